Context: an optimization exercise on an open-source flow, tuned for small area. The choices shown serve that exercise and are no tape-out recipe. The RTL was checked by simulation tests, not by an equivalence proof against the original design. The runs stand in the order in which they began. Some may have run side by side, so a run need not build on the results above it, and the first need not be the original design. Some runs may be left out. An edit can pass the tests and still lose a function that they never use.

==> design.v <==
`timescale 1ns / 1ps
module blk_mem_gen_0 (
    input  wire        clka,
    input  wire        ena,
    input  wire [15:0] addra,
    output reg  [15:0] douta,
    input  wire        clkb,
    input  wire        enb,
    input  wire [15:0] addrb,
    output reg  [15:0] doutb
);
    reg [15:0] mem [0:1023];
    initial $readmemh("sin1024_16bit.hex", mem);
    reg [15:0] qa, qb;
    always @(posedge clka)
        if (ena) begin
            qa      <= mem[addra[9:0]];
            douta   <= qa;
        end
    always @(posedge clkb)
        if (enb) begin
            qb      <= mem[addrb[9:0]];
            doutb   <= qb;
        end
endmodule
`timescale 1ns / 1ps
module Nco_Single_Gen(
    input wire clk, 
	input wire rst_n,
	input wire ref_pps_pedge,
	input wire [15:0] init_phase,
	input wire DDS_enable,
	input wire DDS_CH_enable,
	input wire signed [7:0] DDS_scale,
	input wire [63:0] D_i,
	output wire [31:0] DDS_IQ_o
    );
    reg DDS_CH_enable_d1;
    always @(posedge clk or negedge rst_n)
	if(!rst_n)
        DDS_CH_enable_d1 <= 1'b0;
    else
        DDS_CH_enable_d1 <= DDS_CH_enable;
    wire DDS_CH_enable_pedge;
    assign DDS_CH_enable_pedge = DDS_CH_enable & ~DDS_CH_enable_d1;
	reg ref_pps_pedge_d1;
	always @(posedge clk or negedge rst_n)
	if(!rst_n)
	   ref_pps_pedge_d1 <= 1'b0;
	else
	   ref_pps_pedge_d1 <= ref_pps_pedge;
	reg shock_time;
	always @(posedge clk or negedge rst_n)
	if(!rst_n)
	   shock_time <= 'd0;
	else if(DDS_CH_enable_pedge)
	   shock_time <= 1'b1;
	else if(ref_pps_pedge_d1)
	   shock_time <= 1'b0;
	else
	   shock_time <= shock_time;
    reg [63:0] D;
	always @(posedge clk or negedge rst_n)
	if(!rst_n)
		D <= 'd0;
	else if(DDS_enable)
		D <= D_i;
	else
		D <= 'd0;
	reg [47:0] cnt0;
	always @(posedge clk or negedge rst_n)
	if(!rst_n)
		cnt0 <= 'd0;
	else if(shock_time == 1'b1)
	    cnt0 <= 'd0;
	else
		cnt0 <= cnt0 + D;
wire rd_en1;
wire rd_en2;
wire [15:0] rd_addr1;
wire [15:0] rd_addr2;
wire signed [15:0]  rd_data1;
wire signed [15:0]  rd_data2;
blk_mem_gen_0  r1(
  .clka(clk),     
  .ena(rd_en1),       
  .addra(rd_addr1),   
  .douta(rd_data1),   
  .clkb(clk),     
  .enb(rd_en2),       
  .addrb(rd_addr2),   
  .doutb(rd_data2)   
);
wire signed [15:0] data_I_p1;
assign data_I_p1 = rd_data1 >>> DDS_scale;
wire signed [15:0] data_Q_p1;
assign data_Q_p1 = rd_data2 >>> DDS_scale;
assign rd_addr1 = cnt0[47:38] + 256 + init_phase;
assign rd_en1 = 1'b1;
assign rd_addr2 = cnt0[47:38] + init_phase;
assign rd_en2 = 1'b1;
assign DDS_IQ_o = (DDS_CH_enable == 1'b1) ? {data_Q_p1,data_I_p1} : 32'd0;
endmodule
==> sin1024_16bit.hex <==
0000
00c9
0192
025b
0324
03ed
04b6
057f
0648
0711
07d9
08a2
096a
0a33
0afb
0bc4
0c8c
0d54
0e1c
0ee3
0fab
1072
113a
1201
12c8
138f
1455
151c
15e2
16a8
176e
1833
18f9
19be
1a82
1b47
1c0b
1ccf
1d93
1e57
1f1a
1fdd
209f
2161
2223
22e5
23a6
2467
2528
25e8
26a8
2767
2826
28e5
29a3
2a61
2b1f
2bdc
2c99
2d55
2e11
2ecc
2f87
3041
30fb
31b5
326e
3326
33df
3496
354d
3604
36ba
376f
3824
38d9
398c
3a40
3af2
3ba5
3c56
3d07
3db8
3e68
3f17
3fc5
4073
4121
41ce
427a
4325
43d0
447a
4524
45cd
4675
471c
47c3
4869
490f
49b4
4a58
4afb
4b9d
4c3f
4ce0
4d81
4e20
4ebf
4f5d
4ffb
5097
5133
51ce
5268
5302
539b
5432
54c9
5560
55f5
568a
571d
57b0
5842
58d3
5964
59f3
5a82
5b0f
5b9c
5c28
5cb3
5d3e
5dc7
5e4f
5ed7
5f5d
5fe3
6068
60eb
616e
61f0
6271
62f1
6370
63ee
646c
64e8
6563
65dd
6656
66cf
6746
67bc
6832
68a6
6919
698b
69fd
6a6d
6adc
6b4a
6bb7
6c23
6c8e
6cf8
6d61
6dc9
6e30
6e96
6efb
6f5e
6fc1
7022
7083
70e2
7140
719d
71f9
7254
72ae
7307
735e
73b5
740a
745f
74b2
7504
7555
75a5
75f3
7641
768d
76d8
7722
776b
77b3
77fa
783f
7884
78c7
7909
794a
7989
79c8
7a05
7a41
7a7c
7ab6
7aee
7b26
7b5c
7b91
7bc5
7bf8
7c29
7c59
7c88
7cb6
7ce3
7d0e
7d39
7d62
7d89
7db0
7dd5
7dfa
7e1d
7e3e
7e5f
7e7e
7e9c
7eb9
7ed5
7eef
7f09
7f21
7f37
7f4d
7f61
7f74
7f86
7f97
7fa6
7fb4
7fc1
7fcd
7fd8
7fe1
7fe9
7ff0
7ff5
7ff9
7ffd
7ffe
7fff
7ffe
7ffd
7ff9
7ff5
7ff0
7fe9
7fe1
7fd8
7fcd
7fc1
7fb4
7fa6
7f97
7f86
7f74
7f61
7f4d
7f37
7f21
7f09
7eef
7ed5
7eb9
7e9c
7e7e
7e5f
7e3e
7e1d
7dfa
7dd5
7db0
7d89
7d62
7d39
7d0e
7ce3
7cb6
7c88
7c59
7c29
7bf8
7bc5
7b91
7b5c
7b26
7aee
7ab6
7a7c
7a41
7a05
79c8
7989
794a
7909
78c7
7884
783f
77fa
77b3
776b
7722
76d8
768d
7641
75f3
75a5
7555
7504
74b2
745f
740a
73b5
735e
7307
72ae
7254
71f9
719d
7140
70e2
7083
7022
6fc1
6f5e
6efb
6e96
6e30
6dc9
6d61
6cf8
6c8e
6c23
6bb7
6b4a
6adc
6a6d
69fd
698b
6919
68a6
6832
67bc
6746
66cf
6656
65dd
6563
64e8
646c
63ee
6370
62f1
6271
61f0
616e
60eb
6068
5fe3
5f5d
5ed7
5e4f
5dc7
5d3e
5cb3
5c28
5b9c
5b0f
5a82
59f3
5964
58d3
5842
57b0
571d
568a
55f5
5560
54c9
5432
539b
5302
5268
51ce
5133
5097
4ffb
4f5d
4ebf
4e20
4d81
4ce0
4c3f
4b9d
4afb
4a58
49b4
490f
4869
47c3
471c
4675
45cd
4524
447a
43d0
4325
427a
41ce
4121
4073
3fc5
3f17
3e68
3db8
3d07
3c56
3ba5
3af2
3a40
398c
38d9
3824
376f
36ba
3604
354d
3496
33df
3326
326e
31b5
30fb
3041
2f87
2ecc
2e11
2d55
2c99
2bdc
2b1f
2a61
29a3
28e5
2826
2767
26a8
25e8
2528
2467
23a6
22e5
2223
2161
209f
1fdd
1f1a
1e57
1d93
1ccf
1c0b
1b47
1a82
19be
18f9
1833
176e
16a8
15e2
151c
1455
138f
12c8
1201
113a
1072
0fab
0ee3
0e1c
0d54
0c8c
0bc4
0afb
0a33
096a
08a2
07d9
0711
0648
057f
04b6
03ed
0324
025b
0192
00c9
0000
ff37
fe6e
fda5
fcdc
fc13
fb4a
fa81
f9b8
f8ef
f827
f75e
f696
f5cd
f505
f43c
f374
f2ac
f1e4
f11d
f055
ef8e
eec6
edff
ed38
ec71
ebab
eae4
ea1e
e958
e892
e7cd
e707
e642
e57e
e4b9
e3f5
e331
e26d
e1a9
e0e6
e023
df61
de9f
dddd
dd1b
dc5a
db99
dad8
da18
d958
d899
d7da
d71b
d65d
d59f
d4e1
d424
d367
d2ab
d1ef
d134
d079
cfbf
cf05
ce4b
cd92
ccda
cc21
cb6a
cab3
c9fc
c946
c891
c7dc
c727
c674
c5c0
c50e
c45b
c3aa
c2f9
c248
c198
c0e9
c03b
bf8d
bedf
be32
bd86
bcdb
bc30
bb86
badc
ba33
b98b
b8e4
b83d
b797
b6f1
b64c
b5a8
b505
b463
b3c1
b320
b27f
b1e0
b141
b0a3
b005
af69
aecd
ae32
ad98
acfe
ac65
abce
ab37
aaa0
aa0b
a976
a8e3
a850
a7be
a72d
a69c
a60d
a57e
a4f1
a464
a3d8
a34d
a2c2
a239
a1b1
a129
a0a3
a01d
9f98
9f15
9e92
9e10
9d8f
9d0f
9c90
9c12
9b94
9b18
9a9d
9a23
99aa
9931
98ba
9844
97ce
975a
96e7
9675
9603
9593
9524
94b6
9449
93dd
9372
9308
929f
9237
91d0
916a
9105
90a2
903f
8fde
8f7d
8f1e
8ec0
8e63
8e07
8dac
8d52
8cf9
8ca2
8c4b
8bf6
8ba1
8b4e
8afc
8aab
8a5b
8a0d
89bf
8973
8928
88de
8895
884d
8806
87c1
877c
8739
86f7
86b6
8677
8638
85fb
85bf
8584
854a
8512
84da
84a4
846f
843b
8408
83d7
83a7
8378
834a
831d
82f2
82c7
829e
8277
8250
822b
8206
81e3
81c2
81a1
8182
8164
8147
812b
8111
80f7
80df
80c9
80b3
809f
808c
807a
8069
805a
804c
803f
8033
8028
801f
8017
8010
800b
8007
8003
8002
8001
8002
8003
8007
800b
8010
8017
801f
8028
8033
803f
804c
805a
8069
807a
808c
809f
80b3
80c9
80df
80f7
8111
812b
8147
8164
8182
81a1
81c2
81e3
8206
822b
8250
8277
829e
82c7
82f2
831d
834a
8378
83a7
83d7
8408
843b
846f
84a4
84da
8512
854a
8584
85bf
85fb
8638
8677
86b6
86f7
8739
877c
87c1
8806
884d
8895
88de
8928
8973
89bf
8a0d
8a5b
8aab
8afc
8b4e
8ba1
8bf6
8c4b
8ca2
8cf9
8d52
8dac
8e07
8e63
8ec0
8f1e
8f7d
8fde
903f
90a2
9105
916a
91d0
9237
929f
9308
9372
93dd
9449
94b6
9524
9593
9603
9675
96e7
975a
97ce
9844
98ba
9931
99aa
9a23
9a9d
9b18
9b94
9c12
9c90
9d0f
9d8f
9e10
9e92
9f15
9f98
a01d
a0a3
a129
a1b1
a239
a2c2
a34d
a3d8
a464
a4f1
a57e
a60d
a69c
a72d
a7be
a850
a8e3
a976
aa0b
aaa0
ab37
abce
ac65
acfe
ad98
ae32
aecd
af69
b005
b0a3
b141
b1e0
b27f
b320
b3c1
b463
b505
b5a8
b64c
b6f1
b797
b83d
b8e4
b98b
ba33
badc
bb86
bc30
bcdb
bd86
be32
bedf
bf8d
c03b
c0e9
c198
c248
c2f9
c3aa
c45b
c50e
c5c0
c674
c727
c7dc
c891
c946
c9fc
cab3
cb6a
cc21
ccda
cd92
ce4b
cf05
cfbf
d079
d134
d1ef
d2ab
d367
d424
d4e1
d59f
d65d
d71b
d7da
d899
d958
da18
dad8
db99
dc5a
dd1b
dddd
de9f
df61
e023
e0e6
e1a9
e26d
e331
e3f5
e4b9
e57e
e642
e707
e7cd
e892
e958
ea1e
eae4
ebab
ec71
ed38
edff
eec6
ef8e
f055
f11d
f1e4
f2ac
f374
f43c
f505
f5cd
f696
f75e
f827
f8ef
f9b8
fa81
fb4a
fc13
fcdc
fda5
fe6e
ff37
==> run.sh <==
#!/bin/bash
# synth_recipe.tcl (not shown) runs the flow's synth.tcl, then flattens the netlist and writes it again
# the make line also repeats each setting of config.mk as NAME=value (left out here)
make -C /OpenROAD-flow-scripts/flow DESIGN_CONFIG=/design/flow/config.mk WORK_HOME=/design/flow/orfs CLKGATE_MAP_FILE= SYNTH_SCRIPT=/design/flow/synth_recipe.tcl finish
==> config.mk <==
export PLATFORM = sky130hd
export DESIGN_NAME = Nco_Single_Gen
export DESIGN_NICKNAME = Nco_Single_Gen
export VERILOG_FILES = /design/flow/design.v
export SDC_FILE = /design/flow/constraint.sdc
export NUM_CORES = 4
export LEC_CHECK = 0
export CAP_MARGIN = 20
export CORE_MARGIN = 2
export CORE_UTILIZATION = 25
export PLACE_DENSITY = 0.4
export SLEW_MARGIN = 20
export SYNTH_MEMORY_MAX_BITS = 32768
==> constraint.sdc <==
create_clock -name core_clock -period 8.0 [get_ports {clk}]
set_input_delay 1.6000 -clock core_clock [delete_from_list [all_inputs] [get_ports {clk}]]
set_output_delay 1.6000 -clock core_clock [all_outputs]
set_load 0.01 [all_outputs]
==> results of run 1 <==
## layer usage
layer  GRT usage (%)  part of all wire (%)
met1            66.1                    41
met2            63.1                    36
met3            26.7                    17
met4            25.1                   6.5
met5               0                  0.12
## sequential cells by signal, indices dropped and copies added (netlist names)
signal	cells
shock_time	1
cnt0	48
r1.qa	16
r1.qb	16
D	48
DDS_CH_enable_d1	1
ref_pps_pedge_d1	1
r1.doutb	16
r1.douta	16
## worst max-delay path, delay by kind of cell
family,cells,cell delay (ns)
adders and majority gates,3,1.42
AOI/OAI and AO/OA,5,1.74
and+or+nand+nor,2,0.64
buffers and inverters,7,2.17
## worst min-delay path by stage
stage               cells past startpoint                    to  slack [ns]                 start
finish                                  0   r1.doutb[9]$_DFF_P_        0.32      r1.qb[9]$_DFF_P_
global placement                        0  r1.douta[12]$_DFF_P_        0.31     r1.qa[12]$_DFF_P_
floorplan                               0   r1.douta[0]$_DFF_P_        0.31      r1.qa[0]$_DFF_P_
detailed placement                      0   r1.doutb[9]$_DFF_P_        0.31      r1.qb[9]$_DFF_P_
global route                            0  r1.douta[15]$_DFF_P_        0.33  r1.qa[15]$_SDFF_PP0_
CTS                                     0   r1.doutb[9]$_DFF_P_        0.33      r1.qb[9]$_DFF_P_
## cell families after synthesis
| kind of cell | after synthesis | synth area share [%] |
|---|---|---|
| adder cells (fa/ha/maj) | 114 | 4.30 |
| AND/OR/NAND/NOR | 1870 | 24.3 |
| multiplexers | 96 | 3.56 |
| XOR/XNOR | 70 | 2.07 |
| buffers and inverters | 693 | 9.44 |
| AO/OA/AOI/OAI | 2341 | 45.6 |
| flip-flops | 163 | 10.8 |
## final cells by class
class / instances / area share [%]
flip-flops and latches: 163 / 8.95
inverters: 49 / 0.473
repair buffers: 804 / 16.1
clock buffers: 20 / 1.06
diodes: 27 / 0.161
clock inverters: 12 / 0.458
multi-input cells: 4491 / 67.2
well taps: 1876 / 5.59
## through the flow
step / cell area [um2] / hold slack [ns] / utilization [%] / std cells
after floorplan: 34900 / 0.310 / - / 5347
after global placement: 41200 / 0.313 / 29.6 / 7379
after CTS: 41900 / 0.327 / 30.1 / 7414
after global routing: 42000 / 0.332 / 30.2 / 7418
final: 42000 / 0.325 / 30.2 / 7442
after detailed placement: 41300 / 0.312 / 29.7 / 7382
## cell usage in the layout, fill, tap and decap left out, types with 145 or more instances in the layout
cell	netlist	layout
a31oi_1	149	149
nand3_1	197	197
a21oi_1	533	533
o21ai_0	440	436
nor2_1	576	564
nor3_1	194	190
o211ai_1	145	145
nand2_1	562	560
buf_4	44	663
a211oi_1	160	160
==> impl.org, run 1 <==
** Synthesis
- Yosys instantiated no cell more often than nor2_1.
- After synthesis, flip-flops and latches occupy 10.8% of the total area.
- After synthesis, the cell types taking the most area are a21oi_1, dfrtp_1, o21ai_0, nor2_1, nand2_1.
- Top post-synthesis cells by count :: nor2_1, nand2_1, a21oi_1
- In the synthesized netlist the dominant register cell turns out to be dfrtp_1.
- Biggest area consumer among synthesized cells :: a21oi_1
- Averaged over all synthesized cells, the footprint is around 6.5 um2.
- Post-synth top area share :: 7.63%
- Number of enable-type register cells in the synthesized netlist :: 0
- YS warnings :: 2
- Count of mapped cells out of synthesis :: 5347
- Number of different library cells in the post-synthesis netlist :: 111
- For this run, asynchronously set or reset flops after synthesis account for 60.7%.
- The synthesized design contains 163 register bits.
- Synthesized Nets :: between 5000 and 6000
- Post-Synthesis Cell Area :: 0.0349 mm2

** Setup path
- The worst register-to-register path has a setup slack of 2.15 ns.
- Launch point of the worst path :: init_phase[0]
- Critical Path AT :: 7.60 ns
- For the worst setup path, the data required time is 8.40 ns.
- Along the worst path, the maximum fanout reaches 10.
- Depth of the worst register-to-register path :: 16
- Endpoint of the worst setup timing path :: r1.qa[1]$_DFF_P_
- STA classifies the critical path startpoint as an input pin.
- Start-to-end type of the worst setup path :: in2reg
- Worst flop-to-flop path startpoint :: cnt0[38]$_DFF_PN0_
- Counting stages on the worst path, the most repeated cell is buf_4.
- CP cell instances :: clkdlybuf4s50_1 -> ha_4 -> inv_1 -> fa_4 -> clkinv_1 -> buf_4 -> ha_1 -> nor2_1 -> o311ai_0 -> buf_4 -> a211oi_1 -> nor4_1 -> buf_4 -> a211oi_2 -> buf_4 -> o221ai_1 -> a211oi_1
- Kind of end point of the critical path :: register
- Crit path largest cell delay :: 0.80 ns
- Highest-delay cell along the critical path :: fa_4
- R2r endpoint :: r1.qa[1]$_DFF_P_

** Floorplanning
- The floorplan step set the die height to 378 um.
- In this run the count of I/O pins placed on the die edge is 125.
- Width of the chip :: 378 um
- Die outline area :: 0.143 mm2
- Initial Utilization :: between 20% and 30%
- Core Rows :: 137
- Placeable core region :: around 0.14 mm2

** Placement
- The count of buffers added on input and output ports is 102.
- HPWL after DPL :: approximately 280000 um
- At the end of routability-driven placement, the weighted congestion stood at 1.10.
- Setup WS pre-CTS :: 0.741 ns

** Timing
- Relative max-transition margin :: ~9.0%
- Transition time at the pin with the least slew margin :: 1.36 ns
- Setup repair after global routing left no endpoint under its margin.
- Clock period minus worst slack :: about 7.2 ns
- Count of final setup violators :: 0
- Clk_skew :: 0.0183 ns
- Final hold violations :: 0
- After routing, the total negative slack on setup checks comes to 0 ns.
- Fin. max-slew vios :: 0
- Worst setup margin :: 0.802 ns
- Maximum clock frequency :: 139 MHz
- Final clock period utilization by the worst path :: 90.0%

** Final layout
- Total area of multi-input combinational cells :: around 0.028 mm2
- Compared with the post-synthesis result, the final layout area differs by 20.2%.
- Ratio of cells with drive above 1 in the final layout :: 16.0%
- Count of fill cells added during filler insertion :: 15600
- Sequential cell area :: ~0.0038 mm2
- For this run, the post-layout net count is 5733.

** GRT
- Total GRT Usage :: 49.7%
- Maximum number of pins on one net before global-route repair :: 84
- Wire length of the first global-routing pass :: 481000 um
- The total overflow left after global routing is 0.
- The via count of the first global-routing pass is 49300.
- The number of antenna violations at the first check in global routing is 69.

** Clock network
- Total number of H-tree levels :: 4
- Clock Path Buffers :: 2
- CTS tree :: done
- Later-pin clock latency in the skew report :: 0.49 ns
- Number of clock buffers inserted by TritonCTS :: 17
- Buffer cell driving the clock tree root :: clkbuf_16
- After clock tree synthesis, the setup repair step added 0 buffers.
- Buffers inserted to repair hold after CTS numbered 0.
- Post-cts repair resize count :: 0
- The clock drives 163 sinks.
- Clock-pin slew was measured on the worst setup and hold paths at 0.08 ns.

** Route
- First-pass DRT Iterations :: 8
- In this run the remaining antenna-violating nets after routing total 0.
- For this run, design rule violations remaining after detail routing come to 0.
- Wire per inst :: 49.6 um
- Dividing the detail-routed via count by the number of cells gives 7.32.
- Initial detailed-routing violation count :: 10600
- The final layout contains routed wiring with a total length of around 370000 um.
- Vias post-DR :: approximately 54000

** Status
- The run finished with no timing, DRC or antenna violations.

** Run
- The tool flagged a number of max-cap violations equal to 0.

** Min path
- Path type of the worst min-delay path :: reg2reg
Power of run 1 is left out: the tool's default activity adds up to more than one toggle a clock period on the data nets, which glitch-free logic cannot reach.
==> run 2, diff against run 1 <==
==> design.v (replaced) <==
module blk_mem_gen_0 (
    input  wire [7:0]  x,
    output reg  [14:0] sin_o,
    output reg  [14:0] cos_o
);
    always @(*)
        case (x)
            8'd0: sin_o = 15'd0;
            8'd1: sin_o = 15'd201;
            8'd2: sin_o = 15'd402;
            8'd3: sin_o = 15'd603;
            8'd4: sin_o = 15'd804;
            8'd5: sin_o = 15'd1005;
            8'd6: sin_o = 15'd1206;
            8'd7: sin_o = 15'd1407;
            8'd8: sin_o = 15'd1608;
            8'd9: sin_o = 15'd1809;
            8'd10: sin_o = 15'd2009;
            8'd11: sin_o = 15'd2210;
            8'd12: sin_o = 15'd2410;
            8'd13: sin_o = 15'd2611;
            8'd14: sin_o = 15'd2811;
            8'd15: sin_o = 15'd3012;
            8'd16: sin_o = 15'd3212;
            8'd17: sin_o = 15'd3412;
            8'd18: sin_o = 15'd3612;
            8'd19: sin_o = 15'd3811;
            8'd20: sin_o = 15'd4011;
            8'd21: sin_o = 15'd4210;
            8'd22: sin_o = 15'd4410;
            8'd23: sin_o = 15'd4609;
            8'd24: sin_o = 15'd4808;
            8'd25: sin_o = 15'd5007;
            8'd26: sin_o = 15'd5205;
            8'd27: sin_o = 15'd5404;
            8'd28: sin_o = 15'd5602;
            8'd29: sin_o = 15'd5800;
            8'd30: sin_o = 15'd5998;
            8'd31: sin_o = 15'd6195;
            8'd32: sin_o = 15'd6393;
            8'd33: sin_o = 15'd6590;
            8'd34: sin_o = 15'd6786;
            8'd35: sin_o = 15'd6983;
            8'd36: sin_o = 15'd7179;
            8'd37: sin_o = 15'd7375;
            8'd38: sin_o = 15'd7571;
            8'd39: sin_o = 15'd7767;
            8'd40: sin_o = 15'd7962;
            8'd41: sin_o = 15'd8157;
            8'd42: sin_o = 15'd8351;
            8'd43: sin_o = 15'd8545;
            8'd44: sin_o = 15'd8739;
            8'd45: sin_o = 15'd8933;
            8'd46: sin_o = 15'd9126;
            8'd47: sin_o = 15'd9319;
            8'd48: sin_o = 15'd9512;
            8'd49: sin_o = 15'd9704;
            8'd50: sin_o = 15'd9896;
            8'd51: sin_o = 15'd10087;
            8'd52: sin_o = 15'd10278;
            8'd53: sin_o = 15'd10469;
            8'd54: sin_o = 15'd10659;
            8'd55: sin_o = 15'd10849;
            8'd56: sin_o = 15'd11039;
            8'd57: sin_o = 15'd11228;
            8'd58: sin_o = 15'd11417;
            8'd59: sin_o = 15'd11605;
            8'd60: sin_o = 15'd11793;
            8'd61: sin_o = 15'd11980;
            8'd62: sin_o = 15'd12167;
            8'd63: sin_o = 15'd12353;
            8'd64: sin_o = 15'd12539;
            8'd65: sin_o = 15'd12725;
            8'd66: sin_o = 15'd12910;
            8'd67: sin_o = 15'd13094;
            8'd68: sin_o = 15'd13279;
            8'd69: sin_o = 15'd13462;
            8'd70: sin_o = 15'd13645;
            8'd71: sin_o = 15'd13828;
            8'd72: sin_o = 15'd14010;
            8'd73: sin_o = 15'd14191;
            8'd74: sin_o = 15'd14372;
            8'd75: sin_o = 15'd14553;
            8'd76: sin_o = 15'd14732;
            8'd77: sin_o = 15'd14912;
            8'd78: sin_o = 15'd15090;
            8'd79: sin_o = 15'd15269;
            8'd80: sin_o = 15'd15446;
            8'd81: sin_o = 15'd15623;
            8'd82: sin_o = 15'd15800;
            8'd83: sin_o = 15'd15976;
            8'd84: sin_o = 15'd16151;
            8'd85: sin_o = 15'd16325;
            8'd86: sin_o = 15'd16499;
            8'd87: sin_o = 15'd16673;
            8'd88: sin_o = 15'd16846;
            8'd89: sin_o = 15'd17018;
            8'd90: sin_o = 15'd17189;
            8'd91: sin_o = 15'd17360;
            8'd92: sin_o = 15'd17530;
            8'd93: sin_o = 15'd17700;
            8'd94: sin_o = 15'd17869;
            8'd95: sin_o = 15'd18037;
            8'd96: sin_o = 15'd18204;
            8'd97: sin_o = 15'd18371;
            8'd98: sin_o = 15'd18537;
            8'd99: sin_o = 15'd18703;
            8'd100: sin_o = 15'd18868;
            8'd101: sin_o = 15'd19032;
            8'd102: sin_o = 15'd19195;
            8'd103: sin_o = 15'd19357;
            8'd104: sin_o = 15'd19519;
            8'd105: sin_o = 15'd19680;
            8'd106: sin_o = 15'd19841;
            8'd107: sin_o = 15'd20000;
            8'd108: sin_o = 15'd20159;
            8'd109: sin_o = 15'd20317;
            8'd110: sin_o = 15'd20475;
            8'd111: sin_o = 15'd20631;
            8'd112: sin_o = 15'd20787;
            8'd113: sin_o = 15'd20942;
            8'd114: sin_o = 15'd21096;
            8'd115: sin_o = 15'd21250;
            8'd116: sin_o = 15'd21403;
            8'd117: sin_o = 15'd21554;
            8'd118: sin_o = 15'd21705;
            8'd119: sin_o = 15'd21856;
            8'd120: sin_o = 15'd22005;
            8'd121: sin_o = 15'd22154;
            8'd122: sin_o = 15'd22301;
            8'd123: sin_o = 15'd22448;
            8'd124: sin_o = 15'd22594;
            8'd125: sin_o = 15'd22739;
            8'd126: sin_o = 15'd22884;
            8'd127: sin_o = 15'd23027;
            8'd128: sin_o = 15'd23170;
            default: sin_o = 15'bx;
        endcase
    always @(*)
        case (x)
            8'd0: cos_o = 15'd32767;
            8'd1: cos_o = 15'd32766;
            8'd2: cos_o = 15'd32765;
            8'd3: cos_o = 15'd32761;
            8'd4: cos_o = 15'd32757;
            8'd5: cos_o = 15'd32752;
            8'd6: cos_o = 15'd32745;
            8'd7: cos_o = 15'd32737;
            8'd8: cos_o = 15'd32728;
            8'd9: cos_o = 15'd32717;
            8'd10: cos_o = 15'd32705;
            8'd11: cos_o = 15'd32692;
            8'd12: cos_o = 15'd32678;
            8'd13: cos_o = 15'd32663;
            8'd14: cos_o = 15'd32646;
            8'd15: cos_o = 15'd32628;
            8'd16: cos_o = 15'd32609;
            8'd17: cos_o = 15'd32589;
            8'd18: cos_o = 15'd32567;
            8'd19: cos_o = 15'd32545;
            8'd20: cos_o = 15'd32521;
            8'd21: cos_o = 15'd32495;
            8'd22: cos_o = 15'd32469;
            8'd23: cos_o = 15'd32441;
            8'd24: cos_o = 15'd32412;
            8'd25: cos_o = 15'd32382;
            8'd26: cos_o = 15'd32351;
            8'd27: cos_o = 15'd32318;
            8'd28: cos_o = 15'd32285;
            8'd29: cos_o = 15'd32250;
            8'd30: cos_o = 15'd32213;
            8'd31: cos_o = 15'd32176;
            8'd32: cos_o = 15'd32137;
            8'd33: cos_o = 15'd32098;
            8'd34: cos_o = 15'd32057;
            8'd35: cos_o = 15'd32014;
            8'd36: cos_o = 15'd31971;
            8'd37: cos_o = 15'd31926;
            8'd38: cos_o = 15'd31880;
            8'd39: cos_o = 15'd31833;
            8'd40: cos_o = 15'd31785;
            8'd41: cos_o = 15'd31736;
            8'd42: cos_o = 15'd31685;
            8'd43: cos_o = 15'd31633;
            8'd44: cos_o = 15'd31580;
            8'd45: cos_o = 15'd31526;
            8'd46: cos_o = 15'd31470;
            8'd47: cos_o = 15'd31414;
            8'd48: cos_o = 15'd31356;
            8'd49: cos_o = 15'd31297;
            8'd50: cos_o = 15'd31237;
            8'd51: cos_o = 15'd31176;
            8'd52: cos_o = 15'd31113;
            8'd53: cos_o = 15'd31050;
            8'd54: cos_o = 15'd30985;
            8'd55: cos_o = 15'd30919;
            8'd56: cos_o = 15'd30852;
            8'd57: cos_o = 15'd30783;
            8'd58: cos_o = 15'd30714;
            8'd59: cos_o = 15'd30643;
            8'd60: cos_o = 15'd30571;
            8'd61: cos_o = 15'd30498;
            8'd62: cos_o = 15'd30424;
            8'd63: cos_o = 15'd30349;
            8'd64: cos_o = 15'd30273;
            8'd65: cos_o = 15'd30195;
            8'd66: cos_o = 15'd30117;
            8'd67: cos_o = 15'd30037;
            8'd68: cos_o = 15'd29956;
            8'd69: cos_o = 15'd29874;
            8'd70: cos_o = 15'd29791;
            8'd71: cos_o = 15'd29706;
            8'd72: cos_o = 15'd29621;
            8'd73: cos_o = 15'd29534;
            8'd74: cos_o = 15'd29447;
            8'd75: cos_o = 15'd29358;
            8'd76: cos_o = 15'd29268;
            8'd77: cos_o = 15'd29177;
            8'd78: cos_o = 15'd29085;
            8'd79: cos_o = 15'd28992;
            8'd80: cos_o = 15'd28898;
            8'd81: cos_o = 15'd28803;
            8'd82: cos_o = 15'd28706;
            8'd83: cos_o = 15'd28609;
            8'd84: cos_o = 15'd28510;
            8'd85: cos_o = 15'd28411;
            8'd86: cos_o = 15'd28310;
            8'd87: cos_o = 15'd28208;
            8'd88: cos_o = 15'd28105;
            8'd89: cos_o = 15'd28001;
            8'd90: cos_o = 15'd27896;
            8'd91: cos_o = 15'd27790;
            8'd92: cos_o = 15'd27683;
            8'd93: cos_o = 15'd27575;
            8'd94: cos_o = 15'd27466;
            8'd95: cos_o = 15'd27356;
            8'd96: cos_o = 15'd27245;
            8'd97: cos_o = 15'd27133;
            8'd98: cos_o = 15'd27019;
            8'd99: cos_o = 15'd26905;
            8'd100: cos_o = 15'd26790;
            8'd101: cos_o = 15'd26674;
            8'd102: cos_o = 15'd26556;
            8'd103: cos_o = 15'd26438;
            8'd104: cos_o = 15'd26319;
            8'd105: cos_o = 15'd26198;
            8'd106: cos_o = 15'd26077;
            8'd107: cos_o = 15'd25955;
            8'd108: cos_o = 15'd25832;
            8'd109: cos_o = 15'd25708;
            8'd110: cos_o = 15'd25582;
            8'd111: cos_o = 15'd25456;
            8'd112: cos_o = 15'd25329;
            8'd113: cos_o = 15'd25201;
            8'd114: cos_o = 15'd25072;
            8'd115: cos_o = 15'd24942;
            8'd116: cos_o = 15'd24811;
            8'd117: cos_o = 15'd24680;
            8'd118: cos_o = 15'd24547;
            8'd119: cos_o = 15'd24413;
            8'd120: cos_o = 15'd24279;
            8'd121: cos_o = 15'd24143;
            8'd122: cos_o = 15'd24007;
            8'd123: cos_o = 15'd23870;
            8'd124: cos_o = 15'd23731;
            8'd125: cos_o = 15'd23592;
            8'd126: cos_o = 15'd23452;
            8'd127: cos_o = 15'd23311;
            8'd128: cos_o = 15'd23170;
            default: cos_o = 15'bx;
        endcase
endmodule
`timescale 1ns / 1ps
module Nco_Single_Gen(
    input wire clk,
    input wire rst_n,
    input wire ref_pps_pedge,
    input wire [15:0] init_phase,
    input wire DDS_enable,
    input wire DDS_CH_enable,
    input wire signed [7:0] DDS_scale,
    input wire [63:0] D_i,
    output wire [31:0] DDS_IQ_o
    );
    reg        en_d1;
    reg        pps_d1;
    reg        shock;
    reg [47:0] B;         
    reg [9:0]  acc_hi;    
    always @(posedge clk or negedge rst_n)
        if (!rst_n) begin
            en_d1  <= 1'b0;
            pps_d1 <= 1'b0;
            shock  <= 1'b0;
            B      <= 48'd0;
            acc_hi <= 10'd0;
        end else begin
            en_d1  <= DDS_CH_enable;
            pps_d1 <= ref_pps_pedge;
            if (DDS_CH_enable & ~en_d1)
                shock <= 1'b1;
            else if (pps_d1)
                shock <= 1'b0;
            B      <= (shock ? 48'd0 : B) + (DDS_enable ? D_i[47:0] : 48'd0);
            acc_hi <= shock ? 10'd0 : B[47:38];
        end
    reg [9:0] ph1, ph2;
    always @(posedge clk) begin
        ph1 <= acc_hi + init_phase[9:0];
        ph2 <= ph1;
    end
    wire [7:0] j = ph2[7:0];
    wire [7:0] x = j[7] ? (8'd0 - j) : j;
    wire [14:0] s_o, c_o;
    blk_mem_gen_0 rom (.x(x), .sin_o(s_o), .cos_o(c_o));
    wire swap = ph2[8] ^ j[7];
    wire [14:0] mq = swap ? c_o : s_o;
    wire [14:0] mi = swap ? s_o : c_o;
    wire sq = ph2[9];
    wire si = ph2[9] ^ ph2[8];
    wire signed [15:0] vq = sq ? -{1'b0, mq} : {1'b0, mq};
    wire signed [15:0] vi = si ? -{1'b0, mi} : {1'b0, mi};
    wire signed [15:0] oq = vq >>> DDS_scale;
    wire signed [15:0] oi = vi >>> DDS_scale;
    assign DDS_IQ_o = DDS_CH_enable ? {oq, oi} : 32'd0;
endmodule
--- a/config.mk
+++ b/config.mk
@@ -5,6 +5,7 @@
 export SDC_FILE = /design/flow/constraint.sdc
 export NUM_CORES = 4
 export LEC_CHECK = 0
+export ABC_AREA = 1
 export CAP_MARGIN = 20
 export CORE_MARGIN = 2
 export CORE_UTILIZATION = 25
removed: sin1024_16bit.hex
==> run 2 against run 1 <==
  * Core utilization fell by 0.40 points
  * First-iteration DRC count shrank 87%
  * Cell area fell by 63%
  * Via count shrank 71%
  * Wire length down 85%
  * Count of clock-buffer cells in the layout shrank 11
  * Fmax down 1.8%
  * Clock skew is 0.011 ns lower
  * Die area fell by 62%
  * Worst setup slack got worse by 0.13 ns
  * Sequential share of layout area rose by 3.6 points
  * Largest cell class unchanged
  * Highest routed layer is now met4
==> impl.org, run 2 <==
** GRT
- Grt met2 use :: 33.7%
- Most Crowded Layer GR :: met2
- Entering global routing, the biggest net connects 67 pins.
- Total gr overflow :: 0
- For this run, the total global-route usage over all layers was measured as 20.7%.
- For this run, global-route usage on met1 was measured as 28.5%.
- Initial antenna violation count :: 0
- Met3 layer usage reported by global route :: 1.43%
- Wire length of the first global-routing pass :: between 80000 and 90000 um
- Via count of the first global-routing pass :: 15500

** Timing
- Setup violations remaining at the end of the flow were counted as 0.
- Final total negative setup slack :: 0 ns
- Clock period minus worst slack :: 7.33 ns
- Clk_skew :: 0.00761 ns
- Fin. max-slew vios :: 0
- The number of hold-slack violations in the final timing report was 0.
- Worst setup margin :: 0.672 ns
- The worst path uses approximately nine tenths of the clock period.
- Setup repair after global routing left no endpoint under its margin.
- For the pin with the worst max-slew slack, the measured transition is 0.995 ns.
- Measured against its own limit, the worst slew margin works out to roughly a third.
- Derived from the worst setup path, the maximum achievable clock frequency is 136 MHz.

** Route
- After detailed routing, the number of vias per cell comes to between 5 and 6.
- Number of DRC violations after detailed routing :: 0
- The first detailed-routing pass ran for 6 iterations.
- Vias post-DR :: between 15000 and 20000
- Wire per inst :: 17.8 um
- Final WL :: around 56000 um
- The detailed router finished its first iteration with 1411 violations.
- The detail route stage leaves a number of antenna-violating nets equal to 0.

** Floorplanning
- The floorplan step defined a die boundary enclosing 0.0541 mm2.
- Ports :: 125
- From bottom edge to top edge, the die measures between 200 and 250 um.
- The floorplan has 83 rows.
- The core region is 0.0515 mm2.
- In this run the horizontal extent of the chip is 233 um.
- Initial Utilization :: 25.4%

** Placement
- HPWL after DPL :: 43700 um
- Cell area after placement :: 0.0151 mm2
- Setup WS pre-CTS :: around 1.1 ns
- Buffers placed on the I/O ports in this run total 102.
- Final weighted congestion in routability-driven placement :: 0.958

** Synthesis
- The netlist uses 52 different library cells.
- After synthesis, the mean cell area works out to 5.57 um2.
- Post-Synthesis Cell Area :: around 0.013 mm2
- Most frequently used cell type in the post-synthesis netlist :: nand2_1
- Synth Register Bits :: slightly above 80
- Biggest area consumer among synthesized cells :: nand2_1
- By area the synthesized netlist is led by nand2_1, nand3_1, dfrtp_1, ha_1, inv_1.
- The number of nets in the synthesized netlist is roughly 2500.
- Count of mapped cells out of synthesis :: 2345
- The share of synthesized area in the top cell type comes to 25.2%.
- For this run, the leading register cell type out of synthesis is dfrtp_1.
- Counting instances in the post-synthesis netlist gives the leading cell types as nand2_1, nand3_1, inv_1.
- Share of synthesized flip-flops with an asynchronous set or reset :: around three quarters
- Sequential fraction of the synthesis area :: 14.7%
- Counting flops with a built-in enable in the synthesized netlist gives 0.
- During synthesis, Yosys emitted a total of 2 warnings.

** Clock network
- Clock Path Buffers :: 2
- The cell sitting at the root of the clock tree is a clkbuf_16.
- CTS Sinks :: 81
- Clock-pin slew was measured on the worst setup and hold paths at 0.07 ns.
- Clock tree synthesis inserted a total of 9 buffers.
- Buffer count from post-CTS setup fixing :: 0
- Post-cts repair resize count :: 0
- Later-pin clock latency in the skew report :: 0.35 ns
- CTS tree :: done
- The number of hold buffers added after CTS was 0.
- The clock tree synthesis step divided the H-tree into 3 levels.

** Final layout
- The library cell used most frequently in the layout, excluding fill and tap cells, is nand2_1.
- Counting the fill cells in the layout gives 5997.
- Compared with the post-synthesis result, the final layout area differs by 17.5%.
- Post-route cell area :: 0.0153 mm2
- In the final layout, the multi-input gates occupy between 0.009 and 0.01 mm2.
- The register with the most flip-flops in the layout has 48 of them.
- In the layout the commonest cells are nand2_1, nand3_1, inv_1, nor2_1, a21oi_1.
- Ratio of cells with drive above 1 in the final layout :: 7.71%
- At the end of the flow, the number of nets in the layout was between 2000 and 3000.
- Sequential cell area :: 0.00193 mm2
- Total inserted antenna cells :: 0
- Largest reg by FF count :: B

** Setup path
- Crit-path max FO :: 9
- Kind of start point of the critical path :: register
- The critical path in this run is classified as reg2out.
- Highest-delay cell along the critical path :: dfxtp_1
- Among the stages of the critical path, the cell type that occurs most often is nand2_1.
- The largest single stage delay on the critical path is 0.76 ns.
- Required time at the endpoint of the critical path :: 6.40 ns
- Critical Path AT :: 5.73 ns
- Kind of end point of the critical path :: primary output

** Run
- Max-cap violations in this run came to 0.

** Min path
- The min-delay analysis places its worst path in the category reg2reg.

** Status
- The run finished with no timing, DRC or antenna violations.
==> run 2: cell count changes in the layout (fill, tap and decap cells not counted), moves of 103 or more <==
cell,change
o211ai_1,-135
o311ai_0,-103
a21oi_1,-417
inv_1,+177
buf_4,-566
a211oi_1,-159
a311oi_1,-122
o21ai_0,-387
nand2_1,+316
a31oi_1,-134
nand3_1,+171
nor3_1,-184
nor2_1,-396
==> run 2: logic make-up after synthesis <==
kind of cell | Yosys count | share of synthesized area [%]
AOI/OAI and AO/OA | 262 | 11.5
xor gates and xnor gates | 57 | 3.82
adders and majority gates | 83 | 8.06
buffers and inverters | 346 | 11.8
DFF | 81 | 14.7
and+or+nand+nor | 1516 | 50.1
==> run 2: metal layers <==
metal	part of all wire, %	vias to the layer above
li1	-	7799
met1	46	7343
met2	45	569
met3	5.8	95
met4	3.3	0
met5	0	-
==> run 2: through the flow <==
stage / utilization (%) / hold slack (ns) / cells
floorplan: - / 0.310 / 2345
global placement: 29.2 / 0.310 / 3116
detailed placement: 29.2 / 0.312 / 3116
CTS: 29.8 / 0.329 / 3132
global route: 29.8 / 0.334 / 3132
finish: 29.8 / 0.327 / 3132
==> run 2: final timing paths <==
kind                              startpoint              end  slack, ns  cells after the start
hold reg to reg               ph1[8]$_DFF_P_   ph2[8]$_DFF_P_       0.33                      0
min in group asynchronous              rst_n   B[8]$_DFF_PN0_       1.42                      2
max in group asynchronous              rst_n  B[34]$_DFF_PN0_       6.00                      2
hold / removal                ph1[8]$_DFF_P_   ph2[8]$_DFF_P_       0.33                      0
setup reg to reg           shock$_DFFE_PN0P_  B[41]$_DFF_PN0_       3.03                     20
setup / recovery              ph2[7]$_DFF_P_     DDS_IQ_o[14]       0.67                     32
==> run 2: cell type report <==
class | count | area share (%)
inverters | 235 | 5.75
well taps | 680 | 5.54
repair buffers | 202 | 11.7
flip-flops and latches | 81 | 12.6
clock buffers | 9 | 1.47
multi-input cells | 1918 | 62.6
clock inverters | 7 | 0.375
==> run 2: worst max-delay path, delay by kind of cell (launching register included) <==
family / cells / cell delay (ns)
flip-flops: 1 / 0.76
adder cells (fa/ha/maj): 2 / 0.52
AO/OA/AOI/OAI: 1 / 0.17
buffers and inverters: 2 / 0.73
AND/OR/NAND/NOR: 27 / 3.18
Power of run 2 is left out for the same reason.
==> run 3, diff against run 2 <==
==> design.v (replaced) <==
module blk_mem_gen_0 (
    input  wire [6:0]  x,
    output reg  [14:0] sin_o,
    output reg  [14:0] cos_o
);
    always @(*)
        case (x)
            7'd0: begin sin_o = 15'd0; cos_o = 15'd32767; end
            7'd1: begin sin_o = 15'd201; cos_o = 15'd32766; end
            7'd2: begin sin_o = 15'd402; cos_o = 15'd32765; end
            7'd3: begin sin_o = 15'd603; cos_o = 15'd32761; end
            7'd4: begin sin_o = 15'd804; cos_o = 15'd32757; end
            7'd5: begin sin_o = 15'd1005; cos_o = 15'd32752; end
            7'd6: begin sin_o = 15'd1206; cos_o = 15'd32745; end
            7'd7: begin sin_o = 15'd1407; cos_o = 15'd32737; end
            7'd8: begin sin_o = 15'd1608; cos_o = 15'd32728; end
            7'd9: begin sin_o = 15'd1809; cos_o = 15'd32717; end
            7'd10: begin sin_o = 15'd2009; cos_o = 15'd32705; end
            7'd11: begin sin_o = 15'd2210; cos_o = 15'd32692; end
            7'd12: begin sin_o = 15'd2410; cos_o = 15'd32678; end
            7'd13: begin sin_o = 15'd2611; cos_o = 15'd32663; end
            7'd14: begin sin_o = 15'd2811; cos_o = 15'd32646; end
            7'd15: begin sin_o = 15'd3012; cos_o = 15'd32628; end
            7'd16: begin sin_o = 15'd3212; cos_o = 15'd32609; end
            7'd17: begin sin_o = 15'd3412; cos_o = 15'd32589; end
            7'd18: begin sin_o = 15'd3612; cos_o = 15'd32567; end
            7'd19: begin sin_o = 15'd3811; cos_o = 15'd32545; end
            7'd20: begin sin_o = 15'd4011; cos_o = 15'd32521; end
            7'd21: begin sin_o = 15'd4210; cos_o = 15'd32495; end
            7'd22: begin sin_o = 15'd4410; cos_o = 15'd32469; end
            7'd23: begin sin_o = 15'd4609; cos_o = 15'd32441; end
            7'd24: begin sin_o = 15'd4808; cos_o = 15'd32412; end
            7'd25: begin sin_o = 15'd5007; cos_o = 15'd32382; end
            7'd26: begin sin_o = 15'd5205; cos_o = 15'd32351; end
            7'd27: begin sin_o = 15'd5404; cos_o = 15'd32318; end
            7'd28: begin sin_o = 15'd5602; cos_o = 15'd32285; end
            7'd29: begin sin_o = 15'd5800; cos_o = 15'd32250; end
            7'd30: begin sin_o = 15'd5998; cos_o = 15'd32213; end
            7'd31: begin sin_o = 15'd6195; cos_o = 15'd32176; end
            7'd32: begin sin_o = 15'd6393; cos_o = 15'd32137; end
            7'd33: begin sin_o = 15'd6590; cos_o = 15'd32098; end
            7'd34: begin sin_o = 15'd6786; cos_o = 15'd32057; end
            7'd35: begin sin_o = 15'd6983; cos_o = 15'd32014; end
            7'd36: begin sin_o = 15'd7179; cos_o = 15'd31971; end
            7'd37: begin sin_o = 15'd7375; cos_o = 15'd31926; end
            7'd38: begin sin_o = 15'd7571; cos_o = 15'd31880; end
            7'd39: begin sin_o = 15'd7767; cos_o = 15'd31833; end
            7'd40: begin sin_o = 15'd7962; cos_o = 15'd31785; end
            7'd41: begin sin_o = 15'd8157; cos_o = 15'd31736; end
            7'd42: begin sin_o = 15'd8351; cos_o = 15'd31685; end
            7'd43: begin sin_o = 15'd8545; cos_o = 15'd31633; end
            7'd44: begin sin_o = 15'd8739; cos_o = 15'd31580; end
            7'd45: begin sin_o = 15'd8933; cos_o = 15'd31526; end
            7'd46: begin sin_o = 15'd9126; cos_o = 15'd31470; end
            7'd47: begin sin_o = 15'd9319; cos_o = 15'd31414; end
            7'd48: begin sin_o = 15'd9512; cos_o = 15'd31356; end
            7'd49: begin sin_o = 15'd9704; cos_o = 15'd31297; end
            7'd50: begin sin_o = 15'd9896; cos_o = 15'd31237; end
            7'd51: begin sin_o = 15'd10087; cos_o = 15'd31176; end
            7'd52: begin sin_o = 15'd10278; cos_o = 15'd31113; end
            7'd53: begin sin_o = 15'd10469; cos_o = 15'd31050; end
            7'd54: begin sin_o = 15'd10659; cos_o = 15'd30985; end
            7'd55: begin sin_o = 15'd10849; cos_o = 15'd30919; end
            7'd56: begin sin_o = 15'd11039; cos_o = 15'd30852; end
            7'd57: begin sin_o = 15'd11228; cos_o = 15'd30783; end
            7'd58: begin sin_o = 15'd11417; cos_o = 15'd30714; end
            7'd59: begin sin_o = 15'd11605; cos_o = 15'd30643; end
            7'd60: begin sin_o = 15'd11793; cos_o = 15'd30571; end
            7'd61: begin sin_o = 15'd11980; cos_o = 15'd30498; end
            7'd62: begin sin_o = 15'd12167; cos_o = 15'd30424; end
            7'd63: begin sin_o = 15'd12353; cos_o = 15'd30349; end
            7'd64: begin sin_o = 15'd12539; cos_o = 15'd30273; end
            7'd65: begin sin_o = 15'd12725; cos_o = 15'd30195; end
            7'd66: begin sin_o = 15'd12910; cos_o = 15'd30117; end
            7'd67: begin sin_o = 15'd13094; cos_o = 15'd30037; end
            7'd68: begin sin_o = 15'd13279; cos_o = 15'd29956; end
            7'd69: begin sin_o = 15'd13462; cos_o = 15'd29874; end
            7'd70: begin sin_o = 15'd13645; cos_o = 15'd29791; end
            7'd71: begin sin_o = 15'd13828; cos_o = 15'd29706; end
            7'd72: begin sin_o = 15'd14010; cos_o = 15'd29621; end
            7'd73: begin sin_o = 15'd14191; cos_o = 15'd29534; end
            7'd74: begin sin_o = 15'd14372; cos_o = 15'd29447; end
            7'd75: begin sin_o = 15'd14553; cos_o = 15'd29358; end
            7'd76: begin sin_o = 15'd14732; cos_o = 15'd29268; end
            7'd77: begin sin_o = 15'd14912; cos_o = 15'd29177; end
            7'd78: begin sin_o = 15'd15090; cos_o = 15'd29085; end
            7'd79: begin sin_o = 15'd15269; cos_o = 15'd28992; end
            7'd80: begin sin_o = 15'd15446; cos_o = 15'd28898; end
            7'd81: begin sin_o = 15'd15623; cos_o = 15'd28803; end
            7'd82: begin sin_o = 15'd15800; cos_o = 15'd28706; end
            7'd83: begin sin_o = 15'd15976; cos_o = 15'd28609; end
            7'd84: begin sin_o = 15'd16151; cos_o = 15'd28510; end
            7'd85: begin sin_o = 15'd16325; cos_o = 15'd28411; end
            7'd86: begin sin_o = 15'd16499; cos_o = 15'd28310; end
            7'd87: begin sin_o = 15'd16673; cos_o = 15'd28208; end
            7'd88: begin sin_o = 15'd16846; cos_o = 15'd28105; end
            7'd89: begin sin_o = 15'd17018; cos_o = 15'd28001; end
            7'd90: begin sin_o = 15'd17189; cos_o = 15'd27896; end
            7'd91: begin sin_o = 15'd17360; cos_o = 15'd27790; end
            7'd92: begin sin_o = 15'd17530; cos_o = 15'd27683; end
            7'd93: begin sin_o = 15'd17700; cos_o = 15'd27575; end
            7'd94: begin sin_o = 15'd17869; cos_o = 15'd27466; end
            7'd95: begin sin_o = 15'd18037; cos_o = 15'd27356; end
            7'd96: begin sin_o = 15'd18204; cos_o = 15'd27245; end
            7'd97: begin sin_o = 15'd18371; cos_o = 15'd27133; end
            7'd98: begin sin_o = 15'd18537; cos_o = 15'd27019; end
            7'd99: begin sin_o = 15'd18703; cos_o = 15'd26905; end
            7'd100: begin sin_o = 15'd18868; cos_o = 15'd26790; end
            7'd101: begin sin_o = 15'd19032; cos_o = 15'd26674; end
            7'd102: begin sin_o = 15'd19195; cos_o = 15'd26556; end
            7'd103: begin sin_o = 15'd19357; cos_o = 15'd26438; end
            7'd104: begin sin_o = 15'd19519; cos_o = 15'd26319; end
            7'd105: begin sin_o = 15'd19680; cos_o = 15'd26198; end
            7'd106: begin sin_o = 15'd19841; cos_o = 15'd26077; end
            7'd107: begin sin_o = 15'd20000; cos_o = 15'd25955; end
            7'd108: begin sin_o = 15'd20159; cos_o = 15'd25832; end
            7'd109: begin sin_o = 15'd20317; cos_o = 15'd25708; end
            7'd110: begin sin_o = 15'd20475; cos_o = 15'd25582; end
            7'd111: begin sin_o = 15'd20631; cos_o = 15'd25456; end
            7'd112: begin sin_o = 15'd20787; cos_o = 15'd25329; end
            7'd113: begin sin_o = 15'd20942; cos_o = 15'd25201; end
            7'd114: begin sin_o = 15'd21096; cos_o = 15'd25072; end
            7'd115: begin sin_o = 15'd21250; cos_o = 15'd24942; end
            7'd116: begin sin_o = 15'd21403; cos_o = 15'd24811; end
            7'd117: begin sin_o = 15'd21554; cos_o = 15'd24680; end
            7'd118: begin sin_o = 15'd21705; cos_o = 15'd24547; end
            7'd119: begin sin_o = 15'd21856; cos_o = 15'd24413; end
            7'd120: begin sin_o = 15'd22005; cos_o = 15'd24279; end
            7'd121: begin sin_o = 15'd22154; cos_o = 15'd24143; end
            7'd122: begin sin_o = 15'd22301; cos_o = 15'd24007; end
            7'd123: begin sin_o = 15'd22448; cos_o = 15'd23870; end
            7'd124: begin sin_o = 15'd22594; cos_o = 15'd23731; end
            7'd125: begin sin_o = 15'd22739; cos_o = 15'd23592; end
            7'd126: begin sin_o = 15'd22884; cos_o = 15'd23452; end
            7'd127: begin sin_o = 15'd23027; cos_o = 15'd23311; end
        endcase
endmodule
`timescale 1ns / 1ps
module Nco_Single_Gen(
    input wire clk,
    input wire rst_n,
    input wire ref_pps_pedge,
    input wire [15:0] init_phase,
    input wire DDS_enable,
    input wire DDS_CH_enable,
    input wire signed [7:0] DDS_scale,
    input wire [63:0] D_i,
    output wire [31:0] DDS_IQ_o
    );
    reg        en_d1;
    reg        pps_d1;
    reg        shock;
    reg [47:0] B;         
    reg [9:0]  acc_hi;    
    localparam K  = 6;
    localparam NB = 48 / K;
    wire [47:0] a = shock ? 48'd0 : B;
    wire [47:0] d = DDS_enable ? D_i[47:0] : 48'd0;
    wire [47:0] p = a ^ d;
    wire [47:0] g = a & d;
    wire [NB:0] C;
    wire [47:0] c;
    assign C[0] = 1'b0;
    genvar bk, j;
    generate for (bk = 0; bk < NB; bk = bk + 1) begin: blk
        wire [K:0] gg, pp;
        assign gg[0] = 1'b0;
        assign pp[0] = 1'b1;
        for (j = 0; j < K; j = j + 1) begin: bt
            assign gg[j+1] = g[bk*K+j] | (p[bk*K+j] & gg[j]);
            assign pp[j+1] = p[bk*K+j] & pp[j];
            assign c[bk*K+j] = gg[j] | (pp[j] & C[bk]);
        end
        assign C[bk+1] = gg[K] | (pp[K] & C[bk]);
    end endgenerate
    wire [47:0] sum = p ^ c;
    always @(posedge clk or negedge rst_n)
        if (!rst_n) begin
            en_d1  <= 1'b0;
            pps_d1 <= 1'b0;
            shock  <= 1'b0;
            B      <= 48'd0;
            acc_hi <= 10'd0;
        end else begin
            en_d1  <= DDS_CH_enable;
            pps_d1 <= ref_pps_pedge;
            if (DDS_CH_enable & ~en_d1)
                shock <= 1'b1;
            else if (pps_d1)
                shock <= 1'b0;
            B      <= sum;
            acc_hi <= a[47:38];
        end
    reg [9:0] ph1, ph2;
    always @(posedge clk) begin
        ph1 <= acc_hi + init_phase[9:0];
        ph2 <= ph1;
    end
    wire [7:0] jj = ph2[7:0];
    wire [7:0] x8 = jj[7] ? (8'd0 - jj) : jj;
    wire [14:0] s_t, c_t;
    blk_mem_gen_0 rom (.x(x8[6:0]), .sin_o(s_t), .cos_o(c_t));
    localparam [14:0] K45 = 15'd23170;
    wire [14:0] s_o = s_t | (K45 & {15{x8[7]}});
    wire [14:0] c_o = c_t & ~(~K45 & {15{x8[7]}});
    wire swap = ph2[8] ^ jj[7];
    wire [14:0] mq = swap ? c_o : s_o;
    wire [14:0] mi = swap ? s_o : c_o;
    wire sq = ph2[9];
    wire si = ph2[9] ^ ph2[8];
    wire signed [15:0] vq = sq ? -{1'b0, mq} : {1'b0, mq};
    wire signed [15:0] vi = si ? -{1'b0, mi} : {1'b0, mi};
    wire [3:0] sh = (DDS_scale[7:4] != 4'd0) ? 4'd15 : DDS_scale[3:0];
    wire signed [15:0] oq = vq >>> sh;
    wire signed [15:0] oi = vi >>> sh;
    assign DDS_IQ_o = DDS_CH_enable ? {oq, oi} : 32'd0;
endmodule
==> run 3 against run 2 <==
  * Still clean on timing, DRC and antenna
  * Register-to-register slack worse by 1.0 ns
  * Wire length decreased by 14%
  * Critical path depth shrank 4
  * Clock skew increased by 0.00070 ns
  * Sequential share of layout area increased by 1.6 points
  * Core utilization up 0.20 points
  * Synthesized area decreased by 12%
  * Critical path type unchanged
==> impl.org, run 3 <==
** Clock network
- TritonCTS built the clock tree.
- Clock-pin slew was measured on the worst setup and hold paths at 0.06 ns.
- Buffer count from post-CTS setup fixing :: 0
- Later-pin clock latency in the skew report :: 0.34 ns
- CTS Sinks :: 81
- Total number of H-tree levels :: 3
- In this run the deepest clock path goes through 2 buffers.
- Once the clock tree was built, the resizer swapped 0 gates to a different size.
- Hold-fix buffers, CTS :: 0
- Number of clock buffers inserted by TritonCTS :: 9
- Buffer cell driving the clock tree root :: clkbuf_16

** Final layout
- The layout has 5307 filler cells.
- Leaving out fill and tap cells, the most frequent cell in the layout is nand2_1.
- Total area of multi-input combinational cells :: a little over 0.008 mm2
- Flip-flop count of the largest register, all copies and words added :: 48
- Ratio of cells with drive above 1 in the final layout :: 6.45%
- After the last flow step, the layout net total stands at 2289.
- Most used cells in the layout excluding fill and tap cells :: nand2_1, nand3_1, inv_1, nor2_1, clkdlybuf4s50_1
- Leaving out filler cells and counting taps, the final layout contains 2709.
- Synth-to-Final Area Change :: 18.2%
- The finished cells cover 0.0136 mm2.
- Final design utilization :: 30.0%
- More flip-flops sit in one register than any other, and that register is B.
- Sequential cell area :: 0.00193 mm2

** Setup path
- Most used cell, CP :: nand2_1
- Crit path largest cell delay :: between 0.6 and 0.7 ns
- The worst setup path is launched from a register.
- STA puts the critical path data arrival time at approximately 5.7 ns.
- Depth of the worst register-to-register path :: 32
- For flop-to-flop paths, the worst setup slack is 2.01 ns.
- Along the worst path, the maximum fanout reaches 13.
- Kind of end point of the critical path :: primary output
- STA puts the critical path data required time at 6.40 ns.
- Worst flop-to-flop path startpoint :: shock$_DFFE_PN0P_
- The worst register-to-register path ends at B[43]$_DFF_PN0_.
- Start-to-end type of the worst setup path :: reg2out
- Highest-delay cell along the critical path :: dfxtp_1

** Route
- After detailed routing, the number of remaining DRC violations is 0.
- The pre-antenna-repair detailed-routing pass consisted of 6 iterations.
- Final WL :: 47800 um
- Vias post-DR :: 13500
- The detailed router finished its first iteration with 1046 violations.
- Via-per-instance ratio :: around 5
- Wire per inst :: 17.6 um
- Count of nets left with antenna violations after detail routing :: 0

** Floorplanning
- The initial utilization of the core area, before any placement, comes to 25.4%.
- roughly 130 I/O pins were placed.
- The die covers 0.0479 mm2.
- Core Rows :: 78
- From left edge to right edge, the die measures 219 um.
- Vertical die dimension :: 219 um
- Placeable core region :: 0.0455 mm2

** Synthesis
- Number of different library cells in the post-synthesis netlist :: 48
- In this run the cell area of the synthesized design comes to 0.0115 mm2.
- Top cells by area in the synthesized netlist :: nand2_1, nand3_1, dfrtp_1, ha_1, inv_1
- The share of synthesized area in the top cell type comes to between 20% and 30%.
- Mean instance size in the synthesized netlist :: 5.73 um2
- Synthesized Nets :: 2200
- The cell count after synthesis came out at 2014.
- During synthesis, Yosys emitted a total of 2 warnings.
- In the synthesized netlist the async set-or-reset flop fraction comes to 75.3%.
- Counting flops and latches in the post-synthesis netlist gives 81.
- In this run, synthesis inferred 0 flip-flops with an integrated enable.
- Summed over all instances, the cell type with the most area after synthesis is nand2_1.
- Sequential fraction of the synthesis area :: 16.7%
- Ranked by instance count, the synthesized netlist is headed by nand2_1, nand3_1, inv_1.
- Most frequently used cell type in the post-synthesis netlist :: nand2_1
- The most used flip-flop cell after synthesis is dfrtp_1.

** Status
- The run finished with no timing, DRC or antenna violations.

** Timing
- Count of final setup violators :: 0
- At the pin with the least slew margin, the transition time is 0.948 ns.
- Unrepaired setup endpoints after global routing :: false
- For the finished layout, the period the worst path requires is 7.27 ns.
- Static timing analysis puts the maximum clock frequency at 138 MHz.
- For the final database, setup skew stands at between 0.008 and 0.009 ns.
- The worst pin sits at a relative slew slack of between 30% and 40%.
- The count of final max-slew check failures is 0.
- The number of hold-slack violations in the final timing report came to 0.
- Final total negative setup slack :: 0 ns
- Dividing the final minimum period by the clock period gives 90.8%.

** GRT
- Initial antenna violation count :: 6
- For this run the aggregate overflow at the end of global routing stands at 0.
- The via count of the first global-routing pass is 13200.
- Global routing used ~20% of the available tracks.
- Maximum number of pins on one net before global-route repair :: 62
- Wire length of the first global-routing pass :: 75100 um

** Min path
- The min-delay analysis places its worst path in the category reg2reg.
- The worst hold path passes through 0 cells.
- Launch point of the worst hold path :: ph1[4]$_DFF_P_
- The worst hold path terminates at ph2[4]$_DFF_P_.

** Placement
- HPWL after DPL :: 37400 um
- The count of buffers added on input and output ports is 102.
- Final weighted congestion in routability-driven placement :: 0.998
- After detailed placement, the design holds a cell count of 2692.
- Once placement finished, the instance area stood at between 0.01 and 0.015 mm2.

** Run
- Across the run, the number of max-cap violations was 0.
-- run 3: cell types whose count changed in the layout (fill, tap and decap cells not counted), moves of 5 or more --
cell     previous run  this run
nand2_1           876       680
a21oi_1           116        82
buf_4              97        63
nor2_1            168       146
inv_1             216       231
nand4_1            38        25
nand3_1           368       356
fa_1                2        13
o21a_1             11         3
a31oi_1            15         8
inv_2              16        10
xnor2_1            20        14
nor3_1              6         1
-- run 3: how the worst max path moves through the flow --
stage / start / slack (ns) / endpoint / cells after the start
floorplan: DDS_enable / 1.53 / B[43]$_DFF_PN0_ / 33
CTS: ph2[7]$_DFF_P_ / 0.70 / DDS_IQ_o[21] / 28
detailed placement: D_i[0] / 0.57 / B[43]$_DFF_PN0_ / 33
global placement: D_i[0] / 0.62 / B[43]$_DFF_PN0_ / 33
global route: ph2[7]$_DFF_P_ / 0.21 / DDS_IQ_o[21] / 28
finish: ph2[7]$_DFF_P_ / 0.73 / DDS_IQ_o[21] / 28
-- run 3: critical path: cells and delay by family (launching register included) --
family,cells,cell delay [ns]
simple gates,17,1.93
fa+ha+maj,3,0.87
buf+inv,5,1.11
compound gates,3,0.77
flops,1,0.64
-- run 3: cells by family (layout without fill, tap and decap cells) --
kind of cell / after synthesis / after routing / share of synthesized area (%)
XOR/XNOR: 48 / 48 / 3.71
flip-flops: 81 / 81 / 16.7
other: 0 / 1 / 0
AO/OA/AOI/OAI: 202 / 202 / 9.48
adder cells (fa/ha/maj): 93 / 93 / 10.9
AND/OR/NAND/NOR: 1255 / 1255 / 46.9
buffers and inverters: 335 / 429 / 12.3
-- run 3: stage by stage --
stage,hold WS [ns],setup slack [ns]
detailed placement,0.313,0.574
global placement,0.311,0.616
global route,0.332,0.209
finish,0.325,0.732
CTS,0.325,0.699
floorplan,0.310,1.53
-- run 3: final cells by class --
| type | instances | area share (%) |
|---|---|---|
| well taps | 600 | 5.50 |
| clock inverters | 5 | 0.440 |
| multi-input cells | 1598 | 60.1 |
| inverters | 247 | 6.85 |
| repair buffers | 166 | 11.0 |
| flip-flops and latches | 81 | 14.1 |
| clock buffers | 11 | 1.94 |
| diodes | 1 | 0.0183 |
-- run 3: metal layers --
layer	GRT usage [%]	share of wire (%)	up-vias
li1	-	-	6659
met1	27.1	45	6247
met2	32.5	44	483
met3	2.98	6.9	102
met4	7.86	4.1	10
met5	0	0.14	-
Power of run 3 is left out for the same reason.
==> run 4, diff against run 3 <==
--- a/config.mk
+++ b/config.mk
@@ -8,7 +8,7 @@
 export ABC_AREA = 1
 export CAP_MARGIN = 20
 export CORE_MARGIN = 2
-export CORE_UTILIZATION = 25
-export PLACE_DENSITY = 0.4
+export CORE_UTILIZATION = 55
+export PLACE_DENSITY = 0.7
 export SLEW_MARGIN = 20
 export SYNTH_MEMORY_MAX_BITS = 32768
==> run 4 against run 3 <==
  * Sequential share of layout area up 0.58 points
  * Critical endpoint unchanged
  * Clock skew up 0.0014 ns
  * Count of clock-buffer cells in the layout rose by 4
  * Critical path type unchanged
==> impl.org, run 4 <==
** Clock network
- Once the clock tree was built, the resizer swapped 0 gates to a different size.
- The clock tree synthesis step divided the H-tree into 3 levels.
- Clock tree synthesis found a total of 81 sinks.
- In this run the post-CTS setup repair buffer count came out at 0.
- The tree is rooted in a clkbuf_16.
- Counting along the longest clock path gives a buffer depth of 2.
- After clock tree synthesis, the flow added hold-fix buffers numbering 0.
- At the later pin of the worst-skew pair, clock insertion delay measures 0.34 ns.
- TritonCTS created 9 clock buffers.
- After clock tree synthesis, the clock-pin slew on the worst setup and hold paths is 0.06 ns.
- CTS tree :: done

** Timing
- Final total negative setup slack :: 0 ns
- Relative max-transition margin :: 37.0%
- Final clock period utilization by the worst path :: 93.3%
- The number of hold-slack violations in the final timing report came to 0.
- Final hold slack :: 0.329 ns
- Unrepaired setup endpoints after global routing :: false
- Count of final setup violators :: 0
- Transition time at the pin with the least slew margin :: between 0.9 and 1 ns
- Fin. max-slew vios :: 0
- Based on the critical path, the design can be clocked at up to 134 MHz.
- The clock arrives with slightly below 0.01 ns of skew.
- The routed design could run at a clock period as short as around 7.5 ns.

** Synthesis
- The top cell type by area accounts for 22.1% of the synthesized area.
- A synthesized cell averages ~5.7 um2.
- Number of different library cells in the post-synthesis netlist :: 48
- After synthesis, the share of flip-flops with an asynchronous set or reset is between 70% and 80%.
- The number of nets in the synthesized netlist is 2200.
- The mapped netlist covers about 0.012 mm2.
- Counting every instance in the synthesized netlist gives between 2000 and 2500.
- Top cells by area in the synthesized netlist :: nand2_1, nand3_1, dfrtp_1, ha_1, inv_1
- In this run, synthesis inferred 0 flip-flops with an integrated enable.
- The synthesized design spends more area on one cell type than any other, namely nand2_1.
- YS warnings :: 2
- Most frequently used cell type in the post-synthesis netlist :: nand2_1
- Top post-synthesis cells by count :: nand2_1, nand3_1, inv_1
- Leading register cell type out of synthesis :: dfrtp_1
- In this run, synthesis produced a sequential element count of 81.
- Summing the sequential cell areas from Yosys gives 16.7% of the chip area.

** GRT
- Wire length of the first global-routing pass :: 70800 um
- Met3 layer usage reported by global route :: 6.42%
- Grt met2 use :: 65.6%
- The global routing stage identified its most utilized layer as met2.
- Maximum number of pins on one net before global-route repair :: 62
- Total GRT Usage :: 40.7%
- The number of antenna violations at the first check in global routing came to 0.
- Total gr overflow :: 0
- Global routing used 52.6% of the available met1 tracks.
- The via count of the first global-routing pass was roughly 13000.

** Min path
- The worst hold path was traced through 0 stages.
- The worst hold path belongs to the class reg2reg.
- Launch point of the worst hold path :: ph1[0]$_DFF_P_
- WHS Endpoint :: ph2[0]$_DFF_P_

** Final layout
- Once layout is complete, the cells apart from fillers number 2361.
- Most frequent standard cell in the layout excluding fill and tap cells :: nand2_1
- Relative to the synthesized area, the layout overhead comes to 13.5%.
- For this run, the post-layout net count is 2267.
- After filler insertion, the fill cell instance count of the layout stands at 1966.
- Cells with a size suffix above 1 make up 5.27% of the layout.
- Largest reg by FF count :: B
- Cells fill 62.9% of the core in the end.
- Most used cells in the layout excluding fill and tap cells :: nand2_1, nand3_1, inv_1, nor2_1, clkdlybuf4s50_1
- The register with the most flip-flops in the layout has 48 of them.
- The number of antenna diodes in the final layout is 0.

** Placement
- Final weighted congestion in routability-driven placement :: around 1
- HPWL after DPL :: about 32000 um
- The count of buffers added on input and output ports is between 100 and 150.
- Including well taps, the total number of placed cells is roughly 2300.

** Floorplanning
- Ports :: 125
- Width of the chip :: between 100 and 150 um
- Initial Utilization :: a little under three fifths
- Placeable core region :: 0.0208 mm2
- Vertical die dimension :: 149 um
- After floorplanning, the core was divided into 53 placement rows.
- The die covers 0.0222 mm2.

** Setup path
- Required time at the endpoint of the critical path :: 6.40 ns
- Counting cells, the worst reg-to-reg path comes to 31.
- R2r endpoint :: B[43]$_DFF_PN0_
- Setup slack on the worst flop-to-flop path :: 1.50 ns
- Start-to-end type of the worst setup path :: reg2out
- Launch point of the worst path :: ph2[0]$_DFF_P_
- Most used cell, CP :: nand2_1
- Worst flop-to-flop path startpoint :: shock$_DFFE_PN0P_
- At the worst endpoint, the arrival time is 5.86 ns.
- Kind of end point of the critical path :: primary output
- Kind of start point of the critical path :: register
- For this run, the slowest stage of the critical path takes 0.55 ns.
- Highest-delay cell along the critical path :: clkdlybuf4s50_1
- Crit-path max FO :: 11

** Route
- Once detail routing completed, the nets flagged for antenna violations numbered 0.
- Via-per-instance ratio :: between 6 and 7
- Number of DRC violations after detailed routing :: 0
- For this block, the initial DRC count from the detailed router was 1444.
- Wire per inst :: 19.1 um
- Before antenna repair, the detailed router went through 6 iterations.
- Final WL :: 45100 um
- Detailed routing inserted a total of 14200 vias.

** Run
- Number of max-cap violations :: 0

** Status
- The run finished with no timing, DRC or antenna violations.
==> run 4: cell counts after synthesis <==
No cell type changed its count.
==> run 4: worst max-delay path by stage <==
stage | slack, ns | depth (start not counted) | end
3_5_place_dp | 0.56 | 33 | B[43]$_DFF_PN0_
2_1_floorplan | 1.53 | 33 | B[43]$_DFF_PN0_
3_3_place_gp | 0.75 | 33 | B[43]$_DFF_PN0_
6_report | 0.54 | 30 | DDS_IQ_o[21]
4_1_cts | 0.66 | 30 | DDS_IQ_o[21]
5_1_grt | 0.06 | 32 | DDS_IQ_o[21]
==> run 4: critical path, delay by kind of cell (launching register included) <==
kind,cells,cell delay [ns]
and+or+nand+nor,17,2.07
buffers and inverters,6,1.36
adders and majority gates,4,1.21
AOI/OAI and AO/OA,3,0.56
DFF,1,0.31
==> run 4: logic make-up after synthesis <==
logic type | share of synthesized area, %
buffers and inverters | 12.3
DFF | 16.7
xor gates and xnor gates | 3.71
AOI/OAI and AO/OA | 9.48
and+or+nand+nor | 46.9
adders and majority gates | 10.9
==> run 4: cell type report <==
cell class | count | area [um2] | area share, %
Clock buffer | 15 | 299 | 2.28
Clock inverter | 1 | 30.0 | 0.229
Inverter | 247 | 935 | 7.13
Multi-Input combinational cell | 1598 | 8200 | 62.6
Sequential cell | 81 | 1930 | 14.7
Tap cell | 275 | 344 | 2.63
Timing Repair Buffer | 144 | 1370 | 10.4
==> run 4: routing by layer <==
metal | vias up | part of all wire (%)
li1 | 6615 | -
met1 | 6450 | 39
met5 | - | 0
met4 | 0 | 5.6
met2 | 911 | 45
met3 | 191 | 10
==> run 4: stage by stage <==
stage          cell area (um2)  setup slack (ns)
2_1_floorplan            11500              1.53
3_3_place_gp             12800             0.753
3_5_place_dp             12800             0.562
4_1_cts                  13100             0.663
5_1_grt                  13100            0.0551
6_report                 13100             0.537
Power of run 4 is left out for the same reason.
==> run 5, diff against run 4 <==
==> flow/run.sh (new file) <==
#!/bin/bash
# Standard layout, with one change to synthesis: the technology-mapping ABC
# script is flow/area.abc instead of ORFS's abc_area.script. Everything else
# (registers, flattening, renaming, floorplan to finish) is the standard flow.
set -euo pipefail
W=$(pwd)
# ORFS synthesis script with the ABC script replaced
sed 's#^source $::env(SCRIPTS_DIR)/synth_preamble.tcl#&\nset abc_args [lreplace $abc_args 1 1 $::env(MY_ABC)]#' \
    "$FLOW_HOME/scripts/synth.tcl" > "$W/orfs_synth.tcl"
grep -q 'MY_ABC' "$W/orfs_synth.tcl"
sed "s#source \$::env(SCRIPTS_DIR)/synth.tcl#source $W/orfs_synth.tcl#" synth_recipe.tcl > "$W/my_synth.tcl"
grep -q "orfs_synth.tcl" "$W/my_synth.tcl"
sed "s#$W/synth_recipe.tcl#$W/my_synth.tcl#" standard.sh > "$W/my_standard.sh"
grep -q "my_synth.tcl" "$W/my_standard.sh"
export MY_ABC="$W/flow/area.abc"
bash "$W/my_standard.sh" > "$W/flow_make.log" 2>&1
==> flow/area.abc (new file) <==
strash
dch -f
amap
topo
stime -c
==> standard.sh (new file) <==
#!/bin/bash
# synth_recipe.tcl (not shown) runs the flow's synth.tcl, then flattens the netlist and writes it again
# the make line also repeats each setting of config.mk as NAME=value (left out here)
make -C /OpenROAD-flow-scripts/flow DESIGN_CONFIG=/design/flow/config.mk WORK_HOME=/design/flow/orfs CLKGATE_MAP_FILE= SYNTH_SCRIPT=/design/flow/synth_recipe.tcl "${@:-finish}"
removed: run.sh
==> run 5 against run 4 <==
  * Synthesized area fell by 18%
  * Cell count fell by 22%
  * Sequential cell count did not move
  * Die area fell by 18%
  * Critical path type is now in2reg
  * Largest cell class unchanged
==> impl.org, run 5 <==
** Setup path
- Setup slack on the worst flop-to-flop path :: 0.82 ns
- On the critical path, the stage with the largest delay is an instance of fa_2.
- Crit-path max FO :: 2
- The worst setup path is of the in2reg kind.
- Kind of end point of the critical path :: register
- In this run the worst setup path begins at DDS_enable.
- For this run, the slowest stage of the critical path takes around 0.4 ns.
- The worst register-to-register path has a depth of 32.
- R2r endpoint :: B[45]$_DFF_PN0_
- The worst register-to-register path begins at shock$_DFFE_PN0P_.
- Critical Path AT :: 8.11 ns
- For the worst setup path, the data required time is 8.23 ns.
- The worst setup path is launched from an input pin.
- Counting stages on the worst path, the most repeated cell is a21oi_2.

** Synthesis
- Biggest area consumer among synthesized cells :: dfrtp_1
- Sequential elements use between 20% and 30% of the synthesized area.
- In this run the biggest area consumer among cell types represents 16.2% of the synthesized area.
- Post-Synthesis Cell Area :: approximately 0.0094 mm2
- Synth Register Bits :: 81
- Mean instance size in the synthesized netlist :: just under 7 um2
- By area the synthesized netlist is led by dfrtp_1, nor2_1, ha_1, a21oi_1, nor2b_1.
- Top post-synthesis cells by count :: nor2_1, a21oi_1, o21ai_0
- Yosys mapped a number of flops with a built-in enable equal to 0.
- Most frequently used cell type in the post-synthesis netlist :: nor2_1
- After technology mapping, the gate count stands at 1372.
- The most used flip-flop cell after synthesis is dfrtp_1.
- When the netlist entered floorplanning its net count stood at 1558.
- Share of synthesized flip-flops with an asynchronous set or reset :: between 70 and 80%
- The netlist uses 50 different library cells.
- For this run, the number of Yosys warnings is 2.

** GRT
- The first global-routing pass estimated between 50000 and 60000 um of wire.
- Global routing consumed, over all layers together, 41.1% of the routing resources.
- Via count of the first global-routing pass :: approximately 11000
- Entering global routing, the biggest net connects 62 pins.
- Total gr overflow :: 0
- Initial antenna violation count :: 1

** Placement
- HPWL after DPL :: 25800 um
- Cell total after placement :: 1800
- Final weighted congestion in routability-driven placement :: roughly 1.2
- Input and output buffers added on the ports amount to 102.

** Timing
- Clock period minus worst slack :: ~8 ns
- The count of final max-slew check failures came to 0.
- In this run the tightest slew margin relative to its limit is 34.8%.
- After routing, the total negative slack on setup checks comes to 0 ns.
- Setup violations remaining at the end of the flow were counted as 0.
- For the pin with the worst max-slew slack, the measured transition is 0.979 ns.
- Between clock sinks in the finished design, the worst skew comes to 0.00831 ns.
- Final hold violations :: 0
- Final clock period utilization by the worst path :: between 90% and 100%
- Based on the critical path, the design can be clocked at up to 127 MHz.

** Route
- Via-per-instance ratio :: 6.75
- Final WL :: around 39000 um
- For this run, design rule violations remaining after detail routing come to 0.
- The final route contains between 10000 and 15000 vias.
- Count of nets left with antenna violations after detail routing :: 0
- In this run, the number of DRC markers left after iteration 0 of detailed routing was about 1700.
- Wire per inst :: 21.2 um
- Before antenna repair, the detailed router went through 12 iterations.

** Clock network
- Later-pin clock latency in the skew report :: 0.35 ns
- TritonCTS built the clock tree.
- Clock-pin slew was measured on the worst setup and hold paths at 0.06 ns.
- CTS placed an instance of clkbuf_16 at the clock tree root.
- Number of clock buffers inserted by TritonCTS :: 9
- In this run the deepest clock path goes through 2 buffers.
- The number of hold buffers added after CTS was 0.
- CTS Sinks :: 81
- Total number of H-tree levels :: 3

** Floorplanning
- Ports :: 125
- In this run the core area contains 47 standard-cell rows.
- The die is between 100 and 150 um wide.
- After floorplanning, the core was sized to cover 0.0166 mm2.
- In this run the vertical extent of the chip is 135 um.
- Initial Utilization :: approximately 57%
- The die covers ~0.018 mm2.

** Status
- The run finished with no timing, DRC or antenna violations.

** Final layout
- Ratio of cells with drive above 1 in the final layout :: 14.3%
- From synthesis to final layout, the design area changed by 32.6%.
- The count of cells in the finished layout, fillers not included, comes to around 1800.
- Post-layout nets :: 1800
- The register with the most flip-flops in the layout has 48 of them.
- Largest reg by FF count :: B
- Total inserted antenna cells :: 0
- Most used cells in the layout excluding fill and tap cells :: nor2_1, buf_4, a21oi_1, o21ai_0, clkdlybuf4s50_1
- Most frequent standard cell in the layout excluding fill and tap cells :: nor2_1

** Min path
- The startpoint identified for the worst hold timing path is ph1[9]$_DFF_P_.
- In this run the worst hold path is classified as reg2reg.
- The worst hold path terminates at ph2[9]$_DFF_P_.
- The worst hold path passes through 0 cells.

** Run
- Number of max-cap violations :: 0
## run 5: changes by cell type after synthesis, moves of 41 or more
cell and change:
o21ai_0 +59, nand3_1 -346, nor3_1 +41, o22ai_1 +86, nor2b_1 +94, a21oi_1 +42, inv_1 -231, nand2_1 -597
clkinv_1 +102, nor2_1 +180
## run 5: cells by family after synthesis
logic type / share of synthesized area (%)
buf+inv: 4.19
flops: 20.5
fa+ha+maj: 13.4
simple gates: 27.1
compound gates: 34.8
## run 5: through the flow
step	setup slack [ns]	area, um2	util [%]	hold slack, ns
2_1_floorplan	-0.00488	9500	-	0.310
3_3_place_gp	-0.575	11700	70.0	0.311
3_5_place_dp	-0.725	11700	70.0	0.312
4_1_cts	0.00407	12000	72.3	0.326
5_1_grt	-0.117	12500	75.0	0.332
6_report	0.115	12500	75.0	0.326
## run 5: worst max path at each step
stage / endpoint / slack, ns / cells past startpoint
5_1_grt: DDS_IQ_o[16] / -0.12 / 32
3_3_place_gp: B[43]$_DFF_PN0_ / -0.58 / 32
3_5_place_dp: B[43]$_DFF_PN0_ / -0.73 / 32
2_1_floorplan: DDS_IQ_o[19] / -0.005 / 26
6_report: B[45]$_DFF_PN0_ / 0.12 / 33
4_1_cts: B[45]$_DFF_PN0_ / 0.004 / 32
## run 5: critical path, delay by kind of cell
family	cells	cell delay [ns]
and+or+nand+nor	3	0.25
adders and majority gates	6	2.07
AOI/OAI and AO/OA	16	3.33
buffers and inverters	8	0.84
## run 5: final cells by class
class / count / area, um2
sequential: 81 / 1930
fill: 1237 / 4160
timing repair buffer: 231 / 2080
tap: 220 / 275
multi-input combinational: 1186 / 7480
clock buffer: 11 / 243
clock inverter: 5 / 55.1
inverter: 105 / 432
## run 5: repair_timing
action,4_1_cts,5_1_grt
buffers inserted,6,16
cloned,0,1
setup endpoints to repair,14,40
gates resized for setup,22,87
pin swaps,10,36
## run 5: metal layers
metal | global-route usage [%] | vias to the layer above | part of all wire, %
met1 | 50.5 | 5640 | 36
li1 | - | 5539 | -
met5 | 0 | - | 0
met4 | 21.4 | 0 | 6.8
met3 | 14.5 | 281 | 13
met2 | 63.5 | 961 | 44
Power of run 5 is left out for the same reason.
==> run 6, diff against run 5 <==
==> flow/area.abc (replaced) <==
strash
&get -n
&dch -f
&nf -R 1000
&put
topo
stime -c
==> run 6 against run 5 <==
  * The layout now fails its checks (setup timing)
  * Cell area shrank 1.7%
  * Hold slack improved by 0.0012 ns
  * Cell count down 3.8%
  * Global-route usage grew 2.9 points
  * Critical path type unchanged
  * First-iteration DRC count grew 7.4%
  * Count of clock-buffer cells in the layout decreased by 2
  * Non-clock buffer count down 33
  * Synthesized cell count shrank 3.2%
  * Wire length grew 8.6%
  * Via count is 1.7% lower
==> impl.org, run 6 <==
** Route
- Count of nets left with antenna violations after detail routing :: 0
- Via-per-instance ratio :: 6.90
- Wire per inst :: 24.0 um
- Final WL :: 42400 um
- Summing over every cut layer, the via total after detailed routing is about 12000.
- The first routing iteration left 1821 violations.
- The first detailed-routing pass took 8 iterations.
- In the routed design, unresolved DRC markers number 0.

** Timing
- After layout, the worst setup slack is -0.111 ns.
- Count of final setup violators :: 2
- Measured against its own limit, the worst slew margin works out to 31.4%.
- In the finished design, the share of the clock period the worst path needs comes to 101%.
- For the finished layout, the period the worst path requires is 8.11 ns.
- Final hold violations :: 0
- Static timing analysis puts the maximum clock frequency at around 120 MHz.
- The count of final max-slew check failures came to 0.
- For the pin with the worst max-slew slack, the measured transition is 1.03 ns.
- The clock arrives with 0.0164 ns of skew.

** Clock network
- The clock tree synthesis step divided the H-tree into 3 levels.
- The clock net in this run drives a total of 81 sinks.
- TritonCTS created 9 clock buffers.
- The clock reaches the later pin of the worst-skew pair after 0.36 ns.
- Clock tree synthesis selected as its root buffer the cell clkbuf_16.
- Counting along the longest clock path gives a buffer depth of 2.
- The number of hold buffers added after CTS was 0.
- Clk slew on worst S/H paths :: 0.06 ns
- TritonCTS built the clock tree.

** GRT
- Entering global routing, the biggest net connects 62 pins.
- Wire length of the first global-routing pass :: ~63000 um
- The number of antenna violations at the first check in global routing is 0.
- Most Crowded Layer GR :: met2
- Global routing used 55.1% of the available met1 tracks.
- Global routing finished with a remaining overflow of 0.
- Grt met2 use :: just under 70%
- Met3 layer usage reported by global route :: about a tenth
- Across every metal layer, demand over resource in global routing totals a little over two fifths.
- Via count of the first global-routing pass :: 11300

** Floorplanning
- Initial Utilization :: 55.7%
- Vertical die dimension :: 136 um
- Core Rows :: 48
- 125 I/O pins were placed.
- The die covers 0.0184 mm2.
- Width of the chip :: 136 um
- Placeable core region :: 0.0171 mm2

** Setup path
- Setup slack on the worst flop-to-flop path :: 0.97 ns
- On the critical path the largest part of the delay comes from compound AO/OA/AOI/OAI gates.
- Most used cell, CP :: a21oi_2
- Critical Path AT :: 8.35 ns
- The critical path contains buffers and inverters numbering 5 combined.
- Highest-delay cell along the critical path :: fa_2
- In this run the critical register-to-register path is launched from shock$_DFFE_PN0P_.
- Kind of end point of the critical path :: register
- Kind of start point of the critical path :: input pin
- On the worst path, the slowest cell contributes a delay of about 0.41 ns.
- Required time at the endpoint of the critical path :: around 8.2 ns
- The most critical setup path has its startpoint at D_i[0].
- The critical path in this run is classified as in2reg.
- In this run the worst path has a maximum fanout of 4.

** Placement
- HPWL after DPL :: 27500 um
- Counting tap cells, the placed design contains a total of 1739 instances.
- Final weighted congestion in routability-driven placement :: 1.10
- Buffers on Ports :: 102

** Final layout
- Excluding fillers, the count of instances in the completed layout stands at roughly 1800.
- The final layout contains 1725 nets.
- In the final layout, the share of cells above drive strength 1 is 10.8%.
- Count of fill cells added during filler insertion :: 1291
- The library cell used most frequently in the layout, excluding fill and tap cells, is nor2_1.
- Largest reg by FF count :: B
- Most used cells in the layout excluding fill and tap cells :: nor2_1, a21oi_1, nand2_1, o21ai_0, clkdlybuf4s50_1
- Total inserted antenna cells :: 0
- Synth-to-Final Area Change :: 28.7%
- Flip-flop count of the largest register, all copies and words added :: 48

** Status
- The run did not pass the layout checks because of setup timing.
- Run status :: failed layout checks

** Synthesis
- The cell area that synthesis handed to floorplanning was approximately 0.0095 mm2.
- Top post-synthesis cells by count :: nor2_1, a21oi_1, o21ai_0
- nor2_1 is the most common cell in the netlist.
- Leading register cell type out of synthesis :: dfrtp_1
- The synthesized design contains 81 register bits.
- After synthesis, the cell types taking the most area are dfrtp_1, ha_1, a21oi_1, o21ai_0, nor2_1.
- After technology mapping, the gate count stands at around 1300.
- During synthesis, Yosys emitted a total of 2 warnings.
- Number of different library cells in the post-synthesis netlist :: 49
- Mean instance size in the synthesized netlist :: ~7.2 um2
- Summing the sequential cell areas from Yosys gives 20.2% of the chip area.
- Synthesized Nets :: 1514
- Biggest area consumer among synthesized cells :: dfrtp_1
- The synthesized design devotes to its leading area cell type 16.0% of total area.
- Counting flops with an async set or reset pin after synthesis yields a share of 75.3%.
- Number of enable-type register cells in the synthesized netlist :: 0

** Min path
- In this run the most critical hold path is launched from ph1[1]$_DFF_P_.
- The min-delay analysis places its worst path in the category reg2reg.

** Run
- Number of max-cap violations :: 0
## run 6: changes by cell type after synthesis, moves of 43 or more
cell | previous run | this run
o22ai_1 | 87 | 13
nand2_1 | 83 | 150
xor2_1 | 0 | 43
and2_0 | 1 | 51
clkinv_1 | 105 | 33
o21ai_0 | 110 | 165
nor2_1 | 327 | 176
## run 6: what timing repair did
action,CTS,global route
pin swaps,3,13
resized for setup,10,62
buffers inserted,2,10
cloned,0,2
setup endpoints to repair,16,44
## run 6: final cells by class
cell class | instances | area (um2) | area share, %
multi-input cells | 1216 | 7830 | 63.8
flip-flops and latches | 81 | 1930 | 15.7
repair buffers | 198 | 1760 | 14.3
well taps | 225 | 282 | 2.29
clock buffers | 9 | 225 | 1.84
inverters | 33 | 124 | 1.01
clock inverters | 7 | 119 | 0.969
## run 6: worst register-to-register path: cells and delay by family (launching register included)
| family | cells | cell delay, ns |
|---|---|---|
| AO/OA/AOI/OAI | 14 | 2.77 |
| XOR/XNOR | 1 | 0.20 |
| adder cells (fa/ha/maj) | 6 | 2.23 |
| buffers and inverters | 5 | 0.84 |
| flip-flops | 1 | 0.33 |
| AND/OR/NAND/NOR | 4 | 0.54 |
## run 6: cells by family after synthesis
family                   share of synthesized area, %
AND/OR/NAND/NOR                                  25.7
flip-flops                                       20.2
buffers and inverters                            1.30
multiplexers                                     2.34
adder cells (fa/ha/maj)                          13.2
AO/OA/AOI/OAI                                    29.5
XOR/XNOR                                         7.72
## run 6: metal layers
layer,wire length (um),vias to the layer above
met1,15100,5541
met3,5160,325
li1,-,5269
met5,0,-
met4,3680,0
met2,18400,1071
## run 6: path summary, 6_finish.rpt
path,to,cells past startpoint
max reg2reg,B[47]$_DFF_PN0_,30
max,B[47]$_DFF_PN0_,30
min,ph2[1]$_DFF_P_,0
min reg2reg,ph2[1]$_DFF_P_,0
max in group asynchronous,acc_hi[5]$_DFF_PN0_,2
min in group asynchronous,B[28]$_DFF_PN0_,2
## run 6: metrics by stage
step | util [%] | hold slack (ns) | area, um2 | setup slack [ns] | setup TNS, ns
finish | 71.7 | 0.327 | 12300 | -0.111 | -0.168
global route | 71.7 | 0.331 | 12300 | -0.118 | -0.245
CTS | 70.0 | 0.328 | 12000 | 0.00190 | 0
detailed placement | 67.7 | 0.315 | 11600 | -0.612 | -4.85
global placement | 67.7 | 0.311 | 11600 | -0.212 | -0.715
floorplan | - | 0.310 | 9580 | 0.0862 | 0
Power of run 6 is left out for the same reason.
==> run 7, diff against run 6 <==
==> design.v (replaced) <==
module blk_mem_gen_0 (
    input  wire [6:0]  x,
    output wire [14:0] sin_o,
    output wire [14:0] cos_o
);
    wire n_new_n100;
    wire n_new_n101;
    wire n_new_n102;
    wire n_new_n103;
    wire n_new_n104;
    wire n_new_n105;
    wire n_new_n106;
    wire n_new_n107;
    wire n_new_n108;
    wire n_new_n109;
    wire n_new_n110;
    wire n_new_n111;
    wire n_new_n112;
    wire n_new_n113;
    wire n_new_n114;
    wire n_new_n115;
    wire n_new_n116;
    wire n_new_n117;
    wire n_new_n118;
    wire n_new_n119;
    wire n_new_n120;
    wire n_new_n121;
    wire n_new_n122;
    wire n_new_n123;
    wire n_new_n124;
    wire n_new_n125;
    wire n_new_n127;
    wire n_new_n128;
    wire n_new_n129;
    wire n_new_n130;
    wire n_new_n131;
    wire n_new_n132;
    wire n_new_n133;
    wire n_new_n134;
    wire n_new_n135;
    wire n_new_n136;
    wire n_new_n137;
    wire n_new_n138;
    wire n_new_n139;
    wire n_new_n140;
    wire n_new_n141;
    wire n_new_n142;
    wire n_new_n143;
    wire n_new_n144;
    wire n_new_n145;
    wire n_new_n146;
    wire n_new_n147;
    wire n_new_n148;
    wire n_new_n149;
    wire n_new_n150;
    wire n_new_n151;
    wire n_new_n152;
    wire n_new_n153;
    wire n_new_n154;
    wire n_new_n155;
    wire n_new_n156;
    wire n_new_n157;
    wire n_new_n158;
    wire n_new_n159;
    wire n_new_n160;
    wire n_new_n161;
    wire n_new_n162;
    wire n_new_n163;
    wire n_new_n164;
    wire n_new_n165;
    wire n_new_n166;
    wire n_new_n167;
    wire n_new_n169;
    wire n_new_n170;
    wire n_new_n171;
    wire n_new_n172;
    wire n_new_n173;
    wire n_new_n174;
    wire n_new_n175;
    wire n_new_n176;
    wire n_new_n177;
    wire n_new_n178;
    wire n_new_n179;
    wire n_new_n180;
    wire n_new_n181;
    wire n_new_n182;
    wire n_new_n183;
    wire n_new_n184;
    wire n_new_n185;
    wire n_new_n186;
    wire n_new_n187;
    wire n_new_n188;
    wire n_new_n189;
    wire n_new_n190;
    wire n_new_n191;
    wire n_new_n192;
    wire n_new_n193;
    wire n_new_n194;
    wire n_new_n195;
    wire n_new_n196;
    wire n_new_n197;
    wire n_new_n198;
    wire n_new_n199;
    wire n_new_n200;
    wire n_new_n201;
    wire n_new_n202;
    wire n_new_n203;
    wire n_new_n204;
    wire n_new_n205;
    wire n_new_n206;
    wire n_new_n207;
    wire n_new_n208;
    wire n_new_n209;
    wire n_new_n210;
    wire n_new_n211;
    wire n_new_n213;
    wire n_new_n214;
    wire n_new_n215;
    wire n_new_n216;
    wire n_new_n217;
    wire n_new_n218;
    wire n_new_n219;
    wire n_new_n220;
    wire n_new_n221;
    wire n_new_n222;
    wire n_new_n223;
    wire n_new_n224;
    wire n_new_n225;
    wire n_new_n226;
    wire n_new_n228;
    wire n_new_n229;
    wire n_new_n230;
    wire n_new_n231;
    wire n_new_n232;
    wire n_new_n233;
    wire n_new_n234;
    wire n_new_n235;
    wire n_new_n236;
    wire n_new_n237;
    wire n_new_n238;
    wire n_new_n239;
    wire n_new_n240;
    wire n_new_n241;
    wire n_new_n242;
    wire n_new_n243;
    wire n_new_n244;
    wire n_new_n245;
    wire n_new_n246;
    wire n_new_n247;
    wire n_new_n248;
    wire n_new_n250;
    wire n_new_n251;
    wire n_new_n252;
    wire n_new_n253;
    wire n_new_n254;
    wire n_new_n255;
    wire n_new_n256;
    wire n_new_n257;
    wire n_new_n258;
    wire n_new_n259;
    wire n_new_n260;
    wire n_new_n261;
    wire n_new_n262;
    wire n_new_n263;
    wire n_new_n264;
    wire n_new_n265;
    wire n_new_n266;
    wire n_new_n267;
    wire n_new_n268;
    wire n_new_n269;
    wire n_new_n270;
    wire n_new_n272;
    wire n_new_n273;
    wire n_new_n274;
    wire n_new_n275;
    wire n_new_n276;
    wire n_new_n277;
    wire n_new_n278;
    wire n_new_n279;
    wire n_new_n280;
    wire n_new_n281;
    wire n_new_n282;
    wire n_new_n283;
    wire n_new_n284;
    wire n_new_n285;
    wire n_new_n286;
    wire n_new_n287;
    wire n_new_n288;
    wire n_new_n289;
    wire n_new_n290;
    wire n_new_n291;
    wire n_new_n293;
    wire n_new_n294;
    wire n_new_n295;
    wire n_new_n296;
    wire n_new_n297;
    wire n_new_n298;
    wire n_new_n299;
    wire n_new_n300;
    wire n_new_n301;
    wire n_new_n302;
    wire n_new_n303;
    wire n_new_n304;
    wire n_new_n305;
    wire n_new_n306;
    wire n_new_n307;
    wire n_new_n309;
    wire n_new_n310;
    wire n_new_n311;
    wire n_new_n312;
    wire n_new_n313;
    wire n_new_n314;
    wire n_new_n315;
    wire n_new_n316;
    wire n_new_n317;
    wire n_new_n318;
    wire n_new_n319;
    wire n_new_n320;
    wire n_new_n321;
    wire n_new_n322;
    wire n_new_n323;
    wire n_new_n324;
    wire n_new_n326;
    wire n_new_n327;
    wire n_new_n328;
    wire n_new_n329;
    wire n_new_n330;
    wire n_new_n331;
    wire n_new_n332;
    wire n_new_n333;
    wire n_new_n334;
    wire n_new_n335;
    wire n_new_n336;
    wire n_new_n337;
    wire n_new_n338;
    wire n_new_n339;
    wire n_new_n340;
    wire n_new_n341;
    wire n_new_n342;
    wire n_new_n343;
    wire n_new_n345;
    wire n_new_n346;
    wire n_new_n347;
    wire n_new_n348;
    wire n_new_n349;
    wire n_new_n350;
    wire n_new_n351;
    wire n_new_n352;
    wire n_new_n353;
    wire n_new_n354;
    wire n_new_n355;
    wire n_new_n356;
    wire n_new_n357;
    wire n_new_n358;
    wire n_new_n359;
    wire n_new_n361;
    wire n_new_n362;
    wire n_new_n363;
    wire n_new_n364;
    wire n_new_n365;
    wire n_new_n366;
    wire n_new_n367;
    wire n_new_n368;
    wire n_new_n370;
    wire n_new_n372;
    wire n_new_n373;
    wire n_new_n374;
    wire n_new_n376;
    wire n_new_n378;
    wire n_new_n379;
    wire n_new_n38;
    wire n_new_n380;
    wire n_new_n381;
    wire n_new_n382;
    wire n_new_n383;
    wire n_new_n384;
    wire n_new_n385;
    wire n_new_n386;
    wire n_new_n387;
    wire n_new_n388;
    wire n_new_n389;
    wire n_new_n39;
    wire n_new_n390;
    wire n_new_n391;
    wire n_new_n392;
    wire n_new_n393;
    wire n_new_n394;
    wire n_new_n395;
    wire n_new_n396;
    wire n_new_n398;
    wire n_new_n399;
    wire n_new_n40;
    wire n_new_n400;
    wire n_new_n401;
    wire n_new_n402;
    wire n_new_n403;
    wire n_new_n404;
    wire n_new_n405;
    wire n_new_n406;
    wire n_new_n407;
    wire n_new_n408;
    wire n_new_n409;
    wire n_new_n41;
    wire n_new_n410;
    wire n_new_n411;
    wire n_new_n412;
    wire n_new_n413;
    wire n_new_n415;
    wire n_new_n416;
    wire n_new_n417;
    wire n_new_n418;
    wire n_new_n419;
    wire n_new_n42;
    wire n_new_n420;
    wire n_new_n421;
    wire n_new_n422;
    wire n_new_n423;
    wire n_new_n424;
    wire n_new_n425;
    wire n_new_n426;
    wire n_new_n427;
    wire n_new_n428;
    wire n_new_n429;
    wire n_new_n43;
    wire n_new_n430;
    wire n_new_n431;
    wire n_new_n432;
    wire n_new_n434;
    wire n_new_n435;
    wire n_new_n436;
    wire n_new_n437;
    wire n_new_n438;
    wire n_new_n439;
    wire n_new_n44;
    wire n_new_n440;
    wire n_new_n441;
    wire n_new_n442;
    wire n_new_n443;
    wire n_new_n444;
    wire n_new_n445;
    wire n_new_n447;
    wire n_new_n448;
    wire n_new_n449;
    wire n_new_n45;
    wire n_new_n450;
    wire n_new_n451;
    wire n_new_n452;
    wire n_new_n453;
    wire n_new_n454;
    wire n_new_n455;
    wire n_new_n456;
    wire n_new_n457;
    wire n_new_n458;
    wire n_new_n459;
    wire n_new_n46;
    wire n_new_n460;
    wire n_new_n462;
    wire n_new_n463;
    wire n_new_n464;
    wire n_new_n465;
    wire n_new_n466;
    wire n_new_n467;
    wire n_new_n468;
    wire n_new_n469;
    wire n_new_n47;
    wire n_new_n471;
    wire n_new_n472;
    wire n_new_n473;
    wire n_new_n474;
    wire n_new_n475;
    wire n_new_n476;
    wire n_new_n477;
    wire n_new_n478;
    wire n_new_n479;
    wire n_new_n48;
    wire n_new_n481;
    wire n_new_n482;
    wire n_new_n483;
    wire n_new_n484;
    wire n_new_n485;
    wire n_new_n486;
    wire n_new_n487;
    wire n_new_n488;
    wire n_new_n489;
    wire n_new_n49;
    wire n_new_n491;
    wire n_new_n492;
    wire n_new_n493;
    wire n_new_n494;
    wire n_new_n495;
    wire n_new_n496;
    wire n_new_n497;
    wire n_new_n498;
    wire n_new_n50;
    wire n_new_n500;
    wire n_new_n501;
    wire n_new_n502;
    wire n_new_n503;
    wire n_new_n504;
    wire n_new_n505;
    wire n_new_n506;
    wire n_new_n507;
    wire n_new_n509;
    wire n_new_n51;
    wire n_new_n510;
    wire n_new_n511;
    wire n_new_n512;
    wire n_new_n513;
    wire n_new_n515;
    wire n_new_n516;
    wire n_new_n517;
    wire n_new_n52;
    wire n_new_n53;
    wire n_new_n54;
    wire n_new_n55;
    wire n_new_n56;
    wire n_new_n57;
    wire n_new_n58;
    wire n_new_n59;
    wire n_new_n60;
    wire n_new_n61;
    wire n_new_n62;
    wire n_new_n63;
    wire n_new_n64;
    wire n_new_n65;
    wire n_new_n66;
    wire n_new_n67;
    wire n_new_n68;
    wire n_new_n69;
    wire n_new_n70;
    wire n_new_n71;
    wire n_new_n72;
    wire n_new_n73;
    wire n_new_n74;
    wire n_new_n75;
    wire n_new_n76;
    wire n_new_n77;
    wire n_new_n78;
    wire n_new_n79;
    wire n_new_n80;
    wire n_new_n81;
    wire n_new_n82;
    wire n_new_n83;
    wire n_new_n84;
    wire n_new_n85;
    wire n_new_n86;
    wire n_new_n87;
    wire n_new_n88;
    wire n_new_n89;
    wire n_new_n90;
    wire n_new_n91;
    wire n_new_n92;
    wire n_new_n93;
    wire n_new_n94;
    wire n_new_n95;
    wire n_new_n96;
    wire n_new_n97;
    wire n_new_n98;
    wire n_new_n99;
    assign n_new_n38 = (~x[0]);
    assign n_new_n39 = (~x[1]);
    assign n_new_n40 = (~x[2]);
    assign n_new_n41 = (~x[3]);
    assign n_new_n42 = (~x[4]);
    assign n_new_n43 = (~x[5]);
    assign n_new_n44 = (~x[6]);
    assign n_new_n45 = (~n_new_n39 & ~x[2]);
    assign n_new_n46 = (~n_new_n45);
    assign n_new_n47 = (~n_new_n39 & ~x[3]);
    assign n_new_n48 = (~x[3] & ~n_new_n46);
    assign n_new_n49 = (~x[4]) | (~x[3] & ~n_new_n46);
    assign n_new_n50 = (~x[3] & ~n_new_n42);
    assign n_new_n51 = (~x[0] & ~x[2]);
    assign n_new_n52 = (~n_new_n51);
    assign n_new_n53 = ~((n_new_n50 & n_new_n52));
    assign n_new_n54 = (~n_new_n38 & ~x[2]);
    assign n_new_n55 = (~n_new_n39 & ~n_new_n40);
    assign n_new_n56 = (~n_new_n55);
    assign n_new_n57 = (~x[0] & ~n_new_n39);
    assign n_new_n58 = (~n_new_n57);
    assign n_new_n59 = ~((n_new_n49) | (n_new_n56 & n_new_n58 & n_new_n53));
    assign n_new_n60 = (~x[1] & ~n_new_n40);
    assign n_new_n61 = (~n_new_n41 & ~x[4]);
    assign n_new_n62 = (~n_new_n61);
    assign n_new_n63 = (~n_new_n60 & ~n_new_n62 & ~n_new_n38);
    assign n_new_n64 = (~x[3] & ~x[4]);
    assign n_new_n65 = (~n_new_n64);
    assign n_new_n66 = (~n_new_n38 & ~n_new_n40);
    assign n_new_n67 = (~n_new_n66);
    assign n_new_n68 = (~x[0] & ~n_new_n40);
    assign n_new_n69 = (~n_new_n68);
    assign n_new_n70 = (~x[1] & ~x[2]);
    assign n_new_n71 = (~n_new_n70);
    assign n_new_n72 = (~n_new_n45 & ~n_new_n66 & ~n_new_n65);
    assign n_new_n73 = (~n_new_n44 & ~n_new_n72 & ~n_new_n63 & ~n_new_n59);
    assign n_new_n74 = (~n_new_n41 & ~n_new_n42);
    assign n_new_n75 = (~n_new_n74);
    assign n_new_n76 = (~x[0] & ~x[1]);
    assign n_new_n77 = (~n_new_n38 & ~n_new_n39);
    assign n_new_n78 = (~n_new_n76 & ~n_new_n77);
    assign n_new_n79 = (~n_new_n78);
    assign n_new_n80 = (~x[2] & ~n_new_n79);
    assign n_new_n81 = ~((x[2] & n_new_n77));
    assign n_new_n82 = (~n_new_n81);
    assign n_new_n83 = (~n_new_n40 & ~n_new_n77);
    assign n_new_n84 = (~n_new_n80 & ~n_new_n82);
    assign n_new_n85 = (~n_new_n84);
    assign n_new_n86 = (~x[0] & ~x[3]);
    assign n_new_n87 = (~x[4] & ~n_new_n86);
    assign n_new_n88 = (~n_new_n41 & ~n_new_n78);
    assign n_new_n89 = (~x[4] & ~n_new_n86 & ~n_new_n88);
    assign n_new_n90 = (~n_new_n53 & ~n_new_n78);
    assign n_new_n91 = (~n_new_n85 & ~x[6] & ~n_new_n90 & ~n_new_n89) | (~n_new_n74 & ~x[6] & ~n_new_n90 & ~n_new_n89);
    assign n_new_n92 = (~n_new_n42 & ~n_new_n86);
    assign n_new_n93 = (~x[2] & ~n_new_n42);
    assign n_new_n94 = (~n_new_n92 & ~n_new_n93);
    assign n_new_n95 = (~n_new_n54 & ~n_new_n68);
    assign n_new_n96 = (~n_new_n95);
    assign n_new_n97 = (~n_new_n40 & ~x[3]);
    assign n_new_n98 = (~n_new_n97);
    assign n_new_n99 = ~((n_new_n41 & n_new_n71));
    assign n_new_n100 = (~n_new_n99 & ~n_new_n94) | (~n_new_n95 & ~n_new_n94);
    assign n_new_n101 = (~x[4] & ~n_new_n47);
    assign n_new_n102 = (~n_new_n101);
    assign n_new_n103 = (~n_new_n38 & ~x[3]);
    assign n_new_n104 = ~((n_new_n41 & n_new_n54));
    assign n_new_n105 = (~x[0] & ~n_new_n41);
    assign n_new_n106 = (~n_new_n40 & ~n_new_n41);
    assign n_new_n107 = (~n_new_n106);
    assign n_new_n108 = (~n_new_n41 & ~n_new_n54);
    assign n_new_n109 = (~n_new_n108);
    assign n_new_n110 = (n_new_n101 & n_new_n109 & n_new_n104);
    assign n_new_n111 = (~n_new_n55 & ~n_new_n70);
    assign n_new_n112 = (~n_new_n111);
    assign n_new_n113 = (~n_new_n41 & ~n_new_n111);
    assign n_new_n114 = (~n_new_n113);
    assign n_new_n115 = (~x[0] & ~n_new_n114);
    assign n_new_n116 = ~((n_new_n41 & n_new_n80));
    assign n_new_n117 = (~n_new_n116);
    assign n_new_n118 = (~n_new_n42) | (~n_new_n115 & ~n_new_n117);
    assign n_new_n119 = (~n_new_n76 & ~n_new_n98);
    assign n_new_n120 = (~n_new_n42 & ~n_new_n119);
    assign n_new_n121 = (~n_new_n77 & ~n_new_n105);
    assign n_new_n122 = ~((n_new_n120 & n_new_n121));
    assign n_new_n123 = ~((n_new_n44 & n_new_n122 & n_new_n118));
    assign n_new_n124 = (~n_new_n123) | (~n_new_n44 & ~n_new_n110 & ~n_new_n100);
    assign n_new_n125 = ~((x[5] & n_new_n124));
    assign sin_o[0] = (~n_new_n125) | (~x[5] & ~n_new_n91 & ~n_new_n73);
    assign n_new_n127 = (~n_new_n50) | (~n_new_n39 & ~n_new_n54);
    assign n_new_n128 = (~n_new_n38 & ~x[1]);
    assign n_new_n129 = (~n_new_n128);
    assign n_new_n130 = (~n_new_n55 & ~n_new_n76);
    assign n_new_n131 = ~((n_new_n130 & x[6] & n_new_n127) | (n_new_n62 & x[6] & n_new_n127));
    assign n_new_n132 = (~n_new_n40 & ~n_new_n57);
    assign n_new_n133 = (~x[1] & ~n_new_n51);
    assign n_new_n134 = (~n_new_n66 & ~n_new_n133);
    assign n_new_n135 = (~n_new_n134);
    assign n_new_n136 = (~n_new_n42) | (~x[0] & ~x[1]);
    assign n_new_n137 = (~x[3] & ~n_new_n95);
    assign n_new_n138 = (~x[3] & ~n_new_n95 & ~n_new_n136);
    assign n_new_n139 = (~n_new_n135 & ~n_new_n138 & ~n_new_n131) | (~n_new_n74 & ~n_new_n138 & ~n_new_n131);
    assign n_new_n140 = (~n_new_n41 & ~n_new_n55);
    assign n_new_n141 = (~n_new_n140);
    assign n_new_n142 = (~n_new_n38 & ~n_new_n141);
    assign n_new_n143 = (~n_new_n42) | (~x[2] & ~x[3]);
    assign n_new_n144 = (~x[1] & ~x[3]);
    assign n_new_n145 = (~n_new_n144);
    assign n_new_n146 = (~n_new_n143 & ~n_new_n142) | (~n_new_n136 & ~n_new_n142);
    assign n_new_n147 = (~x[2] & ~n_new_n77);
    assign n_new_n148 = (~x[3] & ~n_new_n147);
    assign n_new_n149 = (~n_new_n148);
    assign n_new_n150 = (~n_new_n66 & ~n_new_n149);
    assign n_new_n151 = (~x[6] & ~n_new_n115 & ~n_new_n146 & ~n_new_n150);
    assign n_new_n152 = (~n_new_n139 & ~n_new_n151);
    assign n_new_n153 = (~n_new_n43 & ~n_new_n152);
    assign n_new_n154 = (~n_new_n69) | (~n_new_n38 & ~n_new_n111);
    assign n_new_n155 = (~x[4]) | (~n_new_n82 & ~n_new_n149);
    assign n_new_n156 = (n_new_n155) | (x[3] & n_new_n154);
    assign n_new_n157 = (~n_new_n41 & ~n_new_n70);
    assign n_new_n158 = (~n_new_n41 & ~n_new_n147);
    assign n_new_n159 = (~n_new_n158);
    assign n_new_n160 = (~n_new_n82 & ~n_new_n159);
    assign n_new_n161 = ~((n_new_n160 & n_new_n44 & n_new_n156) | (n_new_n102 & n_new_n44 & n_new_n156));
    assign n_new_n162 = (~n_new_n114 & ~n_new_n66) | (~n_new_n42 & ~n_new_n66);
    assign n_new_n163 = (~n_new_n54 & ~n_new_n145);
    assign n_new_n164 = (~n_new_n42 & ~n_new_n67);
    assign n_new_n165 = (~n_new_n39 & ~n_new_n42);
    assign n_new_n166 = (~n_new_n165 & ~n_new_n44 & ~n_new_n164) | (~n_new_n98 & ~n_new_n44 & ~n_new_n164);
    assign n_new_n167 = (~n_new_n166) | (~n_new_n48 & ~n_new_n163 & ~n_new_n162);
    assign sin_o[1] = ~((n_new_n153) | (n_new_n43 & n_new_n167 & n_new_n161));
    assign n_new_n169 = (~n_new_n41 & ~n_new_n71);
    assign n_new_n170 = (~n_new_n169);
    assign n_new_n171 = (~n_new_n38 & ~n_new_n111) | (~x[1] & ~n_new_n69);
    assign n_new_n172 = (~n_new_n147 & ~n_new_n171);
    assign n_new_n173 = (~n_new_n128 & ~n_new_n172);
    assign n_new_n174 = (~x[3]) | (~n_new_n128 & ~n_new_n172);
    assign n_new_n175 = ~((n_new_n170 & n_new_n174));
    assign n_new_n176 = (~n_new_n55 & ~n_new_n149);
    assign n_new_n177 = (~n_new_n41 & ~n_new_n81);
    assign n_new_n178 = (~x[4] & ~n_new_n177);
    assign n_new_n179 = ~((x[3] & n_new_n67));
    assign n_new_n180 = (~n_new_n76 & ~n_new_n179);
    assign n_new_n181 = (~x[4]) | (~x[2] & ~x[3]);
    assign n_new_n182 = ~((n_new_n77 & n_new_n93));
    assign n_new_n183 = ~((n_new_n181 & n_new_n182));
    assign n_new_n184 = (~n_new_n183);
    assign n_new_n185 = (~n_new_n180 & ~n_new_n184);
    assign n_new_n186 = (~n_new_n178 & ~n_new_n185) | (~n_new_n98 & ~n_new_n185);
    assign n_new_n187 = (~n_new_n87) | (~n_new_n57 & ~n_new_n179);
    assign n_new_n188 = (~n_new_n42 & ~n_new_n176 & ~n_new_n175);
    assign n_new_n189 = ~((n_new_n188) | (n_new_n129 & n_new_n187 & n_new_n42));
    assign n_new_n190 = (~n_new_n44) | (~x[5] & ~n_new_n186) | (~n_new_n43 & ~n_new_n189);
    assign n_new_n191 = (~x[4] & ~x[5]);
    assign n_new_n192 = (~n_new_n191);
    assign n_new_n193 = (~x[3] & ~n_new_n78);
    assign n_new_n194 = (~n_new_n193);
    assign n_new_n195 = (~n_new_n194) | (~n_new_n38 & ~n_new_n107);
    assign n_new_n196 = (~n_new_n136 & ~n_new_n195);
    assign n_new_n197 = (~n_new_n191 & ~n_new_n196);
    assign n_new_n198 = (~n_new_n88 & ~n_new_n140);
    assign n_new_n199 = ~((~n_new_n154 & n_new_n58));
    assign n_new_n200 = (~n_new_n199) | (~n_new_n88 & ~n_new_n140);
    assign n_new_n201 = ~((n_new_n40 & n_new_n76));
    assign n_new_n202 = ~((n_new_n41 & n_new_n201));
    assign n_new_n203 = ~((n_new_n200 & n_new_n202));
    assign n_new_n204 = (~n_new_n203 & ~n_new_n197) | (~n_new_n43 & ~n_new_n197);
    assign n_new_n205 = (~n_new_n42 & ~n_new_n43);
    assign n_new_n206 = (~n_new_n103 & ~n_new_n105);
    assign n_new_n207 = (~n_new_n205) | (~n_new_n60 & ~n_new_n77 & ~n_new_n206);
    assign n_new_n208 = (~n_new_n108) | (~x[1] & ~n_new_n69);
    assign n_new_n209 = ~((x[4] & n_new_n43));
    assign n_new_n210 = ~((x[4] & n_new_n43 & n_new_n145 & n_new_n208));
    assign n_new_n211 = ~((x[6] & n_new_n207 & n_new_n210));
    assign sin_o[2] = (~n_new_n190) | (~n_new_n204 & ~n_new_n211);
    assign n_new_n213 = ~((n_new_n42 & n_new_n206) | (n_new_n170 & n_new_n174 & n_new_n92));
    assign n_new_n214 = (~n_new_n102 & ~n_new_n158);
    assign n_new_n215 = (~n_new_n41 & ~n_new_n129);
    assign n_new_n216 = (~n_new_n147 & ~n_new_n215);
    assign n_new_n217 = (~n_new_n42 & ~n_new_n216);
    assign n_new_n218 = ~((~x[5] & ~n_new_n213) | (~n_new_n43 & ~n_new_n217 & ~n_new_n214));
    assign n_new_n219 = (~n_new_n45 & ~n_new_n179);
    assign n_new_n220 = (~n_new_n187) | (~n_new_n49 & ~n_new_n219);
    assign n_new_n221 = (~n_new_n76 & ~n_new_n83);
    assign n_new_n222 = (~n_new_n76 & ~n_new_n83 & ~n_new_n41);
    assign n_new_n223 = (~n_new_n95 & ~n_new_n145);
    assign n_new_n224 = (~n_new_n222 & ~n_new_n223);
    assign n_new_n225 = (~x[4] & ~n_new_n224) | (~n_new_n80 & ~n_new_n94);
    assign n_new_n226 = ~((x[5] & n_new_n225) | (n_new_n43 & n_new_n220));
    assign sin_o[3] = ~((~n_new_n44 & ~n_new_n226) | (~x[6] & ~n_new_n218));
    assign n_new_n228 = (~n_new_n42) | (~n_new_n41 & ~n_new_n52);
    assign n_new_n229 = (~n_new_n169 & ~n_new_n228);
    assign n_new_n230 = (n_new_n111 & n_new_n229) | (x[3] & n_new_n229);
    assign n_new_n231 = (~n_new_n140 & ~n_new_n42) | (~n_new_n67 & ~n_new_n42);
    assign n_new_n232 = (~n_new_n43 & ~n_new_n230 & ~n_new_n231);
    assign n_new_n233 = ~((x[3] & n_new_n83));
    assign n_new_n234 = ~((n_new_n170 & n_new_n233));
    assign n_new_n235 = (~n_new_n193 & ~n_new_n209 & ~n_new_n234);
    assign n_new_n236 = (~n_new_n144 & ~n_new_n192 & ~n_new_n88);
    assign n_new_n237 = (~n_new_n80 & ~n_new_n132);
    assign n_new_n238 = (~n_new_n41 & ~n_new_n237);
    assign n_new_n239 = (~n_new_n47 & ~n_new_n238);
    assign n_new_n240 = ~((n_new_n191 & n_new_n239));
    assign n_new_n241 = (~n_new_n77 & ~n_new_n109);
    assign n_new_n242 = (~n_new_n77 & ~n_new_n208);
    assign n_new_n243 = (~n_new_n96 & ~n_new_n41) | (~n_new_n46 & ~n_new_n41);
    assign n_new_n244 = (~n_new_n42 & ~n_new_n163 & ~n_new_n243);
    assign n_new_n245 = ~((n_new_n40 & n_new_n42));
    assign n_new_n246 = (~x[5]) | (~n_new_n76 & ~n_new_n245);
    assign n_new_n247 = ~((~n_new_n244 & ~n_new_n246) | (~n_new_n103 & ~n_new_n209 & ~n_new_n242));
    assign n_new_n248 = (~n_new_n235 & ~n_new_n236 & ~x[6] & ~n_new_n232);
    assign sin_o[4] = ~((n_new_n248) | (x[6] & n_new_n247 & n_new_n240));
    assign n_new_n250 = (~x[4] & ~n_new_n158);
    assign n_new_n251 = (~n_new_n74 & ~n_new_n250);
    assign n_new_n252 = (~x[3] & ~n_new_n71);
    assign n_new_n253 = (~n_new_n252);
    assign n_new_n254 = (~n_new_n42 & ~n_new_n106);
    assign n_new_n255 = (~n_new_n106 & ~n_new_n155);
    assign n_new_n256 = (~x[4] & ~n_new_n160);
    assign n_new_n257 = (~n_new_n256 & ~n_new_n255) | (~n_new_n98 & ~n_new_n255);
    assign n_new_n258 = ~((~x[5] & ~n_new_n257) | (~n_new_n43 & ~n_new_n252 & ~n_new_n251));
    assign n_new_n259 = (~x[0] & ~n_new_n46);
    assign n_new_n260 = (~n_new_n41 & ~n_new_n133);
    assign n_new_n261 = (~x[4]) | (~n_new_n41 & ~n_new_n133 & ~n_new_n259);
    assign n_new_n262 = (~x[3] & ~n_new_n96);
    assign n_new_n263 = (~n_new_n261 & ~n_new_n262);
    assign n_new_n264 = (~n_new_n179 & ~n_new_n259);
    assign n_new_n265 = (~x[0] & ~n_new_n99);
    assign n_new_n266 = (~x[4] & ~n_new_n265 & ~n_new_n264);
    assign n_new_n267 = (~n_new_n43 & ~n_new_n266 & ~n_new_n263);
    assign n_new_n268 = (~n_new_n209 & ~n_new_n239);
    assign n_new_n269 = (~n_new_n55 & ~n_new_n159);
    assign n_new_n270 = (~x[6]) | (~n_new_n97 & ~n_new_n192 & ~n_new_n269);
    assign sin_o[5] = ~((~x[6] & ~n_new_n258) | (~n_new_n268 & ~n_new_n270 & ~n_new_n267));
    assign n_new_n272 = (~x[3] & ~n_new_n199);
    assign n_new_n273 = (~n_new_n42 & ~n_new_n55);
    assign n_new_n274 = (~x[0] & ~n_new_n46) | (~x[1] & ~n_new_n67);
    assign n_new_n275 = (~n_new_n92 & ~n_new_n273) | (~n_new_n41 & ~n_new_n274);
    assign n_new_n276 = (~n_new_n272 & ~n_new_n275);
    assign n_new_n277 = (~n_new_n174 & ~n_new_n276) | (~n_new_n87 & ~n_new_n276);
    assign n_new_n278 = (~n_new_n45 & ~n_new_n109);
    assign n_new_n279 = (~n_new_n66 & ~n_new_n112);
    assign n_new_n280 = (~n_new_n95 & ~n_new_n112);
    assign n_new_n281 = (~n_new_n41) | (~n_new_n95 & ~n_new_n112);
    assign n_new_n282 = (~n_new_n163 & ~n_new_n281);
    assign n_new_n283 = (~n_new_n278 & ~n_new_n282);
    assign n_new_n284 = (~n_new_n42 & ~n_new_n283);
    assign n_new_n285 = (~n_new_n79 & ~n_new_n228);
    assign n_new_n286 = ~((~x[5] & ~n_new_n277) | (~n_new_n43 & ~n_new_n285 & ~n_new_n284));
    assign n_new_n287 = (~n_new_n68 & ~n_new_n80);
    assign n_new_n288 = (~n_new_n65 & ~n_new_n287);
    assign n_new_n289 = (~n_new_n65 & ~n_new_n43 & ~n_new_n288) | (~n_new_n38 & ~n_new_n43 & ~n_new_n288);
    assign n_new_n290 = (~n_new_n42 & ~n_new_n105 & ~n_new_n56);
    assign n_new_n291 = (~x[5] & ~n_new_n86 & ~n_new_n142 & ~n_new_n290);
    assign sin_o[6] = ~((~n_new_n44 & ~n_new_n286) | (~x[6] & ~n_new_n291 & ~n_new_n289));
    assign n_new_n293 = (~n_new_n70 & ~n_new_n78) | (~n_new_n64 & ~n_new_n78);
    assign n_new_n294 = (~x[6]) | (~n_new_n62 & ~n_new_n199);
    assign n_new_n295 = (~n_new_n65 & ~n_new_n154);
    assign n_new_n296 = (~n_new_n57 & ~n_new_n75 & ~n_new_n68);
    assign n_new_n297 = ~((~n_new_n296 & x[4]));
    assign n_new_n298 = (~x[3] & ~n_new_n77);
    assign n_new_n299 = (~x[3] & ~n_new_n77 & ~n_new_n95);
    assign n_new_n300 = (~n_new_n297 & ~n_new_n299);
    assign n_new_n301 = ~((~x[6] & ~n_new_n293) | (~n_new_n295 & ~n_new_n300 & ~n_new_n294));
    assign n_new_n302 = (~x[3] & ~n_new_n274);
    assign n_new_n303 = (~n_new_n101) | (~n_new_n79 & ~n_new_n141);
    assign n_new_n304 = (n_new_n238 & n_new_n303 & x[6]) | (n_new_n302 & n_new_n303 & x[6]) | (n_new_n42 & n_new_n303 & x[6]);
    assign n_new_n305 = (~n_new_n194) | (~x[1] & ~n_new_n103);
    assign n_new_n306 = (~n_new_n44) | (~x[4] & ~n_new_n305);
    assign n_new_n307 = (~n_new_n305 & ~n_new_n306) | (~n_new_n273 & ~n_new_n306);
    assign sin_o[7] = (~n_new_n43 & ~n_new_n301) | (~x[5] & ~n_new_n307 & ~n_new_n304);
    assign n_new_n309 = (~n_new_n49 & ~n_new_n95);
    assign n_new_n310 = (~n_new_n132 & ~n_new_n259);
    assign n_new_n311 = (~n_new_n310);
    assign n_new_n312 = (~n_new_n200) | (~x[3] & ~n_new_n310);
    assign n_new_n313 = (~n_new_n312 & ~n_new_n309) | (~n_new_n42 & ~n_new_n309);
    assign n_new_n314 = (~x[6] & ~n_new_n313);
    assign n_new_n315 = (~n_new_n75 & ~n_new_n171) | (~x[3] & ~n_new_n237);
    assign n_new_n316 = (~n_new_n171 & ~n_new_n315) | (~n_new_n42 & ~n_new_n315);
    assign n_new_n317 = (~n_new_n64 & ~n_new_n316) | (~n_new_n65 & ~n_new_n95);
    assign n_new_n318 = (~n_new_n317 & ~n_new_n314) | (~x[6] & ~n_new_n314);
    assign n_new_n319 = (~n_new_n64 & ~n_new_n311);
    assign n_new_n320 = (~n_new_n54 & ~n_new_n79 & ~n_new_n62);
    assign n_new_n321 = (~n_new_n75 & ~n_new_n133);
    assign n_new_n322 = (~n_new_n44 & ~n_new_n321 & ~n_new_n193 & ~n_new_n320);
    assign n_new_n323 = ~((n_new_n253 & n_new_n322));
    assign n_new_n324 = (~n_new_n323) | (~x[5]) | (~x[6] & ~n_new_n319 & ~n_new_n138);
    assign sin_o[8] = (~n_new_n324) | (~x[5] & ~n_new_n318);
    assign n_new_n326 = (~n_new_n43) | (~n_new_n62 & ~n_new_n280);
    assign n_new_n327 = (~n_new_n326);
    assign n_new_n328 = (~n_new_n77 & ~n_new_n279);
    assign n_new_n329 = (~n_new_n77 & ~n_new_n279 & ~n_new_n41);
    assign n_new_n330 = (~x[4]) | (~x[3] & ~n_new_n328);
    assign n_new_n331 = ~((~n_new_n329 & ~n_new_n330) | (~x[4] & ~n_new_n176));
    assign n_new_n332 = ~((n_new_n47 & n_new_n69));
    assign n_new_n333 = ~((x[5] & n_new_n332));
    assign n_new_n334 = (~n_new_n44) | (~n_new_n234 & ~n_new_n333) | (~n_new_n326 & ~n_new_n331);
    assign n_new_n335 = (~x[4] & ~n_new_n113 & ~n_new_n215);
    assign n_new_n336 = (~n_new_n335) | (~x[3] & ~n_new_n328);
    assign n_new_n337 = ~((~n_new_n42 & ~n_new_n176 & ~n_new_n222));
    assign n_new_n338 = (~x[3] & ~n_new_n279);
    assign n_new_n339 = (~n_new_n338);
    assign n_new_n340 = (~n_new_n278 & ~n_new_n338);
    assign n_new_n341 = (~x[5]) | (~n_new_n42 & ~n_new_n340);
    assign n_new_n342 = (~n_new_n339 & ~n_new_n341) | (~n_new_n256 & ~n_new_n341);
    assign n_new_n343 = ~((n_new_n342) | (n_new_n43 & n_new_n337 & n_new_n336));
    assign sin_o[9] = (~n_new_n334) | (~n_new_n44 & ~n_new_n343);
    assign n_new_n345 = (~x[3] & ~n_new_n55);
    assign n_new_n346 = (~n_new_n345);
    assign n_new_n347 = (~n_new_n42 & ~n_new_n345);
    assign n_new_n348 = (~n_new_n164 & ~n_new_n347);
    assign n_new_n349 = (~n_new_n348);
    assign n_new_n350 = (~n_new_n43 & ~n_new_n178);
    assign n_new_n351 = (n_new_n43) | (n_new_n107 & n_new_n349) | (n_new_n99 & n_new_n178);
    assign n_new_n352 = ~((n_new_n254 & n_new_n346 & n_new_n43));
    assign n_new_n353 = (n_new_n169 & n_new_n352 & n_new_n351) | (n_new_n192 & n_new_n352 & n_new_n351) | (n_new_n119 & n_new_n352 & n_new_n351);
    assign n_new_n354 = (~n_new_n68 & ~n_new_n114);
    assign n_new_n355 = (~n_new_n97 & ~n_new_n354) | (~x[5] & ~n_new_n354);
    assign n_new_n356 = ~((n_new_n250 & n_new_n346) | (n_new_n42 & x[5]));
    assign n_new_n357 = (~n_new_n355 & ~n_new_n356) | (~x[5] & ~n_new_n356);
    assign n_new_n358 = ~((n_new_n120 & n_new_n355));
    assign n_new_n359 = ~((n_new_n44 & n_new_n358));
    assign sin_o[10] = ~((~n_new_n357 & ~n_new_n359) | (~n_new_n44 & ~n_new_n353));
    assign n_new_n361 = (~x[4] & ~n_new_n157);
    assign n_new_n362 = (~n_new_n43 & ~n_new_n361);
    assign n_new_n363 = (~n_new_n362) | (~n_new_n177 & ~n_new_n181);
    assign n_new_n364 = (~n_new_n177 & ~n_new_n348);
    assign n_new_n365 = (~n_new_n250 & ~n_new_n364);
    assign n_new_n366 = (n_new_n365 & n_new_n363) | (x[5] & n_new_n363);
    assign n_new_n367 = (~n_new_n177 & ~n_new_n43 & ~n_new_n252 & ~n_new_n254) | (~n_new_n42 & ~n_new_n43 & ~n_new_n252 & ~n_new_n254);
    assign n_new_n368 = (~x[5] & ~n_new_n347 & ~n_new_n361);
    assign sin_o[11] = ~((~x[6] & ~n_new_n366) | (~n_new_n44 & ~n_new_n368 & ~n_new_n367));
    assign n_new_n370 = (~x[6]) | (~x[5] & ~n_new_n347);
    assign sin_o[14] = (~n_new_n370);
    assign n_new_n372 = (~n_new_n56 & ~n_new_n75);
    assign n_new_n373 = ~((x[0] & n_new_n372));
    assign n_new_n374 = ~((n_new_n43 & n_new_n348) | (n_new_n362 & n_new_n373));
    assign sin_o[12] = ~((~x[6] & ~n_new_n374) | (~n_new_n350 & ~n_new_n370));
    assign n_new_n376 = (~x[6] & ~n_new_n362);
    assign sin_o[13] = (~sin_o[14] & ~n_new_n376);
    assign n_new_n378 = (~n_new_n86 & ~n_new_n303);
    assign n_new_n379 = (~x[6] & ~n_new_n296 & ~n_new_n378);
    assign n_new_n380 = (~n_new_n42) | (~x[3] & ~n_new_n132);
    assign n_new_n381 = (~n_new_n380);
    assign n_new_n382 = (~n_new_n381) | (~n_new_n77 & ~n_new_n208);
    assign n_new_n383 = (~n_new_n50 & ~n_new_n165) | (~n_new_n38 & ~n_new_n346);
    assign n_new_n384 = ~((n_new_n379) | (x[6] & n_new_n383 & n_new_n382));
    assign n_new_n385 = (~n_new_n215 & ~n_new_n245);
    assign n_new_n386 = (~n_new_n112 & ~n_new_n223) | (~n_new_n41 & ~n_new_n223);
    assign n_new_n387 = (~n_new_n386) | (~n_new_n41 & ~n_new_n172);
    assign n_new_n388 = (~n_new_n387 & ~n_new_n385) | (~x[4] & ~n_new_n385);
    assign n_new_n389 = (~x[3] & ~n_new_n173);
    assign n_new_n390 = (~n_new_n389);
    assign n_new_n391 = (~n_new_n64 & ~n_new_n385);
    assign n_new_n392 = (~n_new_n389 & ~n_new_n391);
    assign n_new_n393 = (~n_new_n42 & ~n_new_n242 & ~n_new_n272);
    assign n_new_n394 = (~n_new_n44) | (~n_new_n392 & ~n_new_n393);
    assign n_new_n395 = (~n_new_n394) | (~n_new_n44 & ~n_new_n388);
    assign n_new_n396 = ~((x[5] & n_new_n395));
    assign cos_o[0] = (~n_new_n396) | (~x[5] & ~n_new_n384);
    assign n_new_n398 = (~n_new_n130 & ~n_new_n42) | (~n_new_n104 & ~n_new_n42);
    assign n_new_n399 = ~((n_new_n398) | (n_new_n42 & n_new_n233 & n_new_n253));
    assign n_new_n400 = (~n_new_n160 & ~n_new_n298);
    assign n_new_n401 = (~n_new_n42 & ~n_new_n400);
    assign n_new_n402 = (~n_new_n106 & ~n_new_n136 & ~n_new_n48);
    assign n_new_n403 = ~((~x[6] & ~n_new_n399) | (~n_new_n44 & ~n_new_n402 & ~n_new_n401));
    assign n_new_n404 = (~n_new_n76 & ~n_new_n141) | (~n_new_n40 & ~n_new_n141);
    assign n_new_n405 = (~n_new_n76 & ~n_new_n107);
    assign n_new_n406 = (~n_new_n345 & ~x[4] & ~n_new_n405) | (~n_new_n52 & ~x[4] & ~n_new_n405);
    assign n_new_n407 = (~n_new_n66 & ~n_new_n42 & ~n_new_n404) | (~n_new_n41 & ~n_new_n42 & ~n_new_n404);
    assign n_new_n408 = (~x[6] & ~n_new_n407 & ~n_new_n406);
    assign n_new_n409 = (~n_new_n66 & ~n_new_n198) | (~n_new_n39 & ~n_new_n198);
    assign n_new_n410 = (~n_new_n42 & ~n_new_n150 & ~n_new_n409);
    assign n_new_n411 = (~x[6]) | (~n_new_n65 & ~n_new_n311);
    assign n_new_n412 = (~n_new_n411);
    assign n_new_n413 = (~n_new_n311 & ~n_new_n411 & ~n_new_n410) | (~n_new_n61 & ~n_new_n411 & ~n_new_n410);
    assign cos_o[1] = ~((~x[5] & ~n_new_n403) | (~n_new_n43 & ~n_new_n413 & ~n_new_n408));
    assign n_new_n415 = (~n_new_n262 & ~n_new_n354);
    assign n_new_n416 = ~((n_new_n41 & n_new_n60));
    assign n_new_n417 = ~((x[4] & n_new_n416));
    assign n_new_n418 = (~n_new_n415 & ~n_new_n417);
    assign n_new_n419 = (~x[4] & ~n_new_n70);
    assign n_new_n420 = (~n_new_n109) | (~n_new_n38 & ~n_new_n346);
    assign n_new_n421 = ~((~n_new_n195 & x[4]));
    assign n_new_n422 = (n_new_n228) | (~n_new_n76 & ~n_new_n149);
    assign n_new_n423 = (~n_new_n420 & ~n_new_n43 & ~n_new_n418) | (~n_new_n419 & ~n_new_n43 & ~n_new_n418);
    assign n_new_n424 = ~((n_new_n423) | (n_new_n43 & n_new_n422 & n_new_n421));
    assign n_new_n425 = (~n_new_n419 & ~n_new_n64) | (~n_new_n79 & ~n_new_n64);
    assign n_new_n426 = (~n_new_n425);
    assign n_new_n427 = (~x[4]) | (~n_new_n60 & ~n_new_n298);
    assign n_new_n428 = ~((x[5] & n_new_n427));
    assign n_new_n429 = (~n_new_n426 & ~n_new_n428) | (~n_new_n386 & ~n_new_n428);
    assign n_new_n430 = (~n_new_n103 & ~n_new_n105 & ~n_new_n209 & ~n_new_n147);
    assign n_new_n431 = (~n_new_n66 & ~n_new_n252 & ~n_new_n192);
    assign n_new_n432 = ~((~n_new_n44 & ~n_new_n430 & ~n_new_n429 & ~n_new_n431));
    assign cos_o[2] = (n_new_n424 & n_new_n432) | (x[6] & n_new_n432);
    assign n_new_n434 = ~((n_new_n42 & n_new_n219));
    assign n_new_n435 = ~((n_new_n133 & n_new_n44 & n_new_n434) | (n_new_n65 & n_new_n44 & n_new_n434));
    assign n_new_n436 = ~((n_new_n435) | (n_new_n74 & n_new_n199) | (n_new_n50 & n_new_n84));
    assign n_new_n437 = (~n_new_n56 & ~n_new_n298) | (~n_new_n38 & ~n_new_n298);
    assign n_new_n438 = (~n_new_n241 & ~n_new_n380) | (~n_new_n417 & ~n_new_n437);
    assign n_new_n439 = (~n_new_n438 & ~n_new_n436) | (~x[6] & ~n_new_n436);
    assign n_new_n440 = (~n_new_n43 & ~n_new_n439);
    assign n_new_n441 = ~((n_new_n372) | (n_new_n50 & n_new_n134) | (n_new_n170 & n_new_n381));
    assign n_new_n442 = (~n_new_n260 & ~n_new_n417);
    assign n_new_n443 = ~((n_new_n42 & n_new_n345));
    assign n_new_n444 = ~((n_new_n442) | (n_new_n61 & n_new_n173) | (n_new_n42 & n_new_n345));
    assign n_new_n445 = (~x[6] & ~n_new_n441) | (~n_new_n44 & ~n_new_n444);
    assign cos_o[3] = (~n_new_n445 & ~n_new_n440) | (~n_new_n43 & ~n_new_n440);
    assign n_new_n447 = (~n_new_n150 & ~n_new_n242 & ~n_new_n252);
    assign n_new_n448 = (~x[4] & ~n_new_n447);
    assign n_new_n449 = (~x[4]) | (~n_new_n52 & ~n_new_n145);
    assign n_new_n450 = (~x[5]) | (~n_new_n180 & ~n_new_n449);
    assign n_new_n451 = (~n_new_n62 & ~n_new_n287);
    assign n_new_n452 = ~((n_new_n65 & n_new_n43 & n_new_n127) | (n_new_n56 & n_new_n43 & n_new_n127));
    assign n_new_n453 = (~n_new_n448 & ~n_new_n450) | (~n_new_n451 & ~n_new_n452);
    assign n_new_n454 = ~((x[3] & x[5] & n_new_n85));
    assign n_new_n455 = ~((n_new_n43 & n_new_n234));
    assign n_new_n456 = ~((x[4]) | (n_new_n454 & n_new_n455 & n_new_n390));
    assign n_new_n457 = (~n_new_n181 & ~n_new_n264);
    assign n_new_n458 = (~n_new_n83 & ~n_new_n281);
    assign n_new_n459 = (~n_new_n80 & ~n_new_n179);
    assign n_new_n460 = ~((~n_new_n205 & ~n_new_n457) | (~n_new_n43 & ~n_new_n459 & ~n_new_n458));
    assign cos_o[4] = ~((~x[6] & ~n_new_n453) | (~n_new_n44 & ~n_new_n460 & ~n_new_n456));
    assign n_new_n462 = (~n_new_n137 & ~n_new_n261) | (~n_new_n79 & ~n_new_n443);
    assign n_new_n463 = (~n_new_n294 & ~n_new_n462);
    assign n_new_n464 = ~((~n_new_n42 & ~n_new_n105 & ~n_new_n299));
    assign n_new_n465 = ~((n_new_n463) | (n_new_n44 & n_new_n425 & n_new_n464));
    assign n_new_n466 = (~n_new_n44) | (~n_new_n404 & ~n_new_n449);
    assign n_new_n467 = ~((n_new_n466) | (n_new_n116 & n_new_n416 & n_new_n335));
    assign n_new_n468 = ~((n_new_n229 & n_new_n332));
    assign n_new_n469 = ~((n_new_n44) | (n_new_n182 & n_new_n468 & n_new_n427));
    assign cos_o[5] = ~((~x[5] & ~n_new_n465) | (~n_new_n43 & ~n_new_n469 & ~n_new_n467));
    assign n_new_n471 = ~((~n_new_n42 & ~n_new_n269 & ~n_new_n282));
    assign n_new_n472 = ~((n_new_n61 & n_new_n135));
    assign n_new_n473 = (~n_new_n88 & ~n_new_n330);
    assign n_new_n474 = (~x[6] & ~n_new_n256 & ~n_new_n473);
    assign n_new_n475 = ~((n_new_n474) | (n_new_n412 & n_new_n472 & n_new_n471));
    assign n_new_n476 = ~((n_new_n64 & n_new_n171));
    assign n_new_n477 = (~n_new_n476) | (~n_new_n265 & ~n_new_n297);
    assign n_new_n478 = ~((x[4] & n_new_n158) | (n_new_n41 & n_new_n81 & n_new_n419));
    assign n_new_n479 = ~((~n_new_n44 & ~n_new_n478) | (~x[6] & ~n_new_n451 & ~n_new_n477));
    assign cos_o[6] = ~((~n_new_n43 & ~n_new_n479) | (~x[5] & ~n_new_n475));
    assign n_new_n481 = (~n_new_n54 & ~n_new_n279 & ~n_new_n181);
    assign n_new_n482 = (~n_new_n65 & ~n_new_n221);
    assign n_new_n483 = (~n_new_n90 & ~n_new_n321);
    assign n_new_n484 = (~n_new_n483) | (~x[5]) | (~n_new_n60 & ~n_new_n62 & ~n_new_n76);
    assign n_new_n485 = (~n_new_n482 & ~n_new_n484) | (~x[5] & ~n_new_n178 & ~n_new_n481);
    assign n_new_n486 = ~((n_new_n41 & n_new_n55));
    assign n_new_n487 = ~((n_new_n192) | (n_new_n194 & n_new_n486 & n_new_n200));
    assign n_new_n488 = (~n_new_n44 & ~n_new_n289 & ~n_new_n487);
    assign n_new_n489 = (~n_new_n488) | (~n_new_n209 & ~n_new_n252 & ~n_new_n243 & ~n_new_n389);
    assign cos_o[7] = (~n_new_n489) | (~x[6] & ~n_new_n485);
    assign n_new_n491 = (~n_new_n205) | (~n_new_n113 & ~n_new_n458);
    assign n_new_n492 = (~n_new_n405 & ~x[5]) | (~x[4] & ~x[5]);
    assign n_new_n493 = ~((n_new_n349 & n_new_n492));
    assign n_new_n494 = ~((~n_new_n143 & ~n_new_n404 & ~n_new_n43));
    assign n_new_n495 = (~n_new_n281) | (~n_new_n41 & ~n_new_n328);
    assign n_new_n496 = (~n_new_n64) | (~n_new_n54 & ~n_new_n279);
    assign n_new_n497 = (~x[1] & ~n_new_n43 & ~n_new_n138);
    assign n_new_n498 = (~n_new_n495 & ~n_new_n44 & ~n_new_n497) | (~n_new_n496 & ~n_new_n44 & ~n_new_n497) | (~n_new_n327 & ~n_new_n44 & ~n_new_n497);
    assign cos_o[8] = (n_new_n498) | (n_new_n44 & n_new_n494 & n_new_n493 & n_new_n491);
    assign n_new_n500 = ~((n_new_n67 & n_new_n140) | (n_new_n136 & n_new_n143));
    assign n_new_n501 = (~n_new_n42 & ~n_new_n405 & ~n_new_n148);
    assign n_new_n502 = ~((x[5] & n_new_n112 & n_new_n496));
    assign n_new_n503 = (~n_new_n502) | (~x[5] & ~n_new_n501 & ~n_new_n500);
    assign n_new_n504 = ~((n_new_n205) | (x[3] & x[5] & n_new_n201));
    assign n_new_n505 = (~n_new_n504);
    assign n_new_n506 = (~n_new_n157 & ~n_new_n184);
    assign n_new_n507 = (~n_new_n504 & ~n_new_n506);
    assign cos_o[9] = ~((~n_new_n44 & ~n_new_n503) | (~n_new_n492 & ~n_new_n507 & ~x[6]));
    assign n_new_n509 = (~n_new_n157 & ~x[6]) | (~x[4] & ~x[6]);
    assign n_new_n510 = (~n_new_n61 & ~n_new_n231);
    assign n_new_n511 = (~x[5] & ~n_new_n148 & ~n_new_n510);
    assign n_new_n512 = ~((n_new_n511) | (n_new_n141 & n_new_n486 & x[5]));
    assign n_new_n513 = (~n_new_n44 & ~n_new_n512);
    assign cos_o[10] = (~n_new_n509 & ~n_new_n513) | (~n_new_n505 & ~n_new_n513);
    assign n_new_n515 = (~x[6]) | (~x[5] & ~n_new_n183);
    assign n_new_n516 = (~n_new_n43 & ~n_new_n347);
    assign n_new_n517 = (~n_new_n516 & ~n_new_n515) | (~n_new_n443 & ~n_new_n515);
    assign cos_o[11] = ~((~n_new_n376 & ~n_new_n517 & ~n_new_n509));
    assign cos_o[13] = ~((x[6] & n_new_n346 & n_new_n205));
    assign cos_o[12] = ~((~n_new_n515 & cos_o[13]));
    assign cos_o[14] = 1'b1;
endmodule
`timescale 1ns / 1ps
module Nco_Single_Gen(
    input wire clk,
    input wire rst_n,
    input wire ref_pps_pedge,
    input wire [15:0] init_phase,
    input wire DDS_enable,
    input wire DDS_CH_enable,
    input wire signed [7:0] DDS_scale,
    input wire [63:0] D_i,
    output wire [31:0] DDS_IQ_o
    );
    reg        en_d1;
    reg        pps_d1;
    reg        shock;
    reg [47:0] B;         
    reg [9:0]  acc_hi;    
    wire [47:0] a = shock ? 48'd0 : B;
    wire [47:0] d = DDS_enable ? D_i[47:0] : 48'd0;
    wire [47:0] sum;
    nco_add48 #(.K(4)) add (.a(a), .b(d), .s(sum));
    always @(posedge clk or negedge rst_n)
        if (!rst_n) begin
            en_d1  <= 1'b0;
            pps_d1 <= 1'b0;
            shock  <= 1'b0;
            B      <= 48'd0;
            acc_hi <= 10'd0;
        end else begin
            en_d1  <= DDS_CH_enable;
            pps_d1 <= ref_pps_pedge;
            if (DDS_CH_enable & ~en_d1)
                shock <= 1'b1;
            else if (pps_d1)
                shock <= 1'b0;
            B      <= sum;
            acc_hi <= a[47:38];
        end
    reg [9:0] ph1;
    always @(posedge clk)
        ph1 <= acc_hi + init_phase[9:0];
    wire [7:0] j1 = ph1[7:0];
    wire [7:0] x1 = j1[7] ? (8'd0 - j1) : j1;
    reg  [7:0] x8;
    reg        swap, sq, si;
    always @(posedge clk) begin
        x8   <= x1;
        swap <= ph1[8] ^ j1[7];
        sq   <= ph1[9];
        si   <= ph1[9] ^ ph1[8];
    end
    wire [14:0] s_t, c_t;
    blk_mem_gen_0 rom (.x(x8[6:0]), .sin_o(s_t), .cos_o(c_t));
    localparam [14:0] K45 = 15'd23170;
    wire [14:0] s_o = s_t | (K45 & {15{x8[7]}});
    wire [14:0] c_o = c_t & ~(~K45 & {15{x8[7]}});
    wire [14:0] mq = swap ? c_o : s_o;
    wire [14:0] mi = swap ? s_o : c_o;
    wire signed [15:0] vq = sq ? -{1'b0, mq} : {1'b0, mq};
    wire signed [15:0] vi = si ? -{1'b0, mi} : {1'b0, mi};
    wire [3:0] sh = (DDS_scale[7:4] != 4'd0) ? 4'd15 : DDS_scale[3:0];
    wire signed [15:0] oq = vq >>> sh;
    wire signed [15:0] oi = vi >>> sh;
    assign DDS_IQ_o = DDS_CH_enable ? {oq, oi} : 32'd0;
endmodule
module nco_add48 #(parameter K = 4) (input [47:0] a, input [47:0] b, output [47:0] s);
    localparam NB = 48 / K;
    wire [47:0] p = a ^ b;
    wire [47:0] g = a & b;
    wire [K:0] gg [0:NB-1];
    wire [K:0] pp [0:NB-1];
    wire [47:0] c;
    reg  [NB-1:0] CG;    
    genvar bk, j;
    generate for (bk = 0; bk < NB; bk = bk + 1) begin: blk
        assign gg[bk][0] = 1'b0;
        assign pp[bk][0] = 1'b1;
        for (j = 0; j < K; j = j + 1) begin: bt
            assign gg[bk][j+1] = g[bk*K+j] | (p[bk*K+j] & gg[bk][j]);
            assign pp[bk][j+1] = p[bk*K+j] & pp[bk][j];
        end
    end endgenerate
    integer i, m;
    reg [NB-1:0] pg, pq;
    always @* begin
        for (i = 0; i < NB; i = i + 1) begin
            pg[i] = gg[i][K];
            pq[i] = pp[i][K];
        end
        for (i = 1; (1 << i) <= NB; i = i + 1)
            for (m = (1 << i) - 1; m < NB; m = m + (1 << i)) begin
                pg[m] = pg[m] | (pq[m] & pg[m - (1 << (i-1))]);
                pq[m] = pq[m] & pq[m - (1 << (i-1))];
            end
        for (i = 6; i > 0; i = i - 1)
            if ((1 << i) <= 2*NB)
            for (m = (1 << i) + (1 << (i-1)) - 1; m < NB; m = m + (1 << i)) begin
                pg[m] = pg[m] | (pq[m] & pg[m - (1 << (i-1))]);
                pq[m] = pq[m] & pq[m - (1 << (i-1))];
            end
        CG = pg;    
    end
    generate for (bk = 0; bk < NB; bk = bk + 1) begin: cin
        wire ci;
        if (bk == 0) begin: z
            assign ci = 1'b0;
        end else begin: nz
            assign ci = CG[bk-1];
        end
        for (j = 0; j < K; j = j + 1) begin: bt
            assign c[bk*K+j] = gg[bk][j] | (pp[bk][j] & ci);
        end
    end endgenerate
    assign s = p ^ c;
endmodule
==> flow/area.abc (replaced) <==
strash
dch -f
amap
topo
stime -c
==> run 7 against run 6 <==
  * Die area shrank 4.4%
  * Register-to-register slack lost 0.38 ns
  * Hold slack gained 0.057 ns
  * Via count grew 3.4%
  * Sequential cell count grew 1
  * Cell count grew 2.5%
  * Fmax shrank 1.2%
  * Worst setup slack lost 0.099 ns
  * The layout still fails its checks (setup timing)
  * Critical path type unchanged
  * Cell area shrank 2.7%
  * Highest routed layer is now met5
  * Critical endpoint unchanged
  * Global-route usage grew 5.1 points
==> impl.org, run 7 <==
** Synthesis
- Post-synth top area share :: ~17%
- When the netlist entered floorplanning its net count stood at 1511.
- After synthesis the cells add up to 0.00910 mm2.
- Synthesis instantiated 45 different standard cells from the library.
- Of all cell types, the one taking the most synthesized area is dfrtp_1.
- Dividing the synthesized area by the synthesized cell count gives approximately 7 um2.
- Leading register cell type out of synthesis :: dfrtp_1
- Synth Register Bits :: 82
- Sequential fraction of the synthesis area :: 21.4%
- YS warnings :: 2
- Synthesis produced a netlist whose cell count is 1327.
- By instance count, the leading cell after synthesis is nor2_1.
- Counting flops with an async set or reset pin after synthesis yields a share of about three quarters.
- Number of enable-type register cells in the synthesized netlist :: 0
- Top cells by area in the synthesized netlist :: dfrtp_1, nor2_1, ha_1, a21oi_1, nor2b_1
- Top post-synthesis cells by count :: nor2_1, a21oi_1, clkinv_1

** Timing
- The count of final max-slew check failures came to 0.
- Relative max-transition margin :: between 20% and 30%
- Transition time at the pin with the least slew margin :: 1.07 ns
- In the post-route analysis, the smallest setup slack over all paths is -0.211 ns.
- Between clock sinks in the finished design, the worst skew comes to 0.0145 ns.
- Maximum clock frequency :: between 100 and 150 MHz
- Clock period minus worst slack :: about 8 ns
- Count of final setup violators :: 4
- The number of hold-slack violations in the final timing report was 0.
- Final clock period utilization by the worst path :: 103%

** Clock network
- Hold-fix buffers, CTS :: 0
- CTS saw 82 sinks.
- Buffer cell driving the clock tree root :: clkbuf_16
- CTS tree :: done
- Number of clock buffers inserted by TritonCTS :: 9
- Clock Path Buffers :: 2
- Clk slew on worst S/H paths :: approximately 0.06 ns
- Total number of H-tree levels :: 3
- Later-pin clock latency in the skew report :: 0.36 ns

** Setup path
- Most used cell, CP :: nor3_2
- The worst setup path is launched from an input pin.
- Kind of end point of the critical path :: register
- At the worst endpoint, the required time is 8.21 ns.
- On the worst path, the slowest cell contributes a delay of 0.53 ns.
- Among all stages on the critical path, the largest delay is contributed by clkdlybuf4s50_1.
- Along the worst path, the maximum fanout reaches 4.
- The number of cells on the worst reg-to-reg path is 30.
- The setup path with the least slack is of type in2reg.
- Critical Path AT :: 8.42 ns

** Status
- The reasons given for failing layout checks are setup timing.
- The flow ran to the end, but the layout failed its checks.

** GRT
- The via count of the first global-routing pass is 12000.
- The first global-routing pass estimated 66800 um of wire.
- Entering global routing, the biggest net connects 62 pins.
- Initial antenna violation count :: 3
- For this run the aggregate overflow at the end of global routing stands at 0.
- Total GRT Usage :: between 40% and 50%

** Floorplanning
- The die covers about 0.018 mm2.
- Placeable core region :: 0.0164 mm2
- The die is 133 um wide.
- Initial Utilization :: about 55%
- Vertical die dimension :: 133 um
- Ports :: 125
- Core Rows :: 47

** Min path
- The path class of the tightest hold or removal check is reg2reg.
- Hold depth :: 0

** Final layout
- Post-layout nets :: around 1800
- In the layout the commonest cells are nor2_1, buf_4, a21oi_1, clkinv_1, clkdlybuf4s50_1.
- Synth-to-Final Area Change :: 31.1%
- The register with the most flip-flops in the layout has 48 of them.
- In the final layout, the share of cells above drive strength 1 is between 10% and 20%.
- Largest reg by FF count :: B
- After filler insertion, the fill cell instance count of the layout stands at 1217.
- Most frequent standard cell in the layout excluding fill and tap cells :: nor2_1
- In the final layout, the registers with the most flip-flops are B x48, acc_hi x10, ph1 x10.

** Placement
- In this run the tool buffered the top-level ports with 102 buffer cells.
- Before CTS, the worst setup slack after placement is -0.439 ns.
- HPWL after DPL :: between 20000 and 30000 um
- Final weighted congestion in routability-driven placement :: between 1 and 1.5

** Route
- After detailed routing, the number of vias per cell comes to 6.96.
- Top Metal Used :: met5
- Number of DRC violations after detailed routing :: 0
- Wire per inst :: roughly 25 um
- Met2 Wirelength :: about 19000 um
- Summing over every cut layer, the via total after detailed routing is ~13000.
- Initial detailed-routing violation count :: 1732
- Metal3 WL :: about 6000 um
- The first detailed-routing pass took 9 iterations.
- The detail route stage leaves a number of antenna-violating nets equal to 0.
- The detailed router put a total of approximately 16000 um of wire on met1.
- Final WL :: 44800 um

** Run
- Number of max-cap violations :: 0
[run 7: cell type report]
| cell class | count | area (um2) | area share (%) |
|---|---|---|---|
| Clock inverter | 5 | 77.6 | 0.650 |
| Tap cell | 220 | 275 | 2.31 |
| Sequential cell | 82 | 1950 | 16.3 |
| Clock buffer | 11 | 243 | 2.03 |
| Multi-Input combinational cell | 1131 | 6850 | 57.4 |
| Antenna cell | 2 | 5.00 | 0.0419 |
| Timing Repair Buffer | 248 | 2110 | 17.7 |
| Inverter | 114 | 428 | 3.58 |
[run 7: per-layer routing]
metal,up-vias,GRT usage (%)
met2,1226,76.0
met5,-,0
li1,5357,-
met1,5666,57.1
met4,2,34.6
met3,375,16.5
[run 7: critical path, delay by kind of cell]
kind            cells  cell delay, ns
fa+ha+maj           4            0.81
compound gates      8            1.87
buf+inv             4            0.98
simple gates       16            3.14
[run 7: final timing paths]
path | slack, ns | end | start
min in group asynchronous | 1.41 | B[22]$_DFF_PN0_ | rst_n
hold / removal | 0.38 | x8[0]$_DFF_P_ | ph1[0]$_DFF_P_
setup / recovery | -0.21 | B[47]$_DFF_PN0_ | DDS_enable
hold reg to reg | 0.38 | x8[0]$_DFF_P_ | ph1[0]$_DFF_P_
max in group asynchronous | 5.99 | acc_hi[1]$_DFF_PN0_ | rst_n
setup reg to reg | 0.59 | B[45]$_DFF_PN0_ | shock$_DFFE_PN0P_
[run 7: stage by stage]
step                hold slack (ns)  cell area, um2  std cells  util (%)  setup TNS [ns]
finish                        0.384           11900       1813      72.8          -0.651
global route                  0.394           11900       1812      72.7           -2.11
CTS                           0.380           11800       1810      72.1               0
detailed placement            0.362           11500       1794      70.0          -0.968
global placement              0.356           11500       1794      70.0               0
floorplan                     0.351            9100       1327         -               0
[run 7: timing repair]
action,4_1_cts,5_1_grt
setup buffers,0,1
endpoints found under the setup margin,6,25
pin swaps,0,1
gates resized for setup,6,22
cloned,0,0
[run 7: logic make-up after synthesis]
logic type,share of synthesized area (%)
AND/OR/NAND/NOR,28.8
flip-flops,21.4
adder cells (fa/ha/maj),13.7
buffers and inverters,4.70
AO/OA/AOI/OAI,31.4
Power of run 7 is not shown: the default activity estimate is doubtful for this run.
==> run 8, diff against run 7 <==
==> run.sh (new file) <==
#!/bin/bash
# synth_recipe.tcl (not shown) runs the flow's synth.tcl, then flattens the netlist and writes it again
# the make line also repeats each setting of config.mk as NAME=value (left out here)
make -C /OpenROAD-flow-scripts/flow DESIGN_CONFIG=/design/flow/config.mk WORK_HOME=/design/flow/orfs CLKGATE_MAP_FILE= SYNTH_SCRIPT=/design/flow/synth_recipe.tcl finish
removed: flow/run.sh
removed: flow/area.abc
removed: standard.sh
==> run 8 against run 7 <==
  * Count of clock-buffer cells in the layout rose by 1
  * The run now finishes clean
  * Register-to-register slack improved by 2.4 ns
  * Clock skew fell by 0.011 ns
==> impl.org, run 8 <==
** Route
- In the routed design, unresolved DRC markers number 0.
- For this run, the detailed router's first-pass iteration total came to 9.
- Via-per-instance ratio :: 5.85
- Final WL :: 36500 um
- For this block, the initial DRC count from the detailed router was 1485.
- The detailed router placed 12900 vias in this run.
- In this run the remaining antenna-violating nets after routing total 0.
- Wire per inst :: 16.5 um

** GRT
- Total GRT Usage :: 34.4%
- Total gr overflow :: 0
- Wire length of the first global-routing pass :: 59800 um
- Initial antenna violation count :: 0
- The via count of the first global-routing pass is around 12000.
- Entering global routing, the biggest net connects 62 pins.

** Setup path
- In this run the worst path has a maximum fanout of 14.
- Kind of start point of the critical path :: register
- Critical Path AT :: between 5 and 6 ns
- The setup path with the least slack is of type reg2out.
- The number of cells on the worst reg-to-reg path is 22.
- Required time at the endpoint of the critical path :: 6.40 ns
- The worst setup path is captured at a primary output.

** Synthesis
- The mapped netlist covers 0.0110 mm2.
- Most frequently used cell type in the post-synthesis netlist :: nand2_1
- The synthesized netlist devotes ~45% of its cell area to simple gates.
- When the netlist entered floorplanning its net count stood at 2075.
- Post-synthesis compound-gate area fraction :: about a tenth
- Dominant combinational cell family by area after synthesis :: simple AND/OR/NAND/NOR gates
- Number of enable-type register cells in the synthesized netlist :: 0
- Biggest area consumer among synthesized cells :: nand2_1
- Multiplexer cells account for 0% of the synthesized area.
- Share of synthesized flip-flops with an asynchronous set or reset :: 74.4%
- Number of different library cells in the post-synthesis netlist :: 42
- YS warnings :: 2
- Sequential elements use 17.7% of the synthesized area.
- Of the total synthesized cell area, the portion taken by XOR and XNOR cells is 3.98%.
- After synthesis, the most frequently instantiated cells are nand2_1, nand3_1, inv_1.
- In this run, synthesis produced a sequential element count of between 80 and 90.
- A synthesized cell averages 5.82 um2.
- After Yosys synthesis, full adders, half adders and majority gates account for 11.4% of the synthesized area.
- Count of mapped cells out of synthesis :: 1891
- For this run, the leading register cell type out of synthesis is dfrtp_1.
- Top cells by area in the synthesized netlist :: nand2_1, nand3_1, dfrtp_1, ha_1, inv_1
- Post-synth top area share :: 20.2%

** Final layout
- Ratio of cells with drive above 1 in the final layout :: 4.98%
- Post-layout nets :: 2126
- Most used cells in the layout excluding fill and tap cells :: nand2_1, nand3_1, inv_1, nor2_1, clkdlybuf4s50_1
- Flip-flop count of the largest register, all copies and words added :: 48
- Synth-to-Final Area Change :: 12.9%
- More flip-flops sit in one register than any other, and that register is B.
- Registers with the most flip-flops :: B x48, acc_hi x10, ph1 x10
- Count of fill cells added during filler insertion :: between 1500 and 2000
- Most frequent standard cell in the layout excluding fill and tap cells :: nand2_1
- Final design utilization :: 63.6%
- The repair_antennas step left the layout with diodes totalling 0.

** Status
- Run status :: complete, no violations

** Clock network
- Hold-fix buffers, CTS :: 0
- Buffer count from post-CTS setup fixing :: 0
- Clk slew on worst S/H paths :: roughly 0.06 ns
- The clock passes through at most 2 buffers.
- Buffer cell driving the clock tree root :: clkbuf_16
- Later-pin clock latency in the skew report :: 0.34 ns
- TritonCTS built the clock tree.
- Number of clock buffers inserted by TritonCTS :: 9
- Clock tree synthesis found a total of 82 sinks.
- Post-cts repair resize count :: 0
- The clock tree synthesis step divided the H-tree into 3 levels.

** Timing
- For the final database, setup skew stands at around 0.0038 ns.
- Unrepaired setup endpoints after global routing :: false
- Dividing the final minimum period by the clock period gives between 80 and 90%.
- For the pin with the worst max-slew slack, the measured transition is approximately 0.93 ns.
- The number of hold-slack violations in the final timing report came to 0.
- Fin. max-slew vios :: 0
- Relative max-transition margin :: roughly 38%
- Final hold slack :: 0.371 ns
- Derived from the worst setup path, the maximum achievable clock frequency is 142 MHz.
- Count of final setup violators :: 0
- Clock period minus worst slack :: 7.04 ns
- Final total negative setup slack :: 0 ns
- Across all setup checks in the final design, the least slack found is around 0.96 ns.

** Floorplanning
- The initialized floorplan defines 51 standard-cell rows.
- Width of the chip :: 145 um
- Ports :: 125
- The floorplan step set the die height to 145 um.
- The die covers 0.0212 mm2.
- Placeable core region :: 0.0195 mm2
- The initial utilization of the core area, before any placement, comes to 56.4%.

** Placement
- Once detailed placement completed, the half-perimeter wirelength came to 27800 um.
- Routability-driven placement finished with a final weighted congestion of 1.07.
- Setup WS pre-CTS :: 1.50 ns
- Buffers on Ports :: about 100

** Min path
- The worst hold path passes through 0 cells.
- The min-delay analysis places its worst path in the category reg2reg.

** Run
- Max-cap violations in this run came to 0.
[run 8: final cells by class]
cell class                 count  area, um2  area share [%]
multi-input combinational   1491       7760            62.4
clock buffer                  12        256            2.06
timing repair buffer         118       1140            9.14
sequential                    82       1950            15.7
clock inverter                 4       97.6           0.785
inverter                     240        901            7.25
tap                          265        332            2.67
[run 8: worst max-delay path, stage by stage, from the launching register on]
cell             delay (ns)
dfxtp_1                0.73
inv_2                  0.36
ha_1                   0.63
inv_1                  0.21
nand2_1                0.22
nand2_1                0.13
nand2_1                0.08
nand3_1                0.07
nand3_1                0.17
nand2_1                0.11
nand2_1                0.13
nand2_1                0.08
nand2_1                0.17
ha_1                   0.20
nand2_1                0.06
nor2_1                 0.14
nand2_1                0.10
nand2_2                0.15
nand3_1                0.10
nand2_1                0.10
nand3_1                0.09
nand3_1                0.18
nand2_1                0.07
nand2_1                0.06
nand2_1                0.06
a21oi_1                0.13
clkdlybuf4s50_1        0.55
[run 8: per-stage QoR]
stage,instance area [um2],cells
CTS,12400,2212
global route,12400,2212
floorplan,11000,1891
global placement,12100,2196
finish,12400,2212
detailed placement,12100,2196
[run 8: layer usage]
layer	vias to the layer above	share of wire (%)	GRT usage [%]
li1	6197	-	-
met4	0	5.1	16.9
met3	145	11	6.58
met5	-	0	0
met2	787	45	56.0
met1	5809	39	43.8
[run 8: path summary, 6_finish.rpt]
path                                   start             endpoint  slack [ns]
max                            x8[1]$_DFF_P_         DDS_IQ_o[27]        0.96
min                           ph1[9]$_DFF_P_           sq$_DFF_P_        0.37
max reg2reg                shock$_DFFE_PN0P_      B[45]$_DFF_PN0_        3.02
min reg2reg                   ph1[9]$_DFF_P_           sq$_DFF_P_        0.37
max in group asynchronous              rst_n  acc_hi[6]$_DFF_PN0_        6.09
min in group asynchronous              rst_n      B[21]$_DFF_PN0_        1.40
[run 8: cells by family (layout without fill, tap and decap cells)]
group           Yosys count  after routing
flops                    82             82
simple gates           1137           1137
fa+ha+maj                91             91
compound gates          213            213
xor+xnor                 50             50
buf+inv                 318            374
Power of run 8 is not shown: the default activity estimate is doubtful for this run.
==> run 9, diff against run 8 <==
--- a/design.v
+++ b/design.v
@@ -962,7 +962,7 @@
     wire [47:0] a = shock ? 48'd0 : B;
     wire [47:0] d = DDS_enable ? D_i[47:0] : 48'd0;
     wire [47:0] sum;
-    nco_add48 #(.K(4)) add (.a(a), .b(d), .s(sum));
+    nco_add48 add (.a(a), .b(d), .s(sum));
     always @(posedge clk or negedge rst_n)
         if (!rst_n) begin
             en_d1  <= 1'b0;
@@ -1007,7 +1007,8 @@
     wire signed [15:0] oi = vi >>> sh;
     assign DDS_IQ_o = DDS_CH_enable ? {oq, oi} : 32'd0;
 endmodule
-module nco_add48 #(parameter K = 4) (input [47:0] a, input [47:0] b, output [47:0] s);
+module nco_add48 (input [47:0] a, input [47:0] b, output [47:0] s);
+    localparam K = 4;
     localparam NB = 48 / K;
     wire [47:0] p = a ^ b;
     wire [47:0] g = a & b;
==> flow/run.sh (new file) <==
#!/bin/bash
# Standard layout, with one change to synthesis: technology mapping.
#  - the design is mapped with ABC script flow/area.abc (area-oriented amap)
#    instead of ORFS's abc_area.script;
#  - the carry-lookahead adder module nco_add48 (no registers) is kept apart
#    until mapping and mapped with flow/add.abc (a copy of ORFS's
#    abc_area.script), so that its lookahead structure survives; the design is
#    flattened afterwards as in the standard synthesis.
# Port buffers are sky130_fd_sc_hd__buf_1 (buffer_ports -buffer_cell) rather than
# the tool's default choice; repair may still resize them.
# Registers, flattening, renaming and floorplan-to-finish are the standard flow.
set -euo pipefail
W=$(pwd)
sed -e 's#^source $::env(SCRIPTS_DIR)/synth_preamble.tcl#&\nset abc_args_add [lreplace $abc_args 1 1 $::env(MY_ABC_ADD)]\nset abc_args [lreplace $abc_args 1 1 $::env(MY_ABC)]#' \
    -e 's#^hierarchy -check -top $::env(DESIGN_NAME)#&\nsetattr -mod -set keep_hierarchy 1 nco_add48#' \
    -e 's#^  log_cmd abc {\*}$abc_args$#  log_cmd abc {*}$abc_args_add nco_add48\n  log_cmd abc {*}$abc_args $::env(DESIGN_NAME)#' \
    "$FLOW_HOME/scripts/synth.tcl" > "$W/orfs_synth.tcl"
test "$(grep -c 'MY_ABC\|nco_add48' "$W/orfs_synth.tcl")" -eq 4
sed "s#source \$::env(SCRIPTS_DIR)/synth.tcl#source $W/orfs_synth.tcl#" synth_recipe.tcl > "$W/my_synth.tcl"
grep -q "orfs_synth.tcl" "$W/my_synth.tcl"
sed "s#$W/synth_recipe.tcl#$W/my_synth.tcl#" standard.sh > "$W/my_standard.sh"
grep -q "my_synth.tcl" "$W/my_standard.sh"
export MY_ABC="$W/flow/area.abc"
export MY_ABC_ADD="$W/flow/add.abc"
export BUFFER_PORTS_ARGS="-buffer_cell sky130_fd_sc_hd__buf_1"
bash "$W/my_standard.sh" > "$W/flow_make.log" 2>&1
==> flow/add.abc (new file) <==
strash
dch
map -B 0.9
topo
stime -c
buffer -c
upsize -c
dnsize -c
==> flow/area.abc (new file) <==
strash
dch -f
amap
topo
stime -c
==> standard.sh (new file) <==
#!/bin/bash
# synth_recipe.tcl (not shown) runs the flow's synth.tcl, then flattens the netlist and writes it again
# the make line also repeats each setting of config.mk as NAME=value (left out here)
make -C /OpenROAD-flow-scripts/flow DESIGN_CONFIG=/design/flow/config.mk WORK_HOME=/design/flow/orfs CLKGATE_MAP_FILE= SYNTH_SCRIPT=/design/flow/synth_recipe.tcl "${@:-finish}"
removed: run.sh
==> run 9 against run 8 <==
  * Fmax shrank 4.0%
  * Cell count shrank 17%
  * Via count decreased by 14%
  * Hold slack better by 0.0047 ns
  * Core utilization increased by 1.6 points
  * Still clean
  * Global-route usage up 2.1 points
  * Worst setup slack worse by 0.30 ns
==> impl.org, run 9 <==
** Synthesis
- Synth Register Bits :: 82
- The average instance in the mapped netlist occupies between 6 and 7 um2.
- The top cell type by area accounts for 16.0% of the synthesized area.
- The synthesized netlist devotes between 20 and 30% of its cell area to compound gates.
- Dominant combinational cell family by area after synthesis :: simple AND/OR/NAND/NOR gates
- Number of different library cells in the post-synthesis netlist :: 53
- Synthesized-area fraction occupied by xor and xnor cells :: 2.66%
- In the synthesized netlist the dominant register cell turns out to be dfrtp_1.
- In the post-synthesis netlist, the cell with the most instances is nor2_1.
- The synthesized netlist devotes a little under a third of its cell area to simple gates.
- In the post-synthesis netlist, the biggest area contributors are dfrtp_1, nor2_1, ha_1, nor2b_1, o22ai_1.
- Post-Synthesis Cell Area :: 0.00956 mm2
- Top post-synthesis cells by count :: nor2_1, nand2_1, nor2b_1
- Sequential fraction of the synthesis area :: 20.4%
- Synthesized Nets :: 1585
- Biggest area consumer among synthesized cells :: dfrtp_1
- YS warnings :: 2
- The synthesized netlist devotes 13.1% of its cell area to adder and majority cells.
- Share of synthesized flip-flops with an asynchronous set or reset :: 74.4%
- Synthesis produced 1401 cells.
- Measured against the total synthesized area, the mux share comes to 0%.
- Number of enable-type register cells in the synthesized netlist :: 0

** Final layout
- For this run, the share of the core covered by cells in the final layout is 65.2%.
- The largest registers in the layout are B x48, acc_hi x10, ph1 x10.
- The register with the most flip-flops in the layout has 48 of them.
- For this run, the post-layout net count is 1782.
- Leaving out fill and tap cells, the most frequent cell in the layout is nor2_1.
- Compared with the post-synthesis result, the final layout area differs by 16.8%.
- The repair_antennas step left the layout with diodes totalling 0.
- Counting the fill cells in the layout gives 1560.
- Ratio of cells with drive above 1 in the final layout :: around 7.6%
- With fillers left out, the area of the finished cells amounts to 0.0112 mm2.
- More flip-flops sit in one register than any other, and that register is B.
- The top cell types in the final layout, fill and taps aside, are nor2_1, nand2_1, buf_1, nor2b_1, clkinv_1.

** Clock network
- After clock tree synthesis, the clock-pin slew on the worst setup and hold paths is 0.06 ns.
- The clock reaches the later pin of the worst-skew pair after 0.33 ns.
- Buffer cell driving the clock tree root :: clkbuf_16
- CTS saw ~80 sinks.
- CTS tree :: done
- Clock Path Buffers :: 2
- The number of setup buffers added after CTS is 0.
- Counting the buffers created by CTS gives 9.
- Post-cts repair resize count :: 0
- For this design, the CTS-stage hold fixing added 0 buffers.
- Total number of H-tree levels :: 3

** Timing
- Clk_skew :: 0.00516 ns
- Final hold violations :: 0
- Transition time at the pin with the least slew margin :: 0.815 ns
- Unrepaired setup endpoints after global routing :: false
- Final total negative setup slack :: 0 ns
- Maximum clock frequency :: 136 MHz
- Of the available clock period, the critical path in the final layout requires 91.7%.
- Clock period minus worst slack :: 7.33 ns
- Setup violations remaining at the end of the flow were counted as 0.
- Fin. max-slew vios :: 0
- Relative max-transition margin :: 45.3%

** Setup path
- For the worst setup path, the data required time is between 6 and 7 ns.
- Setup slack on the worst reg-to-reg path comes out at 4.09 ns.
- The worst setup path is launched from a register.
- The worst setup path is captured at a primary output.
- Start-to-end type of the worst setup path :: reg2out
- Critical Path AT :: 5.73 ns
- Of all nets on the critical path, the largest fanout is 7.

** Floorplanning
- Width of the chip :: 136 um
- Core Rows :: 48
- The floorplan step defined a die boundary enclosing 0.0184 mm2.
- The core region is 0.0171 mm2.
- Initial Utilization :: 55.8%
- 125 I/O pins were placed.
- Vertical die dimension :: 136 um

** Route
- Count of nets left with antenna violations after detail routing :: 0
- Across all layers, the routed design uses 11200 vias.
- Final WL :: 33300 um
- In the final routed layout, each cell accounts on average for 18.2 um.
- After detailed routing, the number of vias per cell comes to ~6.1.
- The pre-antenna-repair detailed-routing pass consisted of 6 iterations.
- After detailed routing, the number of remaining DRC violations is 0.
- For this block, the initial DRC count from the detailed router was 936.

** Placement
- Buffers on Ports :: 102
- The placed instances occupy a cell area of about 0.011 mm2.
- Detailed placement ended at an HPWL of about 25000 um.
- At the end of routability-driven placement, the weighted congestion stood at 1.06.

** GRT
- The number of antenna violations at the first check in global routing is 0.
- After global routing the overflow that remains totals 0.
- Via count of the first global-routing pass :: 10500
- Maximum number of pins on one net before global-route repair :: 62
- The first global-routing pass estimated 53200 um of wire.
- In the global route stage, overall resource usage came out at 36.5%.

** Run
- Max-cap violations in this run came to 0.

** Min path
- The tightest min-delay check is of the reg2reg type.

** Status
- The flow ran to the end and the layout has no timing, DRC or antenna violations.
run 9: cell types whose count changed in the layout (fill, tap and decap cells not counted), sizes merged, moves of 101 or more:
cell	delta
buf	+168
nand2	-476
nor2	+118
clkdlybuf4s50	-101
inv	-175
nand3	-296
run 9: Yosys stat by module (local to each module, per instance):
module	area [um2]	cells	flops+latches	copies in the design
Nco_Single_Gen	7520	1099	82	1
nco_add48	2040	302	0	1
run 9: logic make-up (layout without fill, tap and decap cells):
kind of cell / after synthesis / after routing
AND/OR/NAND/NOR: 636 / 636
AO/OA/AOI/OAI: 407 / 407
buffers and inverters: 156 / 358
adder cells (fa/ha/maj): 91 / 91
flip-flops: 82 / 82
XOR/XNOR: 29 / 29
run 9: final cells by class:
cell class	count	area, um2	share of cell area (%)
Timing Repair Buffer	186	1010	9.09
Clock inverter	4	31.3	0.280
Sequential cell	82	1950	17.4
Tap cell	225	282	2.52
Clock buffer	12	278	2.49
Multi-Input combinational cell	1163	7030	62.9
Inverter	156	586	5.24
run 9: final timing paths:
path	from	to	cells after the start
setup reg to reg	shock$_DFFE_PN0P_	B[45]$_DFF_PN0_	18
min in group asynchronous	rst_n	B[21]$_DFF_PN0_	2
setup / recovery	x8[1]$_DFF_P_	DDS_IQ_o[19]	23
hold / removal	ph1[9]$_DFF_P_	sq$_DFF_P_	0
hold reg to reg	ph1[9]$_DFF_P_	sq$_DFF_P_	0
max in group asynchronous	rst_n	B[5]$_DFF_PN0_	2
run 9: stage by stage:
step	std cells	setup WS, ns	hold slack (ns)
6_report	1828	0.667	0.375
5_1_grt	1828	0.256	0.391
3_5_place_dp	1812	1.26	0.370
2_1_floorplan	1401	0.991	0.351
4_1_cts	1828	0.870	0.381
3_3_place_gp	1812	1.27	0.358
run 9: routing by layer:
metal | routed length (um) | track usage, % | vias to the layer above
met3 | 3250 | 7.20 | 133
met2 | 14800 | 58.4 | 615
met1 | 13400 | 46.7 | 5049
met5 | 0 | 0 | -
met4 | 1830 | 18.9 | 0
li1 | - | - | 5367
run 9: critical path, cell delays in order, from the launching register on:
cell and delay (ns):
dfxtp_1 0.31, clkinv_1 0.12, buf_4 0.19, ha_1 0.46
clkinv_1 0.24, nand2_1 0.15, nor2_1 0.07, buf_4 0.13
a2111oi_0 0.37, buf_4 0.20, o311ai_0 0.14, o22ai_1 0.41
ha_1 0.26, nand3_1 0.10, nor3_1 0.29, clkinv_1 0.15
buf_4 0.15, o41ai_1 0.34, o21ai_0 0.22, o22a_1 0.25
o22ai_1 0.22, o22ai_1 0.12, a221oi_1 0.30, buf_1 0.18
Power of run 9 is not shown: the default activity estimate is doubtful for this run.
==> run 10, diff against run 9 <==
--- a/config.mk
+++ b/config.mk
@@ -9,6 +9,7 @@
 export CAP_MARGIN = 20
 export CORE_MARGIN = 2
 export CORE_UTILIZATION = 55
+export GPL_TIMING_DRIVEN = 0
 export PLACE_DENSITY = 0.7
 export SLEW_MARGIN = 20
 export SYNTH_MEMORY_MAX_BITS = 32768
==> run 10 against run 9 <==
  * Critical path depth increased by 2
  * Synthesized cell count unchanged
  * Non-clock buffer count is 78 lower
  * Global-route usage shrank 1.1 points
  * Core utilization decreased by 2.8 points
==> impl.org, run 10 <==
** Run
- Number of max-cap violations :: 0

** Clock network
- Clk slew on worst S/H paths :: roughly 0.070 ns
- CTS Sinks :: 82
- Later-pin clock latency in the skew report :: 0.35 ns
- Hold repair after CTS inserted 0 buffers.
- Counting along the longest clock path gives a buffer depth of 2.
- In this run the number of H-tree levels came out at 3.
- Buffer count from post-CTS setup fixing :: 0
- The root buffer cell chosen for the clock tree is clkbuf_16.
- TritonCTS created 9 clock buffers.
- TritonCTS built the clock tree.

** Final layout
- Registers with the most flip-flops :: B x48, acc_hi x10, ph1 x10
- Ratio of cells with drive above 1 in the final layout :: 4.39%
- Post-route cell area :: 0.0107 mm2
- Most used cells in the layout excluding fill and tap cells :: nor2_1, nand2_1, buf_1, nor2b_1, a21oi_1
- In the final design database the tool counted 1704 nets.
- The library cell used most frequently in the layout, excluding fill and tap cells, is nor2_1.
- Count of fill cells added during filler insertion :: 1600
- The register with the most flip-flops in the final layout is B.
- The register with the most flip-flops in the layout has 48 of them.
- Cells fill 62.4% of the core in the end.
- Post-Layout Cell Count :: around 1800
- The repair_antennas step left the layout with diodes totalling 0.
- Synth-to-Final Area Change :: 11.8%

** Placement
- Routability-driven placement finished with a final weighted congestion of 1.01.
- Before CTS, the worst setup slack after placement is -0.384 ns.
- After legalization and detailed placement, the total HPWL measured around 24000 um.
- Cell area after placement :: around 0.010 mm2
- Once placement completed, the tool counted placed cells totaling between 1500 and 2000.
- Port buffering added 102 buffers.

** Timing
- At the pin with the least slew margin, the transition time is 0.936 ns.
- Unrepaired setup endpoints after global routing :: false
- Final clock period utilization by the worst path :: between 90 and 100%
- After layout, the worst setup slack is about 0.47 ns.
- The count of final max-slew check failures was 0.
- Setup violations remaining at the end of the flow were counted as 0.
- Clk_skew :: 0.00733 ns
- In this run the tightest slew margin relative to its limit is approximately 38%.
- Static timing analysis puts the maximum clock frequency at between 100 and 150 MHz.
- The smallest clock period supported by the final layout is computed as 7.53 ns.
- The number of hold-slack violations in the final timing report came to 0.

** Route
- The routed layout has 10900 vias.
- After detailed routing, the number of vias per cell comes to between 6 and 7.
- Wire per inst :: roughly 19 um
- For this block, the routed nets add up to 32400 um of wire.
- Number of DRC violations after detailed routing :: 0
- Count of nets left with antenna violations after detail routing :: 0
- The first routing iteration left 926 violations.
- For this run, the detailed router's first-pass iteration total came to 5.

** Synthesis
- Counting flops with an async set or reset pin after synthesis yields a share of 74.4%.
- After synthesis, the netlist uses 53 different library cells.
- Sequential fraction of the synthesis area :: 20.4%
- Leading register cell type out of synthesis :: dfrtp_1
- The synthesized design contains 0 enable-type register cells.
- A synthesized cell averages approximately 6.8 um2.
- For this run, the number of Yosys warnings is 2.
- Post-synth top area share :: between 15 and 20%
- When the netlist entered floorplanning its net count stood at around 1600.
- By count the netlist is led by nor2_1, nand2_1, nor2b_1.
- Synth Register Bits :: 82
- Biggest area consumer among synthesized cells :: dfrtp_1
- After synthesis, the cell types taking the most area are dfrtp_1, nor2_1, ha_1, nor2b_1, o22ai_1.
- The mapped netlist covers 0.00956 mm2.
- nor2_1 is the most common cell in the netlist.
- Count of mapped cells out of synthesis :: roughly 1400

** Setup path
- On the worst path, the slowest cell contributes a delay of 0.51 ns.
- The worst setup path is captured at a primary output.
- Crit-path max FO :: 18
- Gate family responsible for the most delay along the worst path :: compound AO/OA/AOI/OAI gates
- The critical path is of the reg2out type.
- Across all register-to-register paths, the minimum setup slack is 4.14 ns.
- Critical Path AT :: around 5.9 ns
- Highest-delay cell along the critical path :: dfxtp_4
- For the worst setup path, the data required time is 6.40 ns.
- Combined buffer and inverter count along the critical path :: 6
- Kind of start point of the critical path :: register

** Floorplanning
- Core Rows :: 48
- In this run the count of I/O pins placed on the die edge is between 100 and 150.
- Vertical die dimension :: 136 um
- Width of the chip :: 136 um
- Placeable core region :: 0.0171 mm2
- Die outline area :: 0.0184 mm2
- The initial utilization of the core area, before any placement, comes to around 56%.

** GRT
- Total GRT Usage :: between 30% and 40%
- Initial antenna violation count :: 0
- The first global-routing pass estimated roughly 52000 um of wire.
- Summed over all layers, the global routing overflow is 0.
- Maximum number of pins on one net before global-route repair :: 49
- Via count of the first global-routing pass :: 10100

** Min path
- Path type of the worst min-delay path :: reg2reg

** Status
- The run finished with no timing, DRC or antenna violations.
-- run 10: cell counts after synthesis --
Identical to the previous run, type by type.
-- run 10: kinds of logic (layout without fill, tap and decap cells) --
| family | count (synthesis) | count (layout) | synth area share, % |
|---|---|---|---|
| AOI/OAI and AO/OA | 407 | 407 | 27.7 |
| adders and majority gates | 91 | 91 | 13.1 |
| DFF | 82 | 82 | 20.4 |
| and+or+nand+nor | 636 | 636 | 30.0 |
| xor gates and xnor gates | 29 | 29 | 2.66 |
| buffers and inverters | 156 | 280 | 6.13 |
-- run 10: area by class of cell --
type | instances | area, um2 | area share (%)
multi-input cells | 1163 | 7050 | 66.0
flip-flops and latches | 82 | 1970 | 18.4
inverters | 156 | 604 | 5.65
repair buffers | 108 | 487 | 4.55
well taps | 225 | 282 | 2.63
clock buffers | 10 | 250 | 2.34
clock inverters | 6 | 45.0 | 0.421
-- run 10: per-layer routing --
layer | wire length (um) | part of all wire, % | GRT usage [%]
met4 | 1770 | 5.4 | 19.0
met2 | 14400 | 44 | 55.0
met5 | 0 | 0 | 0
met1 | 13100 | 40 | 46.4
met3 | 3190 | 9.8 | 7.01
-- run 10: metrics by stage --
step                      TNS [ns]  hold slack [ns]
final                            0            0.365
after global routing             0            0.378
after CTS                        0            0.369
after detailed placement     -8.83            0.363
after global placement      -55.53            0.357
after floorplan                  0            0.351
-- run 10: modules after synthesis (local to each module, per instance) --
module / flip-flops and latches / copies in the design / cell area [um2]
Nco_Single_Gen: 82 / 1 / 7520
nco_add48: 0 / 1 / 2040
-- run 10: path summary, 6_finish.rpt --
| check | startpoint | depth (start not counted) | endpoint |
|---|---|---|---|
| hold reg to reg | ph1[0]$_DFF_P_ | 0 | x8[0]$_DFF_P_ |
| min in group asynchronous | rst_n | 1 | B[21]$_DFF_PN0_ |
| setup / recovery | x8[0]$_DFF_P_ | 25 | DDS_IQ_o[19] |
| max in group asynchronous | rst_n | 3 | B[38]$_DFF_PN0_ |
| hold / removal | ph1[0]$_DFF_P_ | 0 | x8[0]$_DFF_P_ |
| setup reg to reg | shock$_DFFE_PN0P_ | 18 | B[45]$_DFF_PN0_ |
-- run 10: repair_timing --
item,CTS,global route
hold endpoints to repair,0,0
setup endpoints to repair,31,30
gates resized for setup,10,12
pin swaps,0,0
cloned,0,0
Power of run 10 is not shown: the default activity estimate is doubtful for this run.
==> run 11, diff against run 10 <==
--- a/flow/run.sh
+++ b/flow/run.sh
@@ -3,8 +3,8 @@
 #  - the design is mapped with ABC script flow/area.abc (area-oriented amap)
 #    instead of ORFS's abc_area.script;
 #  - the carry-lookahead adder module nco_add48 (no registers) is kept apart
-#    until mapping and mapped with flow/add.abc (a copy of ORFS's
-#    abc_area.script), so that its lookahead structure survives; the design is
+#    until mapping and mapped with flow/add.abc (amap without choice
+#    computation), so that its lookahead structure survives; the design is
 #    flattened afterwards as in the standard synthesis.
 # Port buffers are sky130_fd_sc_hd__buf_1 (buffer_ports -buffer_cell) rather than
 # the tool's default choice; repair may still resize them.
==> flow/add.abc (replaced) <==
strash
amap
topo
stime -c
==> run 11 against run 10 <==
  * First-iteration DRC count increased by 23%
  * Synthesized area down 2.3%
  * Wire length is 4.2% higher
  * Count of clock-buffer cells in the layout unchanged
  * Still clean on timing, DRC and antenna
  * Critical path depth decreased by 1
==> impl.org, run 11 <==
** Status
- The run finished with no timing, DRC or antenna violations.

** Synthesis
- Leading register cell type out of synthesis :: dfrtp_1
- Sorting the synthesized cells by area gives the leading types as dfrtp_1, nor2_1, ha_1, nor2b_1, o21ai_0.
- Counting flops with a built-in enable in the synthesized netlist gives 0.
- Mean instance size in the synthesized netlist :: a little under 7 um2
- The commonest cells after synthesis are nor2_1, clkinv_1, o21ai_0.
- After synthesis, flip-flops and latches occupy 20.8% of the total area.
- dfrtp_1 takes more of the synthesized area than any other cell.
- Synthesized Nets :: between 1500 and 2000
- Share of synthesized flip-flops with an asynchronous set or reset :: 74.4%
- During synthesis, Yosys emitted a total of 2 warnings.
- Summed over its instances, the top area cell type makes up 16.3% of the synthesized netlist area.
- The cell count after synthesis came out at 1362.
- Number of different library cells in the post-synthesis netlist :: 46
- In this run the cell area of the synthesized design comes to around 0.0093 mm2.
- The synthesized design contains ~80 register bits.
- Most frequently used cell type in the post-synthesis netlist :: nor2_1

** Timing
- Count of final setup violators :: 0
- After layout, the worst path uses 96.9% of the clock period.
- Unrepaired setup endpoints after global routing :: false
- The clock arrives with 0.00343 ns of skew.
- Setup slack closes at 0.250 ns.
- Final total negative setup slack :: 0 ns
- Clock period minus worst slack :: 7.75 ns
- Transition time at the pin with the least slew margin :: around 1.0 ns
- Maximum clock frequency :: 129 MHz
- Headroom to the max-slew limit came out at 29.9%.
- The number of hold-slack violations in the final timing report is 0.
- The count of final max-slew check failures came to 0.

** Final layout
- Flip-flop count of the largest register, all copies and words added :: 48
- Leaving out fill and tap cells, the most frequent cell in the layout is nor2_1.
- In the final design database the tool counted 1664 nets.
- The post-route netlist has 3.03% of its cells at a drive strength greater than 1.
- In the layout the commonest cells are nor2_1, clkinv_1, o21ai_0, buf_1, nor2b_1.
- From synthesis to final layout, the design area changed by 11.7%.
- B holds more flip-flops than any other register.
- Final design utilization :: 63.0%
- 0 antenna diodes ended up in the layout.
- Registers with the most flip-flops :: B x48, acc_hi x10, ph1 x10

** Setup path
- Depth of the worst register-to-register path :: 21
- Combined buffer and inverter count along the critical path :: 4
- Launch point of the worst path :: x8[1]$_DFF_P_
- Kind of end point of the critical path :: primary output
- The startpoint identified for the worst register-to-register timing path is shock$_DFFE_PN0P_.
- CP cell instances :: ha_2 -> nor2_1 -> nor2_1 -> clkinv_1 -> nor2_1 -> nor3_1 -> o221a_1 -> nor3_1 -> nor3_1 -> o22ai_1 -> clkinv_1 -> nor3_1 -> clkinv_1 -> nor2_1 -> nand4_1 -> o21ai_0 -> nor2_1 -> a21oi_1 -> o22ai_1 -> o21ai_0 -> a22oi_1 -> o22ai_1 -> nor2_1 -> buf_1
- Crit path largest cell delay :: 0.51 ns
- Along the worst path, the maximum fanout reaches 17.
- Start-to-end type of the worst setup path :: reg2out
- Gate family responsible for the most delay along the worst path :: simple AND/OR/NAND/NOR gates
- Highest-delay cell along the critical path :: dfxtp_4
- Data arrives at the worst endpoint at roughly 6.2 ns.
- At the worst endpoint, the required time is 6.40 ns.
- Cell depth of the worst setup path :: 24
- STA classifies the critical path startpoint as a register.
- By instance count, the cell type seen most on the critical path is nor2_1.

** Floorplanning
- The floorplan step set the die height to about 130 um.
- The floorplan has 47 rows.
- The initial utilization of the core area, before any placement, comes to 56.3%.
- Width of the chip :: between 100 and 150 um
- The total area inside the core boundary comes to 0.0166 mm2.
- The die covers 0.0180 mm2.
- Ports :: about 130

** GRT
- Total gr overflow :: 0
- Entering global routing, the biggest net connects 49 pins.
- Initial antenna violation count :: 0
- The via count of the first global-routing pass came to 10300.
- Wire length of the first global-routing pass :: 52900 um
- In the global route stage, overall resource usage came out at 36.9%.

** Clock network
- CTS tree :: done
- Counting along the longest clock path gives a buffer depth of 2.
- Buffer cell driving the clock tree root :: clkbuf_16
- Total number of H-tree levels :: 3
- The later pin in the worst-skew pair is clocked with a latency of 0.33 ns.
- The clock net in this run drives a total of 82 sinks.
- Hold-fix buffers, CTS :: 0
- Clk slew on worst S/H paths :: 0.06 ns
- Counting the buffers created by CTS gives 9.
- In this run the post-CTS setup repair buffer count came out at 0.

** Route
- Vias post-DR :: 11000
- Dividing the detail-routed via count by the number of cells gives 6.48.
- In the routed design, unresolved DRC markers number 0.
- Count of nets left with antenna violations after detail routing :: 0
- Final WL :: around 34000 um
- After the first detailed-routing iteration, the DRC count stood at ~1100.
- First-pass DRT Iterations :: 6
- Wire per inst :: slightly below 20 um

** Placement
- Prior to clock tree synthesis, the placed netlist has a worst setup slack of -0.315 ns.
- HPWL after DPL :: about 25000 um
- Routability-driven placement finished with a final weighted congestion of 1.02.
- During placement, the flow inserted port buffers numbering 102.

** Run
- Number of max-cap violations :: 0

** Min path
- Hold depth :: 0
- The worst hold path begins at ph1[9]$_DFF_P_.
- The tightest min-delay check is of the reg2reg type.
run 11: final cells by class:
type,count,area [um2]
Clock buffer,10,229
Clock inverter,5,56.3
Fill cell,1520,6140
Inverter,136,524
Multi-Input combinational cell,1144,6920
Sequential cell,82,1960
Tap cell,220,275
Timing Repair Buffer,107,467
run 11: stage by stage:
| step | cells | hold slack, ns | instance area, um2 |
|---|---|---|---|
| 2_1_floorplan | 1362 | 0.351 | 9340 |
| 3_3_place_gp | 1684 | 0.362 | 10000 |
| 3_5_place_dp | 1689 | 0.358 | 10100 |
| 4_1_cts | 1704 | 0.368 | 10400 |
| 5_1_grt | 1704 | 0.380 | 10400 |
| 6_report | 1704 | 0.367 | 10400 |
run 11: per-layer routing:
layer  vias up  GRT usage (%)  share of wire [%]
li1       5174              -                  -
met1      5044           46.2                 39
met2       689           60.2                 45
met3       141           7.94                 11
met4         0           18.8                5.2
met5         -              0                  0
run 11: path summary, 6_finish.rpt:
kind / slack, ns / endpoint
min in group asynchronous: 1.30 / B[22]$_DFF_PN0_
max: 0.25 / DDS_IQ_o[21]
min: 0.37 / sq$_DFF_P_
min reg2reg: 0.37 / sq$_DFF_P_
max in group asynchronous: 6.08 / B[43]$_DFF_PN0_
max reg2reg: 2.01 / B[47]$_DFF_PN0_
run 11: modules after synthesis (local to each module, per instance):
module	area, um2	flops+latches
Nco_Single_Gen	7520	82
nco_add48	1820	0
run 11: logic make-up after synthesis:
family	count (synthesis)	share of synthesized area (%)
compound gates	447	30.7
flops	82	20.8
xor+xnor	12	1.12
simple gates	594	28.5
fa+ha+maj	91	13.4
buf+inv	136	5.46
run 11: what timing repair did:
| item | in CTS | in global routing |
|---|---|---|
| cloned | 0 | 0 |
| gates resized for setup | 10 | 13 |
| endpoints found under the setup margin | 30 | 30 |
Power of run 11 is not shown: the default activity estimate is doubtful for this run.
==> run 12, diff against run 11 <==
--- a/config.mk
+++ b/config.mk
@@ -6,10 +6,10 @@
 export NUM_CORES = 4
 export LEC_CHECK = 0
 export ABC_AREA = 1
-export CAP_MARGIN = 20
+export CAP_MARGIN = 10
 export CORE_MARGIN = 2
-export CORE_UTILIZATION = 55
+export CORE_UTILIZATION = 65
 export GPL_TIMING_DRIVEN = 0
-export PLACE_DENSITY = 0.7
-export SLEW_MARGIN = 20
+export PLACE_DENSITY = 0.8
+export SLEW_MARGIN = 10
 export SYNTH_MEMORY_MAX_BITS = 32768
==> run 12 against run 11 <==
  * Synthesized area unchanged
  * Cell count decreased by 2.3%
  * Global-route usage increased by 9.9 points
  * Critical path type unchanged
  * Critical endpoint is now DDS_IQ_o[20]
==> impl.org, run 12 <==
** Synthesis
- Count of mapped cells out of synthesis :: 1362
- Biggest area consumer among synthesized cells :: dfrtp_1
- The average instance in the mapped netlist occupies 6.86 um2.
- Leading register cell type out of synthesis :: dfrtp_1
- Top cells by area in the synthesized netlist :: dfrtp_1, nor2_1, ha_1, nor2b_1, o21ai_0
- In this run the cell area of the synthesized design comes to 0.00934 mm2.
- Sequential fraction of the synthesis area :: about a fifth
- Top post-synthesis cells by count :: nor2_1, clkinv_1, o21ai_0
- Counting flops with an async set or reset pin after synthesis yields a share of 74.4%.
- Among all cell types in the netlist, the one instantiated most often is nor2_1.
- Synthesized Nets :: 1546
- The share of synthesized area in the top cell type comes to 16.3%.
- Synth Register Bits :: just over 80
- YS warnings :: 2
- Counting flops with a built-in enable in the synthesized netlist gives 0.
- The netlist uses 46 different library cells.

** Final layout
- Synth-to-Final Area Change :: 11.2%
- Count of fill cells added during filler insertion :: 1074
- Total inserted antenna cells :: 0
- The library cell used most frequently in the layout, excluding fill and tap cells, is nor2_1.
- Registers with the most flip-flops :: B x48, acc_hi x10, ph1 x10
- Counting flops per register, the top entry is B.
- Of the cells placed in the final design, the portion with a size suffix greater than 1 is 3.17%.
- Flip-flop count of the largest register, all copies and words added :: 48
- Most used cells in the layout excluding fill and tap cells :: nor2_1, clkinv_1, o21ai_0, buf_1, nor2b_1
- For this run, the post-layout net count is approximately 1700.

** Clock network
- CTS Sinks :: between 80 and 90
- Clock Path Buffers :: 2
- The number of setup buffers added after CTS is 0.
- Number of clock buffers inserted by TritonCTS :: 9
- Clock latency on the worst-skew pair, taken at its later pin, is 0.35 ns.
- CTS tree :: done
- CTS placed an instance of clkbuf_16 at the clock tree root.
- CTS built an H-tree with a depth of 3.
- Clk slew on worst S/H paths :: ~0.060 ns

** Route
- Detailed routing inserted a total of 11600 vias.
- After detailed routing, the total wire length is 35400 um.
- In this run, the number of DRC markers left after iteration 0 of detailed routing was 1947.
- Wire per inst :: 21.3 um
- Count of nets left with antenna violations after detail routing :: 0
- Dividing the detail-routed via count by the number of cells gives around 7.0.
- Number of DRC violations after detailed routing :: 0
- First-pass DRT Iterations :: 7

** GRT
- The number of antenna violations at the first check in global routing was 0.
- Global routing used 73.5% of the available met2 tracks.
- The via count of the first global-routing pass is about 11000.
- Total gr overflow :: 0
- Global routing consumed, over all layers together, between 40 and 50% of the routing resources.
- Entering global routing, the biggest net connects 45 pins.
- Global routing consumed, on the met3 layer, between 10% and 20% of the routing resources.
- Most Crowded Layer GR :: met2
- Wire length of the first global-routing pass :: 55400 um
- Grt met1 use :: 56.9%

** Min path
- Launch point of the worst hold path :: ph1[0]$_DFF_P_
- Path type of the worst min-delay path :: reg2reg

** Timing
- Timing would allow up to between 100 and 150 MHz.
- Fin. max-slew vios :: 0
- Count of final setup violators :: 0
- The smallest clock period supported by the final layout is computed as 7.61 ns.
- At the pin with the least slew margin, the transition time is 1.28 ns.
- Clk_skew :: between 0.006 and 0.007 ns
- Relative max-transition margin :: ~14%
- After layout, the worst path uses 95.1% of the clock period.
- Unrepaired setup endpoints after global routing :: false
- Final hold slack :: 0.367 ns
- Final hold violations :: 0

** Floorplanning
- The floorplan step set the die height to 124 um.
- Width of the chip :: between 100 and 150 um
- After floorplanning, the core was sized to cover roughly 0.014 mm2.
- For this design the top-level I/O count stands at ~130.
- Core Rows :: 43
- Once the floorplan was initialized, standard cells occupied 67.0% of the core.
- The die covers 0.0153 mm2.

** Run
- Across the run, the number of max-cap violations was 0.

** Setup path
- The worst setup path is launched from a register.
- Worst flop-to-flop path startpoint :: shock$_DFFE_PN0P_
- For the worst setup path, the data required time is 6.40 ns.
- By startpoint and endpoint, the worst setup path is classified as reg2out.
- Kind of end point of the critical path :: primary output
- Launch point of the worst path :: x8[1]$_DFF_P_
- STA puts the critical path data arrival time at 6.01 ns.
- Along the worst path, the maximum fanout reaches 17.

** Status
- The run finished with no timing, DRC or antenna violations.

** Placement
- Buffers on Ports :: 102
- Once detailed placement completed, the half-perimeter wirelength came to 23800 um.
- Final weighted congestion in routability-driven placement :: 1.17
[run 12: what timing repair did]
action / CTS / global route
pin swaps: 0 / 0
gates cloned: 0 / 0
endpoints found under the setup margin: 31 / 31
resized for setup: 11 / 22
hold buffers: 0 / 0
[run 12: per-module statistics from Yosys (local to each module, per instance)]
module | flops+latches | area (um2) | cells
nco_add48 | 0 | 1820 | 263
Nco_Single_Gen | 82 | 7520 | 1099
[run 12: layer usage]
metal,share of wire (%),wire (um)
met5,0,0
met4,7.1,2520
met3,13,4670
met2,44,15700
met1,36,12600
[run 12: worst paths after layout]
path | endpoint | slack [ns] | cells after the start
worst max-delay path | DDS_IQ_o[20] | 0.39 | 26
worst min-delay path | x8[0]$_DFF_P_ | 0.37 | 0
worst max register to register | B[45]$_DFF_PN0_ | 1.70 | 21
worst min register to register | x8[0]$_DFF_P_ | 0.37 | 0
max in group asynchronous | B[42]$_DFF_PN0_ | 6.08 | 2
min in group asynchronous | B[25]$_DFF_PN0_ | 1.28 | 1
[run 12: cell families (layout without fill, tap and decap cells)]
logic type / Yosys count / count (layout) / share of synthesized area [%]
compound gates: 447 / 447 / 30.7
xor+xnor: 12 / 12 / 1.12
fa+ha+maj: 91 / 91 / 13.4
buf+inv: 136 / 258 / 5.46
flops: 82 / 82 / 20.8
simple gates: 594 / 594 / 28.5
[run 12: cell type report]
| class | instances | area [um2] | area share, % |
|---|---|---|---|
| Timing Repair Buffer | 106 | 450 | 4.34 |
| Inverter | 136 | 527 | 5.07 |
| Clock buffer | 13 | 250 | 2.41 |
| Tap cell | 180 | 225 | 2.17 |
| Multi-Input combinational cell | 1144 | 6930 | 66.7 |
| Sequential cell | 82 | 1970 | 18.9 |
| Clock inverter | 3 | 38.8 | 0.373 |
[run 12: stage by stage]
step                      cell area, um2  util (%)  cells  worst slack, ns  setup TNS (ns)
after floorplan                     9340         -   1362            0.991               0
after global placement              9950      71.4   1644            -1.39          -39.41
after detailed placement           10000      72.0   1648           -0.454           -9.98
after CTS                          10300      74.1   1664          0.00767               0
after global routing               10400      74.6   1664          0.00306               0
final                              10400      74.6   1664            0.389               0
[run 12: worst max-delay path, cell delays in order, from the launching register on]
cell and delay, ns:
dfxtp_4 0.52, clkinv_2 0.30, ha_2 0.55, clkinv_1 0.27
nor2_2 0.26, clkinv_1 0.11, o21ai_0 0.20, nor2_1 0.08
nor2_1 0.10, a221oi_1 0.06, a21oi_1 0.33, o22ai_1 0.13
o22ai_1 0.38, o22ai_1 0.28, clkinv_1 0.15, nor3_1 0.06
o21ai_0 0.31, clkinv_1 0.15, o21ai_0 0.13, a21oi_1 0.15
o22a_1 0.24, nor2_1 0.09, a21oi_1 0.08, a22oi_1 0.25
nor2_1 0.07, a211oi_1 0.23, buf_1 0.18
Power of run 12 is not shown: the default activity estimate is doubtful for this run.
==> run 13, diff against run 12 <==
--- a/config.mk
+++ b/config.mk
@@ -9,6 +9,7 @@
 export CAP_MARGIN = 10
 export CORE_MARGIN = 2
 export CORE_UTILIZATION = 65
+export CTS_BUF_LIST = sky130_fd_sc_hd__clkbuf_8
 export GPL_TIMING_DRIVEN = 0
 export PLACE_DENSITY = 0.8
 export SLEW_MARGIN = 10
==> run 13 against run 12 <==
  * Cell count unchanged
  * Largest cell class unchanged
  * Synthesized cell count unchanged
  * Sequential share of layout area up 0.19 points
  * Non-clock buffer count is the same
  * Worst setup slack better by 0.11 ns
  * First-iteration DRC count fell by 12%
==> impl.org, run 13 <==
** Final layout
- Total inserted antenna cells :: 0
- Most used cells in the layout excluding fill and tap cells :: nor2_1, clkinv_1, o21ai_0, buf_1, nor2b_1
- Ratio of cells with drive above 1 in the final layout :: 3.17%
- Registers take 0.00197 mm2.
- Counting flops per register, the top entry is B.
- Total area of multi-input combinational cells :: 0.00694 mm2
- Count of fill cells added during filler insertion :: between 1000 and 1500
- Synth-to-Final Area Change :: 10.2%
- The register with the most flip-flops in the layout has 48 of them.
- In the final layout, the registers with the most flip-flops are B x48, acc_hi x10, ph1 x10.
- After the last flow step, the layout net total stands at roughly 1700.
- Most frequent standard cell in the layout excluding fill and tap cells :: nor2_1

** GRT
- For this run, the total global-route usage over all layers was measured as 45.0%.
- Grt met1 use :: 53.5%
- Via count of the first global-routing pass :: about 11000
- Wire length of the first global-routing pass :: 53500 um
- Initial antenna violation count :: 0
- The global routing stage identified its most utilized layer as met2.
- Grt met2 use :: 70.5%
- Global routing used between 10% and 20% of the available met3 tracks.
- Total gr overflow :: 0
- Maximum number of pins on one net before global-route repair :: 45

** Placement
- Buffers placed on the I/O ports in this run total between 100 and 150.
- At the end of routability-driven placement, the weighted congestion stood at 1.17.
- HPWL after DPL :: 23800 um

** Synthesis
- Among all flip-flop cells after synthesis, the most frequent one is dfrtp_1.
- Simple-gate share of the synthesized area :: 28.5%
- Synthesized-area fraction occupied by xor and xnor cells :: approximately 1.1%
- Post-Synthesis Cell Area :: between 0.009 and 0.01 mm2
- Post-synth top area share :: 16.3%
- For this run, the number of Yosys warnings is 2.
- Sorting the synthesized cells by area gives the leading types as dfrtp_1, nor2_1, ha_1, nor2b_1, o21ai_0.
- Biggest area consumer among synthesized cells :: dfrtp_1
- Mean instance size in the synthesized netlist :: 6.86 um2
- Post-synthesis compound-gate area fraction :: approximately 31%
- The share of the Yosys chip area taken by registers is 20.8%.
- Top post-synthesis cells by count :: nor2_1, clkinv_1, o21ai_0
- For this run, asynchronously set or reset flops after synthesis account for approximately 74%.
- Adder-Cell Fraction of Synth Area :: 13.4%
- Number of enable-type register cells in the synthesized netlist :: 0
- The number of nets handed over by synthesis was 1546.
- Counting every instance in the synthesized netlist gives 1362.
- Synthesis instantiated 46 different standard cells from the library.
- After synthesis, the largest family of logic cells by area is compound AO/OA/AOI/OAI gates.
- In the synthesized netlist, mux cells make up 0% of the area.
- Most frequently used cell type in the post-synthesis netlist :: nor2_1
- Synth Register Bits :: 82

** Clock network
- For this design, the CTS-stage hold fixing added 0 buffers.
- In this run the clock root is driven by a clkbuf_8.
- Number of clock buffers inserted by TritonCTS :: 9
- Post-cts repair resize count :: 12
- Counting along the longest clock path gives a buffer depth of 2.
- Buffer count from post-CTS setup fixing :: 0
- After clock tree synthesis, the clock-pin slew on the worst setup and hold paths is approximately 0.08 ns.
- CTS tree :: done
- In this run the number of H-tree levels came out at 3.
- The clock net in this run drives a total of 82 sinks.
- Clock latency on the worst-skew pair, taken at its later pin, is 0.37 ns.

** Setup path
- Crit-path max FO :: 18
- Critical Path AT :: 5.90 ns
- Required time at the endpoint of the critical path :: 6.40 ns
- Kind of end point of the critical path :: primary output
- Start-to-end type of the worst setup path :: reg2out
- Kind of start point of the critical path :: register

** Route
- Number of DRC violations after detailed routing :: 0
- In the final routed layout, each cell accounts on average for between 20 and 25 um.
- Count of nets left with antenna violations after detail routing :: 0
- Vias post-DR :: roughly 11000
- The first routing iteration left 1707 violations.
- The routed design has 34000 um of wire.
- Via-per-instance ratio :: 6.89
- The pre-antenna-repair detailed-routing pass consisted of 8 iterations.

** Floorplanning
- After floorplanning, the core was divided into between 40 and 50 placement rows.
- Die outline area :: 0.0153 mm2
- Placeable core region :: 0.0139 mm2
- Measured along the x axis, the die boundary spans 124 um.
- Vertical die dimension :: roughly 120 um
- Ports :: around 130
- Initial Utilization :: 67.0%

** Status
- The flow ran to the end and the layout has no timing, DRC or antenna violations.

** Timing
- For this run, the top clock speed supported by timing is 133 MHz.
- The count of final max-slew check failures was 0.
- In this run the tightest slew margin relative to its limit is 24.0%.
- Clock period minus worst slack :: 7.50 ns
- Hold timing on the final database bottoms out at a slack of about 0.37 ns.
- Of the available clock period, the critical path in the final layout requires 93.7%.
- Clock skew on the completed layout was measured at 0.00816 ns.
- Transition time at the pin with the least slew margin :: 1.13 ns
- Setup violations remaining at the end of the flow were counted as 0.
- Final hold violations :: 0

** Min path
- Path type of the worst min-delay path :: reg2reg

** Run
- Number of max-cap violations :: 0
==> run 13: cell count changes in the layout (fill, tap and decap cells not counted), moves of 3 or more <==
cell and delta:
clkbuf_8 +9, clkbuf_16 -9, clkbuf_1 -3, inv_1 +3
==> run 13: worst paths after layout <==
kind,start,end,slack (ns),depth (start not counted)
max,x8[2]$_DFF_P_,DDS_IQ_o[22],0.50,23
min,ph1[0]$_DFF_P_,x8[0]$_DFF_P_,0.37,0
max reg2reg,shock$_DFFE_PN0P_,B[45]$_DFF_PN0_,1.92,20
min reg2reg,ph1[0]$_DFF_P_,x8[0]$_DFF_P_,0.37,0
max in group asynchronous,rst_n,B[44]$_DFF_PN0_,6.13,2
min in group asynchronous,rst_n,B[26]$_DFF_PN0_,1.25,1
==> run 13: metal layers <==
| layer | vias up | part of all wire, % |
|---|---|---|
| li1 | 5183 | - |
| met1 | 5125 | 36 |
| met2 | 907 | 45 |
| met3 | 256 | 13 |
| met4 | 0 | 7.2 |
| met5 | - | 0 |
==> run 13: area by class of cell <==
class	instances	share of cell area, %
multi-input cells	1144	67.4
inverters	136	5.13
flip-flops and latches	82	19.1
clock inverters	6	0.486
well taps	180	2.19
clock buffers	10	1.34
repair buffers	106	4.37
==> run 13: kinds of logic (layout without fill, tap and decap cells) <==
kind of cell / count (synthesis) / after routing
AO/OA/AOI/OAI: 447 / 447
XOR/XNOR: 12 / 12
adder cells (fa/ha/maj): 91 / 91
buffers and inverters: 136 / 258
flip-flops: 82 / 82
AND/OR/NAND/NOR: 594 / 594
==> run 13: modules after synthesis (local to each module, per instance) <==
module | times used | cells
Nco_Single_Gen | 1 | 1099
nco_add48 | 1 | 263
==> run 13: metrics by stage <==
step	instances	cell area (um2)	setup TNS, ns	setup WS (ns)	utilization, %
after floorplan	1362	9340	0	0.991	-
after global placement	1644	9950	-39.41	-1.39	71.4
after detailed placement	1648	10000	-9.98	-0.454	72.0
after CTS	1664	10200	0	0.130	73.4
after global routing	1664	10300	0	-0.000000444	73.9
final	1664	10300	0	0.503	73.9
==> run 13: worst max-delay path, stage by stage, from the launching register on <==
cell	delay [ns]
dfxtp_4	0.52
inv_4	0.18
ha_1	0.31
nor2_1	0.41
o21ai_0	0.21
nor2_1	0.34
nor3_1	0.16
o221a_1	0.26
nor3_1	0.28
nor3_1	0.17
o22ai_1	0.30
clkinv_1	0.17
nor3_1	0.24
clkinv_1	0.14
nor2_1	0.17
nand4_1	0.14
o21ai_0	0.27
a21oi_1	0.14
o22ai_1	0.20
o21ai_0	0.14
a22oi_1	0.25
nor2_1	0.09
a211oi_1	0.25
buf_1	0.18
Power of run 13 is not shown: the default activity estimate is doubtful for this run.
==> run 14, diff against run 13 <==
--- a/flow/run.sh
+++ b/flow/run.sh
@@ -1,11 +1,13 @@
 #!/bin/bash
-# Standard layout, with one change to synthesis: technology mapping.
+# Standard layout, with changes to synthesis (technology mapping) and port buffers:
 #  - the design is mapped with ABC script flow/area.abc (area-oriented amap)
 #    instead of ORFS's abc_area.script;
 #  - the carry-lookahead adder module nco_add48 (no registers) is kept apart
 #    until mapping and mapped with flow/add.abc (amap without choice
 #    computation), so that its lookahead structure survives; the design is
 #    flattened afterwards as in the standard synthesis.
+#  - Yosys's full/half-adder extraction (extract_fa with ADDER_MAP_FILE) is
+#    skipped, so ABC maps all the logic.
 # Port buffers are sky130_fd_sc_hd__buf_1 (buffer_ports -buffer_cell) rather than
 # the tool's default choice; repair may still resize them.
 # Registers, flattening, renaming and floorplan-to-finish are the standard flow.
@@ -18,8 +20,9 @@
 test "$(grep -c 'MY_ABC\|nco_add48' "$W/orfs_synth.tcl")" -eq 4
 sed "s#source \$::env(SCRIPTS_DIR)/synth.tcl#source $W/orfs_synth.tcl#" synth_recipe.tcl > "$W/my_synth.tcl"
 grep -q "orfs_synth.tcl" "$W/my_synth.tcl"
-sed "s#$W/synth_recipe.tcl#$W/my_synth.tcl#" standard.sh > "$W/my_standard.sh"
+sed -e "s#$W/synth_recipe.tcl#$W/my_synth.tcl#" -e 's#^make -C #make ADDER_MAP_FILE= -C #' standard.sh > "$W/my_standard.sh"
 grep -q "my_synth.tcl" "$W/my_standard.sh"
+grep -q "^make ADDER_MAP_FILE= -C " "$W/my_standard.sh"
 export MY_ABC="$W/flow/area.abc"
 export MY_ABC_ADD="$W/flow/add.abc"
 export BUFFER_PORTS_ARGS="-buffer_cell sky130_fd_sc_hd__buf_1"
--- a/config.mk
+++ b/config.mk
@@ -10,7 +10,8 @@
 export CORE_MARGIN = 2
 export CORE_UTILIZATION = 65
 export CTS_BUF_LIST = sky130_fd_sc_hd__clkbuf_8
-export GPL_TIMING_DRIVEN = 0
+export GPL_TIMING_DRIVEN = 1
 export PLACE_DENSITY = 0.8
+export SETUP_SLACK_MARGIN = 0.1
 export SLEW_MARGIN = 10
 export SYNTH_MEMORY_MAX_BITS = 32768
==> run 14 against run 13 <==
  * Register-to-register slack improved by 0.89 ns
  * Synthesized cell count increased by 2.1%
  * Synthesized area decreased by 6.4%
  * Critical path depth increased by 5
  * Core utilization increased by 1.4 points
  * First-iteration DRC count increased by 4.9%
  * Hold slack improved by 0.0079 ns
  * Still clean
  * Count of clock-buffer cells in the layout increased by 1
==> impl.org, run 14 <==
** GRT
- Total GRT Usage :: between 40 and 50%
- Initial antenna violation count :: 0
- Global routing finished with a remaining overflow of 0.
- The via count of the first global-routing pass was between 10000 and 15000.
- Maximum number of pins on one net before global-route repair :: 62
- The first global-routing pass estimated 49500 um of wire.

** Setup path
- Combined buffer and inverter count along the critical path :: 4
- Critical Path AT :: 5.83 ns
- The worst setup path is captured at a primary output.
- Start-to-end type of the worst setup path :: reg2out
- STA puts the critical path data required time at 6.40 ns.
- Gate family responsible for the most delay along the worst path :: simple AND/OR/NAND/NOR gates
- The cell that appears most often on the critical path is nor2_1.
- Highest-delay cell along the critical path :: nor2_1
- Crit path largest cell delay :: 0.53 ns
- The startpoint identified for the worst register-to-register timing path is shock$_DFFE_PN0P_.
- Crit-path max FO :: 11
- Launch point of the worst path :: x8[2]$_DFF_P_
- Kind of start point of the critical path :: register

** Synthesis
- In this run the biggest area consumer among cell types represents between 10% and 20% of the synthesized area.
- Number of different library cells in the post-synthesis netlist :: 47
- Of all cell types, the one taking the most synthesized area is dfrtp_1.
- Leading register cell type out of synthesis :: dfrtp_1
- Top post-synthesis cells by count :: nor2_1, o21ai_0, clkinv_1
- Sequential fraction of the synthesis area :: 22.3%
- Share of synthesized flip-flops with an asynchronous set or reset :: 74.4%
- Post-Synthesis Cell Area :: 0.00875 mm2
- After synthesis, the mean cell area works out to 6.29 um2.
- Number of enable-type register cells in the synthesized netlist :: 0
- In the post-synthesis netlist, the cell with the most instances is nor2_1.
- Synthesized Nets :: 1484
- YS warnings :: 2
- Count of mapped cells out of synthesis :: 1391
- Sorting the synthesized cells by area gives the leading types as dfrtp_1, nor2_1, o22ai_1, o21ai_0, nor2b_1.
- Synth Register Bits :: between 80 and 90

** Clock network
- Number of clock buffers inserted by TritonCTS :: 9
- Hold-fix buffers, CTS :: 0
- Clock Path Buffers :: 2
- The clock drives 82 sinks.
- The clock reaches the later pin of the worst-skew pair after 0.36 ns.
- CTS tree :: done
- CTS placed an instance of clkbuf_8 at the clock tree root.
- Clock-pin slew was measured on the worst setup and hold paths at approximately 0.070 ns.
- CTS built an H-tree with a depth of 3.

** Final layout
- Synth-to-Final Area Change :: 13.5%
- The largest registers in the layout are B x48, acc_hi x10, ph1 x10.
- Post-layout nets :: 1642
- Leaving out fill and tap cells, the most frequent cell in the layout is nor2_1.
- Total inserted antenna cells :: 0
- Of the cells placed in the final design, the portion with a size suffix greater than 1 is 4.70%.
- Most used cells in the layout excluding fill and tap cells :: nor2_1, o21ai_0, clkinv_1, nand2_1, o22ai_1
- Flip-flop count of the largest register, all copies and words added :: 48
- Fill cells in the final layout number approximately 1100.
- Largest reg by FF count :: B

** Route
- Initial detailed-routing violation count :: about 1800
- The count of nets left with antenna violations once routing finished came out at 0.
- Number of DRC violations after detailed routing :: 0
- In the final routed layout, each cell accounts on average for between 15 and 20 um.
- The routed layout has 11500 vias.
- The final layout contains routed wiring with a total length of 31000 um.
- Via-per-instance ratio :: around 6.7
- The first detailed-routing pass ran for 15 iterations.

** Timing
- Static timing analysis puts the maximum clock frequency at ~130 MHz.
- Final total negative setup slack :: 0 ns
- For the pin with the worst max-slew slack, the measured transition is a little under 1 ns.
- Setup repair after global routing left no endpoint under its margin.
- Final hold violations :: 0
- The count of final max-slew check failures is 0.
- Clock period minus worst slack :: between 7 and 8 ns
- Relative max-transition margin :: 35.6%
- Clk_skew :: 0.00832 ns
- Setup violations remaining at the end of the flow were counted as 0.
- Of the available clock period, the critical path in the final layout requires 92.9%.

** Floorplanning
- Die outline area :: 0.0144 mm2
- Core Rows :: 42
- Vertical die dimension :: 120 um
- Width of the chip :: 120 um
- The floorplan step defined a core boundary enclosing 0.0132 mm2.
- Initial Utilization :: 66.3%
- Ports :: ~130

** Run
- Number of max-cap violations :: 0

** Status
- Run status :: complete, no violations

** Placement
- Port buffering added a little over 100 buffers.
- The congestion estimate from routability-driven global placement came to 1.23.
- HPWL after DPL :: 22000 um

** Min path
- Launch point of the worst hold path :: ph1[0]$_DFF_P_
- The tightest min-delay check is of the reg2reg type.
-- run 14: cell types whose count changed after synthesis, sizes merged, moves of 15 or more --
cell	before	now
o22ai	78	117
nand2	83	116
ha	76	0
o21ai	119	141
nor2	300	322
nor3	63	46
fa	15	0
-- run 14: cell type report --
cell class                      instances  area, um2  area share, %
Clock buffer                           11        151           1.52
Clock inverter                          5       22.5          0.227
Inverter                              138        522           5.25
Multi-Input combinational cell       1171       6330           63.7
Sequential cell                        82       1950           19.7
Tap cell                              176        220           2.22
Timing Repair Buffer                  147        734           7.39
-- run 14: logic make-up after synthesis --
logic type	Yosys count	share of synthesized area, %
flops	82	22.3
simple gates	622	31.2
xor+xnor	18	1.80
compound gates	531	38.9
buf+inv	138	5.92
-- run 14: modules after synthesis, one instance, submodules excluded --
module	flops+latches	copies in the design
Nco_Single_Gen	82	1
nco_add48	0	1
-- run 14: what timing repair did --
item,in CTS,in global routing
setup endpoints to repair,0,30
buffers inserted,0,3
gates resized for setup,0,17
-- run 14: worst paths after layout --
path,to,slack [ns],cells after the start
min,x8[0]$_DFF_P_,0.38,0
max reg2reg,B[47]$_DFF_PN0_,2.81,21
min reg2reg,x8[0]$_DFF_P_,0.38,0
max,DDS_IQ_o[22],0.57,28
max in group asynchronous,B[32]$_DFF_PN0_,6.08,2
min in group asynchronous,B[9]$_DFF_PN0_,1.39,2
-- run 14: per-layer routing --
metal | wire length, um | track usage, % | up-vias
li1 | - | - | 5400
met1 | 11500 | 51.4 | 5039
met2 | 13500 | 67.8 | 829
met3 | 3830 | 15.0 | 241
met4 | 2110 | 22.2 | 0
met5 | 0 | 0 | -
-- run 14: per-stage QoR --
step / setup slack [ns] / cells / utilization, % / area, um2 / hold WS, ns
after floorplan: 0.828 / 1391 / - / 8750 / 0.350
after global placement: 0.810 / 1711 / 73.3 / 9670 / 0.359
after detailed placement: 0.734 / 1711 / 73.3 / 9670 / 0.367
after CTS: 0.278 / 1727 / 74.6 / 9840 / 0.377
after global routing: 0.0388 / 1730 / 75.3 / 9930 / 0.394
final: 0.569 / 1730 / 75.3 / 9930 / 0.376
Power of run 14 is not shown: the default activity estimate is doubtful for this run.
==> run 15, diff against run 14 <==
--- a/config.mk
+++ b/config.mk
@@ -10,8 +10,8 @@
 export CORE_MARGIN = 2
 export CORE_UTILIZATION = 65
 export CTS_BUF_LIST = sky130_fd_sc_hd__clkbuf_8
-export GPL_TIMING_DRIVEN = 1
+export GPL_TIMING_DRIVEN = 0
 export PLACE_DENSITY = 0.8
-export SETUP_SLACK_MARGIN = 0.1
+export SETUP_SLACK_MARGIN = 0.2
 export SLEW_MARGIN = 10
 export SYNTH_MEMORY_MAX_BITS = 32768
==> run 15 against run 14 <==
  * Synthesized cell count did not move
  * Non-clock buffer count fell by 34
  * Wire length rose by 14%
  * Cell area barely moved
  * First-iteration DRC count rose by 5.5%
  * Hold slack got worse by 0.0021 ns
  * Register-to-register slack got worse by 0.75 ns
  * Cell count fell by 2.0%
  * Critical path type unchanged
  * Largest cell class unchanged
==> impl.org, run 15 <==
** Timing
- Unrepaired setup endpoints after global routing :: false
- Final hold violations :: 0
- Of the available clock period, the critical path in the final layout requires 94.1%.
- Transition time at the pin with the least slew margin :: roughly 1.2 ns
- Relative max-transition margin :: 16.9%
- Subtracting the final worst setup slack from the clock period gives 7.52 ns.
- Clk_skew :: between 0.015 and 0.02 ns
- In the post-route analysis, the smallest setup slack over all paths is 0.475 ns.
- Maximum clock frequency :: 133 MHz
- On the final layout, the worst hold slack is 0.374 ns.
- The count of final max-slew check failures was 0.
- Setup violations remaining at the end of the flow were counted as 0.

** GRT
- Entering global routing, the biggest net connects 46 pins.
- For met1 alone, demand over resource in global routing was roughly 57%.
- Total gr overflow :: 0
- met2 is the most crowded layer.
- Grt met2 use :: 75.8%
- The via count of the first global-routing pass is about 11000.
- Wire length of the first global-routing pass :: 54900 um
- The number of antenna violations at the first check in global routing was 1.
- In the global route stage, overall resource usage came out at between 40 and 50%.
- Met3 layer usage reported by global route :: 12.1%

** Clock network
- The clock reaches the later pin of the worst-skew pair after 0.36 ns.
- Counting every sink on the clock net gives 82.
- Total number of H-tree levels :: 3
- Clock-pin slew was measured on the worst setup and hold paths at 0.07 ns.
- After clock tree synthesis, the flow added hold-fix buffers numbering 0.
- The longest clock path from root to sink contains 2 buffers.
- CTS tree :: done
- Number of clock buffers inserted by TritonCTS :: 9
- Buffer cell driving the clock tree root :: clkbuf_8

** Route
- Final WL :: 35400 um
- Wire per inst :: 20.9 um
- The first detailed-routing pass took 11 iterations.
- Vias post-DR :: 12200
- Number of DRC violations after detailed routing :: 0
- After detailed routing, the number of vias per cell comes to 7.20.
- Count of nets left with antenna violations after detail routing :: 0
- In this run, the number of DRC markers left after iteration 0 of detailed routing was 1890.

** Floorplanning
- The die is 120 um wide.
- The die covers 0.0144 mm2.
- The initial utilization of the core area, before any placement, comes to 66.3%.
- In this run the standard cell core region covers 0.0132 mm2.
- Vertical die dimension :: 120 um
- Ports :: 125
- In this run the core area contains 42 standard-cell rows.

** Final layout
- Total inserted antenna cells :: 0
- Post-Layout Cell Count :: approximately 1700
- Cells fill 75.3% of the core in the end.
- For this run, the post-layout net count is 1608.
- The register with the most flip-flops in the layout has 48 of them.
- Largest reg by FF count :: B
- Count of fill cells added during filler insertion :: around 980
- Registers with the most flip-flops :: B x48, acc_hi x10, ph1 x10
- Most frequent standard cell in the layout excluding fill and tap cells :: nor2_1
- Ratio of cells with drive above 1 in the final layout :: 5.53%
- Most used cells in the layout excluding fill and tap cells :: nor2_1, o21ai_0, clkinv_1, nand2_1, o22ai_1
- Relative to the synthesized area, the layout overhead comes to 13.5%.

** Setup path
- In this design, the critical path's most frequently occurring cell is nor2_1.
- Counting both buffers and inverters, the worst setup path holds a total of 2.
- Kind of start point of the critical path :: register
- Data on the critical path is required at its endpoint by 6.40 ns.
- Kind of end point of the critical path :: primary output
- Along the worst path, the maximum fanout reaches 10.
- The kind of cell with the highest combined delay along the critical path is simple AND/OR/NAND/NOR gates.
- Crit path largest cell delay :: 0.70 ns
- The slowest stage of the critical path is the nor2_1 cell.
- Start-to-end type of the worst setup path :: reg2out
- Critical Path AT :: 5.92 ns

** Synthesis
- Mean instance size in the synthesized netlist :: 6.29 um2
- After synthesis, the share of flip-flops with an asynchronous set or reset is between 70% and 80%.
- Number of enable-type register cells in the synthesized netlist :: 0
- Top post-synthesis cells by count :: nor2_1, o21ai_0, clkinv_1
- Synthesis produced a netlist whose cell count is 1391.
- In this run, synthesis produced a sequential element count of 82.
- Yosys printed 2 warnings.
- For this run, the leading register cell type out of synthesis is dfrtp_1.
- Sorting the synthesized cells by area gives the leading types as dfrtp_1, nor2_1, o22ai_1, o21ai_0, nor2b_1.
- Biggest area consumer among synthesized cells :: dfrtp_1
- The share of synthesized area in the top cell type comes to 17.5%.
- Most frequently used cell type in the post-synthesis netlist :: nor2_1
- Sequential fraction of the synthesis area :: 22.3%
- When the netlist entered floorplanning its net count stood at 1484.
- Post-Synthesis Cell Area :: 0.00875 mm2
- Yosys mapped the design onto 47 distinct sky130hd cell types.

** Placement
- Buffers on Ports :: 102
- Cell total after placement :: between 1500 and 2000
- At the end of routability-driven placement, the weighted congestion stood at 1.17.
- Summed over all nets, the half-perimeter wirelength after detailed placement is 23600 um.
- Setup WS pre-CTS :: -0.522 ns

** Min path
- The tightest min-delay check is of the reg2reg type.

** Run
- Max-cap violations in this run came to 0.

** Status
- The run finished with no timing, DRC or antenna violations.
-- run 15: cell counts after synthesis --
No cell type changed its count.
-- run 15: layout make-up --
class / count / area, um2 / share of cell area, %
Clock inverter: 5 / 23.8 / 0.239
Inverter: 138 / 553 / 5.57
Tap cell: 176 / 220 / 2.22
Sequential cell: 82 / 1970 / 19.8
Timing Repair Buffer: 113 / 544 / 5.48
Clock buffer: 11 / 151 / 1.53
Multi-Input combinational cell: 1171 / 6460 / 65.1
-- run 15: timing repair --
| item | 4_1_cts | 5_1_grt |
|---|---|---|
| endpoints found under the setup margin | 32 | 30 |
| pin swaps | 0 | 4 |
| resized for setup | 30 | 51 |
| buffers inserted | 0 | 6 |
-- run 15: path summary, 6_finish.rpt --
path	startpoint	cells past startpoint	endpoint	slack, ns
max	x8[2]$_DFF_P_	26	DDS_IQ_o[20]	0.48
min	ph1[0]$_DFF_P_	0	x8[0]$_DFF_P_	0.37
max reg2reg	shock$_DFFE_PN0P_	20	B[45]$_DFF_PN0_	2.06
min reg2reg	ph1[0]$_DFF_P_	0	x8[0]$_DFF_P_	0.37
max in group asynchronous	rst_n	2	acc_hi[2]$_DFF_PN0_	6.05
min in group asynchronous	rst_n	1	en_d1$_DFF_PN0_	1.29
-- run 15: cells by family (layout without fill, tap and decap cells) --
logic type / count (synthesis) / after routing / share of synthesized area [%]
buffers and inverters: 138 / 267 / 5.92
AND/OR/NAND/NOR: 622 / 622 / 31.2
AO/OA/AOI/OAI: 531 / 531 / 38.9
flip-flops: 82 / 82 / 22.3
XOR/XNOR: 18 / 18 / 1.80
-- run 15: per-module statistics from Yosys (local to each module, per instance) --
module | copies in the design | cells inside
nco_add48 | 1 | 333
Nco_Single_Gen | 1 | 1058
-- run 15: layer usage --
| layer | vias up | wire, um |
|---|---|---|
| li1 | 5333 | - |
| met1 | 5369 | 12100 |
| met2 | 1168 | 15500 |
| met3 | 347 | 4980 |
| met4 | 0 | 2770 |
| met5 | - | 0 |
-- run 15: stage by stage --
step	instance area, um2	setup TNS (ns)
floorplan	8750	0
global placement	9350	-35.14
detailed placement	9460	-9.52
CTS	9710	0
global route	9930	0
finish	9930	0
Power of run 15 is not shown: the default activity estimate is doubtful for this run.

## port drivers added, routing unchanged
How much do the figures lean on ideal ports? The routed layouts below were timed once more, with nothing changed but the port constraints.
Step 1 sets driving cells, clkbuf_16 on the clock port and buf_2 on the other inputs (assumed; they add their load-dependent delay and slew).
Step 2 times the ports against the registers' clock, not the clock port: input delays grow and output delays shrink by t, the midpoint of the rising clock arrivals with the driver on.
Three values: no drivers, after step 1, after step 2; two values: the first two.
| run | t, ns | setup slack, ns | hold slack, ns | clock arrival spread, ns |
|---|---|---|---|---|
| run 1 | 0.557 | 0.802 / 0.767 / 0.210 | 0.325 / 0.325 / 0.325 | 0.021 / 0.020 |
| run 2 | 0.384 | 0.672 / 0.633 / 1.016 | 0.327 / 0.327 / 0.327 | 0.008 / 0.007 |
| run 3 | 0.377 | 0.732 / 0.692 / 0.658 | 0.325 / 0.325 / 0.325 | 0.008 / 0.008 |
| run 4 | 0.379 | 0.537 / 0.493 / 0.257 | 0.329 / 0.329 / 0.329 | 0.010 / 0.010 |
| run 5 | 0.382 | 0.115 / 0.113 / -0.269 | 0.326 / 0.326 / 0.326 | 0.008 / 0.008 |
| run 6 | 0.390 | -0.111 / -0.090 / -0.480 | 0.327 / 0.327 / 0.327 | 0.016 / 0.016 |
| run 7 | 0.397 | -0.211 / -0.218 / -0.615 | 0.384 / 0.384 / 0.384 | 0.015 / 0.015 |
| run 8 | 0.371 | 0.962 / 0.924 / 1.296 | 0.371 / 0.371 / 0.371 | 0.005 / 0.005 |
| run 9 | 0.372 | 0.667 / 0.626 / 0.998 | 0.375 / 0.375 / 0.375 | 0.007 / 0.006 |
| run 10 | 0.382 | 0.471 / 0.431 / 0.813 | 0.365 / 0.365 / 0.365 | 0.008 / 0.007 |
| run 11 | 0.372 | 0.250 / 0.209 / 0.581 | 0.367 / 0.367 / 0.367 | 0.005 / 0.004 |
| run 12 | 0.381 | 0.389 / 0.351 / 0.189 | 0.367 / 0.367 / 0.367 | 0.007 / 0.007 |
| run 13 | 0.394 | 0.503 / 0.472 / 0.382 | 0.368 / 0.368 / 0.368 | 0.008 / 0.008 |
| run 14 | 0.393 | 0.569 / 0.535 / 0.928 | 0.376 / 0.376 / 0.376 | 0.008 / 0.008 |
| run 15 | 0.387 | 0.475 / 0.441 / 0.130 | 0.374 / 0.374 / 0.374 | 0.019 / 0.019 |
With both steps, setup timing fails in run 5, where it was met with ideal ports. For run 1, which loses most, drivers alone change the setup slack by -0.035 ns; drivers and shift together by -0.592 ns.
